This design comes from an exercise in tuning for small area, a short achievable clock period and few clock cycles on the open sky130 flow, not from production work. RTL that was checked went through simulation tests only; none was proved equivalent to the original. The runs stand in the order in which they began. Some may have run side by side, so a run need not build on the results above it, and the first need not be the original design. Not every run is shown, and edits may drop behaviour that the tests do not exercise. Function not checked in runs 4 to 6, 8, 12, 13 and 26: the RTL went through the layout flow alone.

==> flow/design.v <==
`default_nettype none
module xtea_core(
                 input wire           clk,
                 input wire           reset_n,
                 input wire           encdec,
                 input wire           next,
                 output wire          ready,
                 input wire [5 : 0]   rounds,
                 input wire [127 : 0] key,
                 input wire [63 : 0]  block,
                 output wire [63 : 0] result
                );
  enum {CTRL_IDLE = 2'h0, CTRL_INIT = 2'h1, CTRL_ROUNDS0 = 2'h2, CTRL_ROUNDS1 = 2'h3} core_ctrl_reg, core_ctrl_new;
  localparam DELTA        = 32'h9e3779b9;
  localparam NUM_ROUNDS   = 32;
  logic [31 : 0] v0_reg;
  logic [31 : 0] v0_new;
  logic          v0_we;
  logic [31 : 0] v1_reg;
  logic [31 : 0] v1_new;
  logic          v1_we;
  logic [31 : 0] sum_reg;
  logic [31 : 0] sum_new;
  logic          sum_we;
  logic          ready_reg;
  logic          ready_new;
  logic          ready_we;
  logic [5 : 0]  round_ctr_reg;
  logic [5 : 0]  round_ctr_new;
  logic          round_ctr_rst;
  logic          round_ctr_inc;
  logic          round_ctr_we;
  logic          core_ctrl_we;
  logic init_state;
  logic update_v0;
  logic update_v1;
  logic update_sum;
  assign ready  = ready_reg;
  assign result = {v0_reg, v1_reg};
  always_ff @ (posedge clk or negedge reset_n)
    begin: reg_update
      if (!reset_n)
        begin
          ready_reg     <= 1'h1;
          v0_reg        <= 32'h0;
          v1_reg        <= 32'h0;
          sum_reg       <= 32'h0;
          round_ctr_reg <= NUM_ROUNDS;
          core_ctrl_reg <= CTRL_IDLE;
        end
      else
        begin
          if (ready_we)
            ready_reg <= ready_new;
          if (v0_we)
              v0_reg <= v0_new;
          if (v1_we)
              v1_reg <= v1_new;
          if (sum_we)
            sum_reg <= sum_new;
          if (round_ctr_we)
            round_ctr_reg <= round_ctr_new;
          if (core_ctrl_we)
            core_ctrl_reg <= core_ctrl_new;
        end
    end  
  always_comb 
    begin : xtea_core_dp
      logic [31 : 0] keyw [0 : 3];
      logic [31 : 0] v0_0;
      logic [31 : 0] v0_0_0;
      logic [31 : 0] v0_0_1;
      logic [31 : 0] v0_1;
      logic [31 : 0] v0_delta;
      logic [31 : 0] v1_0;
      logic [31 : 0] v1_0_0;
      logic [31 : 0] v1_0_1;
      logic [31 : 0] v1_1;
      logic [31 : 0] v1_delta;
      v0_new  = 32'h0;
      v0_we   = 1'h0;
      v1_new  = 32'h0;
      v1_we   = 1'h0;
      sum_new = 32'h0;
      sum_we  = 1'h0;
      keyw[0] = key[127 : 096];
      keyw[1] = key[095 : 064];
      keyw[2] = key[063 : 032];
      keyw[3] = key[031 : 000];
      if (init_state)
        begin
          v0_new = block[63 : 32];
          v1_new = block[31 : 0];
          v0_we   = 1'h1;
          v1_we   = 1'h1;
          sum_we  = 1'h1;
          if (encdec)
            sum_new = 32'h0;
          else
            sum_new = DELTA * NUM_ROUNDS;
        end
      v0_0_0 = {v1_reg[27 : 0], 4'h0};
      v0_0_1 = {5'h0, v1_reg[31 : 5]};
      v0_0 = ((v0_0_0 ^ v0_0_1) + v1_reg);
      v0_1 = (sum_reg + keyw[sum_reg[1 : 0]]);
      v0_delta =  v0_0 ^ v0_1;
      if (update_v0)
        begin
          v0_we = 1'h1;
          if (encdec)
            v0_new = v0_reg + v0_delta;
          else
            v0_new = v0_reg - v0_delta;;
        end
      v1_0_0 = {v0_reg[27 : 0], 4'h0};
      v1_0_1 = {5'h0, v0_reg[31 : 5]};
      v1_0 = ((v1_0_0 ^ v1_0_1) + v0_reg);
      v1_1 = (sum_reg + keyw[sum_reg[12 : 11]]);
      v1_delta =  v1_0 ^ v1_1;
      if (update_v1)
        begin
          v1_we = 1'h1;
          if (encdec)
            v1_new = v1_reg + v1_delta;
          else
            v1_new = v1_reg - v1_delta;
        end
      if (update_sum)
        begin
          sum_we  = 1'h1;
          if (encdec)
            sum_new = sum_reg + DELTA;
          else
            sum_new = sum_reg - DELTA;
        end
    end  
  always_comb
    begin : round_ctr
      round_ctr_new = 6'h0;
      round_ctr_we  = 1'h0;
      if (round_ctr_rst)
        round_ctr_we  = 1'h1;
      if (round_ctr_inc)
        begin
          round_ctr_new = round_ctr_reg + 1'h1;
          round_ctr_we  = 1'h1;
        end
    end  
  always_comb
    begin : xtea_core_ctrl
      init_state    = 1'h0;
      update_v0     = 1'h0;
      update_v1     = 1'h0;
      update_sum    = 1'h0;
      ready_new     = 1'h0;
      ready_we      = 1'h0;
      round_ctr_rst = 1'h0;
      round_ctr_inc = 1'h0;
      core_ctrl_new = CTRL_IDLE;
      core_ctrl_we  = 1'h0;
      case (core_ctrl_reg)
        CTRL_IDLE:
          begin
            if (next)
              begin
                ready_new     = 1'h0;
                ready_we      = 1'h1;
                core_ctrl_new = CTRL_INIT;
                core_ctrl_we  = 1'h1;
              end
          end
        CTRL_INIT:
          begin
            round_ctr_rst = 1'h1;
            init_state    = 1'h1;
            core_ctrl_new = CTRL_ROUNDS0;
            core_ctrl_we  = 1'h1;
          end
        CTRL_ROUNDS0:
          begin
            update_sum         = 1'h1;
            if (encdec)
              update_v0        = 1'h1;
            else
              update_v1        = 1'h1;
            core_ctrl_new = CTRL_ROUNDS1;
            core_ctrl_we  = 1'b1;
          end
        CTRL_ROUNDS1:
          begin
            if (encdec)
              update_v1 = 1'h1;
            else
              update_v0 = 1'h1;
            if (round_ctr_reg == (rounds - 1))
              begin
                ready_new     = 1'h1;
                ready_we      = 1'h1;
                core_ctrl_new = CTRL_IDLE;
                core_ctrl_we  = 1'b1;
              end
            else
              begin
                round_ctr_inc = 1'h1;
                core_ctrl_new = CTRL_ROUNDS0;
                core_ctrl_we  = 1'b1;
              end
          end
        default:
          begin
          end
      endcase  
    end  
endmodule  
`default_nettype none
module xtea(
            input wire               clk,
            input wire               reset_n,
            input wire               cs,
            input wire               we,
            input wire      [7 : 0]  address,
            input wire      [31 : 0] write_data,
            output wire     [31 : 0] read_data
           );
  localparam ADDR_CTRL         = 8'h08;
  localparam CTRL_NEXT_BIT     = 1;
  localparam STATUS_READY_BIT  = 0;
  localparam ADDR_CONFIG       = 8'h0a;
  localparam CONFIG_ENCDEC_BIT = 0;
  localparam ADDR_ROUNDS       = 8'h0c;
  localparam ADDR_KEY0         = 8'h10;
  localparam ADDR_KEY3         = 8'h13;
  localparam ADDR_BLOCK0       = 8'h20;
  localparam ADDR_BLOCK1       = 8'h21;
  localparam ADDR_RESULT0      = 8'h30;
  localparam ADDR_RESULT1      = 8'h31;
  localparam CORE_NAME0        = 32'h78746561;  
  localparam CORE_NAME1        = 32'h2d313238;  
  localparam CORE_VERSION      = 32'h302e3630;  
  localparam NUM_ROUNDS        = 32;
  logic next;
  logic next_new;
  logic encdec;
  logic config_we;
  logic [31 : 0] block_reg [0 : 1];
  logic          block_we;
  logic [31 : 0] key_reg [0 : 3];
  logic          key_we;
  logic [5 : 0]  rounds;
  logic          rounds_we;
  logic [31 : 0]   tmp_read_data;
  wire           ready;
  wire [127 : 0] key;
  wire [63 : 0]  block;
  wire [63 : 0]  result;
  assign read_data = tmp_read_data;
  assign key = {key_reg[0], key_reg[1], key_reg[2], key_reg[3]};
  assign block  = {block_reg[0], block_reg[1]};
  xtea_core core(.*);
  enum {ADDR_NAME0 = 4'h0, ADDR_NAME1 = 4'h1, ADDR_VERSION = 4'h2, ADDR_STATUS = 4'h9} address_reg;
  always_ff @ (posedge clk or negedge reset_n)
    begin : reg_update
      integer i;
      if (reset_n == 0) 
        begin
          for (i = 0 ; i < 2 ; i++)
            block_reg[i] <= 32'h0;
          for (i = 0 ; i < 4 ; i++)
            key_reg[i] <= 32'h0;
          rounds <= NUM_ROUNDS;
          next   <= 1'h0;
          encdec <= 1'h0;
        end
      else
        begin
          next <= next_new;
          if (config_we)
            begin
              encdec <= write_data[CONFIG_ENCDEC_BIT];
            end
          if (rounds_we)
            rounds <= write_data[5 : 0];
          if (key_we)
            key_reg[address[1 : 0]] <= write_data;
          if (block_we)
            block_reg[address[0]] <= write_data;
        end
    end  
  always_comb
    begin : api
      rounds_we     = 1'h0;
      next_new      = 1'h0;
      config_we     = 1'h0;
      key_we        = 1'h0;
      block_we      = 1'h0;
      tmp_read_data = 32'h0;
      if (cs)
        begin
          if (we)
            begin
              if (ready)
                begin
                  if (address == ADDR_CTRL)
                    next_new = write_data[CTRL_NEXT_BIT];
                  if (address == ADDR_CONFIG)
                    config_we = 1'h1;
                  if (address == ADDR_ROUNDS)
                    config_we = 1'h1;
                  if ((address >= ADDR_KEY0) && (address <= ADDR_KEY3))
                    key_we = 1'h1;
                  if ((address >= ADDR_BLOCK0) && (address <= ADDR_BLOCK1))
                    block_we = 1'h1;
                end
            end
          else
            begin
              case (address)
                ADDR_NAME0:   tmp_read_data = CORE_NAME0;
                ADDR_NAME1:   tmp_read_data = CORE_NAME1;
                ADDR_VERSION: tmp_read_data = CORE_VERSION;
                ADDR_STATUS:  tmp_read_data = {31'h0, ready};
                default:
                  begin
                  end
              endcase  
              if ((address >= ADDR_RESULT0) && (address <= ADDR_RESULT1))
                tmp_read_data = result[(1 - (address - ADDR_RESULT0)) * 32 +: 32];
            end
        end
    end  
endmodule  
==> flow/run.sh <==
#!/bin/bash
# synth_recipe.tcl (not shown) runs the flow's synth.tcl, then flattens the netlist and writes it again
# the make line also repeats each setting of config.mk as NAME=value (left out here)
make -C /OpenROAD-flow-scripts/flow DESIGN_CONFIG=/design/flow/config.mk WORK_HOME=/design/flow/orfs CLKGATE_MAP_FILE= SYNTH_SCRIPT=/design/flow/synth_recipe.tcl finish
==> flow/config.mk <==
export PLATFORM = sky130hd
export DESIGN_NAME = xtea
export DESIGN_NICKNAME = xtea
export VERILOG_FILES = /design/flow/design.v
export SDC_FILE = /design/flow/constraint.sdc
export NUM_CORES = 4
export LEC_CHECK = 0
export CAP_MARGIN = 20
export CORE_MARGIN = 2
export CORE_UTILIZATION = 40
export SLEW_MARGIN = 20
==> flow/constraint.sdc <==
create_clock -name core_clock -period 7.5 [get_ports {clk}]
set_input_delay 1.5000 -clock core_clock [delete_from_list [all_inputs] [get_ports {clk}]]
set_output_delay 1.5000 -clock core_clock [all_outputs]
set_load 0.01 [all_outputs]
==> results of run 1 <==
-- cell usage in the layout, fill, tap and decap left out, types with 9 or more instances in the layout --
master / instances
o22ai_1: 19
nor4_1: 9
or2_2: 10
mux2i_1: 69
o31ai_1: 10
a211o_1: 9
or3_1: 16
ha_1: 242
and4_1: 10
and3_1: 41
o21ai_0: 149
nand2_1: 179
nor2_1: 175
a21oi_1: 276
and2_1: 24
inv_1: 72
clkbuf_8: 10
clkbuf_16: 37
a31o_2: 13
xor2_1: 137
a311oi_1: 9
nand4_1: 18
dfrtp_1: 292
a21o_1: 90
o211ai_1: 17
clkdlybuf4s50_1: 73
nand2b_1: 24
nor2b_1: 29
a31oi_1: 36
o21a_1: 20
mux4_2: 64
nor3_1: 40
xnor2_1: 190
buf_4: 44
a211oi_1: 35
mux2_2: 220
nand3_1: 62
o21bai_1: 36
-- metal layers --
metal / routed length (um) / up-vias / track usage / share of wire
met2: 40700 / 763 / 0.404 / 0.45
met4: 2540 / 0 / 0.0753 / 0.028
met5: 0 / - / 0 / 0
li1: - / 10900 / - / -
met3: 5990 / 143 / 0.0284 / 0.066
met1: 41400 / 11700 / 0.356 / 0.46
-- how the worst max path moves through the flow --
stage,startpoint,depth (start not counted),slack (ns),end
3_3_place_gp,core.sum_reg[11],26,0.28,core.v1_reg[31]
4_1_cts,core.sum_reg[11],26,0.15,core.v1_reg[31]
6_report,core.sum_reg[1],24,0.41,core.v0_reg[31]
3_5_place_dp,core.sum_reg[11],26,0.17,core.v1_reg[31]
2_1_floorplan,core.sum_reg[1],27,0.67,core.v0_reg[31]
5_1_grt,core.sum_reg[1],24,-0.05,core.v0_reg[31]
-- what timing repair did --
action                                  4_1_cts  5_1_grt
resized for setup                             0       20
hold buffers                                  0        0
setup buffers                                 0        1
endpoints found under the setup margin        0        3
-- synth_stat cells (all sizes together), types with 13 or more instances --
master / count
dfrtp: 297
a21oi: 280
ha: 243
mux2: 220
xnor2: 192
nand2: 179
nor2: 176
o21ai: 154
xor2: 137
a21o: 91
clkbuf: 72
inv: 72
mux2i: 69
mux4: 64
nand3: 64
and3: 41
nor3: 41
a211oi: 38
a31oi: 37
o21bai: 36
buf: 33
nor2b: 29
nand2b: 25
and2: 24
o21a: 20
o22ai: 19
nand4: 18
o211ai: 17
or3: 16
a31o: 13
-- cell type report --
type	instances	area share
Sequential cell	299	0.244
Antenna cell	1	0.0000814
Tap cell	882	0.0359
Clock inverter	10	0.00273
Timing Repair Buffer	126	0.0391
Inverter	72	0.00879
Multi-Input combinational cell	2428	0.635
Clock buffer	51	0.0351
-- metrics by stage --
stage	std cells	hold slack [ns]	setup TNS [ns]
2_1_floorplan	2904	0.453	0
3_3_place_gp	3804	0.463	0
3_5_place_dp	3804	0.486	0
4_1_cts	3865	0.494	0
5_1_grt	3868	0.515	-0.0756
6_report	3869	0.486	0
-- critical path, cell delays in order, from the launching register on --
cell	delay [ns]
dfrtp_4	0.55
mux4_2	0.56
ha_1	0.39
o21a_1	0.22
o21ai_0	0.26
o21ai_1	0.19
a31o_2	0.26
a21oi_1	0.26
xnor3_1	0.57
nor3_1	0.39
nor3b_4	0.36
a21oi_1	0.14
xnor2_1	0.35
ha_1	0.35
a21o_1	0.18
a21oi_1	0.20
o21ai_0	0.14
a21o_1	0.20
a21oi_1	0.22
o41ai_2	0.16
a31oi_1	0.25
a21oi_1	0.10
xnor3_1	0.40
xnor2_1	0.17
a21oi_1	0.08
-- logic make-up after synthesis --
logic type	Yosys count	synth area share
xor gates and xnor gates	337	0.111
muxes	353	0.167
AOI/OAI and AO/OA	807	0.187
DFF	299	0.272
adders and majority gates	250	0.116
buffers and inverters	177	0.0241
and+or+nand+nor	681	0.122
==> results.py, run 1 <==
metrics = {
    "synthesis": {
        "synth_top_cell_area_share": 0.270,
        "netlist_top_cells_area": "dfrtp_1 (27%), ha_1 (11%), mux2_2 (9.0%), xnor2_1 (6.1%), mux4_2 (5.2%)",
        "synth.distinct_cells": 86,
        "yosys_warnings": 5,
        "netlist_instances": 2904,
        "synth_nets": 3198,
        "async_reset_ff_frac": 1.00,
        "synth_area_sq_um": 27500,
        "ys_seq_area_frac": 0.272,
        "ys_ff_latch": 299,
        "yosysTopAreaCell": "dfrtp_1",
        "synth_edf_count": 0,
        "synth_ff_type": "dfrtp_1",
        "synth_area_per_cell_sq_um": 9.48,
    },
    "floorplanning": {
        "core_area_sq_um": 68300,
        "start_util": 0.403,
        "dieWidth_um": 266,
        "num_io_pins": 76,
        "dieArea_sq_um": 70900,
        "die_h_um": 266,
        "fp-row-count": 96,
    },
    "timing": {
        "fmax_ghz": 0.141,
        "report.final.slew_viol_count": 0,
        "max_slew.worst_pin.slew_ns": 1.03,
        "fin_worst_skew_ns": 0.0249,
        "slew-limit-headroom": 0.311,
        "finalHoldViolations": 0,
        "worst_slack_ns": 0.413,
        "post-route-period-util": 0.945,
        "post-route-min-period_ns": 7.09,
        "setup_viol": 0,
    },
    "clock_tree": {
        "cts_sinks": 299,
        "cts_buffers": 34,
        "htree_levels": 2,
        "cts-root-buf": "clkbuf_16",
        "clk_pin_slew_ns": 0.06,
        "cts_tree": "done",
        "cts_buffer_depth": 3,
        "insertion_delay_ns": 0.56,
    },
    "detailed_routing": {
        "num_vias": 23600,
        "wl_per_cell_um": 23.4,
        "detail_route.drc_violations": 0,
        "wl_mm": 90.6,
        "first_pass_iters": 8,
        "via_per_inst": 6.09,
        "drt_iter0_markers": 1955,
        "drtAntennaViolNets": 0,
    },
    "hold_path": {
        "holdCritPathClass": "flop to flop",
        "min_path_cells": 2,
        "hold_end": "core.round_ctr_reg[5]",
        "hold_start": "core.round_ctr_reg[5]",
    },
    "layout": {
        "nNetsFinal": 3255,
        "multiInputGateArea_sq_um": 19500,
        "drive_gt1_frac": 0.156,
        "fill_cells": 6436,
        "regArea_sq_um": 7500,
        "syn_to_final_growth_pct": 11.8,
        "finalCoreUtilization": 0.450,
        "largest_register_ffs": 128,
        "final_cell_area_sq_um": 30800,
    },
    "place": {
        "port_buffers": 75,
        "place_congestion": 0.946,
        "dp_worst_setup_slack_ns": 0.171,
        "dp_hpwl_mm": 70.2,
        "dpl_cell_area_sq_um": 29400,
    },
    "global_routing": {
        "grt_max_degree": 155,
        "grt_pass1_wl_mm": 138,
        "grt_use_total": 0.252,
        "grt_pass1_vias": 23300,
        "grt.overflow.total": 0,
        "antenna_found_initial": 4,
    },
    "worst_setup_path": {
        "path_class": "flop to flop",
        "r2r_start": "core.sum_reg[1]",
        "cp.required_ns": 7.91,
        "crit_path_start_kind": "flop",
        "r2r_end": "core.v0_reg[31]",
        "crit_path_end_kind": "flop",
        "reg2reg_depth": 24,
        "critical_path_peak_fanout": 11,
        "r2r_slack_ns": 0.41,
        "worstPathArrival_ns": 7.50,
    },
    "flow_run": {
        "drv_cap": 0,
    },
    "run_status": {
        "outcome": "no timing/DRC/antenna violations",
    },
}
Testbench counts, summed over its fixed seeds: cycles 37,184.
Power of run 1 is not shown: the default activity estimate is doubtful for this run.
==> inputs of run 2 (changes only) <==
==> flow/design.v (replaced) <==
`default_nettype none
module xtea_core(
                 input wire           clk,
                 input wire           reset_n,
                 input wire           encdec,    
                 input wire           start,     
                 input wire           mode_we,   
                 input wire           mode_new,  
                 output wire          busy,
                 output wire          ready,
                 input wire [127 : 0] key,       
                 input wire [63 : 0]  block,     
                 output wire [63 : 0] result     
                );
  localparam [31 : 0] DELTA    = 32'h9e3779b9;
  localparam [31 : 0] DEC_INIT = 32'hc6ef3720;  
  logic          busy_reg;
  logic [5 : 0]  hr_reg;         
  logic [31 : 0] sum_reg;        
  logic [31 : 0] a_reg;          
  logic [31 : 0] b_reg;          
  logic          last;
  logic          step;
  logic          sum_step;
  logic          fin_dec;
  logic [31 : 0] self_w;
  logic [31 : 0] other_w;
  logic [31 : 0] keyw;
  logic [31 : 0] rk;
  logic [31 : 0] f;
  logic [32 : 0] sum33;
  logic [31 : 0] new_w;
  assign busy   = busy_reg;
  assign last   = (hr_reg == 6'h3f);
  assign ready  = !busy_reg || last;
  assign result = {a_reg, b_reg};
  assign step     = busy_reg || start;
  assign sum_step = step && !hr_reg[0];
  assign fin_dec  = last && !encdec;
  assign self_w  = busy_reg ? a_reg : (encdec ? block[63 : 32] : block[31 : 0]);
  assign other_w = busy_reg ? b_reg : (encdec ? block[31 : 0]  : block[63 : 32]);
  always_comb
    begin
      logic [1 : 0] sel;
      sel = (hr_reg[0] ^ encdec) ? sum_reg[1 : 0] : sum_reg[12 : 11];
      case (sel)
        2'd0: keyw = key[127 : 96];
        2'd1: keyw = key[95 : 64];
        2'd2: keyw = key[63 : 32];
        default: keyw = key[31 : 0];
      endcase
    end
  assign rk    = (sum_reg + keyw) ^ {32{!encdec}};
  assign f     = ({other_w[27 : 0], 4'h0} ^ {5'h0, other_w[31 : 5]}) + other_w;
  assign sum33 = {self_w, 1'b1} + {f ^ rk, !encdec};
  assign new_w = sum33[32 : 1];
  always_ff @ (posedge clk or negedge reset_n)
    begin : ctrl_update
      if (!reset_n)
        begin
          busy_reg <= 1'b0;
          hr_reg   <= 6'h0;
        end
      else
        begin
          if (step)
            hr_reg <= hr_reg + 6'h1;
          if (start)
            busy_reg <= 1'b1;
          else if (last)
            busy_reg <= 1'b0;
        end
    end
  always_ff @ (posedge clk)
    begin : dp_update
      if (step)
        begin
          a_reg <= fin_dec ? new_w : other_w;
          if (!fin_dec)
            b_reg <= new_w;
        end
      if (mode_we)
        sum_reg <= mode_new ? 32'h0 : DEC_INIT;
      else if (last)
        sum_reg <= encdec ? 32'h0 : DEC_INIT;
      else if (sum_step)
        sum_reg <= encdec ? sum_reg + DELTA : sum_reg - DELTA;
    end
endmodule  
`default_nettype none
module xtea(
            input wire               clk,
            input wire               reset_n,
            input wire               cs,
            input wire               we,
            input wire      [7 : 0]  address,
            input wire      [31 : 0] write_data,
            output wire     [31 : 0] read_data
           );
  localparam ADDR_CTRL    = 8'h08;
  localparam ADDR_CONFIG  = 8'h0a;
  localparam ADDR_ROUNDS  = 8'h0c;
  localparam ADDR_KEY0    = 8'h10;
  localparam ADDR_BLOCK0  = 8'h20;
  localparam CORE_NAME0   = 32'h78746561;  
  localparam CORE_NAME1   = 32'h2d313238;  
  localparam CORE_VERSION = 32'h302e3630;  
  logic [31 : 0] key_reg [0 : 3];
  logic [31 : 0] block_reg [0 : 1];
  logic          encdec_reg;
  logic          wr;
  logic          start;
  logic          mode_we;
  logic          busy;
  logic          ready;
  logic [63 : 0] result;
  logic [31 : 0] const_data;
  assign wr      = cs && we && !busy;
  assign start   = wr && (address == ADDR_CTRL) && write_data[1];
  assign mode_we = wr && ((address == ADDR_CONFIG) || (address == ADDR_ROUNDS));
  xtea_core core(
                 .clk(clk),
                 .reset_n(reset_n),
                 .encdec(encdec_reg),
                 .start(start),
                 .mode_we(mode_we),
                 .mode_new(write_data[0]),
                 .busy(busy),
                 .ready(ready),
                 .key({key_reg[0], key_reg[1], key_reg[2], key_reg[3]}),
                 .block({block_reg[0], block_reg[1]}),
                 .result(result)
                );
  always_ff @ (posedge clk)
    begin : reg_update
      if (mode_we)
        encdec_reg <= write_data[0];
      if (wr && (address[7 : 2] == ADDR_KEY0[7 : 2]))
        key_reg[address[1 : 0]] <= write_data;
      if (wr && (address[7 : 1] == ADDR_BLOCK0[7 : 1]))
        block_reg[address[0]] <= write_data;
    end
  always_comb
    begin : const_mux
      if (address[3])
        const_data = {31'h0, ready};
      else if (address[1])
        const_data = CORE_VERSION;
      else if (address[0])
        const_data = CORE_NAME1;
      else
        const_data = CORE_NAME0;
    end
  assign read_data = address[5] ? (address[0] ? result[31 : 0] : result[63 : 32]) :
                     const_data;
endmodule  
==> results.py, run 2 <==
metrics = {
    "worst_setup_path": {
        "crit_path_start_kind": "flop",
        "cp.required_ns": 7.78,
        "r2r_slack_ns": 0.39,
        "critical-path-top-delay-family": "compound AO/OA/AOI/OAI gates",
        "path_depth": 27,
        "r2r_end": "core.a_reg[31]",
        "cp-endpoint": "core.a_reg[31]",
        "reg2reg_depth": 27,
        "crit_path_frequent_cell": "a21o_1",
        "worstPathArrival_ns": 7.39,
        "crit_slowest_cell": "mux4_2",
        "path_class": "flop to flop",
        "cp_num_buf_inv": 0,
        "crit_path_end_kind": "flop",
        "critical_path_peak_fanout": 3,
        "critPathMaxStageDelay_ns": 0.53,
        "crit_path_start": "encdec_reg",
        "r2r_start": "encdec_reg",
    },
    "detailed_routing": {
        "wl_per_cell_um": 21.4,
        "num_vias": 13800,
        "drt_iter0_markers": 1152,
        "wl_mm": 52.2,
        "drtAntennaViolNets": 0,
        "detail_route.drc_violations": 0,
        "first_pass_iters": 5,
        "via_per_inst": 5.66,
    },
    "timing": {
        "report.final.slew_viol_count": 0,
        "post-route-min-period_ns": 7.11,
        "finalHoldViolations": 0,
        "fmax_ghz": 0.141,
        "setup_viol": 0,
        "worst_slack_ns": 0.388,
        "rsz0062_at_grt": "no",
        "post-route-period-util": 0.948,
        "max_slew.worst_pin.slew_ns": 1.06,
        "fin_worst_skew_ns": 0.0252,
        "slew-limit-headroom": 0.291,
        "setup_tns_ns": 0,
    },
    "clock_tree": {
        "insertion_delay_ns": 0.53,
        "cts_tree": "done",
        "htree_levels": 2,
        "ctsHoldBuffers": 0,
        "cts_buffer_depth": 3,
        "cts_buffers": 34,
        "cts-root-buf": "clkbuf_16",
        "cts_sinks": 296,
        "clk_pin_slew_ns": 0.06,
    },
    "hold_path": {
        "holdCritPathClass": "flop to flop",
    },
    "synthesis": {
        "synth_top_cell_area_share": 0.456,
        "synth_area_per_cell_sq_um": 11.2,
        "netlist_top_cells_area": "edfxtp_1 (46%), ha_1 (8.4%), xnor2_1 (7.2%), mux2i_1 (4.4%), a21oi_1 (4.2%)",
        "synth_area_sq_um": 19000,
        "synth_nets": 1875,
        "yosys_warnings": 2,
        "synth_edf_count": 289,
        "netlist_instances": 1699,
        "synth_ff_type": "edfxtp_1",
        "async_reset_ff_frac": 0.0236,
        "ys_ff_latch": 296,
        "ys_seq_area_frac": 0.465,
        "yosysMostFrequentCell": "edfxtp_1",
        "yosysTopAreaCell": "edfxtp_1",
        "synth.distinct_cells": 70,
        "ys_top_cells_by_count": "edfxtp_1 (289), a21oi_1 (159), xnor2_1 (156)",
    },
    "floorplanning": {
        "start_util": 0.407,
        "die_h_um": 222,
        "num_io_pins": 76,
        "core_area_sq_um": 46800,
        "fp-row-count": 79,
        "dieWidth_um": 222,
        "dieArea_sq_um": 49400,
    },
    "run_status": {
        "outcome": "no timing/DRC/antenna violations",
    },
    "global_routing": {
        "antenna_found_initial": 8,
        "grt_max_degree": 92,
        "grt_pass1_vias": 13200,
        "grt_use_total": 0.207,
        "grt_pass1_wl_mm": 78.0,
        "grt.overflow.total": 0,
    },
    "place": {
        "dp_worst_setup_slack_ns": 0.209,
        "dp_hpwl_mm": 38.0,
        "port_buffers": 75,
        "dpl_cell_area_sq_um": 20700,
        "place_congestion": 0.932,
    },
    "layout": {
        "layout_commonest_cell": "edfxtp_1",
        "fill_cells": 4297,
        "syn_to_final_growth_pct": 15.1,
        "final_cell_area_sq_um": 21900,
        "nNetsFinal": 1976,
        "drive_gt1_frac": 0.0937,
        "largest_register_ffs": 128,
        "layout_common_cells": "edfxtp_1 (289), a21oi_1 (157), xnor2_1 (156)",
    },
    "flow_run": {
        "drv_cap": 0,
    },
}
## run 2: changes by cell type after synthesis, sizes merged, moves of 33 or more
cell	delta
a21oi	-121
dfrtp	-290
edfxtp	+289
ha	-115
mux2	-211
nand3	-46
nor2	-89
o21ai	-38
xnor2	-33
xor2	-80
## run 2: cell families (layout without fill, tap and decap cells)
| kind of cell | Yosys count | after routing | share of synthesized area |
|---|---|---|---|
| other | 0 | 2 | 0 |
| AOI/OAI and AO/OA | 462 | 462 | 0.152 |
| DFF | 296 | 296 | 0.465 |
| and+or+nand+nor | 352 | 352 | 0.0840 |
| adders and majority gates | 132 | 132 | 0.0883 |
| muxes | 124 | 124 | 0.0868 |
| xor gates and xnor gates | 216 | 216 | 0.101 |
| buffers and inverters | 117 | 243 | 0.0233 |
## run 2: layer usage
metal,wire [um],share of wire,track usage
met1,24600,0.47,0.301
met2,23000,0.44,0.321
met3,3330,0.064,0.0336
met4,1120,0.022,0.0508
met5,51,0.00098,0
## run 2: area by class of cell
cell class | count | area [sq um] | area share
Multi-Input combinational cell | 1286 | 9830 | 0.448
Sequential cell | 296 | 8860 | 0.404
Timing Repair Buffer | 122 | 1120 | 0.0512
Clock buffer | 44 | 952 | 0.0434
Tap cell | 607 | 759 | 0.0346
Inverter | 60 | 225 | 0.0103
Clock inverter | 17 | 174 | 0.00793
Antenna cell | 2 | 5.00 | 0.000228
## run 2: how the worst min path moves through the flow
stage	to	cells after the start	start
3_5_place_dp	core.hr_reg[5]	1	core.hr_reg[5]
3_3_place_gp	core.hr_reg[5]	1	core.hr_reg[5]
6_report	core.hr_reg[5]	1	core.hr_reg[5]
5_1_grt	core.hr_reg[5]	1	core.hr_reg[5]
2_1_floorplan	core.hr_reg[5]	1	core.hr_reg[5]
4_1_cts	core.hr_reg[5]	1	core.hr_reg[5]
## run 2: repair_timing
item                                    4_1_cts  5_1_grt
buffers inserted                              0        1
gates resized for setup                       0        8
endpoints found under the setup margin        0        2
## run 2: metrics by stage
stage          hold slack (ns)   util  std cells
2_1_floorplan            0.434      -       1699
3_3_place_gp             0.449  0.444       2369
3_5_place_dp             0.453  0.444       2369
4_1_cts                  0.466  0.468       2430
5_1_grt                  0.472  0.469       2432
6_report                 0.466  0.469       2434
Testbench counts for the RTL of run 2, summed over its fixed seeds: cycles 35,136.
Power of run 2 is not shown: default switching activity piles up to over one toggle a cycle in this logic, so the estimate is an artifact.
==> inputs of run 3 (changes only) <==
--- a/flow/design.v
+++ b/flow/design.v
@@ -13,36 +13,34 @@
                  output wire [63 : 0] result     
                 );
-  localparam [31 : 0] DELTA    = 32'h9e3779b9;
-  localparam [31 : 0] DEC_INIT = 32'hc6ef3720;  
+  localparam [31 : 0] DELTA        = 32'h9e3779b9;
+  localparam [31 : 0] DEC_INIT     = ~32'hc6ef3720;  
+  localparam [1 : 0]  DEC_INIT_SEL = 2'd2;           
   logic          busy_reg;
   logic [5 : 0]  hr_reg;         
   logic [31 : 0] sum_reg;        
+  logic [1 : 0]  sel_reg;        
+  logic          swap_reg;       
   logic [31 : 0] a_reg;          
   logic [31 : 0] b_reg;          
   logic          last;
   logic          step;
-  logic          sum_step;
-  logic          fin_dec;
+  logic [31 : 0] sum_inc;
+  logic [1 : 0]  sel_next;
   logic [31 : 0] self_w;
   logic [31 : 0] other_w;
   logic [31 : 0] keyw;
-  logic [31 : 0] rk;
+  logic [32 : 0] rk33;
   logic [31 : 0] f;
-  logic [32 : 0] sum33;
-  logic [31 : 0] new_w;
+  logic [32 : 0] new33;
   assign busy   = busy_reg;
   assign last   = (hr_reg == 6'h3f);
   assign ready  = !busy_reg || last;
-  assign result = {a_reg, b_reg};
-  assign step     = busy_reg || start;
-  assign sum_step = step && !hr_reg[0];
-  assign fin_dec  = last && !encdec;
+  assign result = swap_reg ? {b_reg, a_reg} : {a_reg, b_reg};
+  assign step = busy_reg || start;
   assign self_w  = busy_reg ? a_reg : (encdec ? block[63 : 32] : block[31 : 0]);
   assign other_w = busy_reg ? b_reg : (encdec ? block[31 : 0]  : block[63 : 32]);
   always_comb
     begin
-      logic [1 : 0] sel;
-      sel = (hr_reg[0] ^ encdec) ? sum_reg[1 : 0] : sum_reg[12 : 11];
-      case (sel)
+      case (sel_reg)
         2'd0: keyw = key[127 : 96];
         2'd1: keyw = key[95 : 64];
@@ -51,8 +49,15 @@
       endcase
     end
-  assign rk    = (sum_reg + keyw) ^ {32{!encdec}};
+  assign rk33  = {sum_reg, 1'b1} + {keyw ^ {32{!encdec}}, !encdec};
   assign f     = ({other_w[27 : 0], 4'h0} ^ {5'h0, other_w[31 : 5]}) + other_w;
-  assign sum33 = {self_w, 1'b1} + {f ^ rk, !encdec};
-  assign new_w = sum33[32 : 1];
+  assign new33 = {self_w, 1'b1} + {f ^ rk33[32 : 1], !encdec};
+  assign sum_inc = sum_reg + DELTA;
+  always_comb
+    begin
+      if (!hr_reg[0])
+        sel_next = encdec ? sum_inc[12 : 11] : ~sum_inc[1 : 0];
+      else
+        sel_next = encdec ? sum_reg[1 : 0] : ~sum_reg[12 : 11];
+    end
   always_ff @ (posedge clk or negedge reset_n)
     begin : ctrl_update
@@ -76,14 +81,25 @@
       if (step)
         begin
-          a_reg <= fin_dec ? new_w : other_w;
-          if (!fin_dec)
-            b_reg <= new_w;
+          a_reg <= other_w;
+          b_reg <= new33[32 : 1];
         end
+      if (start)
+        swap_reg <= !encdec;
       if (mode_we)
-        sum_reg <= mode_new ? 32'h0 : DEC_INIT;
+        begin
+          sum_reg <= mode_new ? 32'h0 : DEC_INIT;
+          sel_reg <= mode_new ? 2'd0 : DEC_INIT_SEL;
+        end
       else if (last)
-        sum_reg <= encdec ? 32'h0 : DEC_INIT;
-      else if (sum_step)
-        sum_reg <= encdec ? sum_reg + DELTA : sum_reg - DELTA;
+        begin
+          sum_reg <= encdec ? 32'h0 : DEC_INIT;
+          sel_reg <= encdec ? 2'd0 : DEC_INIT_SEL;
+        end
+      else if (step)
+        begin
+          if (!hr_reg[0])
+            sum_reg <= sum_inc;
+          sel_reg <= sel_next;
+        end
     end
 endmodule  
==> results.py, run 3 <==
metrics = {
    "run_status": {
        "outcome": "no timing/DRC/antenna violations",
    },
    "timing": {
        "rsz0062_at_grt": "no",
        "fmax_ghz": 0.152,
        "slew-limit-headroom": 0.336,
        "max_slew.worst_pin.slew_ns": 0.997,
        "setup_tns_ns": 0,
        "setup_viol": 0,
        "fin_worst_skew_ns": 0.0155,
        "post-route-period-util": 0.874,
        "report.final.slew_viol_count": 0,
        "post-route-min-period_ns": 6.56,
        "worst_slack_ns": 0.942,
        "finalHoldViolations": 0,
    },
    "clock_tree": {
        "cts-root-buf": "clkbuf_16",
        "htree_levels": 2,
        "cts_buffer_depth": 3,
        "insertion_delay_ns": 0.54,
        "post_cts_buffers": 0,
        "ctsHoldBuffers": 0,
        "clk_pin_slew_ns": 0.06,
        "cts_tree": "done",
        "cts_buffers": 35,
        "cts_resized": 0,
        "cts_sinks": 299,
    },
    "synthesis": {
        "synth_nets": 1677,
        "ys_top_cells_by_count": "edfxtp_1 (292), xnor2_1 (160), nand2_1 (147)",
        "synth.distinct_cells": 70,
        "yosysTopAreaCell": "edfxtp_1",
        "netlist_instances": 1534,
        "synth_top_cell_area_share": 0.492,
        "synth_area_sq_um": 17800,
        "ys_seq_area_frac": 0.502,
        "yosys_warnings": 2,
        "yosysMostFrequentCell": "edfxtp_1",
        "ys_ff_latch": 299,
        "synth_area_per_cell_sq_um": 11.6,
        "synth_edf_count": 292,
        "synth_ff_type": "edfxtp_1",
        "async_reset_ff_frac": 0.0234,
        "netlist_top_cells_area": "edfxtp_1 (49%), xnor2_1 (7.9%), ha_1 (6.8%), mux2i_1 (4.3%), mux4_2 (4.2%)",
    },
    "worst_setup_path": {
        "crit_path_end_kind": "flop",
        "path_cells": "o21ai_0, xnor2_1, ha_1, a21o_1, a221o_1, a41oi_1, nand3b_1, nand2_1, a21o_1, a21o_1, a21o_1, a21oi_1, xnor2_1, ha_1, a21oi_1, nor3_1, nor4_1, nor4_1, a2111oi_0, o21ai_1, a21oi_1, o2bb2ai_1, o21ai_0, xnor3_1",
        "r2r_start": "core.busy_reg",
        "crit_slowest_cell": "dfrtp_4",
        "crit_path_start_kind": "flop",
        "r2r_slack_ns": 0.94,
        "crit_path_frequent_cell": "a21o_1",
        "path_class": "flop to flop",
        "r2r_end": "core.b_reg[31]",
        "worstPathArrival_ns": 6.83,
        "critical-path-top-delay-family": "compound AO/OA/AOI/OAI gates",
        "cp_num_buf_inv": 0,
        "reg2reg_depth": 24,
        "critical_path_peak_fanout": 84,
        "cp.required_ns": 7.78,
        "critPathMaxStageDelay_ns": 0.93,
    },
    "global_routing": {
        "grt_max_degree": 85,
        "antenna_found_initial": 1,
        "grt_pass1_vias": 12000,
        "grt.overflow.total": 0,
        "grt_use_total": 0.200,
        "grt_pass1_wl_mm": 71.1,
    },
    "detailed_routing": {
        "via_per_inst": 5.52,
        "first_pass_iters": 5,
        "num_vias": 12400,
        "drt_iter0_markers": 1078,
        "wl_mm": 46.5,
        "detail_route.drc_violations": 0,
        "drtAntennaViolNets": 0,
        "wl_per_cell_um": 20.8,
    },
    "layout": {
        "nNetsFinal": 1762,
        "finalCoreUtilization": 0.465,
        "syn_to_final_growth_pct": 15.1,
        "largest_register_ffs": 128,
        "layout_commonest_cell": "edfxtp_1",
        "finalNonFillerCells": 2238,
        "layout_common_cells": "edfxtp_1 (292), xnor2_1 (159), nand2_1 (147)",
        "drive_gt1_frac": 0.0833,
    },
    "floorplanning": {
        "die_h_um": 215,
        "num_io_pins": 76,
        "core_area_sq_um": 44100,
        "fp-row-count": 77,
        "dieArea_sq_um": 46300,
        "dieWidth_um": 215,
        "start_util": 0.404,
    },
    "place": {
        "dp_cells": 2174,
        "dp_hpwl_mm": 34.0,
        "dp_worst_setup_slack_ns": 0.970,
        "place_congestion": 0.891,
        "port_buffers": 75,
    },
    "hold_path": {
        "holdCritPathClass": "flop to flop",
        "hold_end": "core.hr_reg[4]",
        "hold_start": "core.hr_reg[4]",
        "min_path_cells": 1,
    },
    "flow_run": {
        "drv_cap": 0,
    },
}
## run 3: cell types whose count changed in the layout (fill, tap and decap cells not counted), moves of 4 or more
cell | before | now
a211o_1 | 5 | 1
a21boi_1 | 0 | 4
a21o_1 | 82 | 53
a21oi_1 | 157 | 114
a22o_1 | 4 | 0
a31oi_1 | 8 | 17
buf_4 | 43 | 25
ha_1 | 128 | 97
inv_1 | 60 | 39
mux2_2 | 9 | 0
mux2i_1 | 81 | 77
nor2b_1 | 23 | 8
o21a_1 | 18 | 14
xor2_1 | 57 | 51
## run 3: worst max-delay path by stage
stage | slack, ns | startpoint | endpoint | cells past startpoint
floorplan | 1.32 | encdec_reg | core.b_reg[31] | 28
global placement | 1.08 | core.sel_reg[0] | core.b_reg[31] | 23
detailed placement | 0.97 | encdec_reg | core.b_reg[31] | 27
CTS | 0.98 | core.sel_reg[0] | core.b_reg[28] | 23
global route | 0.38 | core.sel_reg[0] | core.b_reg[31] | 23
finish | 0.94 | core.busy_reg | core.b_reg[31] | 24
## run 3: final cells by class
| class | count | area, sq um |
|---|---|---|
| inverter | 40 | 150 |
| antenna | 2 | 5.00 |
| multi-input combinational | 1141 | 8570 |
| sequential | 299 | 8950 |
| timing repair buffer | 102 | 978 |
| clock inverter | 23 | 238 |
| fill | 4037 | 23600 |
| clock buffer | 39 | 891 |
| tap | 592 | 741 |
## run 3: logic make-up after synthesis
logic type,after synthesis,share of synthesized area
adder cells (fa/ha/maj),99,0.0703
AO/OA/AOI/OAI,381,0.133
AND/OR/NAND/NOR,338,0.0838
flip-flops,299,0.502
multiplexers,111,0.0862
XOR/XNOR,212,0.105
buffers and inverters,94,0.0202
## run 3: metrics by stage
step / area, sq um / hold WS (ns)
finish: 20500 / 0.474
detailed placement: 19400 / 0.465
global placement: 19400 / 0.464
floorplan: 17800 / 0.442
CTS: 20500 / 0.475
global route: 20500 / 0.502
## run 3: layer usage
layer / routed length (um) / up-vias / global-route usage
met5: 0 / - / 0
met4: 971 / 0 / 0.0497
met3: 2880 / 64 / 0.0347
met2: 20000 / 380 / 0.298
met1: 22700 / 6013 / 0.300
li1: - / 5895 / -
Testbench counts for the RTL of run 3, summed over its fixed seeds: cycles 35,136.
Power of run 3 is not shown: the default activity estimate is doubtful for this run.
==> inputs of run 4 (changes only) <==
--- a/flow/design.v
+++ b/flow/design.v
@@ -10,10 +10,12 @@
                  output wire          ready,
                  input wire [127 : 0] key,       
-                 input wire [63 : 0]  block,     
+                 input wire [31 : 0]  blk_self,  
+                 input wire [31 : 0]  blk_other,
+                 output wire          swap,      
                  output wire [63 : 0] result     
                 );
   localparam [31 : 0] DELTA        = 32'h9e3779b9;
-  localparam [31 : 0] DEC_INIT     = ~32'hc6ef3720;  
-  localparam [1 : 0]  DEC_INIT_SEL = 2'd2;           
+  localparam [31 : 0] DEC_INIT     = 32'hc6ef3720;  
+  localparam [1 : 0]  DEC_INIT_SEL = 2'd2;          
   logic          busy_reg;
   logic [5 : 0]  hr_reg;         
@@ -25,10 +27,10 @@
   logic          last;
   logic          step;
-  logic [31 : 0] sum_inc;
+  logic [31 : 0] sum_next;
   logic [1 : 0]  sel_next;
   logic [31 : 0] self_w;
   logic [31 : 0] other_w;
   logic [31 : 0] keyw;
-  logic [32 : 0] rk33;
+  logic [31 : 0] rk;
   logic [31 : 0] f;
   logic [32 : 0] new33;
@@ -36,8 +38,9 @@
   assign last   = (hr_reg == 6'h3f);
   assign ready  = !busy_reg || last;
-  assign result = swap_reg ? {b_reg, a_reg} : {a_reg, b_reg};
+  assign swap   = swap_reg;
+  assign result = {a_reg, b_reg};
   assign step = busy_reg || start;
-  assign self_w  = busy_reg ? a_reg : (encdec ? block[63 : 32] : block[31 : 0]);
-  assign other_w = busy_reg ? b_reg : (encdec ? block[31 : 0]  : block[63 : 32]);
+  assign self_w  = busy_reg ? a_reg : blk_self;
+  assign other_w = busy_reg ? b_reg : blk_other;
   always_comb
     begin
@@ -49,14 +52,14 @@
       endcase
     end
-  assign rk33  = {sum_reg, 1'b1} + {keyw ^ {32{!encdec}}, !encdec};
+  assign rk    = (sum_reg + keyw) ^ {32{!encdec}};
   assign f     = ({other_w[27 : 0], 4'h0} ^ {5'h0, other_w[31 : 5]}) + other_w;
-  assign new33 = {self_w, 1'b1} + {f ^ rk33[32 : 1], !encdec};
-  assign sum_inc = sum_reg + DELTA;
+  assign new33 = {self_w, 1'b1} + {f ^ rk, !encdec};
+  assign sum_next = encdec ? sum_reg + DELTA : sum_reg - DELTA;
   always_comb
     begin
       if (!hr_reg[0])
-        sel_next = encdec ? sum_inc[12 : 11] : ~sum_inc[1 : 0];
+        sel_next = encdec ? sum_next[12 : 11] : sum_next[1 : 0];
       else
-        sel_next = encdec ? sum_reg[1 : 0] : ~sum_reg[12 : 11];
+        sel_next = encdec ? sum_reg[1 : 0] : sum_reg[12 : 11];
     end
   always_ff @ (posedge clk or negedge reset_n)
@@ -99,5 +102,5 @@
         begin
           if (!hr_reg[0])
-            sum_reg <= sum_inc;
+            sum_reg <= sum_next;
           sel_reg <= sel_next;
         end
@@ -119,20 +122,30 @@
   localparam ADDR_KEY0    = 8'h10;
   localparam ADDR_BLOCK0  = 8'h20;
+  localparam ADDR_BLOCK1  = 8'h21;
   localparam CORE_NAME0   = 32'h78746561;  
   localparam CORE_NAME1   = 32'h2d313238;  
   localparam CORE_VERSION = 32'h302e3630;  
   logic [31 : 0] key_reg [0 : 3];
-  logic [31 : 0] block_reg [0 : 1];
+  logic [31 : 0] blk_self_reg;   
+  logic [31 : 0] blk_other_reg;  
   logic          encdec_reg;
   logic          wr;
   logic          start;
   logic          mode_we;
+  logic          mode_swap;
+  logic          self_we;
+  logic          other_we;
   logic          busy;
   logic          ready;
+  logic          swap;
+  logic          rd_b;
   logic [63 : 0] result;
   logic [31 : 0] const_data;
-  assign wr      = cs && we && !busy;
-  assign start   = wr && (address == ADDR_CTRL) && write_data[1];
-  assign mode_we = wr && ((address == ADDR_CONFIG) || (address == ADDR_ROUNDS));
+  assign wr        = cs && we && !busy;
+  assign start     = wr && (address == ADDR_CTRL) && write_data[1];
+  assign mode_we   = wr && ((address == ADDR_CONFIG) || (address == ADDR_ROUNDS));
+  assign mode_swap = mode_we && (write_data[0] != encdec_reg);
+  assign self_we   = wr && (address == (encdec_reg ? ADDR_BLOCK0 : ADDR_BLOCK1));
+  assign other_we  = wr && (address == (encdec_reg ? ADDR_BLOCK1 : ADDR_BLOCK0));
   xtea_core core(
                  .clk(clk),
@@ -145,15 +158,28 @@
                  .ready(ready),
                  .key({key_reg[0], key_reg[1], key_reg[2], key_reg[3]}),
-                 .block({block_reg[0], block_reg[1]}),
+                 .blk_self(blk_self_reg),
+                 .blk_other(blk_other_reg),
+                 .swap(swap),
                  .result(result)
                 );
+  always_ff @ (posedge clk or negedge reset_n)
+    begin : mode_update
+      if (!reset_n)
+        encdec_reg <= 1'b0;
+      else if (mode_we)
+        encdec_reg <= write_data[0];
+    end
   always_ff @ (posedge clk)
     begin : reg_update
-      if (mode_we)
-        encdec_reg <= write_data[0];
       if (wr && (address[7 : 2] == ADDR_KEY0[7 : 2]))
         key_reg[address[1 : 0]] <= write_data;
-      if (wr && (address[7 : 1] == ADDR_BLOCK0[7 : 1]))
-        block_reg[address[0]] <= write_data;
+      if (self_we)
+        blk_self_reg <= write_data;
+      else if (mode_swap)
+        blk_self_reg <= blk_other_reg;
+      if (other_we)
+        blk_other_reg <= write_data;
+      else if (mode_swap)
+        blk_other_reg <= blk_self_reg;
     end
   always_comb
@@ -168,5 +194,6 @@
         const_data = CORE_NAME0;
     end
-  assign read_data = address[5] ? (address[0] ? result[31 : 0] : result[63 : 32]) :
+  assign rd_b      = address[0] ^ swap;
+  assign read_data = address[5] ? (rd_b ? result[31 : 0] : result[63 : 32]) :
                      const_data;
 endmodule  
--- a/flow/config.mk
+++ b/flow/config.mk
@@ -9,3 +9,4 @@
 export CORE_MARGIN = 2
 export CORE_UTILIZATION = 40
+export SETUP_SLACK_MARGIN = 1.5
 export SLEW_MARGIN = 20
==> results.py, run 4 <==
metrics = {
    "flow_run": {
        "drv_cap": 0,
    },
    "clock_tree": {
        "cts_sinks": 299,
        "cts_buffer_depth": 3,
        "ctsHoldBuffers": 0,
        "cts_tree": "done",
        "cts_buffers": 37,
        "insertion_delay_ns": 0.54,
        "htree_levels": 2,
        "clk_pin_slew_ns": 0.06,
        "cts-root-buf": "clkbuf_16",
    },
    "layout": {
        "largest_register_ffs": 128,
        "layout_common_cells": "edfxtp_1 (291), xnor2_1 (148), ha_1 (133)",
        "antennaDiodeCount": 0,
        "layout_commonest_cell": "edfxtp_1",
        "nNetsFinal": 1904,
        "syn_to_final_growth_pct": 15.5,
        "drive_gt1_frac": 0.155,
        "finalNonFillerCells": 2364,
        "finalCoreUtilization": 0.467,
    },
    "detailed_routing": {
        "drt_iter0_markers": 1072,
        "wl_mm": 52.1,
        "wl_per_cell_um": 22.1,
        "detail_route.drc_violations": 0,
        "via_per_inst": 5.67,
        "first_pass_iters": 5,
        "drtAntennaViolNets": 0,
        "num_vias": 13400,
    },
    "global_routing": {
        "grt_pass1_wl_mm": 78.8,
        "grt_use_met2": 0.331,
        "grt_max_degree": 65,
        "grt_use_met3": 0.0232,
        "grt_use_total": 0.207,
        "antenna_found_initial": 1,
        "met1_usage": 0.297,
        "grt_pass1_vias": 13400,
        "grt.overflow.total": 0,
        "top_usage_layer": "met2",
    },
    "floorplanning": {
        "dieWidth_um": 223,
        "start_util": 0.404,
        "fp-row-count": 80,
        "num_io_pins": 76,
        "die_h_um": 223,
        "dieArea_sq_um": 49800,
        "core_area_sq_um": 47500,
    },
    "hold_path": {
        "min_path_cells": 1,
        "hold_end": "core.hr_reg[5]",
        "hold_start": "core.hr_reg[5]",
        "holdCritPathClass": "flop to flop",
    },
    "worst_setup_path": {
        "cp.required_ns": 6.00,
        "r2r_start": "core.busy_reg",
        "crit_path_end_kind": "output port",
        "worstPathArrival_ns": 4.43,
        "path_class": "primary input to output port",
        "r2r_slack_ns": 1.79,
        "crit_path_start_kind": "primary input",
        "critical_path_peak_fanout": 24,
        "r2r_end": "core.b_reg[30]",
        "reg2reg_depth": 20,
    },
    "synthesis": {
        "synth_area_per_cell_sq_um": 11.8,
        "async_reset_ff_frac": 0.0268,
        "synth_ff_type": "edfxtp_1",
        "synth.distinct_cells": 68,
        "netlist_instances": 1630,
        "synth_nets": 1811,
        "yosysTopAreaCell": "edfxtp_1",
        "ys_seq_area_frac": 0.465,
        "ys_ff_latch": 299,
        "yosys_warnings": 2,
        "ys_top_cells_by_count": "edfxtp_1 (291), xnor2_1 (151), ha_1 (133)",
        "synth_edf_count": 291,
        "synth_top_cell_area_share": 0.455,
        "synth_area_sq_um": 19200,
        "netlist_top_cells_area": "edfxtp_1 (45%), ha_1 (8.7%), xnor2_1 (6.9%), mux2_2 (6.3%), mux4_2 (3.7%)",
        "yosysMostFrequentCell": "edfxtp_1",
    },
    "place": {
        "dp_cells": 2290,
        "port_buffers": 75,
        "dp_hpwl_mm": 38.5,
        "place_congestion": 0.883,
    },
    "timing": {
        "max_slew.worst_pin.slew_ns": 1.06,
        "setup_tns_ns": 0,
        "slew-limit-headroom": 0.292,
        "setup_viol": 0,
        "finalHoldViolations": 0,
        "rsz0062_at_grt": "no",
        "post-route-min-period_ns": 5.93,
        "post-route-period-util": 0.791,
        "fmax_ghz": 0.169,
        "fin_worst_skew_ns": 0.0241,
        "report.final.slew_viol_count": 0,
    },
    "run_status": {
        "outcome": "no timing/DRC/antenna violations",
    },
}
run 4: cell count changes after synthesis, sizes merged, moves of 8 or more:
cell / delta
mux2: +108
mux2i: -40
nand2: -38
ha: +36
o21ai: -32
inv: +19
a21oi: +13
nor2: -13
o21bai: +11
xnor2: -9
and2: +8
run 4: area by class of cell:
type,count,area [sq um]
clock buffer,43,991
clock inverter,22,249
fill,4270,25300
inverter,60,225
multi-input combinational,1222,10100
sequential,299,8940
tap,615,769
timing repair buffer,103,978
run 4: kinds of logic after synthesis:
| group | after synthesis | synth area share |
|---|---|---|
| AO/OA/AOI/OAI | 390 | 0.129 |
| XOR/XNOR | 211 | 0.0983 |
| adder cells (fa/ha/maj) | 137 | 0.0907 |
| buffers and inverters | 109 | 0.0214 |
| flip-flops | 299 | 0.465 |
| multiplexers | 178 | 0.121 |
| AND/OR/NAND/NOR | 306 | 0.0746 |
run 4: what timing repair did:
action | 4_1_cts | 5_1_grt
resized for setup | 4 | 21
pin swaps | 0 | 8
buffers inserted | 3 | 6
setup endpoints to repair | 9 | 11
run 4: metrics by stage:
| step | area [sq um] | hold WS (ns) | setup slack (ns) |
|---|---|---|---|
| global route | 22200 | 0.494 | 1.50 |
| detailed placement | 20800 | 0.472 | 1.20 |
| floorplan | 19200 | 0.438 | 1.61 |
| CTS | 22100 | 0.483 | 1.49 |
| global placement | 20800 | 0.456 | 1.30 |
| finish | 22200 | 0.476 | 1.57 |
run 4: worst max path at each step:
stage                          startpoint              to  slack, ns  cells past startpoint
after floorplan           core.sel_reg[0]  core.b_reg[30]       1.61                     23
after global placement    core.sel_reg[0]  core.b_reg[29]       1.30                     21
after detailed placement  core.sel_reg[0]  core.b_reg[29]       1.20                     21
after CTS                 core.sel_reg[1]  core.b_reg[29]       1.49                     21
after global routing        core.busy_reg  core.b_reg[30]       1.50                     23
final                          address[5]   read_data[14]       1.57                      4
run 4: metal layers:
metal / share of wire / vias up
met5: 0 / -
met4: 0.026 / 0
met3: 0.055 / 92
met2: 0.46 / 429
met1: 0.46 / 6555
li1: - / 6338
run 4: worst max-delay path, cell delays in order:
cell and delay [ns]:
clkdlybuf4s50_1 1.06, inv_1 0.70, o21ai_0 0.53, clkdlybuf4s50_1 0.62
Power of run 4 is not shown: default switching activity piles up to over one toggle a cycle in this logic, so the estimate is an artifact.
==> inputs of run 5 (changes only) <==
--- a/flow/config.mk
+++ b/flow/config.mk
@@ -9,4 +9,3 @@
 export CORE_MARGIN = 2
 export CORE_UTILIZATION = 40
-export SETUP_SLACK_MARGIN = 1.5
 export SLEW_MARGIN = 20
==> results.py, run 5 <==
metrics = {
    "timing": {
        "setup_viol": 0,
        "setup_tns_ns": 0,
        "rsz0062_at_grt": "no",
        "fin_worst_skew_ns": 0.0221,
        "max_slew.worst_pin.slew_ns": 1.07,
        "report.final.slew_viol_count": 0,
        "slew-limit-headroom": 0.285,
        "fmax_ghz": 0.157,
        "post-route-min-period_ns": 6.36,
        "finalHoldViolations": 0,
        "post-route-period-util": 0.848,
    },
    "worst_setup_path": {
        "critical-path-top-delay-family": "compound AO/OA/AOI/OAI gates",
        "cp_num_buf_inv": 0,
        "crit_path_start_kind": "flop",
        "cp.required_ns": 7.77,
        "path_class": "flop to flop",
        "r2r_slack_ns": 1.14,
        "cp-endpoint": "core.b_reg[29]",
        "r2r_end": "core.b_reg[29]",
        "path_cells": "mux4_2, ha_1, fa_1, a21o_1, a221oi_1, a21oi_1, a31oi_1, o21ai_0, a21o_1, a21oi_1, o21bai_1, a21o_1, xnor2_1, ha_1, nand3_1, o211ai_1, nor4_1, nor3b_2, a41oi_1, o311ai_1, xor2_1",
        "reg2reg_depth": 21,
        "critPathMaxStageDelay_ns": 0.75,
        "path_depth": 21,
        "crit_slowest_cell": "edfxtp_1",
        "crit_path_frequent_cell": "a21o_1",
        "crit_path_end_kind": "flop",
        "critical_path_peak_fanout": 10,
        "crit_path_start": "core.sel_reg[0]",
        "r2r_start": "core.sel_reg[0]",
        "worstPathArrival_ns": 6.63,
    },
    "clock_tree": {
        "insertion_delay_ns": 0.54,
        "cts-root-buf": "clkbuf_16",
        "cts_buffers": 37,
        "cts_sinks": 299,
        "ctsHoldBuffers": 0,
        "post_cts_buffers": 0,
        "cts_resized": 0,
        "clk_pin_slew_ns": 0.06,
        "htree_levels": 2,
        "cts_buffer_depth": 3,
        "cts_tree": "done",
    },
    "layout": {
        "layout_common_cells": "edfxtp_1 (291), xnor2_1 (150), ha_1 (133)",
        "drive_gt1_frac": 0.141,
        "antennaDiodeCount": 0,
        "fill_cells": 4284,
        "layout_commonest_cell": "edfxtp_1",
        "multiInputGateArea_sq_um": 9950,
        "nNetsFinal": 1895,
        "largest_register_ffs": 128,
        "regArea_sq_um": 8940,
        "syn_to_final_growth_pct": 14.5,
    },
    "synthesis": {
        "synth_area_per_cell_sq_um": 11.8,
        "yosysMostFrequentCell": "edfxtp_1",
        "synth_edf_count": 291,
        "synth_area_sq_um": 19200,
        "yosys_warnings": 2,
        "netlist_instances": 1630,
        "ys_seq_area_frac": 0.465,
        "synth_nets": 1811,
        "async_reset_ff_frac": 0.0268,
        "ys_top_cells_by_count": "edfxtp_1 (291), xnor2_1 (151), ha_1 (133)",
        "synth_ff_type": "edfxtp_1",
        "synth.distinct_cells": 68,
        "ys_ff_latch": 299,
        "yosysTopAreaCell": "edfxtp_1",
        "synth_top_cell_area_share": 0.455,
        "netlist_top_cells_area": "edfxtp_1 (45%), ha_1 (8.7%), xnor2_1 (6.9%), mux2_2 (6.3%), mux4_2 (3.7%)",
    },
    "flow_run": {
        "drv_cap": 0,
    },
    "detailed_routing": {
        "wl_per_cell_um": 22.0,
        "drt_iter0_markers": 1008,
        "drtAntennaViolNets": 0,
        "via_per_inst": 5.65,
        "num_vias": 13300,
        "detail_route.drc_violations": 0,
        "first_pass_iters": 5,
        "wl_mm": 51.9,
    },
    "global_routing": {
        "grt_use_total": 0.207,
        "grt_pass1_wl_mm": 78.8,
        "antenna_found_initial": 1,
        "grt_max_degree": 65,
        "grt_pass1_vias": 13400,
        "grt.overflow.total": 0,
    },
    "floorplanning": {
        "dieArea_sq_um": 49800,
        "dieWidth_um": 223,
        "start_util": 0.404,
        "die_h_um": 223,
        "num_io_pins": 76,
        "fp-row-count": 80,
        "core_area_sq_um": 47500,
    },
    "place": {
        "dp_hpwl_mm": 38.5,
        "port_buffers": 75,
        "place_congestion": 0.883,
    },
    "run_status": {
        "outcome": "no timing/DRC/antenna violations",
    },
    "hold_path": {
        "min_path_cells": 1,
        "holdCritPathClass": "flop to flop",
    },
}
run 5: stage by stage:
stage          hold slack [ns]  std cells  instance area (sq um)  worst slack [ns]   util
2_1_floorplan            0.438       1630                  19200              1.61      -
3_3_place_gp             0.456       2290                  20800              1.30  0.437
3_5_place_dp             0.472       2290                  20800              1.20  0.437
4_1_cts                  0.483       2355                  22000              1.16  0.463
5_1_grt                  0.494       2355                  22000             0.544  0.463
6_report                 0.476       2355                  22000              1.14  0.463
run 5: logic make-up (layout without fill, tap and decap cells):
kind of cell,Yosys count,count (layout),synth area share
muxes,178,178,0.121
and+or+nand+nor,306,306,0.0746
adders and majority gates,137,137,0.0907
buffers and inverters,109,219,0.0214
xor gates and xnor gates,211,211,0.0983
DFF,299,299,0.465
AOI/OAI and AO/OA,390,390,0.129
run 5: per-layer routing:
layer | global-route usage | routed length (um) | vias up
li1 | - | - | 6312
met1 | 0.297 | 24100 | 6519
met2 | 0.331 | 23600 | 401
met3 | 0.0236 | 2750 | 81
met4 | 0.0626 | 1340 | 0
met5 | 0 | 0 | -
run 5: area by class of cell:
class | instances | share of cell area
timing repair buffer | 94 | 0.0406
inverter | 60 | 0.0102
sequential | 299 | 0.406
clock inverter | 22 | 0.0113
clock buffer | 43 | 0.0450
tap | 615 | 0.0350
multi-input combinational | 1222 | 0.452
run 5: worst min-delay path by stage:
| stage | slack, ns | end | start |
|---|---|---|---|
| floorplan | 0.44 | core.hr_reg[5] | core.hr_reg[5] |
| global placement | 0.46 | core.hr_reg[5] | core.hr_reg[5] |
| detailed placement | 0.47 | core.hr_reg[5] | core.hr_reg[5] |
| CTS | 0.48 | core.hr_reg[5] | core.hr_reg[5] |
| global route | 0.49 | core.hr_reg[5] | core.hr_reg[5] |
| finish | 0.48 | core.hr_reg[5] | core.hr_reg[5] |
run 5: worst reg2reg max path, stage by stage, from the launching register on:
cell and delay, ns:
edfxtp_1 0.75, mux4_2 0.59, ha_1 0.25, fa_1 0.44
a21o_1 0.19, a221oi_1 0.35, a21oi_1 0.22, a31oi_1 0.19
o21ai_0 0.16, a21o_1 0.22, a21oi_1 0.23, o21bai_1 0.09
a21o_1 0.20, xnor2_1 0.40, ha_1 0.34, nand3_1 0.11
o211ai_1 0.13, nor4_1 0.44, nor3b_2 0.17, a41oi_1 0.33
o311ai_1 0.14, xor2_1 0.16
Power of run 5 is left out for the same reason.
==> inputs of run 6 (changes only) <==
--- a/flow/config.mk
+++ b/flow/config.mk
@@ -9,3 +9,4 @@
 export CORE_MARGIN = 2
 export CORE_UTILIZATION = 40
+export SETUP_SLACK_MARGIN = 3.0
 export SLEW_MARGIN = 20
==> results.py, run 6 <==
metrics = {
    "worst_setup_path": {
        "r2r_end": "core.b_reg[24]",
        "crit_path_start_kind": "flop",
        "critical-path-top-delay-family": "compound AO/OA/AOI/OAI gates",
        "cp-endpoint": "core.b_reg[24]",
        "path_depth": 23,
        "path_class": "flop to flop",
        "cp_num_buf_inv": 3,
        "reg2reg_depth": 23,
        "path_cells": "buf_6, mux4_2, ha_4, fa_2, a21o_1, a221oi_4, a21oi_2, a31oi_1, o21ai_1, buf_4, xnor2_2, xnor2_2, ha_1, and2_4, nand4_1, nor4bb_2, a211oi_2, a21o_1, a21oi_2, buf_4, o21a_1, o31ai_2, xnor2_1",
        "crit_path_start": "core.sel_reg[0]",
        "crit_path_end_kind": "flop",
        "critPathMaxStageDelay_ns": 0.53,
        "critical_path_peak_fanout": 6,
        "worstPathArrival_ns": 5.61,
        "cp.required_ns": 7.78,
        "crit_slowest_cell": "mux4_2",
        "r2r_slack_ns": 2.16,
        "r2r_start": "core.sel_reg[0]",
    },
    "place": {
        "port_buffers": 75,
        "dp_hpwl_mm": 39.4,
        "place_congestion": 0.918,
    },
    "layout": {
        "largest_register_ffs": 128,
        "layout_commonest_cell": "edfxtp_1",
        "syn_to_final_growth_pct": 24.5,
        "nNetsFinal": 1975,
        "fill_cells": 4087,
        "drive_gt1_frac": 0.270,
        "layout_common_cells": "edfxtp_1 (291), xnor2_1 (122), nand2_1 (106), mux2_2 (106), a21oi_1 (101)",
    },
    "timing": {
        "slew-limit-headroom": 0.469,
        "fmax_ghz": 0.187,
        "max_slew.worst_pin.slew_ns": 0.797,
        "setup_viol": 0,
        "post-route-min-period_ns": 5.34,
        "setup_tns_ns": 0,
        "fin_worst_skew_ns": 0.0180,
        "report.final.slew_viol_count": 0,
        "rsz0062_at_grt": "yes",
        "finalHoldViolations": 0,
        "post-route-period-util": 0.711,
    },
    "clock_tree": {
        "ctsHoldBuffers": 0,
        "clk_pin_slew_ns": 0.06,
        "cts-root-buf": "clkbuf_16",
        "cts_tree": "done",
        "insertion_delay_ns": 0.54,
        "cts_buffer_depth": 3,
        "htree_levels": 2,
        "cts_sinks": 299,
        "cts_buffers": 36,
    },
    "detailed_routing": {
        "detail_route.drc_violations": 0,
        "wl_per_cell_um": 23.2,
        "num_vias": 14000,
        "first_pass_iters": 5,
        "drtAntennaViolNets": 0,
        "drt_iter0_markers": 1018,
        "wl_mm": 56.5,
        "via_per_inst": 5.74,
    },
    "synthesis": {
        "ys_top_cells_by_count": "edfxtp_1 (291), xnor2_1 (151), ha_1 (133)",
        "synth_area_per_cell_sq_um": 11.8,
        "netlist_top_cells_area": "edfxtp_1 (45%), ha_1 (8.7%), xnor2_1 (6.9%), mux2_2 (6.3%), mux4_2 (3.7%)",
        "yosys_warnings": 2,
        "ys_seq_area_frac": 0.465,
        "synth_area_sq_um": 19200,
        "synth_edf_count": 291,
        "netlist_instances": 1630,
        "synth_top_cell_area_share": 0.455,
        "ys_ff_latch": 299,
        "synth_nets": 1811,
        "async_reset_ff_frac": 0.0268,
        "yosysTopAreaCell": "edfxtp_1",
        "synth_ff_type": "edfxtp_1",
        "synth.distinct_cells": 68,
        "yosysMostFrequentCell": "edfxtp_1",
    },
    "hold_path": {
        "holdCritPathClass": "flop to flop",
    },
    "floorplanning": {
        "dieArea_sq_um": 49800,
        "core_area_sq_um": 47500,
        "num_io_pins": 76,
        "start_util": 0.404,
        "die_h_um": 223,
        "dieWidth_um": 223,
        "fp-row-count": 80,
    },
    "run_status": {
        "outcome": "no timing/DRC/antenna violations",
    },
    "global_routing": {
        "grt.overflow.total": 0,
        "grt_pass1_wl_mm": 83.6,
        "grt_pass1_vias": 13900,
        "grt_max_degree": 52,
        "grt_use_total": 0.221,
        "antenna_found_initial": 1,
    },
    "flow_run": {
        "drv_cap": 0,
    },
}
run 6: stage by stage:
stage                     hold WS (ns)  utilization  cells  worst slack (ns)  cell area, sq um
after detailed placement         0.470        0.439   2293              1.36             20900
after global routing             0.508        0.503   2434              1.99             23900
after CTS                        0.481        0.482   2407              2.17             22900
final                            0.475        0.503   2435              2.16             23900
after floorplan                  0.438            -   1630              2.32             19400
after global placement           0.459        0.439   2293              1.37             20900
run 6: final cells by class:
cell class	instances	area, sq um	area share
sequential	299	8940	0.374
multi-input combinational	1222	11200	0.467
inverter	60	231	0.00967
clock buffer	41	941	0.0393
tap	615	769	0.0322
clock inverter	22	223	0.00931
timing repair buffer	175	1630	0.0682
antenna	1	2.50	0.000105
run 6: worst min path at each step:
stage,end,from,cells after the start,slack (ns)
2_1_floorplan,core.hr_reg[5],core.hr_reg[5],1,0.44
3_3_place_gp,core.hr_reg[5],core.hr_reg[5],1,0.46
3_5_place_dp,core.hr_reg[5],core.hr_reg[5],1,0.47
4_1_cts,core.hr_reg[5],core.hr_reg[5],1,0.48
5_1_grt,core.hr_reg[5],core.hr_reg[5],1,0.51
6_report,core.hr_reg[5],core.hr_reg[5],1,0.47
run 6: cells by family after synthesis:
| family | after synthesis | synth area share |
|---|---|---|
| AOI/OAI and AO/OA | 390 | 0.129 |
| xor gates and xnor gates | 211 | 0.0983 |
| adders and majority gates | 137 | 0.0907 |
| buffers and inverters | 109 | 0.0214 |
| DFF | 299 | 0.465 |
| muxes | 178 | 0.121 |
| and+or+nand+nor | 306 | 0.0746 |
run 6: repair_timing:
item / in CTS / in global routing
buffers inserted: 50 / 26
gates cloned: 1 / 0
pin swaps: 64 / 83
gates resized for setup: 144 / 139
setup endpoints to repair: 56 / 54
run 6: per-layer routing:
metal / track usage / share of wire / vias up
li1: - / - / 6489
met1: 0.315 / 0.46 / 6942
met2: 0.342 / 0.45 / 440
met3: 0.0394 / 0.062 / 105
met4: 0.0727 / 0.033 / 2
met5: 0 / 0.00023 / -
Power of run 6 is left out for the same reason.
==> inputs of run 7 (changes only) <==
==> flow/design.v: back to that of run 3 <==
--- a/flow/config.mk
+++ b/flow/config.mk
@@ -9,4 +9,4 @@
 export CORE_MARGIN = 2
 export CORE_UTILIZATION = 40
-export SETUP_SLACK_MARGIN = 3.0
+export SETUP_SLACK_MARGIN = 1.5
 export SLEW_MARGIN = 20
==> results.py, run 7 <==
metrics = {
    "hold_path": {
        "holdCritPathClass": "flop to flop",
        "min_path_cells": 1,
    },
    "clock_tree": {
        "insertion_delay_ns": 0.53,
        "cts_tree": "done",
        "htree_levels": 2,
        "cts_buffers": 35,
        "cts_sinks": 299,
        "cts_buffer_depth": 3,
        "cts-root-buf": "clkbuf_16",
        "clk_pin_slew_ns": 0.06,
    },
    "floorplanning": {
        "num_io_pins": 76,
        "die_h_um": 215,
        "fp-row-count": 77,
        "dieWidth_um": 215,
        "core_area_sq_um": 44100,
        "start_util": 0.404,
        "dieArea_sq_um": 46300,
    },
    "worst_setup_path": {
        "critical-path-top-delay-family": "compound AO/OA/AOI/OAI gates",
        "crit_path_frequent_cell": "a21o_1",
        "worstPathArrival_ns": 6.06,
        "crit_slowest_cell": "edfxtp_1",
        "cp.required_ns": 7.76,
        "reg2reg_depth": 28,
        "cp_num_buf_inv": 4,
        "path_depth": 28,
        "crit_path_start_kind": "flop",
        "path_class": "flop to flop",
        "critical_path_peak_fanout": 9,
        "critPathMaxStageDelay_ns": 0.40,
        "crit_path_end_kind": "flop",
    },
    "layout": {
        "fill_cells": 3998,
        "multiInputGateArea_sq_um": 8780,
        "largest_register_ffs": 128,
        "layout_commonest_cell": "edfxtp_1",
        "regArea_sq_um": 8950,
        "drive_gt1_frac": 0.130,
        "nNetsFinal": 1805,
        "syn_to_final_growth_pct": 18.5,
        "layout_common_cells": "edfxtp_1 (292), xnor2_1 (156), nand2_1 (147)",
    },
    "timing": {
        "rsz0062_at_grt": "no",
        "max_slew.worst_pin.slew_ns": 0.806,
        "fmax_ghz": 0.172,
        "setup_tns_ns": 0,
        "finalHoldViolations": 0,
        "post-route-period-util": 0.774,
        "slew-limit-headroom": 0.462,
        "post-route-min-period_ns": 5.80,
        "setup_viol": 0,
        "fin_worst_skew_ns": 0.0169,
        "report.final.slew_viol_count": 0,
    },
    "detailed_routing": {
        "first_pass_iters": 6,
        "wl_per_cell_um": 21.1,
        "via_per_inst": 5.51,
        "drtAntennaViolNets": 0,
        "num_vias": 12600,
        "drt_iter0_markers": 1214,
        "detail_route.drc_violations": 0,
        "wl_mm": 48.1,
    },
    "synthesis": {
        "synth_area_per_cell_sq_um": 11.6,
        "yosysTopAreaCell": "edfxtp_1",
        "ys_ff_latch": 299,
        "synth_area_sq_um": 17800,
        "yosys_warnings": 2,
        "yosysMostFrequentCell": "edfxtp_1",
        "ys_seq_area_frac": 0.502,
        "synth_nets": 1677,
        "async_reset_ff_frac": 0.0234,
        "synth_top_cell_area_share": 0.492,
        "synth_ff_type": "edfxtp_1",
        "synth_edf_count": 292,
        "synth.distinct_cells": 70,
        "netlist_top_cells_area": "edfxtp_1 (49%), xnor2_1 (7.9%), ha_1 (6.8%), mux2i_1 (4.3%), mux4_2 (4.2%)",
        "ys_top_cells_by_count": "edfxtp_1 (292), xnor2_1 (160), nand2_1 (147)",
        "netlist_instances": 1534,
    },
    "flow_run": {
        "drv_cap": 0,
    },
    "global_routing": {
        "grt_pass1_vias": 12200,
        "grt_pass1_wl_mm": 72.7,
        "grt.overflow.total": 0,
        "grt_max_degree": 51,
        "grt_use_total": 0.204,
        "antenna_found_initial": 1,
    },
    "place": {
        "place_congestion": 0.901,
        "dp_hpwl_mm": 34.2,
        "port_buffers": 75,
    },
    "run_status": {
        "outcome": "no timing/DRC/antenna violations",
    },
}
[run 7: logic make-up (layout without fill, tap and decap cells)]
family,count (synthesis),in the layout,synth area share
AOI/OAI and AO/OA,381,381,0.133
and+or+nand+nor,338,338,0.0838
DFF,299,299,0.502
xor gates and xnor gates,212,212,0.105
muxes,111,111,0.0862
adders and majority gates,99,99,0.0703
buffers and inverters,94,247,0.0202
other,0,2,0
[run 7: final cells by class]
| cell class | count | area share |
|---|---|---|
| sequential | 299 | 0.423 |
| multi-input combinational | 1141 | 0.415 |
| timing repair buffer | 145 | 0.0689 |
| clock buffer | 42 | 0.0436 |
| tap | 592 | 0.0350 |
| inverter | 40 | 0.00710 |
| clock inverter | 20 | 0.00622 |
| antenna | 2 | 0.000237 |
[run 7: worst paths after layout]
check	start	to	slack, ns
min in group asynchronous	reset_n	core.busy_reg	1.24
max in group asynchronous	reset_n	core.busy_reg	5.98
min	core.hr_reg[4]	core.hr_reg[4]	0.47
max reg2reg	encdec_reg	core.b_reg[31]	1.70
max	encdec_reg	core.b_reg[31]	1.70
min reg2reg	core.hr_reg[4]	core.hr_reg[4]	0.47
[run 7: layer usage]
layer  vias to the layer above  GRT usage  routed length, um
li1                       5974          -                  -
met1                      6111      0.308              23000
met2                       426      0.307              20900
met3                        62     0.0314               3160
met4                         0     0.0510               1150
met5                         -          0                  0
[run 7: per-stage QoR]
stage | utilization | setup slack (ns) | hold slack [ns] | instances | cell area [sq um]
floorplan | - | 1.67 | 0.442 | 1534 | 17800
global route | 0.479 | 1.44 | 0.498 | 2279 | 21100
detailed placement | 0.439 | 0.975 | 0.467 | 2175 | 19400
finish | 0.479 | 1.70 | 0.471 | 2281 | 21100
CTS | 0.469 | 1.50 | 0.480 | 2252 | 20700
global placement | 0.439 | 1.07 | 0.461 | 2175 | 19400
[run 7: repair_timing]
| item | CTS | global route |
|---|---|---|
| pin swaps | 0 | 14 |
| gates cloned | 1 | 1 |
| buffers inserted | 14 | 25 |
| hold buffers | 0 | 0 |
| endpoints found under the setup margin | 11 | 11 |
| resized for setup | 27 | 43 |
Testbench counts for the RTL of run 7, summed over its fixed seeds: cycles 35,136.
Power of run 7 is not shown: the default activity estimate is doubtful for this run.
==> inputs of run 8 (changes only) <==
--- a/flow/design.v
+++ b/flow/design.v
@@ -11,4 +11,5 @@
                  input wire [127 : 0] key,       
                  input wire [63 : 0]  block,     
+                 output wire          swap,      
                  output wire [63 : 0] result     
                 );
@@ -36,5 +37,6 @@
   assign last   = (hr_reg == 6'h3f);
   assign ready  = !busy_reg || last;
-  assign result = swap_reg ? {b_reg, a_reg} : {a_reg, b_reg};
+  assign swap   = swap_reg;
+  assign result = {a_reg, b_reg};
   assign step = busy_reg || start;
   assign self_w  = busy_reg ? a_reg : (encdec ? block[63 : 32] : block[31 : 0]);
@@ -130,4 +132,6 @@
   logic          busy;
   logic          ready;
+  logic          swap;
+  logic          rd_b;
   logic [63 : 0] result;
   logic [31 : 0] const_data;
@@ -146,4 +150,5 @@
                  .key({key_reg[0], key_reg[1], key_reg[2], key_reg[3]}),
                  .block({block_reg[0], block_reg[1]}),
+                 .swap(swap),
                  .result(result)
                 );
@@ -168,5 +173,6 @@
         const_data = CORE_NAME0;
     end
-  assign read_data = address[5] ? (address[0] ? result[31 : 0] : result[63 : 32]) :
+  assign rd_b      = address[0] ^ swap;
+  assign read_data = address[5] ? (rd_b ? result[31 : 0] : result[63 : 32]) :
                      const_data;
 endmodule  
==> results.py, run 8 <==
metrics = {
    "timing": {
        "post-route-min-period_ns": 5.77,
        "post-route-period-util": 0.769,
        "rsz0062_at_grt": "no",
        "setup_tns_ns": 0,
        "max_slew.worst_pin.slew_ns": 0.832,
        "setup_viol": 0,
        "finalHoldViolations": 0,
        "fmax_ghz": 0.173,
        "report.final.slew_viol_count": 0,
        "fin_worst_skew_ns": 0.0151,
        "slew-limit-headroom": 0.444,
    },
    "worst_setup_path": {
        "r2r_end": "core.b_reg[29]",
        "crit_slowest_cell": "nor3_1",
        "r2r_start": "encdec_reg",
        "reg2reg_depth": 24,
        "path_class": "flop to flop",
        "r2r_slack_ns": 1.73,
        "critical-path-top-delay-family": "compound AO/OA/AOI/OAI gates",
        "worstPathArrival_ns": 6.08,
        "path_depth": 24,
        "critPathMaxStageDelay_ns": 0.45,
        "cp_num_buf_inv": 4,
        "crit_path_start_kind": "flop",
        "crit_path_frequent_cell": "a21o_1",
        "cp-endpoint": "core.b_reg[29]",
        "critical_path_peak_fanout": 16,
        "cp.required_ns": 7.81,
        "path_cells": "buf_12, bufbuf_16, mux2i_1, o21ai_1, buf_4, ha_1, a21oi_2, nand2_1, o31ai_4, o221ai_2, o31a_1, a21o_1, a21oi_1, xnor2_1, ha_1, nand4_1, nor3_1, a2111oi_4, buf_4, o31ai_1, a21o_1, a21o_1, a21oi_1, xnor2_1",
        "crit_path_start": "encdec_reg",
        "crit_path_end_kind": "flop",
    },
    "global_routing": {
        "grt_use_total": 0.199,
        "grt_use_met2": 0.304,
        "grt_pass1_wl_mm": 71.6,
        "top_usage_layer": "met2",
        "grt.overflow.total": 0,
        "grt_pass1_vias": 12100,
        "grt_max_degree": 49,
        "antenna_found_initial": 1,
        "met1_usage": 0.299,
        "grt_use_met3": 0.0278,
    },
    "layout": {
        "nNetsFinal": 1825,
        "fill_cells": 3904,
        "regArea_sq_um": 8950,
        "layout_common_cells": "edfxtp_1 (292), xnor2_1 (148), nand2_1 (145)",
        "drive_gt1_frac": 0.149,
        "largest_register_ffs": 128,
        "multiInputGateArea_sq_um": 9050,
        "layout_commonest_cell": "edfxtp_1",
        "antennaDiodeCount": 0,
        "syn_to_final_growth_pct": 19.8,
    },
    "synthesis": {
        "async_reset_ff_frac": 0.0234,
        "synth_edf_count": 292,
        "netlist_top_cells_area": "edfxtp_1 (49%), xnor2_1 (7.8%), ha_1 (6.8%), mux2i_1 (4.4%), mux4_2 (4.2%)",
        "yosysTopAreaCell": "edfxtp_1",
        "synth.distinct_cells": 69,
        "synth_nets": 1694,
        "yosys_warnings": 2,
        "ys_ff_latch": 299,
        "synth_ff_type": "edfxtp_1",
        "ys_seq_area_frac": 0.500,
        "ys_top_cells_by_count": "edfxtp_1 (292), xnor2_1 (159), nand2_1 (146)",
        "synth_area_per_cell_sq_um": 11.5,
        "netlist_instances": 1551,
        "yosysMostFrequentCell": "edfxtp_1",
        "synth_area_sq_um": 17900,
        "synth_top_cell_area_share": 0.490,
    },
    "place": {
        "port_buffers": 75,
        "dp_hpwl_mm": 33.9,
        "place_congestion": 0.898,
    },
    "detailed_routing": {
        "wl_per_cell_um": 20.8,
        "num_vias": 12700,
        "detail_route.drc_violations": 0,
        "drtAntennaViolNets": 0,
        "drt_iter0_markers": 1172,
        "first_pass_iters": 5,
        "wl_mm": 47.8,
        "via_per_inst": 5.51,
    },
    "clock_tree": {
        "clk_pin_slew_ns": 0.06,
        "cts_buffer_depth": 3,
        "htree_levels": 1,
        "cts_sinks": 299,
        "cts-root-buf": "clkbuf_16",
        "cts_tree": "done",
        "ctsHoldBuffers": 0,
        "insertion_delay_ns": 0.57,
        "cts_buffers": 31,
    },
    "floorplanning": {
        "start_util": 0.405,
        "die_h_um": 216,
        "dieWidth_um": 216,
        "core_area_sq_um": 44200,
        "dieArea_sq_um": 46500,
        "num_io_pins": 76,
        "fp-row-count": 77,
    },
    "hold_path": {
        "holdCritPathClass": "flop to flop",
    },
    "run_status": {
        "outcome": "no timing/DRC/antenna violations",
    },
    "flow_run": {
        "drv_cap": 0,
    },
}
==> run 8: worst min path at each step <==
stage	start	to	slack, ns	cells after the start
after detailed placement	core.hr_reg[5]	core.hr_reg[5]	0.46	1
after CTS	core.hr_reg[5]	core.hr_reg[5]	0.47	1
final	core.hr_reg[5]	core.hr_reg[5]	0.48	1
after floorplan	core.hr_reg[5]	core.hr_reg[5]	0.43	1
after global routing	core.hr_reg[5]	core.hr_reg[5]	0.49	1
after global placement	core.hr_reg[5]	core.hr_reg[5]	0.46	1
==> run 8: cell families (layout without fill, tap and decap cells) <==
kind of cell,after synthesis,in the layout,share of synthesized area
AO/OA/AOI/OAI,380,380,0.133
AND/OR/NAND/NOR,350,350,0.0869
flip-flops,299,299,0.500
XOR/XNOR,210,210,0.104
multiplexers,111,111,0.0851
buffers and inverters,102,257,0.0215
adder cells (fa/ha/maj),99,99,0.0700
==> run 8: per-layer routing <==
metal,up-vias,routed length (um)
li1,6032,-
met1,6153,22500
met2,412,20800
met3,67,3480
met4,0,1060
met5,-,0
==> run 8: repair_timing <==
item,4_1_cts,5_1_grt
gates cloned,2,1
setup buffers,10,31
endpoints found under the setup margin,8,7
gates resized for setup,27,83
pin swaps,3,35
==> run 8: final cells by class <==
class,count,share of cell area
Sequential cell,299,0.417
Multi-Input combinational cell,1150,0.422
Clock inverter,17,0.00940
Clock buffer,40,0.0392
Inverter,54,0.00945
Tap cell,592,0.0345
Timing Repair Buffer,146,0.0678
==> run 8: stage by stage <==
stage,hold slack [ns],setup WS (ns),cells,util,area (sq um)
2_1_floorplan,0.435,1.51,1551,-,17900
3_3_place_gp,0.458,1.05,2196,0.440,19500
3_5_place_dp,0.460,0.971,2196,0.440,19500
4_1_cts,0.474,1.50,2265,0.470,20800
5_1_grt,0.493,1.51,2298,0.485,21400
6_report,0.482,1.73,2298,0.485,21400
Power of run 8 is not shown: default switching activity piles up to over one toggle a cycle in this logic, so the estimate is an artifact.
==> inputs of run 9 (changes only) <==
--- a/flow/design.v
+++ b/flow/design.v
@@ -11,5 +11,4 @@
                  input wire [127 : 0] key,       
                  input wire [63 : 0]  block,     
-                 output wire          swap,      
                  output wire [63 : 0] result     
                 );
@@ -37,6 +36,5 @@
   assign last   = (hr_reg == 6'h3f);
   assign ready  = !busy_reg || last;
-  assign swap   = swap_reg;
-  assign result = {a_reg, b_reg};
+  assign result = swap_reg ? {b_reg, a_reg} : {a_reg, b_reg};
   assign step = busy_reg || start;
   assign self_w  = busy_reg ? a_reg : (encdec ? block[63 : 32] : block[31 : 0]);
@@ -132,6 +130,4 @@
   logic          busy;
   logic          ready;
-  logic          swap;
-  logic          rd_b;
   logic [63 : 0] result;
   logic [31 : 0] const_data;
@@ -150,5 +146,4 @@
                  .key({key_reg[0], key_reg[1], key_reg[2], key_reg[3]}),
                  .block({block_reg[0], block_reg[1]}),
-                 .swap(swap),
                  .result(result)
                 );
@@ -173,6 +168,5 @@
         const_data = CORE_NAME0;
     end
-  assign rd_b      = address[0] ^ swap;
-  assign read_data = address[5] ? (rd_b ? result[31 : 0] : result[63 : 32]) :
+  assign read_data = address[5] ? (address[0] ? result[31 : 0] : result[63 : 32]) :
                      const_data;
 endmodule  
--- a/flow/config.mk
+++ b/flow/config.mk
@@ -9,4 +9,4 @@
 export CORE_MARGIN = 2
 export CORE_UTILIZATION = 40
-export SETUP_SLACK_MARGIN = 1.5
+export SETUP_SLACK_MARGIN = 2.5
 export SLEW_MARGIN = 20
==> results.py, run 9 <==
metrics = {
    "synthesis": {
        "netlist_instances": 1534,
        "synth_top_cell_area_share": 0.492,
        "async_reset_ff_frac": 0.0234,
        "synth_edf_count": 292,
        "synth_area_sq_um": 17800,
        "synth_area_per_cell_sq_um": 11.6,
        "yosysTopAreaCell": "edfxtp_1",
        "synth.distinct_cells": 70,
        "ys_top_cells_by_count": "edfxtp_1 (292), xnor2_1 (160), nand2_1 (147)",
        "ys_seq_area_frac": 0.502,
        "synth_nets": 1677,
        "yosys_warnings": 2,
        "ys_ff_latch": 299,
        "netlist_top_cells_area": "edfxtp_1 (49%), xnor2_1 (7.9%), ha_1 (6.8%), mux2i_1 (4.3%), mux4_2 (4.2%)",
        "yosysMostFrequentCell": "edfxtp_1",
        "synth_ff_type": "edfxtp_1",
    },
    "floorplanning": {
        "dieArea_sq_um": 46300,
        "core_area_sq_um": 44100,
        "fp-row-count": 77,
        "die_h_um": 215,
        "dieWidth_um": 215,
        "num_io_pins": 76,
        "start_util": 0.404,
    },
    "timing": {
        "setup_viol": 0,
        "slew-limit-headroom": 0.558,
        "finalHoldViolations": 0,
        "fmax_ghz": 0.177,
        "report.final.slew_viol_count": 0,
        "post-route-period-util": 0.755,
        "fin_worst_skew_ns": 0.0181,
        "setup_tns_ns": 0,
        "rsz0062_at_grt": "yes",
        "post-route-min-period_ns": 5.66,
        "max_slew.worst_pin.slew_ns": 0.658,
    },
    "place": {
        "port_buffers": 75,
        "place_congestion": 0.898,
        "dp_hpwl_mm": 34.7,
    },
    "worst_setup_path": {
        "path_class": "flop to flop",
        "crit_path_end_kind": "flop",
        "critical_path_peak_fanout": 4,
        "worstPathArrival_ns": 5.93,
        "crit_path_start_kind": "flop",
        "cp.required_ns": 7.76,
    },
    "clock_tree": {
        "cts-root-buf": "clkbuf_16",
        "cts_buffer_depth": 3,
        "cts_sinks": 299,
        "htree_levels": 2,
        "cts_tree": "done",
        "insertion_delay_ns": 0.53,
        "cts_buffers": 34,
        "clk_pin_slew_ns": 0.06,
    },
    "detailed_routing": {
        "drt_iter0_markers": 959,
        "wl_per_cell_um": 21.3,
        "first_pass_iters": 5,
        "via_per_inst": 5.54,
        "drtAntennaViolNets": 0,
        "num_vias": 13000,
        "wl_mm": 50.1,
        "detail_route.drc_violations": 0,
    },
    "run_status": {
        "outcome": "no timing/DRC/antenna violations",
    },
    "global_routing": {
        "grt.overflow.total": 0,
        "grt_use_total": 0.209,
        "grt_pass1_vias": 12600,
        "antenna_found_initial": 1,
        "grt_pass1_wl_mm": 74.6,
        "grt_max_degree": 48,
    },
    "layout": {
        "nNetsFinal": 1881,
        "antennaDiodeCount": 0,
        "layout_common_cells": "edfxtp_1 (292), nand2_1 (145), xnor2_1 (138)",
        "syn_to_final_growth_pct": 25.7,
        "fill_cells": 3906,
        "finalCoreUtilization": 0.508,
        "largest_register_ffs": 128,
        "drive_gt1_frac": 0.222,
        "layout_commonest_cell": "edfxtp_1",
    },
    "flow_run": {
        "drv_cap": 0,
    },
    "hold_path": {
        "holdCritPathClass": "flop to flop",
    },
}
## run 9: cell types whose count changed in the layout (fill, tap and decap cells not counted), moves of 7 or more
| cell | change |
|---|---|
| buf_4 | +48 |
| buf_6 | +23 |
| o21ai_1 | -18 |
| inv_1 | -14 |
| xnor2_2 | +12 |
| a21oi_1 | +10 |
| o21ai_2 | +10 |
| xnor2_1 | -10 |
| a21oi_2 | +8 |
| ha_1 | -8 |
| nor2_1 | -7 |
## run 9: what timing repair did
action                     in CTS  in global routing
pin swaps                      62                 74
setup buffers                  82                 30
hold buffers                    0                  0
setup endpoints to repair      54                 31
cloned                          2                  0
resized for setup             101                 93
## run 9: final timing paths
check | slack, ns | from | cells past startpoint | to
worst max-delay path | 1.84 | core.sel_reg[0] | 27 | core.b_reg[28]
worst min-delay path | 0.48 | core.hr_reg[4] | 1 | core.hr_reg[4]
worst max register to register | 1.84 | core.sel_reg[0] | 27 | core.b_reg[28]
worst min register to register | 0.48 | core.hr_reg[4] | 1 | core.hr_reg[4]
max in group asynchronous | 5.87 | reset_n | 1 | core.busy_reg
min in group asynchronous | 1.29 | reset_n | 1 | core.busy_reg
## run 9: cell type report
class	count	area (sq um)	share of cell area
timing repair buffer	221	2090	0.0934
sequential	299	8950	0.399
clock buffer	41	877	0.0391
clock inverter	20	211	0.00943
multi-input combinational	1141	9390	0.419
inverter	40	154	0.00686
tap	592	741	0.0330
timing repair inverter	1	7.51	0.000335
## run 9: stage by stage
step	instances	setup WS (ns)	cell area [sq um]	hold WS [ns]
global placement	2179	1.29	19500	0.463
global route	2355	1.58	22400	0.498
detailed placement	2179	1.16	19500	0.464
finish	2355	1.84	22400	0.476
floorplan	1534	2.31	18000	0.442
CTS	2324	1.90	21700	0.478
## run 9: kinds of logic after synthesis
group | synth area share
mux | 0.0862
flops | 0.502
simple gates | 0.0838
compound gates | 0.133
buf+inv | 0.0202
fa+ha+maj | 0.0703
xor+xnor | 0.105
## run 9: worst max-delay path, stage by stage (launching register included)
cell and delay (ns):
edfxtp_1 0.43, buf_6 0.13, mux4_2 0.54, xnor2_2 0.16, ha_1 0.29, nor2b_4 0.14
o21ai_2 0.20, o211ai_1 0.10, buf_4 0.17, a31oi_4 0.18, buf_6 0.14, o21ai_4 0.05
a21o_1 0.18, a21oi_2 0.19, xnor2_2 0.11, xnor2_2 0.21, ha_1 0.30, buf_6 0.13
buf_6 0.10, a21o_1 0.18, a221oi_2 0.35, nand2_1 0.14, o21ai_2 0.22, a41oi_2 0.18
nand3_2 0.14, a21oi_2 0.07, a311oi_2 0.27, xnor2_1 0.11
## run 9: metal layers
metal / part of all wire / wire [um] / GRT usage
met5: 0 / 0 / 0
met4: 0.021 / 1050 / 0.0531
met3: 0.053 / 2670 / 0.0224
met2: 0.45 / 22600 / 0.328
met1: 0.48 / 23800 / 0.310
Testbench counts for the RTL of run 9, summed over its fixed seeds: cycles 35,136.
Power of run 9 is not shown: the default activity estimate is doubtful for this run.
==> inputs of run 10 (changes only) <==
--- a/flow/config.mk
+++ b/flow/config.mk
@@ -9,4 +9,6 @@
 export CORE_MARGIN = 2
 export CORE_UTILIZATION = 40
-export SETUP_SLACK_MARGIN = 2.5
+export CTS_BUF_LIST = sky130_fd_sc_hd__clkbuf_8
+export CTS_CLUSTER_SIZE = 30
+export SETUP_SLACK_MARGIN = 1.5
 export SLEW_MARGIN = 20
==> results.py, run 10 <==
metrics = {
    "floorplanning": {
        "num_io_pins": 76,
        "dieWidth_um": 215,
        "dieArea_sq_um": 46300,
        "die_h_um": 215,
        "core_area_sq_um": 44100,
        "fp-row-count": 77,
        "start_util": 0.404,
    },
    "detailed_routing": {
        "detail_route.drc_violations": 0,
        "drtAntennaViolNets": 0,
        "num_vias": 12700,
        "wl_mm": 48.5,
        "drt_iter0_markers": 1261,
        "wl_per_cell_um": 20.9,
        "via_per_inst": 5.48,
        "first_pass_iters": 5,
    },
    "worst_setup_path": {
        "path_class": "flop to flop",
        "critPathMaxStageDelay_ns": 0.50,
        "crit_path_frequent_cell": "a21o_1",
        "critical_path_peak_fanout": 8,
        "critical-path-top-delay-family": "compound AO/OA/AOI/OAI gates",
        "crit_path_end_kind": "flop",
        "cp.required_ns": 7.85,
        "worstPathArrival_ns": 6.18,
        "cp_num_buf_inv": 3,
        "crit_path_start_kind": "flop",
        "crit_slowest_cell": "edfxtp_1",
    },
    "global_routing": {
        "antenna_found_initial": 1,
        "grt_pass1_wl_mm": 73.2,
        "grt.overflow.total": 0,
        "grt_pass1_vias": 12400,
        "grt_use_total": 0.205,
        "grt_max_degree": 51,
    },
    "synthesis": {
        "synth.distinct_cells": 70,
        "synth_ff_type": "edfxtp_1",
        "ys_ff_latch": 299,
        "ys_seq_area_frac": 0.502,
        "yosysMostFrequentCell": "edfxtp_1",
        "async_reset_ff_frac": 0.0234,
        "synth_area_per_cell_sq_um": 11.6,
        "yosys_warnings": 2,
        "netlist_top_cells_area": "edfxtp_1 (49%), xnor2_1 (7.9%), ha_1 (6.8%), mux2i_1 (4.3%), mux4_2 (4.2%)",
        "synth_nets": 1677,
        "synth_top_cell_area_share": 0.492,
        "netlist_instances": 1534,
        "ys_top_cells_by_count": "edfxtp_1 (292), xnor2_1 (160), nand2_1 (147)",
        "synth_edf_count": 292,
        "yosysTopAreaCell": "edfxtp_1",
        "synth_area_sq_um": 17800,
    },
    "timing": {
        "finalHoldViolations": 0,
        "fin_worst_skew_ns": 0.0329,
        "report.final.slew_viol_count": 0,
        "post-route-min-period_ns": 5.83,
        "setup_viol": 0,
        "post-route-period-util": 0.778,
        "max_slew.worst_pin.slew_ns": 0.831,
        "rsz0062_at_grt": "no",
        "slew-limit-headroom": 0.445,
        "fmax_ghz": 0.171,
        "setup_tns_ns": 0,
    },
    "layout": {
        "syn_to_final_growth_pct": 18.8,
        "fill_cells": 4016,
        "layout_commonest_cell": "edfxtp_1",
        "drive_gt1_frac": 0.142,
        "largest_register_ffs": 128,
        "layout_common_cells": "edfxtp_1 (292), xnor2_1 (156), nand2_1 (147)",
        "nNetsFinal": 1826,
    },
    "place": {
        "dp_hpwl_mm": 34.2,
        "port_buffers": 75,
        "place_congestion": 0.901,
    },
    "hold_path": {
        "holdCritPathClass": "flop to flop",
    },
    "flow_run": {
        "drv_cap": 0,
    },
    "clock_tree": {
        "cts_buffer_depth": 3,
        "cts_sinks": 299,
        "insertion_delay_ns": 0.62,
        "cts_buffers": 51,
        "cts-root-buf": "clkbuf_8",
        "htree_levels": 2,
        "cts_tree": "done",
        "clk_pin_slew_ns": 0.07,
    },
    "run_status": {
        "outcome": "no timing/DRC/antenna violations",
    },
}
run 10: cell counts after synthesis:
No cell type changed its count.
run 10: routing by layer:
metal | wire, um | vias to the layer above | track usage
met2 | 20900 | 428 | 0.303
met3 | 3340 | 84 | 0.0347
li1 | - | 6024 | -
met1 | 23000 | 6172 | 0.307
met5 | 0 | - | 0
met4 | 1260 | 0 | 0.0625
run 10: layout make-up:
cell class | count | area [sq um] | area share
flip-flops and latches | 299 | 8950 | 0.423
repair buffers | 150 | 1490 | 0.0704
inverters | 40 | 150 | 0.00709
diodes | 2 | 5.00 | 0.000236
multi-input cells | 1141 | 8790 | 0.415
clock buffers | 54 | 743 | 0.0351
well taps | 592 | 741 | 0.0350
clock inverters | 39 | 308 | 0.0145
run 10: logic make-up after synthesis:
| logic type | after synthesis | share of synthesized area |
|---|---|---|
| xor+xnor | 212 | 0.105 |
| compound gates | 381 | 0.133 |
| simple gates | 338 | 0.0838 |
| mux | 111 | 0.0862 |
| buf+inv | 94 | 0.0202 |
| fa+ha+maj | 99 | 0.0703 |
| flops | 299 | 0.502 |
run 10: final timing paths:
kind | startpoint | endpoint | slack, ns | depth (start not counted)
max reg2reg | encdec_reg | core.b_reg[31] | 1.67 | 27
min in group asynchronous | reset_n | core.hr_reg[5] | 1.15 | 1
max | encdec_reg | core.b_reg[31] | 1.67 | 27
max in group asynchronous | reset_n | core.busy_reg | 6.07 | 1
min reg2reg | core.hr_reg[4] | core.hr_reg[4] | 0.47 | 1
min | core.hr_reg[4] | core.hr_reg[4] | 0.47 | 1
run 10: what timing repair did:
action                     in CTS  in global routing
hold buffers                    0                  0
cloned                          1                  1
setup endpoints to repair      11                 11
pin swaps                       0                 17
gates resized for setup        27                 44
hold endpoints to repair        0                  0
buffers inserted               14                 30
run 10: through the flow:
stage	instance area [sq um]	utilization	hold slack, ns	setup WS [ns]	std cells
2_1_floorplan	17800	-	0.442	1.67	1534
3_3_place_gp	19400	0.439	0.461	1.07	2175
3_5_place_dp	19400	0.439	0.467	0.975	2175
4_1_cts	20700	0.469	0.480	1.50	2283
5_1_grt	21200	0.480	0.499	1.47	2315
6_report	21200	0.480	0.472	1.67	2317
run 10: worst reg2reg max path, delay by kind of cell (launching register included):
kind / cells / cell delay (ns)
AOI/OAI and AO/OA: 14 / 2.90
xor gates and xnor gates: 2 / 0.32
adders and majority gates: 2 / 0.50
buffers and inverters: 3 / 0.55
DFF: 1 / 0.50
muxes: 1 / 0.12
and+or+nand+nor: 5 / 0.67
Power of run 10 is not shown: the default activity estimate is doubtful for this run.
==> inputs of run 11 (changes only) <==
--- a/flow/config.mk
+++ b/flow/config.mk
@@ -9,6 +9,6 @@
 export CORE_MARGIN = 2
 export CORE_UTILIZATION = 40
-export CTS_BUF_LIST = sky130_fd_sc_hd__clkbuf_8
-export CTS_CLUSTER_SIZE = 30
+export CTS_BUF_LIST = sky130_fd_sc_hd__clkbuf_4
+export CTS_CLUSTER_SIZE = 20
 export SETUP_SLACK_MARGIN = 1.5
 export SLEW_MARGIN = 20
==> results.py, run 11 <==
metrics = {
    "synthesis": {
        "synth_ff_type": "edfxtp_1",
        "synth.area.mux_share": 0.0862,
        "ys_seq_area_frac": 0.502,
        "yosysTopAreaCell": "edfxtp_1",
        "synth_top_family_by_area": "compound AO/OA/AOI/OAI gates",
        "synth_area_per_cell_sq_um": 11.6,
        "ys_top_cells_by_count": "edfxtp_1 (292), xnor2_1 (160), nand2_1 (147)",
        "ys_ff_latch": 299,
        "yosysMostFrequentCell": "edfxtp_1",
        "synth_top_cell_area_share": 0.492,
        "netlist_instances": 1534,
        "synth-compound-area-share": 0.133,
        "synth.distinct_cells": 70,
        "async_reset_ff_frac": 0.0234,
        "synth_area_sq_um": 17800,
        "netlist_top_cells_area": "edfxtp_1 (49%), xnor2_1 (7.9%), ha_1 (6.8%), mux2i_1 (4.3%), mux4_2 (4.2%)",
        "synth-adder-area-share": 0.0703,
        "synth_edf_count": 292,
        "yosys_warnings": 2,
        "synth_nets": 1677,
        "synth-simple-area-share": 0.0838,
        "synthXorXnorAreaFrac": 0.105,
    },
    "worst_setup_path": {
        "reg2reg_depth": 29,
        "critPathMaxStageDelay_ns": 0.44,
        "critical_path_peak_fanout": 4,
        "crit_path_frequent_cell": "a21oi_2",
        "crit_path_end_kind": "flop",
        "cp.required_ns": 8.01,
        "crit_path_start_kind": "flop",
        "path_class": "flop to flop",
        "worstPathArrival_ns": 6.36,
        "crit_slowest_cell": "nor4_1",
    },
    "timing": {
        "slew-limit-headroom": 0.456,
        "report.final.slew_viol_count": 0,
        "fmax_ghz": 0.171,
        "post-route-min-period_ns": 5.85,
        "fin_worst_skew_ns": 0.0495,
        "setup_tns_ns": 0,
        "rsz0062_at_grt": "no",
        "max_slew.worst_pin.slew_ns": 0.810,
        "finalHoldViolations": 0,
        "post-route-period-util": 0.780,
        "setup_viol": 0,
    },
    "detailed_routing": {
        "wl_mm": 49.3,
        "detail_route.drc_violations": 0,
        "num_vias": 13000,
        "drt_iter0_markers": 1248,
        "via_per_inst": 5.51,
        "first_pass_iters": 8,
        "drtAntennaViolNets": 0,
        "wl_per_cell_um": 20.9,
    },
    "floorplanning": {
        "start_util": 0.404,
        "dieWidth_um": 215,
        "dieArea_sq_um": 46300,
        "die_h_um": 215,
        "core_area_sq_um": 44100,
        "fp-row-count": 77,
        "num_io_pins": 76,
    },
    "layout": {
        "final_cell_area_sq_um": 21300,
        "nNetsFinal": 1857,
        "finalNonFillerCells": 2361,
        "layout_common_cells": "edfxtp_1 (292), xnor2_1 (154), nand2_1 (147)",
        "layout_commonest_cell": "edfxtp_1",
        "syn_to_final_growth_pct": 19.3,
        "drive_gt1_frac": 0.172,
        "largest_register_ffs": 128,
        "finalCoreUtilization": 0.482,
    },
    "hold_path": {
        "holdCritPathClass": "flop to flop",
        "min_path_cells": 1,
    },
    "clock_tree": {
        "clk_pin_slew_ns": 0.08,
        "cts-root-buf": "clkbuf_4",
        "cts_buffer_depth": 3,
        "cts_tree": "done",
        "htree_levels": 3,
        "insertion_delay_ns": 0.80,
        "cts_buffers": 80,
        "cts_sinks": 299,
    },
    "run_status": {
        "outcome": "no timing/DRC/antenna violations",
    },
    "global_routing": {
        "grt.overflow.total": 0,
        "grt_pass1_wl_mm": 73.5,
        "grt_use_total": 0.209,
        "grt_max_degree": 51,
        "grt_pass1_vias": 12700,
        "antenna_found_initial": 2,
    },
    "place": {
        "place_congestion": 0.901,
        "dp_hpwl_mm": 34.2,
        "dpl_cell_area_sq_um": 19400,
        "dp_cells": 2175,
        "port_buffers": 75,
    },
    "flow_run": {
        "drv_cap": 0,
    },
}
-- run 11: critical path: cells and delay by family, from the launching register on --
kind	cells	cell delay, ns
and+or+nand+nor	7	1.24
DFF	1	0.43
adders and majority gates	2	0.64
buffers and inverters	3	0.47
AOI/OAI and AO/OA	13	2.15
muxes	1	0.13
xor gates and xnor gates	3	0.53
-- run 11: cells by family after synthesis --
family | after synthesis
buf+inv | 94
compound gates | 381
fa+ha+maj | 99
mux | 111
simple gates | 338
xor+xnor | 212
flops | 299
-- run 11: metal layers --
metal	GRT usage	vias up	share of wire
met5	0	-	0
met4	0.0779	0	0.025
met3	0.0392	84	0.065
met2	0.311	445	0.44
met1	0.302	6342	0.47
li1	-	6135	-
-- run 11: layout make-up --
cell class,count,area [sq um]
timing repair buffer,152,1560
tap,592,741
clock inverter,24,208
antenna,2,5.00
clock buffer,111,833
inverter,40,150
sequential,299,8950
multi-input combinational,1141,8820
fill,4032,22900
-- run 11: what timing repair did --
action | in CTS | in global routing
pin swaps | 0 | 20
cloned | 1 | 3
buffers inserted | 15 | 29
hold buffers | 0 | 0
setup endpoints to repair | 12 | 11
resized for setup | 29 | 50
-- run 11: worst paths after layout --
| path | start | endpoint | slack (ns) |
|---|---|---|---|
| max | encdec_reg | core.b_reg[31] | 1.65 |
| min | core.hr_reg[4] | core.hr_reg[4] | 0.47 |
| max reg2reg | encdec_reg | core.b_reg[31] | 1.65 |
| min reg2reg | core.hr_reg[4] | core.hr_reg[4] | 0.47 |
| max in group asynchronous | reset_n | core.busy_reg | 6.23 |
| min in group asynchronous | reset_n | core.hr_reg[3] | 1.00 |
-- run 11: through the flow --
step / worst slack [ns] / hold WS [ns]
after global routing: 1.41 / 0.499
after detailed placement: 0.975 / 0.467
after global placement: 1.07 / 0.461
final: 1.65 / 0.473
after CTS: 1.51 / 0.479
after floorplan: 1.67 / 0.442
Power of run 11 is not shown: the default activity estimate is doubtful for this run.
==> inputs of run 12 (changes only) <==
--- a/flow/design.v
+++ b/flow/design.v
@@ -11,13 +11,15 @@
                  input wire [127 : 0] key,       
                  input wire [63 : 0]  block,     
+                 output wire          swap,      
                  output wire [63 : 0] result     
                 );
   localparam [31 : 0] DELTA        = 32'h9e3779b9;
-  localparam [31 : 0] DEC_INIT     = ~32'hc6ef3720;  
-  localparam [1 : 0]  DEC_INIT_SEL = 2'd2;           
+  localparam [31 : 0] DEC_INIT     = 32'hc6ef3720;  
+  localparam [1 : 0]  DEC_INIT_SEL = 2'd2;          
   logic          busy_reg;
   logic [5 : 0]  hr_reg;         
   logic [31 : 0] sum_reg;        
   logic [1 : 0]  sel_reg;        
+  logic [31 : 0] rk_reg;         
   logic          swap_reg;       
   logic [31 : 0] a_reg;          
@@ -25,19 +27,15 @@
   logic          last;
   logic          step;
-  logic [31 : 0] sum_inc;
+  logic [31 : 0] sum_next;
   logic [1 : 0]  sel_next;
-  logic [31 : 0] self_w;
-  logic [31 : 0] other_w;
   logic [31 : 0] keyw;
-  logic [32 : 0] rk33;
   logic [31 : 0] f;
   logic [32 : 0] new33;
   assign busy   = busy_reg;
-  assign last   = (hr_reg == 6'h3f);
+  assign last   = busy_reg && (hr_reg == 6'h0);
   assign ready  = !busy_reg || last;
-  assign result = swap_reg ? {b_reg, a_reg} : {a_reg, b_reg};
+  assign swap   = swap_reg;
+  assign result = {a_reg, b_reg};
   assign step = busy_reg || start;
-  assign self_w  = busy_reg ? a_reg : (encdec ? block[63 : 32] : block[31 : 0]);
-  assign other_w = busy_reg ? b_reg : (encdec ? block[31 : 0]  : block[63 : 32]);
   always_comb
     begin
@@ -49,14 +47,13 @@
       endcase
     end
-  assign rk33  = {sum_reg, 1'b1} + {keyw ^ {32{!encdec}}, !encdec};
-  assign f     = ({other_w[27 : 0], 4'h0} ^ {5'h0, other_w[31 : 5]}) + other_w;
-  assign new33 = {self_w, 1'b1} + {f ^ rk33[32 : 1], !encdec};
-  assign sum_inc = sum_reg + DELTA;
+  assign f     = ({b_reg[27 : 0], 4'h0} ^ {5'h0, b_reg[31 : 5]}) + b_reg;
+  assign new33 = {a_reg, 1'b1} + {f ^ rk_reg, !encdec};
+  assign sum_next = encdec ? sum_reg + DELTA : sum_reg - DELTA;
   always_comb
     begin
       if (!hr_reg[0])
-        sel_next = encdec ? sum_inc[12 : 11] : ~sum_inc[1 : 0];
+        sel_next = encdec ? sum_next[12 : 11] : sum_next[1 : 0];
       else
-        sel_next = encdec ? sum_reg[1 : 0] : ~sum_reg[12 : 11];
+        sel_next = encdec ? sum_reg[1 : 0] : sum_reg[12 : 11];
     end
   always_ff @ (posedge clk or negedge reset_n)
@@ -69,5 +66,5 @@
       else
         begin
-          if (step)
+          if (step && !last)
             hr_reg <= hr_reg + 6'h1;
           if (start)
@@ -79,11 +76,16 @@
   always_ff @ (posedge clk)
     begin : dp_update
-      if (step)
+      rk_reg <= (sum_reg + keyw) ^ {32{!encdec}};
+      if (start)
         begin
-          a_reg <= other_w;
+          swap_reg <= !encdec;
+          a_reg    <= encdec ? block[63 : 32] : block[31 : 0];
+          b_reg    <= encdec ? block[31 : 0]  : block[63 : 32];
+        end
+      else if (busy_reg)
+        begin
+          a_reg <= b_reg;
           b_reg <= new33[32 : 1];
         end
-      if (start)
-        swap_reg <= !encdec;
       if (mode_we)
         begin
@@ -99,5 +101,5 @@
         begin
           if (!hr_reg[0])
-            sum_reg <= sum_inc;
+            sum_reg <= sum_next;
           sel_reg <= sel_next;
         end
@@ -130,4 +132,6 @@
   logic          busy;
   logic          ready;
+  logic          swap;
+  logic          rd_b;
   logic [63 : 0] result;
   logic [31 : 0] const_data;
@@ -146,4 +150,5 @@
                  .key({key_reg[0], key_reg[1], key_reg[2], key_reg[3]}),
                  .block({block_reg[0], block_reg[1]}),
+                 .swap(swap),
                  .result(result)
                 );
@@ -168,5 +173,6 @@
         const_data = CORE_NAME0;
     end
-  assign read_data = address[5] ? (address[0] ? result[31 : 0] : result[63 : 32]) :
+  assign rd_b      = address[0] ^ swap;
+  assign read_data = address[5] ? (rd_b ? result[31 : 0] : result[63 : 32]) :
                      const_data;
 endmodule  
--- a/flow/config.mk
+++ b/flow/config.mk
@@ -9,6 +9,4 @@
 export CORE_MARGIN = 2
 export CORE_UTILIZATION = 40
-export CTS_BUF_LIST = sky130_fd_sc_hd__clkbuf_4
-export CTS_CLUSTER_SIZE = 20
-export SETUP_SLACK_MARGIN = 1.5
+export SETUP_SLACK_MARGIN = 2.5
 export SLEW_MARGIN = 20
==> results.py, run 12 <==
metrics = {
    "run_status": {
        "outcome": "no timing/DRC/antenna violations",
    },
    "timing": {
        "fmax_ghz": 0.201,
        "slew-limit-headroom": 0.320,
        "rsz0062_at_grt": "yes",
        "post-route-period-util": 0.663,
        "finalHoldViolations": 0,
        "fin_worst_skew_ns": 0.0124,
        "setup_viol": 0,
        "report.final.slew_viol_count": 0,
        "worst_slack_ns": 2.53,
        "max_slew.worst_pin.slew_ns": 1.02,
        "setup_tns_ns": 0,
        "post-route-min-period_ns": 4.97,
        "whs_ns": 0.480,
    },
    "place": {
        "place_congestion": 0.923,
        "dp_cells": 2346,
        "port_buffers": 75,
        "dp_worst_setup_slack_ns": 1.99,
        "dp_hpwl_mm": 36.7,
    },
    "detailed_routing": {
        "wl_mm": 50.4,
        "wl_per_cell_um": 20.5,
        "first_pass_iters": 5,
        "num_vias": 13500,
        "detail_route.drc_violations": 0,
        "drtAntennaViolNets": 0,
        "drt_iter0_markers": 1193,
        "via_per_inst": 5.49,
    },
    "flow_run": {
        "drv_cap": 0,
    },
    "clock_tree": {
        "cts-root-buf": "clkbuf_16",
        "htree_levels": 2,
        "clk_pin_slew_ns": 0.06,
        "insertion_delay_ns": 0.53,
        "cts_tree": "done",
        "cts_buffers": 36,
        "cts_buffer_depth": 3,
        "cts_sinks": 331,
    },
    "floorplanning": {
        "die_h_um": 225,
        "dieArea_sq_um": 50500,
        "core_area_sq_um": 47900,
        "dieWidth_um": 225,
        "fp-row-count": 80,
        "num_io_pins": 76,
        "start_util": 0.407,
    },
    "global_routing": {
        "antenna_found_initial": 0,
        "grt_use_total": 0.199,
        "grt_pass1_vias": 13100,
        "grt_max_degree": 127,
        "grt.overflow.total": 0,
        "grt_pass1_wl_mm": 76.7,
    },
    "layout": {
        "layout_common_cells": "edfxtp_1 (292), nand2_1 (151), xnor2_1 (130)",
        "antennaDiodeCount": 0,
        "largest_register_ffs": 128,
        "layout_commonest_cell": "edfxtp_1",
        "nNetsFinal": 1988,
        "drive_gt1_frac": 0.114,
        "syn_to_final_growth_pct": 16.3,
        "finalNonFillerCells": 2451,
        "fill_cells": 4252,
    },
    "worst_setup_path": {
        "worstPathArrival_ns": 5.23,
        "crit_path_end_kind": "flop",
        "crit_path_start_kind": "flop",
        "critical_path_peak_fanout": 3,
        "cp.required_ns": 7.76,
        "path_class": "flop to flop",
    },
    "synthesis": {
        "yosys_warnings": 2,
        "ys_top_cells_by_count": "edfxtp_1 (292), nand2_1 (153), xnor2_1 (133)",
        "synth.distinct_cells": 69,
        "netlist_top_cells_area": "edfxtp_1 (45%), ha_1 (8.5%), xnor2_1 (6.0%), mux2i_1 (4.0%), mux4_2 (3.8%)",
        "synth_area_per_cell_sq_um": 11.6,
        "yosysTopAreaCell": "edfxtp_1",
        "synth_nets": 1868,
        "ys_seq_area_frac": 0.492,
        "synth_top_cell_area_share": 0.450,
        "synth_area_sq_um": 19500,
        "synth_ff_type": "edfxtp_1",
        "synth_edf_count": 292,
        "netlist_instances": 1688,
        "yosysMostFrequentCell": "edfxtp_1",
        "ys_ff_latch": 331,
        "async_reset_ff_frac": 0.0211,
    },
    "hold_path": {
        "holdCritPathClass": "flop to flop",
    },
}
[run 12: worst paths after layout]
kind	startpoint	slack (ns)	cells past startpoint	to
max reg2reg	core.b_reg[1]	2.53	21	core.b_reg[31]
min	core.hr_reg[5]	0.48	1	core.hr_reg[5]
min in group asynchronous	reset_n	1.22	1	core.hr_reg[3]
min reg2reg	core.hr_reg[5]	0.48	1	core.hr_reg[5]
max in group asynchronous	reset_n	6.04	1	core.hr_reg[4]
max	core.b_reg[1]	2.53	21	core.b_reg[31]
[run 12: per-layer routing]
| metal | global-route usage | vias to the layer above | wire [um] | share of wire |
|---|---|---|---|---|
| met3 | 0.0239 | 69 | 2630 | 0.052 |
| met2 | 0.311 | 356 | 22400 | 0.45 |
| li1 | - | 6575 | - | - |
| met4 | 0.0540 | 0 | 1160 | 0.023 |
| met5 | 0 | - | 0 | 0 |
| met1 | 0.292 | 6464 | 24100 | 0.48 |
[run 12: cell type report]
class	instances	area, sq um	area share
timing repair inverter	1	7.51	0.000331
clock buffer	48	998	0.0440
tap	615	769	0.0339
clock inverter	18	114	0.00502
sequential	331	9580	0.423
inverter	45	184	0.00811
multi-input combinational	1263	9820	0.433
timing repair buffer	130	1200	0.0531
[run 12: what timing repair did]
item | CTS | global route
hold buffers | 0 | 0
setup endpoints to repair | 39 | 43
pin swaps | 9 | 32
cloned | 1 | 0
resized for setup | 28 | 29
setup buffers | 18 | 20
[run 12: cell families after synthesis]
group,synth area share
AND/OR/NAND/NOR,0.0826
buffers and inverters,0.0182
flip-flops,0.492
AO/OA/AOI/OAI,0.148
XOR/XNOR,0.0934
adder cells (fa/ha/maj),0.0888
multiplexers,0.0776
[run 12: stage by stage]
| stage | cell area, sq um | utilization |
|---|---|---|
| final | 22700 | 0.473 |
| after global routing | 22700 | 0.473 |
| after CTS | 22400 | 0.467 |
| after detailed placement | 21000 | 0.439 |
| after global placement | 21000 | 0.439 |
| after floorplan | 19500 | - |
[run 12: critical path: stages, from the launching register on]
cell	delay, ns
edfxtp_1	0.44
buf_4	0.19
fa_2	0.40
a21o_1	0.17
a21o_1	0.18
a31o_1	0.25
a221oi_4	0.26
buf_4	0.17
a22oi_2	0.07
xnor2_1	0.22
ha_1	0.28
a21o_1	0.18
a211o_1	0.28
a21oi_2	0.19
o21bai_1	0.10
a31o_1	0.20
a211oi_2	0.20
nor3_2	0.08
a41o_1	0.24
o41a_1	0.39
xor2_1	0.15
a21oi_1	0.08
Power of run 12 is not shown: the default activity estimate is doubtful for this run.
==> inputs of run 13 (changes only) <==
--- a/flow/config.mk
+++ b/flow/config.mk
@@ -9,4 +9,4 @@
 export CORE_MARGIN = 2
 export CORE_UTILIZATION = 40
-export SETUP_SLACK_MARGIN = 2.5
+export SETUP_SLACK_MARGIN = 1.5
 export SLEW_MARGIN = 20
==> results.py, run 13 <==
metrics = {
    "clock_tree": {
        "htree_levels": 2,
        "cts_buffers": 36,
        "cts_tree": "done",
        "insertion_delay_ns": 0.53,
        "cts_buffer_depth": 3,
        "ctsHoldBuffers": 0,
        "cts_resized": 0,
        "cts_sinks": 331,
        "clk_pin_slew_ns": 0.06,
        "cts-root-buf": "clkbuf_16",
        "post_cts_buffers": 0,
    },
    "layout": {
        "layout_common_cells": "edfxtp_1 (292), nand2_1 (153), xnor2_1 (132), ha_1 (132), a21oi_1 (125)",
        "drive_gt1_frac": 0.0746,
        "syn_to_final_growth_pct": 13.6,
        "final_cell_area_sq_um": 22100,
        "largest_register_ffs": 128,
        "layout_commonest_cell": "edfxtp_1",
        "nNetsFinal": 1949,
        "finalCoreUtilization": 0.462,
        "antennaDiodeCount": 0,
    },
    "detailed_routing": {
        "detail_route.drc_violations": 0,
        "num_vias": 13200,
        "met1_length_mm": 24.1,
        "met2WireLength_mm": 22.0,
        "drtAntennaViolNets": 0,
        "via_per_inst": 5.48,
        "top_layer": "met4",
        "first_pass_iters": 5,
        "wl_per_cell_um": 20.5,
        "drt_iter0_markers": 1343,
        "wl_mm": 49.5,
        "dr_wl_met3_mm": 2.30,
    },
    "synthesis": {
        "yosysMostFrequentCell": "edfxtp_1",
        "yosys_warnings": 2,
        "netlist_instances": 1688,
        "synth-simple-area-share": 0.0826,
        "synthXorXnorAreaFrac": 0.0934,
        "synth.distinct_cells": 69,
        "ys_top_cells_by_count": "edfxtp_1 (292), nand2_1 (153), xnor2_1 (133)",
        "synth_nets": 1868,
        "synth-adder-area-share": 0.0888,
        "netlist_top_cells_area": "edfxtp_1 (45%), ha_1 (8.5%), xnor2_1 (6.0%), mux2i_1 (4.0%), mux4_2 (3.8%)",
        "synth_edf_count": 292,
        "ys_seq_area_frac": 0.492,
        "synth_top_cell_area_share": 0.450,
        "async_reset_ff_frac": 0.0211,
        "ys_ff_latch": 331,
        "yosysTopAreaCell": "edfxtp_1",
        "synth.area.mux_share": 0.0776,
        "synth-compound-area-share": 0.148,
        "synth_ff_type": "edfxtp_1",
        "synth_area_sq_um": 19500,
        "synth_top_family_by_area": "compound AO/OA/AOI/OAI gates",
        "synth_area_per_cell_sq_um": 11.6,
    },
    "worst_setup_path": {
        "r2r_start": "core.b_reg[5]",
        "cp-endpoint": "read_data[20]",
        "critPathMaxStageDelay_ns": 0.85,
        "crit_path_frequent_cell": "clkdlybuf4s50_1",
        "crit_path_end_kind": "output port",
        "r2r_end": "core.b_reg[31]",
        "crit_path_start": "address[0]",
        "path_cells": "clkdlybuf4s50_1, xnor2_2, buf_4, mux2i_1, o21ai_0, clkdlybuf4s50_1",
        "critical_path_peak_fanout": 31,
        "r2r_slack_ns": 2.11,
        "worstPathArrival_ns": 4.08,
        "crit_slowest_cell": "clkdlybuf4s50_1",
        "cp.required_ns": 6.00,
        "crit_path_start_kind": "primary input",
        "path_class": "primary input to output port",
        "reg2reg_depth": 20,
    },
    "global_routing": {
        "grt_pass1_vias": 13000,
        "grt_use_total": 0.197,
        "antenna_found_initial": 0,
        "grt_pass1_wl_mm": 76.0,
        "grt.overflow.total": 0,
        "grt_max_degree": 127,
    },
    "timing": {
        "report.final.slew_viol_count": 0,
        "finalHoldViolations": 0,
        "fmax_ghz": 0.179,
        "slew-limit-headroom": 0.322,
        "rsz0062_at_grt": "no",
        "setup_viol": 0,
        "post-route-min-period_ns": 5.58,
        "max_slew.worst_pin.slew_ns": 1.02,
        "setup_tns_ns": 0,
        "whs_ns": 0.480,
        "fin_worst_skew_ns": 0.0118,
        "post-route-period-util": 0.744,
    },
    "flow_run": {
        "drv_cap": 0,
    },
    "floorplanning": {
        "num_io_pins": 76,
        "dieArea_sq_um": 50500,
        "start_util": 0.407,
        "dieWidth_um": 225,
        "fp-row-count": 80,
        "die_h_um": 225,
        "core_area_sq_um": 47900,
    },
    "place": {
        "dp_hpwl_mm": 36.7,
        "dpl_cell_area_sq_um": 21000,
        "port_buffers": 75,
        "place_congestion": 0.923,
    },
    "hold_path": {
        "hold_start": "core.hr_reg[5]",
        "min_path_cells": 1,
        "holdCritPathClass": "flop to flop",
    },
    "run_status": {
        "outcome": "no timing/DRC/antenna violations",
    },
}
[run 13: cell types whose count changed in the layout (fill, tap and decap cells not counted), sizes merged]
cell	delta
dlymetal6s2s	-1
dlygate4sd2	-1
clkinvlp	-5
clkdlybuf4s50	+3
inv	+4
clkdlybuf4s18	-1
buf	-38
[run 13: final cells by class]
class                           count  area [sq um]
Multi-Input combinational cell   1263          9620
Clock inverter                     18           114
Sequential cell                   331          9580
Clock buffer                       48           998
Inverter                           45           169
Tap cell                          615           769
Fill cell                        4303         25800
Timing Repair Buffer               92           891
[run 13: metal layers]
layer / GRT usage / up-vias
li1: - / 6492
met1: 0.291 / 6379
met2: 0.307 / 281
met3: 0.0243 / 62
met4: 0.0517 / 0
met5: 0 / -
[run 13: worst max-delay path: cells and delay by family]
kind	cells	cell delay, ns
buffers and inverters	3	1.90
muxes	1	0.13
xor gates and xnor gates	1	0.18
AOI/OAI and AO/OA	1	0.33
[run 13: kinds of logic after synthesis]
group	after synthesis
AO/OA/AOI/OAI	455
flip-flops	331
XOR/XNOR	208
multiplexers	110
AND/OR/NAND/NOR	354
adder cells (fa/ha/maj)	136
buffers and inverters	94
[run 13: how the worst min path moves through the flow]
| stage | end | slack, ns |
|---|---|---|
| after floorplan | core.hr_reg[5] | 0.44 |
| after global placement | core.hr_reg[5] | 0.45 |
| after detailed placement | core.hr_reg[5] | 0.47 |
| after CTS | core.hr_reg[5] | 0.48 |
| after global routing | core.hr_reg[5] | 0.49 |
| final | core.hr_reg[5] | 0.48 |
[run 13: stage by stage]
stage	instances	setup slack, ns
floorplan	1688	2.47
global route	2412	1.80
detailed placement	2346	1.99
CTS	2412	1.99
global placement	2346	2.02
finish	2412	1.92
Power of run 13 is not shown: the default activity estimate is doubtful for this run.
==> inputs of run 14 (changes only) <==
--- a/flow/design.v
+++ b/flow/design.v
@@ -15,5 +15,5 @@
                 );
   localparam [31 : 0] DELTA        = 32'h9e3779b9;
-  localparam [31 : 0] DEC_INIT     = 32'hc6ef3720;  
+  localparam [31 : 0] DEC_INIT     = ~32'hc6ef3720;  
   localparam [1 : 0]  DEC_INIT_SEL = 2'd2;          
   logic          busy_reg;
@@ -28,4 +28,5 @@
   logic          step;
   logic [31 : 0] sum_next;
+  logic [32 : 0] rk33;
   logic [1 : 0]  sel_next;
   logic [31 : 0] keyw;
@@ -47,13 +48,14 @@
       endcase
     end
+  assign rk33  = {sum_reg, 1'b1} + {keyw ^ {32{!encdec}}, !encdec};
   assign f     = ({b_reg[27 : 0], 4'h0} ^ {5'h0, b_reg[31 : 5]}) + b_reg;
   assign new33 = {a_reg, 1'b1} + {f ^ rk_reg, !encdec};
-  assign sum_next = encdec ? sum_reg + DELTA : sum_reg - DELTA;
+  assign sum_next = sum_reg + DELTA;
   always_comb
     begin
       if (!hr_reg[0])
-        sel_next = encdec ? sum_next[12 : 11] : sum_next[1 : 0];
+        sel_next = encdec ? sum_next[12 : 11] : ~sum_next[1 : 0];
       else
-        sel_next = encdec ? sum_reg[1 : 0] : sum_reg[12 : 11];
+        sel_next = encdec ? sum_reg[1 : 0] : ~sum_reg[12 : 11];
     end
   always_ff @ (posedge clk or negedge reset_n)
@@ -76,5 +78,5 @@
   always_ff @ (posedge clk)
     begin : dp_update
-      rk_reg <= (sum_reg + keyw) ^ {32{!encdec}};
+      rk_reg <= rk33[32 : 1];
       if (start)
         begin
--- a/flow/config.mk
+++ b/flow/config.mk
@@ -9,4 +9,4 @@
 export CORE_MARGIN = 2
 export CORE_UTILIZATION = 40
-export SETUP_SLACK_MARGIN = 1.5
+export SETUP_SLACK_MARGIN = 3.2
 export SLEW_MARGIN = 20
==> results.py, run 14 <==
metrics = {
    "run_status": {
        "outcome": "no timing/DRC/antenna violations",
    },
    "timing": {
        "post-route-period-util": 0.657,
        "finalHoldViolations": 0,
        "slew-limit-headroom": 0.330,
        "fmax_ghz": 0.203,
        "setup_tns_ns": 0,
        "report.final.slew_viol_count": 0,
        "rsz0062_at_grt": "yes",
        "post-route-min-period_ns": 4.93,
        "setup_viol": 0,
        "fin_worst_skew_ns": 0.0210,
        "max_slew.worst_pin.slew_ns": 1.00,
    },
    "layout": {
        "syn_to_final_growth_pct": 22.0,
        "layout_common_cells": "edfxtp_1 (292), nand2_1 (141), xnor2_1 (130)",
        "drive_gt1_frac": 0.177,
        "antennaDiodeCount": 0,
        "fill_cells": 4082,
        "layout_commonest_cell": "edfxtp_1",
        "finalNonFillerCells": 2437,
        "nNetsFinal": 1951,
        "largest_register_ffs": 128,
    },
    "place": {
        "port_buffers": 75,
        "dp_hpwl_mm": 37.0,
        "place_congestion": 0.919,
        "dp_cells": 2276,
    },
    "global_routing": {
        "grt_use_total": 0.209,
        "grt_pass1_wl_mm": 78.8,
        "grt_max_degree": 96,
        "grt.overflow.total": 0,
        "grt_pass1_vias": 13100,
        "antenna_found_initial": 0,
    },
    "clock_tree": {
        "insertion_delay_ns": 0.54,
        "cts_buffers": 37,
        "cts_buffer_depth": 3,
        "htree_levels": 2,
        "cts-root-buf": "clkbuf_16",
        "cts_sinks": 331,
        "cts_tree": "done",
        "clk_pin_slew_ns": 0.06,
    },
    "detailed_routing": {
        "drt_iter0_markers": 1258,
        "num_vias": 13600,
        "first_pass_iters": 5,
        "detail_route.drc_violations": 0,
        "wl_per_cell_um": 21.5,
        "drtAntennaViolNets": 0,
        "wl_mm": 52.5,
        "via_per_inst": 5.59,
    },
    "floorplanning": {
        "core_area_sq_um": 46600,
        "fp-row-count": 79,
        "dieArea_sq_um": 48900,
        "num_io_pins": 76,
        "dieWidth_um": 221,
        "start_util": 0.405,
        "die_h_um": 221,
    },
    "synthesis": {
        "synth_area_per_cell_sq_um": 11.5,
        "synth_ff_type": "edfxtp_1",
        "async_reset_ff_frac": 0.0211,
        "ys_top_cells_by_count": "edfxtp_1 (292), nand2_1 (144), xnor2_1 (136)",
        "ys_seq_area_frac": 0.508,
        "ys_ff_latch": 331,
        "yosys_warnings": 2,
        "netlist_instances": 1634,
        "synth_nets": 1783,
        "synth.distinct_cells": 64,
        "netlist_top_cells_area": "edfxtp_1 (46%), ha_1 (6.8%), xnor2_1 (6.3%), mux2i_1 (4.0%), mux4_2 (3.9%)",
        "yosysTopAreaCell": "edfxtp_1",
        "synth_area_sq_um": 18900,
        "synth_top_cell_area_share": 0.465,
        "synth_edf_count": 292,
        "yosysMostFrequentCell": "edfxtp_1",
    },
    "worst_setup_path": {
        "r2r_end": "core.b_reg[29]",
        "r2r_start": "core.b_reg[5]",
        "r2r_slack_ns": 2.57,
        "worstPathArrival_ns": 5.18,
        "crit_path_start": "core.b_reg[5]",
        "crit_path_start_kind": "flop",
        "cp-endpoint": "core.b_reg[29]",
        "path_class": "flop to flop",
        "critical_path_peak_fanout": 5,
        "reg2reg_depth": 22,
        "crit_path_end_kind": "flop",
        "cp.required_ns": 7.75,
    },
    "flow_run": {
        "drv_cap": 0,
    },
    "hold_path": {
        "holdCritPathClass": "flop to flop",
    },
}
-- run 14: final cells by class --
cell class	instances	area, sq um	area share
Timing Repair Buffer	187	1710	0.0744
Clock inverter	19	138	0.00598
Timing Repair inverter	1	7.51	0.000326
Sequential cell	331	9580	0.417
Tap cell	607	759	0.0330
Inverter	33	128	0.00555
Clock buffer	48	1050	0.0457
Multi-Input combinational cell	1211	9630	0.419
-- run 14: worst min-delay path by stage --
stage | start | to | slack [ns] | cells after the start
3_3_place_gp | core.hr_reg[5] | core.hr_reg[5] | 0.46 | 1
4_1_cts | core.hr_reg[5] | core.hr_reg[5] | 0.48 | 1
2_1_floorplan | core.hr_reg[5] | core.hr_reg[5] | 0.45 | 1
6_report | core.hr_reg[5] | core.hr_reg[5] | 0.47 | 1
3_5_place_dp | core.hr_reg[5] | core.hr_reg[5] | 0.48 | 1
5_1_grt | core.hr_reg[5] | core.hr_reg[5] | 0.51 | 1
-- run 14: cells by family after synthesis --
logic type | share of synthesized area
buffers and inverters | 0.0184
AO/OA/AOI/OAI | 0.139
XOR/XNOR | 0.0947
adder cells (fa/ha/maj) | 0.0705
AND/OR/NAND/NOR | 0.0890
multiplexers | 0.0805
flip-flops | 0.508
-- run 14: routing by layer --
layer | vias up | wire length, um | track usage
met1 | 6660 | 24500 | 0.306
met4 | 0 | 1530 | 0.0593
met2 | 423 | 23400 | 0.323
met5 | - | 0 | 0
li1 | 6455 | - | -
met3 | 82 | 3080 | 0.0291
-- run 14: critical path, stage by stage, from the launching register on --
cell       delay [ns]
edfxtp_1         0.42
buf_6            0.15
ha_4             0.16
fa_2             0.40
a21o_1           0.22
a21oi_4          0.18
o211ai_1         0.19
nand3b_1         0.27
a21oi_4          0.13
o21ai_1          0.13
nand2b_1         0.08
a21oi_2          0.15
xnor2_1          0.09
ha_1             0.35
buf_6            0.14
and3_4           0.15
a311o_1          0.38
o311ai_4         0.33
o21ai_4          0.11
o2111ai_2        0.24
nand2_1          0.13
xnor2_2          0.16
mux2i_1          0.09
-- run 14: stage by stage --
| step | hold WS, ns | setup slack [ns] | area (sq um) | util |
|---|---|---|---|---|
| final | 0.473 | 2.57 | 23000 | 0.494 |
| after global routing | 0.505 | 2.40 | 23000 | 0.494 |
| after CTS | 0.483 | 2.73 | 22500 | 0.483 |
| after detailed placement | 0.476 | 1.96 | 20400 | 0.438 |
| after global placement | 0.464 | 1.70 | 20400 | 0.438 |
| after floorplan | 0.446 | 2.50 | 18900 | - |
-- run 14: what timing repair did --
action	in CTS	in global routing
buffers inserted	66	25
gates cloned	2	1
gates resized for setup	138	69
endpoints found under the setup margin	109	34
pin swaps	65	54
hold buffers	0	0
Testbench counts for the RTL of run 14, summed over its fixed seeds: cycles 35,648.
Power of run 14 is not shown: the default activity estimate is doubtful for this run.
==> inputs of run 15 (changes only) <==
--- a/flow/config.mk
+++ b/flow/config.mk
@@ -9,4 +9,4 @@
 export CORE_MARGIN = 2
 export CORE_UTILIZATION = 40
-export SETUP_SLACK_MARGIN = 3.2
+export SETUP_SLACK_MARGIN = 2.5
 export SLEW_MARGIN = 20
==> results.py, run 15 <==
metrics = {
    "synthesis": {
        "yosysMostFrequentCell": "edfxtp_1",
        "synth_nets": 1783,
        "netlist_top_cells_area": "edfxtp_1 (46%), ha_1 (6.8%), xnor2_1 (6.3%), mux2i_1 (4.0%), mux4_2 (3.9%)",
        "synth_ff_type": "edfxtp_1",
        "yosys_warnings": 2,
        "synth_edf_count": 292,
        "ys_seq_area_frac": 0.508,
        "synth.distinct_cells": 64,
        "synth_top_cell_area_share": 0.465,
        "synth_area_sq_um": 18900,
        "synth_area_per_cell_sq_um": 11.5,
        "async_reset_ff_frac": 0.0211,
        "ys_top_cells_by_count": "edfxtp_1 (292), nand2_1 (144), xnor2_1 (136)",
        "yosysTopAreaCell": "edfxtp_1",
        "netlist_instances": 1634,
        "ys_ff_latch": 331,
    },
    "detailed_routing": {
        "num_vias": 13300,
        "first_pass_iters": 6,
        "wl_mm": 50.3,
        "via_per_inst": 5.63,
        "wl_per_cell_um": 21.2,
        "drt_iter0_markers": 1266,
        "drtAntennaViolNets": 0,
        "detail_route.drc_violations": 0,
    },
    "layout": {
        "fill_cells": 4170,
        "nNetsFinal": 1880,
        "layout_commonest_cell": "edfxtp_1",
        "largest_register_ffs": 128,
        "syn_to_final_growth_pct": 15.7,
        "drive_gt1_frac": 0.0973,
        "layout_common_cells": "edfxtp_1 (292), nand2_1 (142), xnor2_1 (135)",
    },
    "floorplanning": {
        "core_area_sq_um": 46600,
        "dieWidth_um": 221,
        "dieArea_sq_um": 48900,
        "num_io_pins": 76,
        "fp-row-count": 79,
        "start_util": 0.405,
        "die_h_um": 221,
    },
    "place": {
        "port_buffers": 75,
        "place_congestion": 0.929,
        "dp_hpwl_mm": 37.2,
    },
    "run_status": {
        "outcome": "no timing/DRC/antenna violations",
    },
    "global_routing": {
        "grt_use_total": 0.203,
        "grt_max_degree": 97,
        "grt_pass1_vias": 13000,
        "antenna_found_initial": 1,
        "grt.overflow.total": 0,
        "grt_pass1_wl_mm": 76.8,
    },
    "clock_tree": {
        "cts_buffer_depth": 3,
        "cts_sinks": 331,
        "cts_buffers": 38,
        "cts_tree": "done",
        "clk_pin_slew_ns": 0.06,
        "insertion_delay_ns": 0.53,
        "ctsHoldBuffers": 0,
        "htree_levels": 2,
        "cts-root-buf": "clkbuf_16",
    },
    "worst_setup_path": {
        "cp_num_buf_inv": 2,
        "worstPathArrival_ns": 3.50,
        "critical_path_peak_fanout": 8,
        "crit_slowest_cell": "clkdlybuf4s50_1",
        "crit_path_start_kind": "primary input",
        "critPathMaxStageDelay_ns": 0.70,
        "path_cells": "clkdlybuf4s50_1, nor2_1, a311o_1, o21ai_0, clkdlybuf4s50_1",
        "crit_path_frequent_cell": "clkdlybuf4s50_1",
        "cp.required_ns": 6.00,
        "path_class": "primary input to output port",
        "critical-path-top-delay-family": "buffers and inverters",
        "crit_path_end_kind": "output port",
    },
    "timing": {
        "fmax_ghz": 0.200,
        "max_slew.worst_pin.slew_ns": 1.02,
        "report.final.slew_viol_count": 0,
        "setup_viol": 0,
        "rsz0062_at_grt": "yes",
        "slew-limit-headroom": 0.318,
        "fin_worst_skew_ns": 0.0172,
        "post-route-min-period_ns": 5.00,
        "finalHoldViolations": 0,
        "post-route-period-util": 0.666,
        "setup_tns_ns": 0,
    },
    "hold_path": {
        "holdCritPathClass": "flop to flop",
    },
    "flow_run": {
        "drv_cap": 0,
    },
}
[run 15: cell counts after synthesis]
Identical to the previous run, type by type.
[run 15: per-stage QoR]
step	util	cell area (sq um)	cells	hold WS [ns]	setup slack [ns]
global placement	0.437	20400	2278	0.466	2.12
CTS	0.465	21700	2355	0.496	2.47
global route	0.469	21800	2365	0.536	2.35
finish	0.469	21800	2366	0.497	2.50
floorplan	-	18900	1634	0.446	2.50
detailed placement	0.437	20400	2278	0.487	2.08
[run 15: metal layers]
metal / share of wire / global-route usage / wire length (um)
met5: 0 / 0 / 0
met4: 0.026 / 0.0580 / 1320
met3: 0.064 / 0.0304 / 3210
met2: 0.45 / 0.318 / 22400
met1: 0.46 / 0.291 / 23300
[run 15: cells by family (layout without fill, tap and decap cells)]
family | count (synthesis) | after routing | synth area share
xor+xnor | 204 | 204 | 0.0947
mux | 110 | 110 | 0.0805
compound gates | 425 | 425 | 0.139
other cells | 0 | 1 | 0
fa+ha+maj | 105 | 105 | 0.0705
buf+inv | 92 | 216 | 0.0184
simple gates | 367 | 367 | 0.0890
flops | 331 | 331 | 0.508
[run 15: final timing paths]
| check | start | to | slack, ns | cells past startpoint |
|---|---|---|---|---|
| worst max register to register | core.b_reg[0] | core.b_reg[31] | 2.63 | 20 |
| worst min-delay path | core.hr_reg[5] | core.hr_reg[5] | 0.50 | 1 |
| worst max-delay path | address[3] | read_data[0] | 2.50 | 5 |
| min in group asynchronous | reset_n | core.hr_reg[1] | 1.23 | 1 |
| max in group asynchronous | reset_n | core.hr_reg[0] | 6.03 | 1 |
| worst min register to register | core.hr_reg[5] | core.hr_reg[5] | 0.50 | 1 |
[run 15: final cells by class]
| class | instances | area [sq um] | area share |
|---|---|---|---|
| clock buffers | 52 | 1070 | 0.0489 |
| flip-flops and latches | 331 | 9580 | 0.439 |
| inverters | 33 | 128 | 0.00585 |
| well taps | 607 | 759 | 0.0348 |
| diodes | 1 | 2.50 | 0.000115 |
| clock inverters | 15 | 135 | 0.00619 |
| repair inverters | 1 | 7.51 | 0.000344 |
| repair buffers | 115 | 1070 | 0.0490 |
| multi-input cells | 1211 | 9070 | 0.416 |
[run 15: repair_timing]
item	in CTS	in global routing
setup endpoints to repair	42	26
gates resized for setup	14	28
cloned	1	0
pin swaps	1	8
setup buffers	9	10
Power of run 15 is not shown: the default activity estimate is doubtful for this run.
==> inputs of run 16 (changes only) <==
==> flow/flow/run.sh (new file) <==
#!/bin/bash
# Standard layout, but the port buffers inserted during placement use
# buf_2 cells (the default choice is a slow delay buffer).
set -euo pipefail
cat >> config.mk <<'EOC'
export BUFFER_PORTS_ARGS = -buffer_cell sky130_fd_sc_hd__buf_2
EOC
bash standard.sh > standard.log 2>&1
==> flow/standard.sh (new file) <==
#!/bin/bash
# synth_recipe.tcl (not shown) runs the flow's synth.tcl, then flattens the netlist and writes it again
# the make line also repeats each setting of config.mk as NAME=value (left out here)
make -C /OpenROAD-flow-scripts/flow DESIGN_CONFIG=/design/flow/config.mk WORK_HOME=/design/flow/orfs CLKGATE_MAP_FILE= SYNTH_SCRIPT=/design/flow/synth_recipe.tcl "${@:-finish}"
--- a/flow/config.mk
+++ b/flow/config.mk
@@ -11,2 +11,3 @@
 export SETUP_SLACK_MARGIN = 2.5
 export SLEW_MARGIN = 20
+export BUFFER_PORTS_ARGS = -buffer_cell sky130_fd_sc_hd__buf_2
removed: flow/run.sh
==> results.py, run 16 <==
metrics = {
    "run_status": {
        "outcome": "no timing/DRC/antenna violations",
    },
    "synthesis": {
        "yosys_warnings": 2,
        "synth_area_per_cell_sq_um": 11.5,
        "async_reset_ff_frac": 0.0211,
        "yosysMostFrequentCell": "edfxtp_1",
        "synthXorXnorAreaFrac": 0.0947,
        "synth.distinct_cells": 64,
        "synth.area.mux_share": 0.0805,
        "synth_top_cell_area_share": 0.465,
        "synth_ff_type": "edfxtp_1",
        "synth_edf_count": 292,
        "synth_nets": 1783,
        "synth_top_family_by_area": "compound AO/OA/AOI/OAI gates",
        "synth-adder-area-share": 0.0705,
        "ys_seq_area_frac": 0.508,
        "netlist_top_cells_area": "edfxtp_1 (46%), ha_1 (6.8%), xnor2_1 (6.3%), mux2i_1 (4.0%), mux4_2 (3.9%)",
        "synth-simple-area-share": 0.0890,
        "netlist_instances": 1634,
        "ys_top_cells_by_count": "edfxtp_1 (292), nand2_1 (144), xnor2_1 (136)",
        "yosysTopAreaCell": "edfxtp_1",
        "ys_ff_latch": 331,
        "synth_area_sq_um": 18900,
        "synth-compound-area-share": 0.139,
    },
    "worst_setup_path": {
        "crit_slowest_cell": "edfxtp_1",
        "r2r_end": "core.b_reg[31]",
        "crit_path_start_kind": "flop",
        "reg2reg_depth": 18,
        "critical_path_peak_fanout": 7,
        "path_class": "flop to flop",
        "crit_path_frequent_cell": "a21oi_1",
        "r2r_slack_ns": 2.62,
        "cp.required_ns": 7.74,
        "r2r_start": "core.b_reg[2]",
        "worstPathArrival_ns": 5.11,
        "crit_path_start": "core.b_reg[2]",
        "critPathMaxStageDelay_ns": 0.46,
        "path_cells": "xor2_1, ha_1, a211o_1, a211o_1, nand4_1, o21ai_0, a21oi_1, xnor2_1, ha_1, nand4_1, a2111oi_4, o31ai_2, or2_2, o21ai_2, o2111ai_1, a21oi_1, xnor2_1, a21oi_1",
        "crit_path_end_kind": "flop",
    },
    "floorplanning": {
        "num_io_pins": 76,
        "die_h_um": 221,
        "dieWidth_um": 221,
        "fp-row-count": 79,
        "start_util": 0.405,
        "core_area_sq_um": 46600,
        "dieArea_sq_um": 48900,
    },
    "hold_path": {
        "hold_start": "core.hr_reg[5]",
        "hold_end": "core.hr_reg[5]",
        "min_path_cells": 1,
        "holdCritPathClass": "flop to flop",
    },
    "clock_tree": {
        "cts_buffers": 36,
        "cts-root-buf": "clkbuf_16",
        "cts_tree": "done",
        "clk_pin_slew_ns": 0.06,
        "ctsHoldBuffers": 0,
        "cts_sinks": 331,
        "insertion_delay_ns": 0.53,
        "htree_levels": 2,
        "cts_buffer_depth": 3,
    },
    "flow_run": {
        "drv_cap": 0,
    },
    "global_routing": {
        "grt_pass1_vias": 13000,
        "grt_max_degree": 96,
        "grt_pass1_wl_mm": 77.9,
        "antenna_found_initial": 3,
        "grt.overflow.total": 0,
        "grt_use_total": 0.207,
    },
    "timing": {
        "setup_tns_ns": 0,
        "whs_ns": 0.477,
        "finalHoldViolations": 0,
        "slew-limit-headroom": 0.320,
        "post-route-min-period_ns": 4.88,
        "report.final.slew_viol_count": 0,
        "fmax_ghz": 0.205,
        "max_slew.worst_pin.slew_ns": 1.02,
        "post-route-period-util": 0.650,
        "rsz0062_at_grt": "yes",
        "fin_worst_skew_ns": 0.0152,
        "setup_viol": 0,
    },
    "detailed_routing": {
        "via_per_inst": 5.62,
        "drtAntennaViolNets": 0,
        "wl_mm": 51.0,
        "detail_route.drc_violations": 0,
        "first_pass_iters": 6,
        "wl_per_cell_um": 21.7,
        "num_vias": 13200,
        "drt_iter0_markers": 1231,
    },
    "layout": {
        "multiInputGateArea_sq_um": 9120,
        "largest_register_ffs": 128,
        "fill_cells": 4232,
        "layout_commonest_cell": "edfxtp_1",
        "syn_to_final_growth_pct": 13.9,
        "nNetsFinal": 1870,
        "antennaDiodeCount": 0,
        "drive_gt1_frac": 0.140,
        "layout_common_cells": "edfxtp_1 (292), nand2_1 (144), xnor2_1 (133)",
        "regArea_sq_um": 9580,
    },
    "place": {
        "dp_hpwl_mm": 38.0,
        "place_congestion": 0.907,
        "port_buffers": 75,
    },
}
[run 16: cell counts after synthesis]
Identical to the previous run, type by type.
[run 16: cells by family (layout without fill, tap and decap cells)]
family | after synthesis | after routing
adders and majority gates | 105 | 105
and+or+nand+nor | 367 | 367
xor gates and xnor gates | 204 | 204
buffers and inverters | 92 | 206
DFF | 331 | 331
AOI/OAI and AO/OA | 425 | 425
muxes | 110 | 110
[run 16: final cells by class]
cell class / count / share of cell area
Clock buffer: 47 / 0.0453
Inverter: 33 / 0.00577
Timing Repair Buffer: 108 / 0.0302
Sequential cell: 331 / 0.446
Tap cell: 607 / 0.0354
Clock inverter: 18 / 0.0126
Multi-Input combinational cell: 1211 / 0.425
[run 16: how the worst max path moves through the flow]
stage | to | slack, ns | cells past startpoint
finish | core.b_reg[31] | 2.62 | 18
global placement | core.b_reg[31] | 2.25 | 21
global route | core.b_reg[31] | 2.35 | 21
CTS | core.b_reg[31] | 2.46 | 20
detailed placement | core.b_reg[31] | 2.21 | 21
floorplan | key_reg[2][0] | 2.50 | 4
[run 16: stage by stage]
stage               instances  worst slack, ns  cell area, sq um   util
CTS                      2349             2.46             21300  0.458
global route             2355             2.35             21500  0.461
floorplan                1634             2.50             18900      -
global placement         2274             2.25             20000  0.429
finish                   2355             2.62             21500  0.461
detailed placement       2274             2.21             20000  0.429
[run 16: per-layer routing]
metal,up-vias,wire (um),track usage
li1,6298,-,-
met1,6522,24200,0.304
met2,348,23000,0.322
met3,57,2870,0.0311
met4,2,939,0.0474
met5,-,11,0
[run 16: critical path: cells and delay by family, from the launching register on]
| family | cells | cell delay [ns] |
|---|---|---|
| AOI/OAI and AO/OA | 10 | 2.07 |
| adders and majority gates | 2 | 0.79 |
| and+or+nand+nor | 3 | 0.76 |
| xor gates and xnor gates | 3 | 0.50 |
| DFF | 1 | 0.46 |
[run 16: what timing repair did]
item | in CTS | in global routing
resized for setup | 6 | 27
pin swaps | 3 | 10
setup endpoints to repair | 11 | 13
buffers inserted | 10 | 6
Power of run 16 is not shown: the default activity estimate is doubtful for this run.
==> inputs of run 17 (changes only) <==
==> flow/flow/run.sh (replaced) <==
#!/bin/bash
# Standard layout, but the port buffers inserted during placement use
# buf_4 cells (the default choice is a slow delay buffer).
set -euo pipefail
cat >> config.mk <<'EOC'
export BUFFER_PORTS_ARGS = -buffer_cell sky130_fd_sc_hd__buf_4
EOC
bash standard.sh > standard.log 2>&1
--- a/flow/config.mk
+++ b/flow/config.mk
@@ -6,4 +6,5 @@
 export NUM_CORES = 4
 export LEC_CHECK = 0
+export ABC_AREA = 1
 export CAP_MARGIN = 20
 export CORE_MARGIN = 2
@@ -11,3 +12,3 @@
 export SETUP_SLACK_MARGIN = 2.5
 export SLEW_MARGIN = 20
-export BUFFER_PORTS_ARGS = -buffer_cell sky130_fd_sc_hd__buf_2
+export BUFFER_PORTS_ARGS = -buffer_cell sky130_fd_sc_hd__buf_4
==> results.py, run 17 <==
metrics = {
    "hold_path": {
        "holdCritPathClass": "flop to flop",
        "min_path_cells": 1,
    },
    "worst_setup_path": {
        "reg2reg_depth": 23,
        "path_class": "primary input to output port",
        "crit_path_end_kind": "output port",
        "worstPathArrival_ns": 3.25,
        "cp-endpoint": "read_data[0]",
        "cp.required_ns": 6.00,
        "crit_path_start_kind": "primary input",
        "r2r_end": "core.b_reg[31]",
        "critical_path_peak_fanout": 32,
        "r2r_start": "core.b_reg[5]",
        "crit_path_start": "address[0]",
        "r2r_slack_ns": 3.05,
    },
    "floorplanning": {
        "core_area_sq_um": 50000,
        "fp-row-count": 82,
        "start_util": 0.403,
        "num_io_pins": 76,
        "die_h_um": 228,
        "dieWidth_um": 228,
        "dieArea_sq_um": 52100,
    },
    "detailed_routing": {
        "num_vias": 16500,
        "drtAntennaViolNets": 0,
        "detail_route.drc_violations": 0,
        "wl_mm": 62.6,
        "drt_iter0_markers": 1507,
        "via_per_inst": 5.30,
        "first_pass_iters": 5,
        "wl_per_cell_um": 20.2,
    },
    "timing": {
        "report.final.slew_viol_count": 0,
        "finalHoldViolations": 0,
        "setup_viol": 0,
        "post-route-period-util": 0.633,
        "post-route-min-period_ns": 4.75,
        "max_slew.worst_pin.slew_ns": 0.933,
        "fmax_ghz": 0.211,
        "setup_tns_ns": 0,
        "slew-limit-headroom": 0.378,
        "rsz0062_at_grt": "no",
        "fin_worst_skew_ns": 0.0261,
    },
    "synthesis": {
        "synth_area_sq_um": 20100,
        "yosysTopAreaCell": "edfxtp_1",
        "async_reset_ff_frac": 0.0211,
        "synth_top_cell_area_share": 0.436,
        "ys_seq_area_frac": 0.476,
        "netlist_instances": 2327,
        "synth.distinct_cells": 51,
        "ys_top_cells_by_count": "nand2_1 (579), edfxtp_1 (292), nor2_1 (236)",
        "ys_ff_latch": 331,
        "synth_edf_count": 292,
        "yosys_warnings": 2,
        "yosysMostFrequentCell": "nand2_1",
        "synth_area_per_cell_sq_um": 8.65,
        "synth_ff_type": "edfxtp_1",
        "netlist_top_cells_area": "edfxtp_1 (44%), nand2_1 (11%), ha_1 (6.4%), xor2_1 (5.8%), nor2_1 (4.4%)",
        "synth_nets": 2476,
    },
    "clock_tree": {
        "insertion_delay_ns": 0.56,
        "post_cts_buffers": 0,
        "htree_levels": 2,
        "cts_resized": 0,
        "cts_tree": "done",
        "cts_sinks": 331,
        "cts_buffers": 37,
        "cts_buffer_depth": 3,
        "ctsHoldBuffers": 0,
        "cts-root-buf": "clkbuf_16",
        "clk_pin_slew_ns": 0.06,
    },
    "place": {
        "place_congestion": 0.974,
        "port_buffers": 75,
        "dp_hpwl_mm": 48.5,
        "dpl_cell_area_sq_um": 21500,
    },
    "layout": {
        "layout_commonest_cell": "nand2_1",
        "layout_common_cells": "nand2_1 (577), edfxtp_1 (292), nor2_1 (230)",
        "fill_cells": 4872,
        "antennaDiodeCount": 0,
        "syn_to_final_growth_pct": 13.0,
        "final_cell_area_sq_um": 22800,
        "largest_register_ffs": 128,
        "drive_gt1_frac": 0.0852,
        "nNetsFinal": 2554,
    },
    "global_routing": {
        "antenna_found_initial": 6,
        "grt_use_total": 0.239,
        "grt.overflow.total": 0,
        "grt_pass1_vias": 16100,
        "grt_pass1_wl_mm": 95.3,
        "grt_max_degree": 66,
    },
    "run_status": {
        "outcome": "no timing/DRC/antenna violations",
    },
    "flow_run": {
        "drv_cap": 0,
    },
}
run 17: cell count changes in the layout (fill, tap and decap cells not counted), sizes merged, moves of 61 or more:
cell / change
nand3: +93
xor2: +65
nor2: +150
inv: +167
mux2i: -61
nand2: +444
xnor2: -102
run 17: layout make-up:
cell class	instances	area (sq um)	share of cell area
Sequential cell	331	9580	0.421
Multi-Input combinational cell	1737	9600	0.422
Clock inverter	14	138	0.00605
Timing Repair Buffer	95	778	0.0342
Inverter	203	762	0.0335
Tap cell	672	841	0.0369
Clock buffer	51	1050	0.0462
run 17: kinds of logic after synthesis:
kind of cell | share of synthesized area
adder cells (fa/ha/maj) | 0.0660
AND/OR/NAND/NOR | 0.204
AO/OA/AOI/OAI | 0.123
buffers and inverters | 0.0494
XOR/XNOR | 0.0727
flip-flops | 0.476
multiplexers | 0.00796
run 17: stage by stage:
| stage | util | std cells | setup WS, ns | hold slack (ns) |
|---|---|---|---|---|
| after CTS | 0.454 | 3100 | 2.74 | 0.477 |
| after global routing | 0.455 | 3103 | 2.63 | 0.502 |
| final | 0.455 | 3103 | 2.75 | 0.479 |
| after floorplan | - | 2327 | 2.58 | 0.442 |
| after detailed placement | 0.430 | 3035 | 2.75 | 0.467 |
| after global placement | 0.430 | 3034 | 2.81 | 0.462 |
run 17: worst min path at each step:
stage | start | endpoint
2_1_floorplan | core.hr_reg[5] | core.hr_reg[5]
3_3_place_gp | core.hr_reg[5] | core.hr_reg[5]
3_5_place_dp | core.hr_reg[5] | core.hr_reg[5]
4_1_cts | core.hr_reg[5] | core.hr_reg[5]
5_1_grt | core.hr_reg[5] | core.hr_reg[5]
6_report | core.hr_reg[5] | core.hr_reg[5]
run 17: routing by layer:
layer,GRT usage,part of all wire
met5,0,0
met4,0.0792,0.032
met3,0.0311,0.055
met2,0.391,0.46
met1,0.328,0.45
run 17: worst max-delay path: stages:
cell	delay, ns
buf_4	0.15
or2_2	0.29
nand2_1	0.06
buf_4	0.29
inv_1	0.19
o21ai_0	0.21
a21oi_1	0.08
o21ai_0	0.27
buf_4	0.18
Power of run 17 is not shown: the default activity estimate is doubtful for this run.
==> inputs of run 18 (changes only) <==
--- a/flow/config.mk
+++ b/flow/config.mk
@@ -6,5 +6,4 @@
 export NUM_CORES = 4
 export LEC_CHECK = 0
-export ABC_AREA = 1
 export CAP_MARGIN = 20
 export CORE_MARGIN = 2
==> results.py, run 18 <==
metrics = {
    "worst_setup_path": {
        "critical_path_peak_fanout": 6,
        "crit_path_start_kind": "flop",
        "worstPathArrival_ns": 5.09,
        "path_class": "flop to flop",
        "cp.required_ns": 7.74,
        "crit_path_end_kind": "flop",
    },
    "timing": {
        "max_slew.worst_pin.slew_ns": 1.02,
        "setup_tns_ns": 0,
        "post-route-min-period_ns": 4.86,
        "slew-limit-headroom": 0.315,
        "finalHoldViolations": 0,
        "fin_worst_skew_ns": 0.0201,
        "post-route-period-util": 0.647,
        "fmax_ghz": 0.206,
        "report.final.slew_viol_count": 0,
        "rsz0062_at_grt": "yes",
        "setup_viol": 0,
    },
    "synthesis": {
        "ys_seq_area_frac": 0.508,
        "synth-compound-area-share": 0.139,
        "synth_nets": 1783,
        "synth_area_per_cell_sq_um": 11.5,
        "synth_top_cell_area_share": 0.465,
        "async_reset_ff_frac": 0.0211,
        "synth_edf_count": 292,
        "netlist_instances": 1634,
        "netlist_top_cells_area": "edfxtp_1 (46%), ha_1 (6.8%), xnor2_1 (6.3%), mux2i_1 (4.0%), mux4_2 (3.9%)",
        "yosys_warnings": 2,
        "synth.area.mux_share": 0.0805,
        "synth-simple-area-share": 0.0890,
        "synth_top_family_by_area": "compound AO/OA/AOI/OAI gates",
        "yosysTopAreaCell": "edfxtp_1",
        "synth_ff_type": "edfxtp_1",
        "ys_top_cells_by_count": "edfxtp_1 (292), nand2_1 (144), xnor2_1 (136)",
        "synth.distinct_cells": 64,
        "ys_ff_latch": 331,
        "yosysMostFrequentCell": "edfxtp_1",
        "synth_area_sq_um": 18900,
        "synthXorXnorAreaFrac": 0.0947,
        "synth-adder-area-share": 0.0705,
    },
    "run_status": {
        "outcome": "no timing/DRC/antenna violations",
    },
    "detailed_routing": {
        "wl_per_cell_um": 21.5,
        "detail_route.drc_violations": 0,
        "num_vias": 13200,
        "wl_mm": 50.6,
        "drt_iter0_markers": 1157,
        "first_pass_iters": 5,
        "via_per_inst": 5.60,
        "drtAntennaViolNets": 0,
    },
    "place": {
        "dp_hpwl_mm": 37.8,
        "place_congestion": 0.935,
        "port_buffers": 75,
        "dpl_cell_area_sq_um": 20200,
    },
    "clock_tree": {
        "clk_pin_slew_ns": 0.06,
        "insertion_delay_ns": 0.53,
        "cts-root-buf": "clkbuf_16",
        "cts_buffer_depth": 3,
        "ctsHoldBuffers": 0,
        "cts_tree": "done",
        "cts_buffers": 37,
        "cts_sinks": 331,
        "htree_levels": 2,
    },
    "floorplanning": {
        "dieWidth_um": 221,
        "dieArea_sq_um": 48900,
        "die_h_um": 221,
        "core_area_sq_um": 46600,
        "fp-row-count": 79,
        "start_util": 0.405,
        "num_io_pins": 76,
    },
    "hold_path": {
        "holdCritPathClass": "flop to flop",
    },
    "layout": {
        "multiInputGateArea_sq_um": 9130,
        "fill_cells": 4239,
        "drive_gt1_frac": 0.143,
        "regArea_sq_um": 9580,
        "antennaDiodeCount": 0,
        "nNetsFinal": 1875,
        "layout_commonest_cell": "edfxtp_1",
        "layout_common_cells": "edfxtp_1 (292), nand2_1 (144), xnor2_1 (133)",
        "syn_to_final_growth_pct": 14.5,
        "final_cell_area_sq_um": 21600,
        "largest_register_ffs": 128,
    },
    "global_routing": {
        "grt_pass1_wl_mm": 77.2,
        "grt_pass1_vias": 13000,
        "grt.overflow.total": 0,
        "grt_max_degree": 96,
        "grt_use_total": 0.204,
        "antenna_found_initial": 0,
    },
    "flow_run": {
        "drv_cap": 0,
    },
}
[run 18: cell types whose count changed in the layout (fill, tap and decap cells not counted), sizes merged, moves of 22 or more]
cell and change:
o21ai -36, nor2b +22, a21o +35, nand3 -93
a31oi -29, xnor2 +102, inv -168, a21oi -46
nor2 -150, mux4 +33, xor2 -65, nand2 -444
mux2i +61
[run 18: worst max-delay path, stage by stage, from the launching register on]
cell       delay [ns]
edfxtp_1         0.48
xor2_1           0.20
ha_2             0.34
a211o_1          0.32
a211o_1          0.24
nand4_1          0.17
o21ai_1          0.12
a31oi_1          0.28
nor3_2           0.11
a21oi_2          0.17
xnor2_2          0.10
ha_2             0.40
nand2_1          0.11
a2111oi_4        0.29
o31ai_2          0.14
or2_2            0.33
o21ai_2          0.18
o2111ai_2        0.17
a21oi_2          0.17
xnor2_1          0.14
a21oi_1          0.08
[run 18: routing by layer]
layer  vias up  part of all wire  GRT usage
met4         0             0.023     0.0543
met5         -                 0          0
met3        64             0.051     0.0226
met2       382              0.44      0.317
met1      6453              0.48      0.302
li1       6311                 -          -
[run 18: cells by family after synthesis]
group	after synthesis
mux	110
fa+ha+maj	105
buf+inv	92
flops	331
simple gates	367
xor+xnor	204
compound gates	425
[run 18: final timing paths]
path                                start              to  slack, ns  cells after the start
min                        core.hr_reg[5]  core.hr_reg[5]       0.49                      1
max in group asynchronous         reset_n   core.busy_reg       6.60                      1
min reg2reg                core.hr_reg[5]  core.hr_reg[5]       0.49                      1
min in group asynchronous         reset_n  core.hr_reg[4]       0.78                      1
max reg2reg                 core.b_reg[2]  core.b_reg[31]       2.64                     20
max                         core.b_reg[2]  core.b_reg[31]       2.64                     20
[run 18: per-stage QoR]
stage	utilization	setup WS (ns)	std cells	hold slack [ns]
finish	0.464	2.64	2358	0.488
global route	0.464	2.37	2358	0.499
CTS	0.458	2.38	2342	0.497
detailed placement	0.433	2.25	2275	0.487
global placement	0.432	2.31	2274	0.467
floorplan	-	2.50	1634	0.446
[run 18: area by class of cell]
cell class	instances	area share
tap	607	0.0352
clock buffer	50	0.0465
inverter	33	0.00574
timing repair buffer	112	0.0395
multi-input combinational	1211	0.423
sequential	331	0.444
clock inverter	14	0.00626
[run 18: timing repair]
item                                    4_1_cts  5_1_grt
endpoints found under the setup margin        9       13
pin swaps                                     0       10
gates resized for setup                       4       37
buffers inserted                              3       16
Power of run 18 is not shown: the default activity estimate is doubtful for this run.
==> inputs of run 19 (changes only) <==
==> flow/flow/run.sh (replaced) <==
#!/bin/bash
# Standard layout, but the port buffers inserted during placement use
# buf_1 cells (the default choice is a slow delay buffer).
set -euo pipefail
cat >> config.mk <<'EOC'
export BUFFER_PORTS_ARGS = -buffer_cell sky130_fd_sc_hd__buf_1
EOC
bash standard.sh > standard.log 2>&1
--- a/flow/config.mk
+++ b/flow/config.mk
@@ -8,6 +8,6 @@
 export CAP_MARGIN = 20
 export CORE_MARGIN = 2
-export CORE_UTILIZATION = 40
+export CORE_UTILIZATION = 65
 export SETUP_SLACK_MARGIN = 2.5
 export SLEW_MARGIN = 20
-export BUFFER_PORTS_ARGS = -buffer_cell sky130_fd_sc_hd__buf_4
+export BUFFER_PORTS_ARGS = -buffer_cell sky130_fd_sc_hd__buf_1
==> results.py, run 19 <==
metrics = {
    "timing": {
        "max_slew.worst_pin.slew_ns": 1.06,
        "setup_tns_ns": 0,
        "setup_viol": 0,
        "slew-limit-headroom": 0.291,
        "post-route-min-period_ns": 4.80,
        "finalHoldViolations": 0,
        "fin_worst_skew_ns": 0.0319,
        "report.final.slew_viol_count": 0,
        "rsz0062_at_grt": "yes",
        "post-route-period-util": 0.640,
        "fmax_ghz": 0.208,
    },
    "detailed_routing": {
        "drt_iter0_markers": 1453,
        "detail_route.drc_violations": 0,
        "wl_mm": 49.3,
        "wl_per_cell_um": 23.0,
        "num_vias": 13600,
        "via_per_inst": 6.35,
        "first_pass_iters": 6,
        "drtAntennaViolNets": 0,
    },
    "synthesis": {
        "synth_nets": 1783,
        "yosys_warnings": 2,
        "synth_area_sq_um": 18900,
        "async_reset_ff_frac": 0.0211,
        "synth.distinct_cells": 64,
        "synth_area_per_cell_sq_um": 11.5,
        "synth_ff_type": "edfxtp_1",
        "ys_top_cells_by_count": "edfxtp_1 (292), nand2_1 (144), xnor2_1 (136)",
        "ys_ff_latch": 331,
        "netlist_top_cells_area": "edfxtp_1 (46%), ha_1 (6.8%), xnor2_1 (6.3%), mux2i_1 (4.0%), mux4_2 (3.9%)",
        "synth_top_cell_area_share": 0.465,
        "netlist_instances": 1634,
        "yosysTopAreaCell": "edfxtp_1",
        "ys_seq_area_frac": 0.508,
        "yosysMostFrequentCell": "edfxtp_1",
        "synth_edf_count": 292,
    },
    "layout": {
        "antennaDiodeCount": 0,
        "finalCoreUtilization": 0.732,
        "layout_commonest_cell": "edfxtp_1",
        "layout_common_cells": "edfxtp_1 (292), nand2_1 (144), xnor2_1 (135)",
        "regArea_sq_um": 9580,
        "multiInputGateArea_sq_um": 9120,
        "largest_register_ffs": 128,
        "drive_gt1_frac": 0.100,
        "nNetsFinal": 1879,
        "syn_to_final_growth_pct": 11.2,
        "fill_cells": 1939,
    },
    "clock_tree": {
        "htree_levels": 2,
        "clk_pin_slew_ns": 0.06,
        "cts_buffer_depth": 3,
        "cts_sinks": 331,
        "cts_tree": "done",
        "cts-root-buf": "clkbuf_16",
        "cts_buffers": 35,
        "insertion_delay_ns": 0.53,
    },
    "worst_setup_path": {
        "critical-path-top-delay-family": "compound AO/OA/AOI/OAI gates",
        "crit_slowest_cell": "edfxtp_1",
        "critical_path_peak_fanout": 7,
        "path_class": "flop to flop",
        "worstPathArrival_ns": 5.01,
        "cp.required_ns": 7.71,
        "crit_path_start_kind": "flop",
        "critPathMaxStageDelay_ns": 0.52,
        "crit_path_end_kind": "flop",
        "cp_num_buf_inv": 1,
        "path_cells": "buf_4, ha_4, a211o_1, a211o_1, nand4_1, o21ai_0, a21oi_1, xnor2_1, ha_1, nand4_1, a2111oi_4, o31ai_2, or2_2, o21ai_2, o2111ai_2, a21oi_2, xnor2_1, a21oi_1",
    },
    "global_routing": {
        "grt_use_met3": 0.0595,
        "top_usage_layer": "met1",
        "grt_use_total": 0.327,
        "grt_use_met2": 0.490,
        "met1_usage": 0.498,
        "grt_pass1_vias": 13200,
        "grt.overflow.total": 0,
        "grt_max_degree": 97,
        "antenna_found_initial": 0,
        "grt_pass1_wl_mm": 76.0,
    },
    "place": {
        "place_congestion": 0.957,
        "dp_hpwl_mm": 35.2,
        "port_buffers": 75,
    },
    "floorplanning": {
        "core_area_sq_um": 28600,
        "dieWidth_um": 174,
        "die_h_um": 174,
        "dieArea_sq_um": 30400,
        "num_io_pins": 76,
        "fp-row-count": 62,
        "start_util": 0.659,
    },
    "hold_path": {
        "holdCritPathClass": "flop to flop",
    },
    "flow_run": {
        "drv_cap": 0,
    },
    "run_status": {
        "outcome": "no timing/DRC/antenna violations",
    },
}
-- run 19: routing by layer --
metal  share of wire  vias up
met5               0        -
met4           0.021        0
met3           0.093       72
met2            0.44      616
met1            0.45     6579
li1                -     6313
-- run 19: worst paths after layout --
path,end,slack (ns),startpoint,cells after the start
setup / recovery,core.b_reg[31],2.70,core.b_reg[6],18
hold / removal,core.hr_reg[5],0.51,core.hr_reg[5],1
setup reg to reg,core.b_reg[31],2.70,core.b_reg[6],18
hold reg to reg,core.hr_reg[5],0.51,core.hr_reg[5],1
max in group asynchronous,core.hr_reg[5],6.26,reset_n,1
min in group asynchronous,core.hr_reg[1],0.90,reset_n,1
-- run 19: kinds of logic after synthesis --
family / Yosys count / share of synthesized area
AO/OA/AOI/OAI: 425 / 0.139
XOR/XNOR: 204 / 0.0947
adder cells (fa/ha/maj): 105 / 0.0705
buffers and inverters: 92 / 0.0184
flip-flops: 331 / 0.508
multiplexers: 110 / 0.0805
AND/OR/NAND/NOR: 367 / 0.0890
-- run 19: metrics by stage --
stage | instances | worst slack [ns] | hold slack [ns] | area [sq um]
final | 2140 | 2.70 | 0.511 | 21000
after global routing | 2140 | 2.45 | 0.538 | 21000
after CTS | 2124 | 2.52 | 0.514 | 20700
after detailed placement | 2052 | 2.25 | 0.469 | 19600
after global placement | 2052 | 2.37 | 0.465 | 19600
after floorplan | 1634 | 2.50 | 0.446 | 18900
-- run 19: cell type report --
| cell class | count | area share |
|---|---|---|
| timing repair buffer | 118 | 0.0290 |
| inverter | 33 | 0.00591 |
| clock buffer | 46 | 0.0452 |
| clock inverter | 17 | 0.00483 |
| tap | 384 | 0.0229 |
| sequential | 331 | 0.457 |
| multi-input combinational | 1211 | 0.435 |
-- run 19: timing repair --
action | in CTS | in global routing
pin swaps | 1 | 13
setup buffers | 9 | 16
resized for setup | 4 | 35
gates cloned | 0 | 0
hold buffers | 0 | 0
endpoints found under the setup margin | 5 | 14
-- run 19: worst reg2reg max path, cell delays in order (launching register included) --
cell and delay (ns):
edfxtp_1 0.52, buf_4 0.21, ha_4 0.26, a211o_1 0.32
a211o_1 0.23, nand4_1 0.18, o21ai_0 0.18, a21oi_1 0.31
xnor2_1 0.16, ha_1 0.40, nand4_1 0.28, a2111oi_4 0.28
o31ai_2 0.14, or2_2 0.33, o21ai_2 0.18, o2111ai_2 0.15
a21oi_2 0.16, xnor2_1 0.13, a21oi_1 0.09
Power of run 19 is not shown: the default activity estimate is doubtful for this run.
==> inputs of run 20 (changes only) <==
--- a/flow/config.mk
+++ b/flow/config.mk
@@ -9,4 +9,6 @@
 export CORE_MARGIN = 2
 export CORE_UTILIZATION = 65
+export CTS_CLUSTER_DIAMETER = 60
+export CTS_CLUSTER_SIZE = 35
 export SETUP_SLACK_MARGIN = 2.5
 export SLEW_MARGIN = 20
==> results.py, run 20 <==
metrics = {
    "run_status": {
        "outcome": "no timing/DRC/antenna violations",
    },
    "synthesis": {
        "synth_area_sq_um": 18900,
        "netlist_instances": 1634,
        "yosysMostFrequentCell": "edfxtp_1",
        "synth_nets": 1783,
        "synth_area_per_cell_sq_um": 11.5,
        "netlist_top_cells_area": "edfxtp_1 (46%), ha_1 (6.8%), xnor2_1 (6.3%), mux2i_1 (4.0%), mux4_2 (3.9%)",
        "synth.distinct_cells": 64,
        "yosys_warnings": 2,
        "ys_seq_area_frac": 0.508,
        "ys_top_cells_by_count": "edfxtp_1 (292), nand2_1 (144), xnor2_1 (136)",
        "ys_ff_latch": 331,
        "synth_ff_type": "edfxtp_1",
        "async_reset_ff_frac": 0.0211,
        "synth_top_cell_area_share": 0.465,
        "yosysTopAreaCell": "edfxtp_1",
        "synth_edf_count": 292,
    },
    "clock_tree": {
        "ctsHoldBuffers": 0,
        "insertion_delay_ns": 0.57,
        "htree_levels": 1,
        "cts_buffers": 27,
        "cts_tree": "done",
        "cts_buffer_depth": 3,
        "cts_sinks": 331,
        "cts-root-buf": "clkbuf_16",
        "clk_pin_slew_ns": 0.09,
    },
    "timing": {
        "worst_slack_ns": 2.69,
        "report.final.slew_viol_count": 0,
        "rsz0062_at_grt": "yes",
        "finalHoldViolations": 0,
        "fin_worst_skew_ns": 0.0275,
        "post-route-period-util": 0.641,
        "setup_tns_ns": 0,
        "slew-limit-headroom": 0.291,
        "max_slew.worst_pin.slew_ns": 1.06,
        "post-route-min-period_ns": 4.81,
        "fmax_ghz": 0.208,
        "setup_viol": 0,
    },
    "detailed_routing": {
        "num_vias": 13500,
        "drtAntennaViolNets": 0,
        "detail_route.drc_violations": 0,
        "via_per_inst": 6.37,
        "drt_iter0_markers": 1490,
        "wl_per_cell_um": 22.9,
        "first_pass_iters": 5,
        "wl_mm": 48.7,
    },
    "worst_setup_path": {
        "crit_path_start_kind": "flop",
        "worstPathArrival_ns": 5.08,
        "reg2reg_depth": 18,
        "crit_slowest_cell": "edfxtp_1",
        "path_class": "flop to flop",
        "crit_path_end_kind": "flop",
        "critical_path_peak_fanout": 7,
        "path_cells": "buf_4, ha_1, o21a_1, a211o_1, nand4_1, o21ai_0, a21oi_1, xnor2_1, ha_1, nand4_1, a2111oi_4, o31ai_2, or2_2, o21ai_2, o2111ai_2, a21oi_2, xnor2_1, a21oi_1",
        "cp.required_ns": 7.77,
        "critPathMaxStageDelay_ns": 0.46,
    },
    "layout": {
        "antennaDiodeCount": 0,
        "regArea_sq_um": 9580,
        "nNetsFinal": 1872,
        "fill_cells": 1947,
        "drive_gt1_frac": 0.101,
        "finalNonFillerCells": 2127,
        "largest_register_ffs": 128,
        "multiInputGateArea_sq_um": 9120,
        "layout_common_cells": "edfxtp_1 (292), nand2_1 (144), xnor2_1 (135)",
        "syn_to_final_growth_pct": 11.2,
        "layout_commonest_cell": "edfxtp_1",
    },
    "place": {
        "place_congestion": 0.957,
        "dp_worst_setup_slack_ns": 2.25,
        "dp_hpwl_mm": 35.2,
        "dp_cells": 2052,
        "port_buffers": 75,
    },
    "global_routing": {
        "grt_max_degree": 97,
        "grt_use_total": 0.320,
        "grt_pass1_wl_mm": 74.6,
        "grt.overflow.total": 0,
        "antenna_found_initial": 0,
        "grt_pass1_vias": 13100,
    },
    "floorplanning": {
        "core_area_sq_um": 28600,
        "dieArea_sq_um": 30400,
        "dieWidth_um": 174,
        "fp-row-count": 62,
        "start_util": 0.659,
        "num_io_pins": 76,
        "die_h_um": 174,
    },
    "hold_path": {
        "min_path_cells": 1,
        "holdCritPathClass": "flop to flop",
    },
    "flow_run": {
        "drv_cap": 0,
    },
}
## run 20: cell count changes in the layout (fill, tap and decap cells not counted), sizes merged
| cell | change |
|---|---|
| clkinv | -6 |
| buf | +1 |
| clkbuf | -19 |
| inv | +9 |
| bufinv | +1 |
| clkinvlp | +1 |
## run 20: area by class of cell
| class | instances | share of cell area |
|---|---|---|
| clock inverter | 22 | 0.0174 |
| timing repair buffer | 119 | 0.0294 |
| multi-input combinational | 1211 | 0.435 |
| clock buffer | 27 | 0.0322 |
| sequential | 331 | 0.457 |
| inverter | 33 | 0.00591 |
| tap | 384 | 0.0229 |
## run 20: kinds of logic after synthesis
group	synth area share
compound gates	0.139
xor+xnor	0.0947
fa+ha+maj	0.0705
buf+inv	0.0184
flops	0.508
mux	0.0805
simple gates	0.0890
## run 20: critical path: cells and delay by family, from the launching register on
family / cells / cell delay [ns]
AO/OA/AOI/OAI: 10 / 2.03
AND/OR/NAND/NOR: 3 / 0.77
adder cells (fa/ha/maj): 2 / 0.75
flip-flops: 1 / 0.46
XOR/XNOR: 2 / 0.29
buffers and inverters: 1 / 0.19
## run 20: per-stage QoR
stage / area (sq um) / hold WS (ns) / util
global placement: 19600 / 0.465 / 0.684
global route: 21000 / 0.519 / 0.732
CTS: 20700 / 0.508 / 0.723
floorplan: 18900 / 0.446 / -
detailed placement: 19600 / 0.469 / 0.684
finish: 21000 / 0.506 / 0.732
## run 20: final timing paths
path | startpoint | endpoint | slack [ns]
worst max-delay path | core.b_reg[2] | core.b_reg[31] | 2.69
worst min-delay path | core.hr_reg[5] | core.hr_reg[5] | 0.51
worst max register to register | core.b_reg[2] | core.b_reg[31] | 2.69
worst min register to register | core.hr_reg[5] | core.hr_reg[5] | 0.51
max in group asynchronous | reset_n | core.hr_reg[0] | 6.39
min in group asynchronous | reset_n | core.hr_reg[5] | 0.82
## run 20: repair_timing
item | in CTS | in global routing
resized for setup | 4 | 34
pin swaps | 1 | 15
endpoints found under the setup margin | 5 | 14
buffers inserted | 9 | 17
## run 20: layer usage
layer / routed length, um / GRT usage / vias to the layer above
met5: 0 / 0 / -
met4: 999 / 0.0704 / 0
met3: 4790 / 0.0630 / 69
met2: 21200 / 0.483 / 597
met1: 21700 / 0.485 / 6571
li1: - / - / 6306
Power of run 20 is not shown: the default activity estimate is doubtful for this run.
==> inputs of run 21 (changes only) <==
--- a/flow/config.mk
+++ b/flow/config.mk
@@ -9,6 +9,7 @@
 export CORE_MARGIN = 2
 export CORE_UTILIZATION = 65
-export CTS_CLUSTER_DIAMETER = 60
-export CTS_CLUSTER_SIZE = 35
+export CTS_BUF_LIST = sky130_fd_sc_hd__clkbuf_8
+export CTS_CLUSTER_DIAMETER = 50
+export CTS_CLUSTER_SIZE = 25
 export SETUP_SLACK_MARGIN = 2.5
 export SLEW_MARGIN = 20
==> results.py, run 21 <==
metrics = {
    "run_status": {
        "outcome": "no timing/DRC/antenna violations",
    },
    "synthesis": {
        "synth_area_per_cell_sq_um": 11.5,
        "synth-adder-area-share": 0.0705,
        "yosysTopAreaCell": "edfxtp_1",
        "netlist_top_cells_area": "edfxtp_1 (46%), ha_1 (6.8%), xnor2_1 (6.3%), mux2i_1 (4.0%), mux4_2 (3.9%)",
        "synthXorXnorAreaFrac": 0.0947,
        "async_reset_ff_frac": 0.0211,
        "synth_nets": 1783,
        "synth_area_sq_um": 18900,
        "synth_top_family_by_area": "compound AO/OA/AOI/OAI gates",
        "yosys_warnings": 2,
        "synth-compound-area-share": 0.139,
        "ys_ff_latch": 331,
        "synth.distinct_cells": 64,
        "synth_edf_count": 292,
        "synth_ff_type": "edfxtp_1",
        "synth_top_cell_area_share": 0.465,
        "ys_seq_area_frac": 0.508,
        "ys_top_cells_by_count": "edfxtp_1 (292), nand2_1 (144), xnor2_1 (136)",
        "yosysMostFrequentCell": "edfxtp_1",
        "synth.area.mux_share": 0.0805,
        "netlist_instances": 1634,
        "synth-simple-area-share": 0.0890,
    },
    "layout": {
        "largest_register_ffs": 128,
        "nNetsFinal": 1880,
        "drive_gt1_frac": 0.110,
        "final_cell_area_sq_um": 20700,
        "fill_cells": 2026,
        "layout_common_cells": "edfxtp_1 (292), nand2_1 (144), xnor2_1 (135)",
        "syn_to_final_growth_pct": 9.69,
        "layout_commonest_cell": "edfxtp_1",
        "antennaDiodeCount": 0,
    },
    "detailed_routing": {
        "wl_per_cell_um": 22.4,
        "via_per_inst": 6.29,
        "first_pass_iters": 8,
        "num_vias": 13500,
        "drt_iter0_markers": 1486,
        "drtAntennaViolNets": 0,
        "detail_route.drc_violations": 0,
        "wl_mm": 48.0,
    },
    "global_routing": {
        "grt.overflow.total": 0,
        "grt_max_degree": 97,
        "grt_pass1_vias": 13000,
        "grt_use_total": 0.316,
        "grt_pass1_wl_mm": 73.7,
        "antenna_found_initial": 0,
    },
    "hold_path": {
        "holdCritPathClass": "flop to flop",
        "hold_start": "core.hr_reg[5]",
        "min_path_cells": 1,
        "hold_end": "core.hr_reg[5]",
    },
    "clock_tree": {
        "cts-root-buf": "clkbuf_8",
        "cts_tree": "done",
        "cts_sinks": 331,
        "ctsHoldBuffers": 0,
        "insertion_delay_ns": 0.56,
        "cts_buffers": 34,
        "htree_levels": 2,
        "clk_pin_slew_ns": 0.11,
        "cts_buffer_depth": 3,
    },
    "worst_setup_path": {
        "reg2reg_depth": 18,
        "r2r_slack_ns": 2.68,
        "crit_path_end_kind": "flop",
        "critical_path_peak_fanout": 7,
        "r2r_start": "core.b_reg[2]",
        "r2r_end": "core.b_reg[31]",
        "worstPathArrival_ns": 5.06,
        "cp.required_ns": 7.74,
        "crit_path_start_kind": "flop",
        "path_class": "flop to flop",
    },
    "floorplanning": {
        "dieWidth_um": 174,
        "fp-row-count": 62,
        "num_io_pins": 76,
        "start_util": 0.659,
        "dieArea_sq_um": 30400,
        "die_h_um": 174,
        "core_area_sq_um": 28600,
    },
    "timing": {
        "finalHoldViolations": 0,
        "max_slew.worst_pin.slew_ns": 1.05,
        "slew-limit-headroom": 0.301,
        "setup_viol": 0,
        "setup_tns_ns": 0,
        "rsz0062_at_grt": "yes",
        "report.final.slew_viol_count": 0,
        "post-route-min-period_ns": 4.82,
        "post-route-period-util": 0.643,
        "fin_worst_skew_ns": 0.0477,
        "fmax_ghz": 0.208,
    },
    "place": {
        "dp_hpwl_mm": 35.2,
        "port_buffers": 75,
        "dpl_cell_area_sq_um": 19600,
        "place_congestion": 0.957,
    },
    "flow_run": {
        "drv_cap": 0,
    },
}
## run 21: cell count changes in the layout (fill, tap and decap cells not counted), sizes merged
cell      previous run  this run
clkbuf              27        35
bufinv               1         0
buf                119       120
clkinv               9         5
inv                 44        48
clkinvlp             1         6
## run 21: layer usage
metal | GRT usage | up-vias | share of wire
li1 | - | 6312 | -
met3 | 0.0647 | 70 | 0.088
met1 | 0.474 | 6491 | 0.45
met4 | 0.0777 | 0 | 0.023
met2 | 0.475 | 580 | 0.44
met5 | 0 | - | 0
## run 21: metrics by stage
step,cells,hold slack (ns),setup slack (ns),util
finish,2140,0.516,2.68,0.723
global route,2140,0.523,2.47,0.723
CTS,2122,0.519,2.51,0.711
detailed placement,2052,0.469,2.25,0.684
global placement,2052,0.465,2.37,0.684
floorplan,1634,0.446,2.50,-
## run 21: area by class of cell
type	count	area [sq um]	share of cell area
Clock buffer	35	482	0.0233
Clock inverter	26	233	0.0112
Inverter	33	124	0.00599
Multi-Input combinational cell	1211	9160	0.443
Sequential cell	331	9580	0.463
Tap cell	384	480	0.0232
Timing Repair Buffer	120	623	0.0301
## run 21: worst max-delay path: stages, from the launching register on
cell and delay, ns:
edfxtp_1 0.46, buf_4 0.19, ha_1 0.35, o21a_1 0.23, a211o_1 0.30, nand4_1 0.17
o21ai_0 0.18, a21oi_1 0.32, xnor2_1 0.16, ha_1 0.40, nand4_1 0.28, a2111oi_4 0.28
o31ai_2 0.15, or2_2 0.33, o21ai_2 0.18, o2111ai_2 0.15, a21oi_2 0.16, xnor2_1 0.13
a21oi_1 0.09
## run 21: logic make-up after synthesis
group / count (synthesis)
and+or+nand+nor: 367
buffers and inverters: 92
muxes: 110
adders and majority gates: 105
xor gates and xnor gates: 204
DFF: 331
AOI/OAI and AO/OA: 425
## run 21: worst max-delay path by stage
stage,to,startpoint
2_1_floorplan,key_reg[2][0],address[6]
3_3_place_gp,core.b_reg[31],core.b_reg[5]
3_5_place_dp,core.b_reg[31],core.b_reg[5]
4_1_cts,core.b_reg[31],core.b_reg[6]
5_1_grt,core.b_reg[31],core.b_reg[2]
6_report,core.b_reg[31],core.b_reg[2]
## run 21: what timing repair did
action / in CTS / in global routing
setup buffers: 9 / 18
gates resized for setup: 4 / 43
setup endpoints to repair: 6 / 14
pin swaps: 1 / 17
endpoints found under the hold margin: 0 / 0
Power of run 21 is not shown: the default activity estimate is doubtful for this run.
==> inputs of run 22 (changes only) <==
--- a/flow/config.mk
+++ b/flow/config.mk
@@ -10,7 +10,7 @@
 export CORE_UTILIZATION = 65
 export CTS_BUF_LIST = sky130_fd_sc_hd__clkbuf_8
-export CTS_CLUSTER_DIAMETER = 50
-export CTS_CLUSTER_SIZE = 25
-export SETUP_SLACK_MARGIN = 2.5
+export CTS_CLUSTER_DIAMETER = 40
+export CTS_CLUSTER_SIZE = 20
+export SETUP_SLACK_MARGIN = 2.2
 export SLEW_MARGIN = 20
 export BUFFER_PORTS_ARGS = -buffer_cell sky130_fd_sc_hd__buf_1
==> results.py, run 22 <==
metrics = {
    "timing": {
        "rsz0062_at_grt": "yes",
        "post-route-period-util": 0.667,
        "setup_tns_ns": 0,
        "setup_viol": 0,
        "report.final.slew_viol_count": 0,
        "fmax_ghz": 0.200,
        "finalHoldViolations": 0,
        "max_slew.worst_pin.slew_ns": 1.02,
        "worst_slack_ns": 2.50,
        "fin_worst_skew_ns": 0.0202,
        "slew-limit-headroom": 0.320,
        "post-route-min-period_ns": 5.00,
    },
    "global_routing": {
        "antenna_found_initial": 0,
        "grt_pass1_wl_mm": 73.6,
        "grt_use_total": 0.315,
        "grt_pass1_vias": 13100,
        "grt_max_degree": 97,
        "grt.overflow.total": 0,
    },
    "worst_setup_path": {
        "crit_path_end_kind": "flop",
        "crit_slowest_cell": "edfxtp_1",
        "crit_path_frequent_cell": "a21oi_1",
        "cp-endpoint": "core.b_reg[31]",
        "r2r_slack_ns": 2.50,
        "path_class": "flop to flop",
        "crit_path_start": "core.b_reg[0]",
        "critical_path_peak_fanout": 7,
        "path_cells": "ha_1, fa_1, a21o_1, a21oi_2, o211ai_1, nand3b_1, a21oi_1, o21ai_0, nand2b_1, a21oi_1, xnor2_1, ha_2, nand2_1, a2111oi_2, o31ai_1, or2_2, o21ai_2, o2111ai_2, a21oi_1, xnor2_1, a21oi_1",
        "r2r_start": "core.b_reg[0]",
        "cp.required_ns": 7.77,
        "worstPathArrival_ns": 5.27,
        "r2r_end": "core.b_reg[31]",
        "crit_path_start_kind": "flop",
        "critPathMaxStageDelay_ns": 0.47,
        "reg2reg_depth": 21,
    },
    "detailed_routing": {
        "via_per_inst": 6.25,
        "wl_mm": 47.6,
        "drt_iter0_markers": 1266,
        "detail_route.drc_violations": 0,
        "drtAntennaViolNets": 0,
        "first_pass_iters": 5,
        "num_vias": 13300,
        "wl_per_cell_um": 22.3,
    },
    "run_status": {
        "outcome": "no timing/DRC/antenna violations",
    },
    "synthesis": {
        "async_reset_ff_frac": 0.0211,
        "netlist_instances": 1634,
        "yosys_warnings": 2,
        "synth_ff_type": "edfxtp_1",
        "synth_top_cell_area_share": 0.465,
        "synth_area_sq_um": 18900,
        "synth_area_per_cell_sq_um": 11.5,
        "yosysTopAreaCell": "edfxtp_1",
        "ys_top_cells_by_count": "edfxtp_1 (292), nand2_1 (144), xnor2_1 (136)",
        "ys_ff_latch": 331,
        "netlist_top_cells_area": "edfxtp_1 (46%), ha_1 (6.8%), xnor2_1 (6.3%), mux2i_1 (4.0%), mux4_2 (3.9%)",
        "yosysMostFrequentCell": "edfxtp_1",
        "ys_seq_area_frac": 0.508,
        "synth_nets": 1783,
        "synth.distinct_cells": 64,
        "synth_edf_count": 292,
    },
    "layout": {
        "largest_register_ffs": 128,
        "nNetsFinal": 1866,
        "layout_common_cells": "edfxtp_1 (292), nand2_1 (144), xnor2_1 (135)",
        "layout_commonest_cell": "edfxtp_1",
        "final_cell_area_sq_um": 20600,
        "syn_to_final_growth_pct": 9.06,
        "drive_gt1_frac": 0.0887,
        "finalCoreUtilization": 0.719,
        "antennaDiodeCount": 0,
    },
    "place": {
        "dp_hpwl_mm": 35.2,
        "port_buffers": 75,
        "dp_worst_setup_slack_ns": 2.25,
        "dpl_cell_area_sq_um": 19600,
        "place_congestion": 0.957,
    },
    "floorplanning": {
        "core_area_sq_um": 28600,
        "num_io_pins": 76,
        "fp-row-count": 62,
        "dieArea_sq_um": 30400,
        "dieWidth_um": 174,
        "start_util": 0.659,
        "die_h_um": 174,
    },
    "clock_tree": {
        "cts_buffer_depth": 3,
        "cts_sinks": 331,
        "insertion_delay_ns": 0.56,
        "clk_pin_slew_ns": 0.08,
        "htree_levels": 2,
        "cts_tree": "done",
        "ctsHoldBuffers": 0,
        "cts_buffers": 41,
        "cts-root-buf": "clkbuf_8",
    },
    "hold_path": {
        "holdCritPathClass": "flop to flop",
    },
    "flow_run": {
        "drv_cap": 0,
    },
}
==> run 22: cell types whose count changed in the layout (fill, tap and decap cells not counted), sizes merged <==
cell and delta:
clkbuf +7, clkinv +4, clkinvlp -2, buf -21
bufinv +3, inv +1
==> run 22: layer usage <==
metal / routed length [um] / up-vias / global-route usage
met5: 0 / - / 0
met4: 1220 / 0 / 0.0875
met3: 4120 / 74 / 0.0580
met2: 20500 / 555 / 0.468
met1: 21700 / 6404 / 0.479
li1: - / 6292 / -
==> run 22: critical path: cells and delay by family (launching register included) <==
| kind | cells | cell delay, ns |
|---|---|---|
| xor gates and xnor gates | 2 | 0.24 |
| and+or+nand+nor | 4 | 0.65 |
| AOI/OAI and AO/OA | 12 | 2.22 |
| adders and majority gates | 3 | 1.11 |
| DFF | 1 | 0.47 |
==> run 22: kinds of logic (layout without fill, tap and decap cells) <==
| group | after synthesis | after routing | synth area share |
|---|---|---|---|
| buffers and inverters | 92 | 206 | 0.0184 |
| xor gates and xnor gates | 204 | 204 | 0.0947 |
| muxes | 110 | 110 | 0.0805 |
| and+or+nand+nor | 367 | 367 | 0.0890 |
| adders and majority gates | 105 | 105 | 0.0705 |
| DFF | 331 | 331 | 0.508 |
| AOI/OAI and AO/OA | 425 | 425 | 0.139 |
==> run 22: repair_timing <==
action	in CTS	in global routing
gates resized for setup	0	12
buffers inserted	0	6
endpoints found under the setup margin	0	11
==> run 22: how the worst min path moves through the flow <==
stage                               from              to  slack, ns  cells past startpoint
after floorplan           core.hr_reg[5]  core.hr_reg[5]       0.45                      1
after global placement    core.hr_reg[5]  core.hr_reg[5]       0.47                      1
after detailed placement  core.hr_reg[5]  core.hr_reg[5]       0.47                      1
after CTS                 core.hr_reg[5]  core.hr_reg[5]       0.48                      1
after global routing      core.hr_reg[5]  core.hr_reg[5]       0.51                      1
final                     core.hr_reg[5]  core.hr_reg[5]       0.49                      1
==> run 22: cell type report <==
| class | count | area, sq um |
|---|---|---|
| Clock buffer | 42 | 578 |
| Sequential cell | 331 | 9580 |
| Timing Repair Buffer | 99 | 462 |
| Multi-Input combinational cell | 1211 | 9010 |
| Inverter | 33 | 124 |
| Clock inverter | 32 | 327 |
| Fill cell | 1993 | 8060 |
| Tap cell | 384 | 480 |
==> run 22: through the flow <==
step           cells  hold slack, ns
2_1_floorplan   1634           0.446
3_3_place_gp    2052           0.465
3_5_place_dp    2052           0.469
4_1_cts         2126           0.483
5_1_grt         2132           0.507
6_report        2132           0.488
Power of run 22 is not shown: the default activity estimate is doubtful for this run.
==> inputs of run 23 (changes only) <==
--- a/flow/config.mk
+++ b/flow/config.mk
@@ -12,5 +12,5 @@
 export CTS_CLUSTER_DIAMETER = 40
 export CTS_CLUSTER_SIZE = 20
-export SETUP_SLACK_MARGIN = 2.2
+export SETUP_SLACK_MARGIN = 2.8
 export SLEW_MARGIN = 20
 export BUFFER_PORTS_ARGS = -buffer_cell sky130_fd_sc_hd__buf_1
==> results.py, run 23 <==
metrics = {
    "layout": {
        "layout_commonest_cell": "edfxtp_1",
        "largest_register_ffs": 128,
        "nNetsFinal": 1909,
        "layout_common_cells": "edfxtp_1 (292), nand2_1 (144), xnor2_1 (134)",
        "finalNonFillerCells": 2178,
        "syn_to_final_growth_pct": 12.8,
        "antennaDiodeCount": 0,
        "drive_gt1_frac": 0.136,
    },
    "worst_setup_path": {
        "reg2reg_depth": 20,
        "crit_path_start_kind": "flop",
        "cp.required_ns": 7.79,
        "r2r_slack_ns": 2.79,
        "r2r_end": "core.b_reg[31]",
        "r2r_start": "core.b_reg[6]",
        "critical_path_peak_fanout": 6,
        "crit_path_end_kind": "flop",
        "worstPathArrival_ns": 4.99,
        "path_class": "flop to flop",
    },
    "synthesis": {
        "ys_ff_latch": 331,
        "synth-adder-area-share": 0.0705,
        "netlist_top_cells_area": "edfxtp_1 (46%), ha_1 (6.8%), xnor2_1 (6.3%), mux2i_1 (4.0%), mux4_2 (3.9%)",
        "synth_area_per_cell_sq_um": 11.5,
        "synth_top_family_by_area": "compound AO/OA/AOI/OAI gates",
        "netlist_instances": 1634,
        "synth-compound-area-share": 0.139,
        "synth-simple-area-share": 0.0890,
        "synth_top_cell_area_share": 0.465,
        "yosysTopAreaCell": "edfxtp_1",
        "async_reset_ff_frac": 0.0211,
        "synth_area_sq_um": 18900,
        "ys_seq_area_frac": 0.508,
        "synth_nets": 1783,
        "ys_top_cells_by_count": "edfxtp_1 (292), nand2_1 (144), xnor2_1 (136)",
        "synth_ff_type": "edfxtp_1",
        "yosys_warnings": 2,
        "yosysMostFrequentCell": "edfxtp_1",
        "synthXorXnorAreaFrac": 0.0947,
        "synth.area.mux_share": 0.0805,
        "synth.distinct_cells": 64,
        "synth_edf_count": 292,
    },
    "timing": {
        "slew-limit-headroom": 0.291,
        "fmax_ghz": 0.212,
        "whs_ns": 0.485,
        "worst_slack_ns": 2.79,
        "fin_worst_skew_ns": 0.0440,
        "finalHoldViolations": 0,
        "post-route-min-period_ns": 4.71,
        "setup_tns_ns": 0,
        "post-route-period-util": 0.628,
        "rsz0062_at_grt": "yes",
        "max_slew.worst_pin.slew_ns": 1.06,
        "setup_viol": 0,
        "report.final.slew_viol_count": 0,
    },
    "global_routing": {
        "antenna_found_initial": 0,
        "grt_use_met3": 0.0402,
        "grt.overflow.total": 0,
        "grt_max_degree": 96,
        "grt_use_met2": 0.489,
        "grt_pass1_vias": 13100,
        "grt_pass1_wl_mm": 74.0,
        "top_usage_layer": "met2",
        "met1_usage": 0.486,
        "grt_use_total": 0.317,
    },
    "detailed_routing": {
        "first_pass_iters": 5,
        "num_vias": 13700,
        "drt_iter0_markers": 1519,
        "detail_route.drc_violations": 0,
        "wl_per_cell_um": 22.4,
        "via_per_inst": 6.29,
        "drtAntennaViolNets": 0,
        "wl_mm": 48.7,
    },
    "floorplanning": {
        "dieWidth_um": 174,
        "fp-row-count": 62,
        "core_area_sq_um": 28600,
        "start_util": 0.659,
        "dieArea_sq_um": 30400,
        "die_h_um": 174,
        "num_io_pins": 76,
    },
    "place": {
        "dp_worst_setup_slack_ns": 2.25,
        "place_congestion": 0.974,
        "dp_cells": 2050,
        "port_buffers": 75,
        "dp_hpwl_mm": 34.6,
    },
    "hold_path": {
        "hold_end": "core.hr_reg[5]",
        "holdCritPathClass": "flop to flop",
        "min_path_cells": 1,
        "hold_start": "core.hr_reg[5]",
    },
    "clock_tree": {
        "cts-root-buf": "clkbuf_8",
        "cts_sinks": 331,
        "cts_buffer_depth": 3,
        "cts_buffers": 42,
        "cts_tree": "done",
        "htree_levels": 2,
        "clk_pin_slew_ns": 0.09,
        "insertion_delay_ns": 0.60,
    },
    "run_status": {
        "outcome": "no timing/DRC/antenna violations",
    },
    "flow_run": {
        "drv_cap": 0,
    },
}
[run 23: worst max path at each step]
stage,depth (start not counted),end,slack (ns),startpoint
5_1_grt,21,core.b_reg[31],2.57,core.b_reg[0]
3_3_place_gp,21,core.b_reg[31],2.32,core.b_reg[5]
2_1_floorplan,4,key_reg[2][0],2.50,address[6]
4_1_cts,19,core.b_reg[31],2.71,core.b_reg[6]
3_5_place_dp,21,core.b_reg[31],2.25,core.b_reg[5]
6_report,20,core.b_reg[31],2.79,core.b_reg[6]
[run 23: cell type report]
cell class / count / area [sq um]
sequential: 331 / 9580
multi-input combinational: 1211 / 9300
fill: 1949 / 7360
timing repair buffer: 140 / 787
clock buffer: 43 / 592
tap: 384 / 480
clock inverter: 35 / 392
inverter: 33 / 128
timing repair inverter: 1 / 5.00
[run 23: kinds of logic (layout without fill, tap and decap cells)]
group                    Yosys count  count (layout)
multiplexers                     110             110
AND/OR/NAND/NOR                  367             367
XOR/XNOR                         204             204
buffers and inverters             92             252
flip-flops                       331             331
AO/OA/AOI/OAI                    425             425
adder cells (fa/ha/maj)          105             105
[run 23: what timing repair did]
action	4_1_cts	5_1_grt
buffers inserted	23	25
gates cloned	0	1
pin swaps	5	37
endpoints found under the setup margin	20	21
gates resized for setup	18	62
hold buffers	0	0
[run 23: layer usage]
layer  vias to the layer above  routed length, um
li1                       6378                  -
met1                      6668              21900
met2                       581              21700
met3                        73               4270
met4                         0                918
met5                         -                  0
[run 23: critical path: stages (launching register included)]
cell       delay, ns
edfxtp_1        0.50
buf_4           0.19
ha_4            0.26
a211o_1         0.32
a211o_1         0.23
nand4_1         0.17
o21ai_2         0.11
a31oi_4         0.25
nor3_4          0.07
a21oi_2         0.16
xnor2_1         0.18
ha_1            0.35
a21oi_1         0.14
a21boi_0        0.09
a311o_1         0.39
o311ai_4        0.35
o21ai_4         0.12
o2111ai_4       0.22
a21oi_2         0.09
xnor2_1         0.14
a21oi_1         0.10
[run 23: stage by stage]
step,utilization,area (sq um)
CTS,0.726,20800
finish,0.743,21300
floorplan,-,18900
global route,0.743,21300
detailed placement,0.684,19600
global placement,0.684,19600
Power of run 23 is not shown: the default activity estimate is doubtful for this run.
==> inputs of run 24 (changes only) <==
--- a/flow/config.mk
+++ b/flow/config.mk
@@ -12,5 +12,5 @@
 export CTS_CLUSTER_DIAMETER = 40
 export CTS_CLUSTER_SIZE = 20
-export SETUP_SLACK_MARGIN = 2.8
+export SETUP_SLACK_MARGIN = 2.5
 export SLEW_MARGIN = 20
 export BUFFER_PORTS_ARGS = -buffer_cell sky130_fd_sc_hd__buf_1
==> results.py, run 24 <==
metrics = {
    "synthesis": {
        "synthXorXnorAreaFrac": 0.0947,
        "yosysMostFrequentCell": "edfxtp_1",
        "synth-simple-area-share": 0.0890,
        "netlist_instances": 1634,
        "synth-adder-area-share": 0.0705,
        "yosys_warnings": 2,
        "ys_top_cells_by_count": "edfxtp_1 (292), nand2_1 (144), xnor2_1 (136)",
        "synth_nets": 1783,
        "synth_area_per_cell_sq_um": 11.5,
        "synth_top_family_by_area": "compound AO/OA/AOI/OAI gates",
        "synth.distinct_cells": 64,
        "synth_ff_type": "edfxtp_1",
        "ys_ff_latch": 331,
        "synth_area_sq_um": 18900,
        "synth_edf_count": 292,
        "async_reset_ff_frac": 0.0211,
        "yosysTopAreaCell": "edfxtp_1",
        "synth_top_cell_area_share": 0.465,
        "netlist_top_cells_area": "edfxtp_1 (46%), ha_1 (6.8%), xnor2_1 (6.3%), mux2i_1 (4.0%), mux4_2 (3.9%)",
        "synth.area.mux_share": 0.0805,
        "ys_seq_area_frac": 0.508,
        "synth-compound-area-share": 0.139,
    },
    "worst_setup_path": {
        "path_cells": "buf_4, ha_4, a211o_1, a211o_1, nand4_1, o21ai_0, a21oi_1, xnor2_1, ha_1, nand4_1, nor2_1, o311ai_2, a211oi_2, o21bai_1, a31oi_1, xnor2_1, a21oi_1",
        "critical-path-top-delay-family": "compound AO/OA/AOI/OAI gates",
        "critPathMaxStageDelay_ns": 0.53,
        "crit_path_start_kind": "flop",
        "r2r_end": "core.b_reg[30]",
        "cp_num_buf_inv": 1,
        "cp-endpoint": "core.b_reg[30]",
        "critical_path_peak_fanout": 7,
        "crit_slowest_cell": "edfxtp_1",
        "worstPathArrival_ns": 5.05,
        "path_depth": 17,
        "reg2reg_depth": 17,
        "cp.required_ns": 7.77,
        "r2r_start": "core.b_reg[6]",
        "r2r_slack_ns": 2.72,
        "crit_path_start": "core.b_reg[6]",
        "path_class": "flop to flop",
        "crit_path_end_kind": "flop",
    },
    "place": {
        "place_congestion": 0.957,
        "port_buffers": 75,
        "dp_hpwl_mm": 35.2,
        "dp_cells": 2052,
    },
    "detailed_routing": {
        "first_pass_iters": 5,
        "met1_length_mm": 21.5,
        "num_vias": 13400,
        "drtAntennaViolNets": 0,
        "wl_mm": 47.8,
        "met2WireLength_mm": 20.8,
        "dr_wl_met3_mm": 4.29,
        "via_per_inst": 6.25,
        "detail_route.drc_violations": 0,
        "top_layer": "met4",
        "drt_iter0_markers": 1379,
        "wl_per_cell_um": 22.3,
    },
    "clock_tree": {
        "cts-root-buf": "clkbuf_8",
        "clk_pin_slew_ns": 0.08,
        "cts_sinks": 331,
        "cts_buffer_depth": 3,
        "insertion_delay_ns": 0.57,
        "cts_tree": "done",
        "htree_levels": 2,
        "cts_buffers": 41,
    },
    "flow_run": {
        "drv_cap": 0,
    },
    "global_routing": {
        "grt_max_degree": 97,
        "grt.overflow.total": 0,
        "grt_use_total": 0.317,
        "antenna_found_initial": 0,
        "grt_pass1_vias": 13200,
        "grt_pass1_wl_mm": 73.9,
    },
    "floorplanning": {
        "dieWidth_um": 174,
        "fp-row-count": 62,
        "start_util": 0.659,
        "num_io_pins": 76,
        "core_area_sq_um": 28600,
        "die_h_um": 174,
        "dieArea_sq_um": 30400,
    },
    "layout": {
        "nNetsFinal": 1882,
        "layout_commonest_cell": "edfxtp_1",
        "drive_gt1_frac": 0.108,
        "antennaDiodeCount": 0,
        "largest_register_ffs": 128,
        "finalNonFillerCells": 2148,
        "syn_to_final_growth_pct": 10.3,
        "finalCoreUtilization": 0.727,
        "layout_common_cells": "edfxtp_1 (292), nand2_1 (144), xnor2_1 (135)",
    },
    "hold_path": {
        "holdCritPathClass": "flop to flop",
    },
    "timing": {
        "post-route-min-period_ns": 4.78,
        "max_slew.worst_pin.slew_ns": 1.03,
        "slew-limit-headroom": 0.314,
        "fin_worst_skew_ns": 0.0223,
        "setup_tns_ns": 0,
        "report.final.slew_viol_count": 0,
        "rsz0062_at_grt": "yes",
        "finalHoldViolations": 0,
        "setup_viol": 0,
        "post-route-period-util": 0.637,
        "fmax_ghz": 0.209,
    },
    "run_status": {
        "outcome": "no timing/DRC/antenna violations",
    },
}
[run 24: worst min-delay path by stage]
stage / startpoint / to / slack, ns / cells past startpoint
CTS: core.hr_reg[5] / core.hr_reg[5] / 0.48 / 1
detailed placement: core.hr_reg[5] / core.hr_reg[5] / 0.47 / 1
floorplan: core.hr_reg[5] / core.hr_reg[5] / 0.45 / 1
global placement: core.hr_reg[5] / core.hr_reg[5] / 0.47 / 1
global route: core.hr_reg[5] / core.hr_reg[5] / 0.51 / 1
finish: core.hr_reg[5] / core.hr_reg[5] / 0.49 / 1
[run 24: layout make-up]
| class | count | area [sq um] |
|---|---|---|
| sequential | 331 | 9580 |
| multi-input combinational | 1211 | 9120 |
| fill | 1962 | 7830 |
| timing repair buffer | 115 | 586 |
| clock buffer | 42 | 578 |
| tap | 384 | 480 |
| clock inverter | 32 | 327 |
| inverter | 33 | 124 |
[run 24: worst register-to-register path: stages, from the launching register on]
cell and delay (ns):
edfxtp_1 0.53, buf_4 0.21, ha_4 0.26, a211o_1 0.32
a211o_1 0.23, nand4_1 0.15, o21ai_0 0.16, a21oi_1 0.31
xnor2_1 0.16, ha_1 0.40, nand4_1 0.26, nor2_1 0.35
o311ai_2 0.28, a211oi_2 0.29, o21bai_1 0.11, a31oi_1 0.20
xnor2_1 0.17, a21oi_1 0.10
[run 24: cell families (layout without fill, tap and decap cells)]
family / after synthesis / in the layout
compound gates: 425 / 425
simple gates: 367 / 367
flops: 331 / 331
fa+ha+maj: 105 / 105
buf+inv: 92 / 222
xor+xnor: 204 / 204
mux: 110 / 110
[run 24: per-layer routing]
| metal | vias to the layer above | global-route usage |
|---|---|---|
| li1 | 6327 | - |
| met1 | 6439 | 0.476 |
| met2 | 593 | 0.471 |
| met3 | 68 | 0.0636 |
| met4 | 0 | 0.0893 |
| met5 | - | 0 |
[run 24: what timing repair did]
| item | in CTS | in global routing |
|---|---|---|
| pin swaps | 1 | 15 |
| setup buffers | 9 | 13 |
| setup endpoints to repair | 5 | 14 |
| cloned | 0 | 0 |
| hold buffers | 0 | 0 |
| gates resized for setup | 4 | 35 |
[run 24: through the flow]
| step | hold slack (ns) | setup slack, ns | instance area, sq um |
|---|---|---|---|
| finish | 0.488 | 2.72 | 20800 |
| global route | 0.507 | 2.45 | 20800 |
| CTS | 0.483 | 2.51 | 20600 |
| detailed placement | 0.469 | 2.25 | 19600 |
| global placement | 0.465 | 2.37 | 19600 |
| floorplan | 0.446 | 2.50 | 18900 |
Power of run 24 is not shown: the default activity estimate is doubtful for this run.
==> inputs of run 25 (changes only) <==
--- a/flow/config.mk
+++ b/flow/config.mk
@@ -12,4 +12,5 @@
 export CTS_CLUSTER_DIAMETER = 40
 export CTS_CLUSTER_SIZE = 20
+export PLACE_DENSITY = 0.8
 export SETUP_SLACK_MARGIN = 2.5
 export SLEW_MARGIN = 20
==> results.py, run 25 <==
metrics = {
    "detailed_routing": {
        "wl_mm": 48.5,
        "num_vias": 13700,
        "detail_route.drc_violations": 0,
        "wl_per_cell_um": 22.5,
        "via_per_inst": 6.34,
        "drtAntennaViolNets": 0,
        "drt_iter0_markers": 1649,
        "first_pass_iters": 7,
    },
    "synthesis": {
        "synth-adder-area-share": 0.0705,
        "synth_ff_type": "edfxtp_1",
        "synth-compound-area-share": 0.139,
        "synth_area_sq_um": 18900,
        "ys_ff_latch": 331,
        "async_reset_ff_frac": 0.0211,
        "synth.distinct_cells": 64,
        "synth_top_cell_area_share": 0.465,
        "ys_top_cells_by_count": "edfxtp_1 (292), nand2_1 (144), xnor2_1 (136)",
        "synth_nets": 1783,
        "synth-simple-area-share": 0.0890,
        "yosysTopAreaCell": "edfxtp_1",
        "netlist_top_cells_area": "edfxtp_1 (46%), ha_1 (6.8%), xnor2_1 (6.3%), mux2i_1 (4.0%), mux4_2 (3.9%)",
        "ys_seq_area_frac": 0.508,
        "netlist_instances": 1634,
        "synth.area.mux_share": 0.0805,
        "synthXorXnorAreaFrac": 0.0947,
        "synth_area_per_cell_sq_um": 11.5,
        "yosysMostFrequentCell": "edfxtp_1",
        "yosys_warnings": 2,
        "synth_top_family_by_area": "compound AO/OA/AOI/OAI gates",
        "synth_edf_count": 292,
    },
    "flow_run": {
        "drv_cap": 0,
    },
    "clock_tree": {
        "htree_levels": 2,
        "cts_sinks": 331,
        "ctsHoldBuffers": 0,
        "cts_buffers": 41,
        "cts_tree": "done",
        "cts_buffer_depth": 3,
        "clk_pin_slew_ns": 0.09,
        "insertion_delay_ns": 0.59,
        "cts-root-buf": "clkbuf_8",
    },
    "global_routing": {
        "grt_pass1_wl_mm": 74.6,
        "grt.overflow.total": 0,
        "grt_max_degree": 65,
        "grt_pass1_vias": 13200,
        "antenna_found_initial": 0,
        "grt_use_total": 0.320,
    },
    "timing": {
        "fin_worst_skew_ns": 0.0487,
        "max_slew.worst_pin.slew_ns": 1.05,
        "whs_ns": 0.497,
        "setup_tns_ns": 0,
        "fmax_ghz": 0.203,
        "setup_viol": 0,
        "post-route-min-period_ns": 4.92,
        "rsz0062_at_grt": "yes",
        "report.final.slew_viol_count": 0,
        "post-route-period-util": 0.656,
        "slew-limit-headroom": 0.301,
        "finalHoldViolations": 0,
    },
    "worst_setup_path": {
        "worstPathArrival_ns": 3.42,
        "path_class": "primary input to output port",
        "critical_path_peak_fanout": 20,
        "cp.required_ns": 6.00,
        "r2r_slack_ns": 2.73,
        "crit_path_start_kind": "primary input",
        "crit_path_end_kind": "output port",
    },
    "layout": {
        "layout_commonest_cell": "edfxtp_1",
        "nNetsFinal": 1885,
        "largest_register_ffs": 128,
        "antennaDiodeCount": 0,
        "syn_to_final_growth_pct": 10.8,
        "layout_common_cells": "edfxtp_1 (292), nand2_1 (144), xnor2_1 (135)",
        "drive_gt1_frac": 0.113,
    },
    "floorplanning": {
        "num_io_pins": 76,
        "dieWidth_um": 174,
        "die_h_um": 174,
        "start_util": 0.659,
        "fp-row-count": 62,
        "core_area_sq_um": 28600,
        "dieArea_sq_um": 30400,
    },
    "place": {
        "port_buffers": 75,
        "dp_hpwl_mm": 34.9,
        "place_congestion": 0.966,
    },
    "run_status": {
        "outcome": "no timing/DRC/antenna violations",
    },
    "hold_path": {
        "holdCritPathClass": "flop to flop",
    },
}
==> run 25: changes by cell type in the layout (fill, tap and decap cells not counted), sizes merged <==
cell and delta:
clkbuf +2, buf +1, inv +6, clkinvlp +1, clkdlybuf4s15 +1, bufinv -2, clkinv -4
==> run 25: metrics by stage <==
stage / cells / instance area (sq um) / util / setup slack [ns]
after global routing: 2153 / 20900 / 0.730 / 2.43
after detailed placement: 2050 / 19600 / 0.683 / 2.21
after CTS: 2131 / 20600 / 0.718 / 2.43
final: 2153 / 20900 / 0.730 / 2.58
after floorplan: 1634 / 18900 / - / 2.50
after global placement: 2050 / 19600 / 0.683 / 2.17
==> run 25: cell type report <==
type / count / area, sq um
fillers: 1982 / 7730
clock buffers: 44 / 606
inverters: 33 / 128
repair inverters: 1 / 5.00
flip-flops and latches: 331 / 9580
multi-input cells: 1211 / 9120
clock inverters: 32 / 348
repair buffers: 117 / 621
well taps: 384 / 480
==> run 25: path summary, 6_finish.rpt <==
check / from / end / cells past startpoint
worst max-delay path: address[5] / read_data[14] / 4
worst min-delay path: core.hr_reg[5] / core.hr_reg[5] / 1
worst max register to register: core.b_reg[11] / core.b_reg[31] / 19
worst min register to register: core.hr_reg[5] / core.hr_reg[5] / 1
max in group asynchronous: reset_n / core.busy_reg / 1
min in group asynchronous: reset_n / core.hr_reg[4] / 1
==> run 25: kinds of logic (layout without fill, tap and decap cells) <==
kind of cell / Yosys count / count (layout)
XOR/XNOR: 204 / 204
multiplexers: 110 / 110
buffers and inverters: 92 / 227
AO/OA/AOI/OAI: 425 / 425
adder cells (fa/ha/maj): 105 / 105
flip-flops: 331 / 331
AND/OR/NAND/NOR: 367 / 367
==> run 25: what timing repair did <==
item / 4_1_cts / 5_1_grt
endpoints found under the setup margin: 6 / 15
gates resized for setup: 5 / 35
pin swaps: 0 / 14
setup buffers: 4 / 21
gates cloned: 1 / 0
==> run 25: per-layer routing <==
metal	vias up	global-route usage	routed length [um]
met1	6565	0.492	22000
met2	666	0.472	20900
li1	6334	-	-
met5	-	0	0
met3	91	0.0523	4460
met4	0	0.0900	1250
==> run 25: critical path: stages <==
cell,delay [ns]
clkdlybuf4s15_2,0.54
clkinvlp_2,0.80
o21ai_0,0.38
buf_1,0.19
Power of run 25 is not shown: the default activity estimate is doubtful for this run.
==> inputs of run 26 (changes only) <==
--- a/flow/design.v
+++ b/flow/design.v
@@ -18,4 +18,5 @@
   localparam [1 : 0]  DEC_INIT_SEL = 2'd2;          
   logic          busy_reg;
+  logic          load2_reg;      
   logic [5 : 0]  hr_reg;         
   logic [31 : 0] sum_reg;        
@@ -34,9 +35,9 @@
   logic [32 : 0] new33;
   assign busy   = busy_reg;
-  assign last   = busy_reg && (hr_reg == 6'h0);
+  assign last   = busy_reg && !load2_reg && (hr_reg == 6'h0);
   assign ready  = !busy_reg || last;
   assign swap   = swap_reg;
   assign result = {a_reg, b_reg};
-  assign step = busy_reg || start;
+  assign step = busy_reg;
   always_comb
     begin
@@ -63,6 +64,7 @@
       if (!reset_n)
         begin
-          busy_reg <= 1'b0;
-          hr_reg   <= 6'h0;
+          busy_reg  <= 1'b0;
+          load2_reg <= 1'b0;
+          hr_reg    <= 6'h0;
         end
       else
@@ -70,4 +72,5 @@
           if (step && !last)
             hr_reg <= hr_reg + 6'h1;
+          load2_reg <= start;
           if (start)
             busy_reg <= 1'b1;
@@ -80,13 +83,14 @@
       rk_reg <= rk33[32 : 1];
       if (start)
-        begin
-          swap_reg <= !encdec;
-          a_reg    <= encdec ? block[63 : 32] : block[31 : 0];
-          b_reg    <= encdec ? block[31 : 0]  : block[63 : 32];
-        end
-      else if (busy_reg)
+        swap_reg <= !encdec;
+      if (start || busy_reg)
         begin
           a_reg <= b_reg;
-          b_reg <= new33[32 : 1];
+          if (start)
+            b_reg <= encdec ? block[63 : 32] : block[31 : 0];
+          else if (load2_reg)
+            b_reg <= encdec ? block[31 : 0] : block[63 : 32];
+          else
+            b_reg <= new33[32 : 1];
         end
       if (mode_we)
--- a/flow/config.mk
+++ b/flow/config.mk
@@ -12,5 +12,4 @@
 export CTS_CLUSTER_DIAMETER = 40
 export CTS_CLUSTER_SIZE = 20
-export PLACE_DENSITY = 0.8
 export SETUP_SLACK_MARGIN = 2.5
 export SLEW_MARGIN = 20
==> results.py, run 26 <==
metrics = {
    "synthesis": {
        "synthXorXnorAreaFrac": 0.0977,
        "synth_area_per_cell_sq_um": 11.9,
        "yosys_warnings": 2,
        "synth-adder-area-share": 0.0716,
        "synth_nets": 1712,
        "synth.distinct_cells": 72,
        "yosysMostFrequentCell": "edfxtp_1",
        "synth_top_family_by_area": "compound AO/OA/AOI/OAI gates",
        "synth_ff_type": "edfxtp_1",
        "synth_area_sq_um": 18600,
        "netlist_instances": 1563,
        "synth_top_cell_area_share": 0.472,
        "yosysTopAreaCell": "edfxtp_1",
        "synth.area.mux_share": 0.0495,
        "netlist_top_cells_area": "edfxtp_1 (47%), ha_1 (6.9%), xnor2_1 (6.4%), mux4_2 (4.0%), dfxtp_1 (3.5%)",
        "synth-simple-area-share": 0.0860,
        "synth-compound-area-share": 0.157,
        "ys_ff_latch": 332,
        "ys_seq_area_frac": 0.518,
        "synth_edf_count": 292,
        "async_reset_ff_frac": 0.0241,
        "ys_top_cells_by_count": "edfxtp_1 (292), xnor2_1 (135), nand2_1 (117)",
    },
    "floorplanning": {
        "core_area_sq_um": 27900,
        "dieWidth_um": 173,
        "num_io_pins": 76,
        "fp-row-count": 61,
        "start_util": 0.664,
        "die_h_um": 173,
        "dieArea_sq_um": 29900,
    },
    "global_routing": {
        "grt_pass1_wl_mm": 72.2,
        "grt_use_total": 0.310,
        "grt.overflow.total": 0,
        "grt_pass1_vias": 12900,
        "grt_max_degree": 54,
        "antenna_found_initial": 2,
    },
    "worst_setup_path": {
        "cp-endpoint": "core.b_reg[31]",
        "r2r_start": "core.b_reg[0]",
        "critical_path_peak_fanout": 6,
        "crit_path_start_kind": "flop",
        "r2r_end": "core.b_reg[31]",
        "reg2reg_depth": 20,
        "crit_path_start": "core.b_reg[0]",
        "r2r_slack_ns": 2.43,
        "worstPathArrival_ns": 5.38,
        "cp.required_ns": 7.81,
        "crit_path_end_kind": "flop",
        "path_class": "flop to flop",
    },
    "clock_tree": {
        "cts_tree": "done",
        "cts-root-buf": "clkbuf_8",
        "htree_levels": 2,
        "clk_pin_slew_ns": 0.08,
        "cts_buffers": 42,
        "ctsHoldBuffers": 0,
        "cts_buffer_depth": 3,
        "insertion_delay_ns": 0.60,
        "cts_sinks": 332,
    },
    "timing": {
        "post-route-period-util": 0.676,
        "fmax_ghz": 0.197,
        "finalHoldViolations": 0,
        "report.final.slew_viol_count": 0,
        "max_slew.worst_pin.slew_ns": 0.911,
        "setup_viol": 0,
        "rsz0062_at_grt": "yes",
        "fin_worst_skew_ns": 0.0452,
        "post-route-min-period_ns": 5.07,
        "slew-limit-headroom": 0.392,
        "setup_tns_ns": 0,
    },
    "place": {
        "dp_hpwl_mm": 33.7,
        "port_buffers": 75,
        "dpl_cell_area_sq_um": 19200,
        "dp_cells": 1964,
        "place_congestion": 1.04,
    },
    "layout": {
        "layout_common_cells": "edfxtp_1 (292), xnor2_1 (134), nand2_1 (116)",
        "drive_gt1_frac": 0.123,
        "fill_cells": 1926,
        "finalCoreUtilization": 0.739,
        "finalNonFillerCells": 2065,
        "syn_to_final_growth_pct": 11.2,
        "nNetsFinal": 1802,
        "layout_commonest_cell": "edfxtp_1",
        "final_cell_area_sq_um": 20600,
        "largest_register_ffs": 128,
    },
    "hold_path": {
        "holdCritPathClass": "flop to flop",
    },
    "detailed_routing": {
        "num_vias": 13400,
        "drt_iter0_markers": 1432,
        "drtAntennaViolNets": 0,
        "detail_route.drc_violations": 0,
        "wl_mm": 46.4,
        "first_pass_iters": 6,
        "via_per_inst": 6.50,
        "wl_per_cell_um": 22.5,
    },
    "flow_run": {
        "drv_cap": 0,
    },
    "run_status": {
        "outcome": "no timing/DRC/antenna violations",
    },
}
-- run 26: changes by cell type in the layout (fill, tap and decap cells not counted), sizes merged, moves of 15 or more --
| cell | delta |
|---|---|
| inv | -17 |
| mux2i | -61 |
| o22ai | +23 |
| a21oi | -27 |
| nand2 | -27 |
| nor2 | -15 |
| a221oi | +50 |
| o21ai | -40 |
-- run 26: per-layer routing --
| metal | up-vias | global-route usage | share of wire |
|---|---|---|---|
| met4 | 2 | 0.0773 | 0.021 |
| met5 | - | 0 | 0.00028 |
| met1 | 6556 | 0.479 | 0.45 |
| met2 | 587 | 0.467 | 0.45 |
| met3 | 90 | 0.0418 | 0.085 |
| li1 | 6195 | - | - |
-- run 26: worst min-delay path by stage --
stage / depth (start not counted) / slack, ns / endpoint / from
after global routing: 1 / 0.52 / core.hr_reg[4] / core.hr_reg[4]
final: 1 / 0.48 / core.hr_reg[5] / core.hr_reg[5]
after floorplan: 1 / 0.44 / core.hr_reg[5] / core.hr_reg[5]
after detailed placement: 1 / 0.46 / core.hr_reg[5] / core.hr_reg[5]
after global placement: 1 / 0.46 / core.hr_reg[5] / core.hr_reg[5]
after CTS: 1 / 0.48 / core.hr_reg[5] / core.hr_reg[5]
-- run 26: stage by stage --
stage	worst slack [ns]	hold slack, ns
2_1_floorplan	2.49	0.443
3_3_place_gp	2.14	0.461
3_5_place_dp	2.27	0.463
4_1_cts	2.50	0.478
5_1_grt	2.31	0.520
6_report	2.43	0.477
-- run 26: repair_timing --
action | 4_1_cts | 5_1_grt
setup buffers | 7 | 15
endpoints found under the setup margin | 7 | 10
gates resized for setup | 13 | 28
pin swaps | 1 | 13
-- run 26: cell families after synthesis --
family / after synthesis
adder cells (fa/ha/maj): 105
XOR/XNOR: 207
multiplexers: 50
buffers and inverters: 97
flip-flops: 332
AO/OA/AOI/OAI: 434
AND/OR/NAND/NOR: 338
-- run 26: layout make-up --
class,instances,area (sq um),share of cell area
Sequential cell,332,9610,0.466
Timing Repair Buffer,118,617,0.0299
Antenna cell,1,2.50,0.000121
Tap cell,378,473,0.0229
Clock buffer,43,592,0.0287
Clock inverter,34,435,0.0211
Multi-Input combinational cell,1134,8810,0.427
Inverter,25,93.8,0.00455
-- run 26: worst max-delay path, stage by stage (launching register included) --
cell      delay, ns
edfxtp_1       0.47
xor2_1         0.18
ha_1           0.39
o211ai_1       0.13
o211ai_1       0.31
nand3_1        0.18
a22oi_2        0.23
a21o_1         0.19
a21o_1         0.21
a31oi_4        0.12
o41ai_2        0.39
xnor2_1        0.12
ha_1           0.38
and3_1         0.23
a221o_1        0.34
a21oi_1        0.20
o21a_1         0.15
a31oi_1        0.05
xnor2_1        0.16
nor4_1         0.29
nor4_1         0.09
Power of run 26 is not shown: the default activity estimate is doubtful for this run.
==> inputs of run 27 (changes only) <==
--- a/flow/design.v
+++ b/flow/design.v
@@ -18,5 +18,4 @@
   localparam [1 : 0]  DEC_INIT_SEL = 2'd2;          
   logic          busy_reg;
-  logic          load2_reg;      
   logic [5 : 0]  hr_reg;         
   logic [31 : 0] sum_reg;        
@@ -35,9 +34,9 @@
   logic [32 : 0] new33;
   assign busy   = busy_reg;
-  assign last   = busy_reg && !load2_reg && (hr_reg == 6'h0);
+  assign last   = busy_reg && (hr_reg == 6'h0);
   assign ready  = !busy_reg || last;
   assign swap   = swap_reg;
   assign result = {a_reg, b_reg};
-  assign step = busy_reg;
+  assign step = busy_reg || start;
   always_comb
     begin
@@ -64,7 +63,6 @@
       if (!reset_n)
         begin
-          busy_reg  <= 1'b0;
-          load2_reg <= 1'b0;
-          hr_reg    <= 6'h0;
+          busy_reg <= 1'b0;
+          hr_reg   <= 6'h0;
         end
       else
@@ -72,5 +70,4 @@
           if (step && !last)
             hr_reg <= hr_reg + 6'h1;
-          load2_reg <= start;
           if (start)
             busy_reg <= 1'b1;
@@ -83,14 +80,13 @@
       rk_reg <= rk33[32 : 1];
       if (start)
-        swap_reg <= !encdec;
-      if (start || busy_reg)
+        begin
+          swap_reg <= !encdec;
+          a_reg    <= encdec ? block[63 : 32] : block[31 : 0];
+          b_reg    <= encdec ? block[31 : 0]  : block[63 : 32];
+        end
+      else if (busy_reg)
         begin
           a_reg <= b_reg;
-          if (start)
-            b_reg <= encdec ? block[63 : 32] : block[31 : 0];
-          else if (load2_reg)
-            b_reg <= encdec ? block[31 : 0] : block[63 : 32];
-          else
-            b_reg <= new33[32 : 1];
+          b_reg <= new33[32 : 1];
         end
       if (mode_we)
==> flow/run.sh (new file) <==
#!/bin/bash
# synth_recipe.tcl (not shown) runs the flow's synth.tcl, then flattens the netlist and writes it again
# the make line also repeats each setting of config.mk as NAME=value (left out here)
make -C /OpenROAD-flow-scripts/flow DESIGN_CONFIG=/design/flow/config.mk WORK_HOME=/design/flow/orfs CLKGATE_MAP_FILE= SYNTH_SCRIPT=/design/flow/synth_recipe.tcl finish
--- a/flow/config.mk
+++ b/flow/config.mk
@@ -14,3 +14,2 @@
 export SETUP_SLACK_MARGIN = 2.5
 export SLEW_MARGIN = 20
-export BUFFER_PORTS_ARGS = -buffer_cell sky130_fd_sc_hd__buf_1
removed: flow/flow/run.sh
removed: flow/standard.sh
==> results.py, run 27 <==
metrics = {
    "global_routing": {
        "antenna_found_initial": 1,
        "grt_pass1_wl_mm": 74.7,
        "grt_pass1_vias": 13200,
        "grt_max_degree": 97,
        "grt.overflow.total": 0,
        "grt_use_total": 0.320,
    },
    "clock_tree": {
        "insertion_delay_ns": 0.59,
        "cts_buffers": 42,
        "clk_pin_slew_ns": 0.08,
        "cts_sinks": 331,
        "cts-root-buf": "clkbuf_8",
        "cts_tree": "done",
        "cts_buffer_depth": 3,
        "ctsHoldBuffers": 0,
        "htree_levels": 2,
    },
    "synthesis": {
        "synth-simple-area-share": 0.0890,
        "ys_seq_area_frac": 0.508,
        "synth-compound-area-share": 0.139,
        "ys_ff_latch": 331,
        "netlist_top_cells_area": "edfxtp_1 (46%), ha_1 (6.8%), xnor2_1 (6.3%), mux2i_1 (4.0%), mux4_2 (3.9%)",
        "synth.area.mux_share": 0.0805,
        "ys_top_cells_by_count": "edfxtp_1 (292), nand2_1 (144), xnor2_1 (136)",
        "async_reset_ff_frac": 0.0211,
        "synth_area_sq_um": 18900,
        "synth-adder-area-share": 0.0705,
        "synth_area_per_cell_sq_um": 11.5,
        "yosysMostFrequentCell": "edfxtp_1",
        "synth_nets": 1783,
        "synth_top_cell_area_share": 0.465,
        "synth.distinct_cells": 64,
        "synth_top_family_by_area": "compound AO/OA/AOI/OAI gates",
        "yosysTopAreaCell": "edfxtp_1",
        "synth_ff_type": "edfxtp_1",
        "yosys_warnings": 2,
        "synthXorXnorAreaFrac": 0.0947,
        "synth_edf_count": 292,
        "netlist_instances": 1634,
    },
    "floorplanning": {
        "dieWidth_um": 174,
        "die_h_um": 174,
        "dieArea_sq_um": 30400,
        "fp-row-count": 62,
        "num_io_pins": 76,
        "core_area_sq_um": 28600,
        "start_util": 0.659,
    },
    "layout": {
        "syn_to_final_growth_pct": 13.2,
        "largest_register_ffs": 128,
        "nNetsFinal": 1882,
        "finalNonFillerCells": 2149,
        "drive_gt1_frac": 0.112,
        "layout_commonest_cell": "edfxtp_1",
        "antennaDiodeCount": 0,
        "layout_common_cells": "edfxtp_1 (292), nand2_1 (144), xnor2_1 (134)",
    },
    "worst_setup_path": {
        "crit_slowest_cell": "clkdlybuf4s50_1",
        "critPathMaxStageDelay_ns": 0.58,
        "cp.required_ns": 6.00,
        "critical-path-top-delay-family": "buffers and inverters",
        "crit_path_end_kind": "output port",
        "cp_num_buf_inv": 3,
        "worstPathArrival_ns": 3.45,
        "critical_path_peak_fanout": 20,
        "path_cells": "clkdlybuf4s15_2, clkinvlp_4, o21ai_0, clkdlybuf4s50_1",
        "crit_path_start_kind": "primary input",
        "path_class": "primary input to output port",
    },
    "detailed_routing": {
        "wl_per_cell_um": 22.6,
        "wl_mm": 48.7,
        "via_per_inst": 6.40,
        "first_pass_iters": 5,
        "detail_route.drc_violations": 0,
        "num_vias": 13800,
        "drt_iter0_markers": 1720,
        "drtAntennaViolNets": 0,
    },
    "place": {
        "dp_hpwl_mm": 34.9,
        "dp_cells": 2052,
        "port_buffers": 75,
        "place_congestion": 1.08,
    },
    "flow_run": {
        "drv_cap": 0,
    },
    "timing": {
        "fin_worst_skew_ns": 0.0371,
        "rsz0062_at_grt": "yes",
        "post-route-period-util": 0.660,
        "max_slew.worst_pin.slew_ns": 0.939,
        "report.final.slew_viol_count": 0,
        "setup_tns_ns": 0,
        "slew-limit-headroom": 0.358,
        "setup_viol": 0,
        "finalHoldViolations": 0,
        "post-route-min-period_ns": 4.95,
        "fmax_ghz": 0.202,
    },
    "hold_path": {
        "holdCritPathClass": "flop to flop",
    },
    "run_status": {
        "outcome": "no timing/DRC/antenna violations",
    },
}
==> run 27: changes by cell type after synthesis, sizes merged, moves of 10 or more <==
cell / change
nor2b: +10
o22ai: -23
nand2: +27
a221oi: -50
mux2i: +61
nor2: +15
clkbuf: -19
a21oi: +27
o21ai: +40
==> run 27: repair_timing <==
item,CTS,global route
cloned,1,0
pin swaps,0,7
buffers inserted,7,12
endpoints found under the hold margin,0,0
endpoints found under the setup margin,36,16
resized for setup,11,28
==> run 27: final timing paths <==
kind | startpoint | to | slack (ns) | depth (start not counted)
setup / recovery | address[5] | read_data[24] | 2.55 | 4
hold / removal | core.hr_reg[5] | core.hr_reg[5] | 0.49 | 1
setup reg to reg | core.b_reg[14] | core.b_reg[31] | 2.62 | 21
hold reg to reg | core.hr_reg[5] | core.hr_reg[5] | 0.49 | 1
max in group asynchronous | reset_n | core.hr_reg[0] | 6.03 | 1
min in group asynchronous | reset_n | core.hr_reg[1] | 1.21 | 1
==> run 27: kinds of logic (layout without fill, tap and decap cells) <==
logic type,Yosys count,in the layout
compound gates,425,425
xor+xnor,204,204
fa+ha+maj,105,105
buf+inv,92,223
flops,331,331
mux,110,110
simple gates,367,367
==> run 27: metal layers <==
metal,GRT usage,wire length [um]
met3,0.0464,4450
met1,0.498,21800
met5,0,13
met4,0.0931,1300
met2,0.469,21100
==> run 27: layout make-up <==
type	instances	area, sq um
multi-input combinational	1211	9080
tap	384	480
clock buffer	42	578
inverter	33	128
clock inverter	34	428
sequential	331	9580
timing repair buffer	113	1060
fill	1946	7280
timing repair inverter	1	7.51
==> run 27: metrics by stage <==
step | utilization | cell area [sq um] | hold slack [ns] | worst slack, ns
2_1_floorplan | - | 18900 | 0.446 | 2.50
3_5_place_dp | 0.700 | 20000 | 0.469 | 2.07
6_report | 0.746 | 21300 | 0.491 | 2.55
5_1_grt | 0.746 | 21300 | 0.504 | 2.38
3_3_place_gp | 0.700 | 20000 | 0.466 | 2.19
4_1_cts | 0.738 | 21100 | 0.488 | 2.52
Testbench counts for the RTL of run 27, summed over its fixed seeds: cycles 35,648.
Power of run 27 is not shown: the default activity estimate is doubtful for this run.
==> inputs of run 28 (changes only) <==
==> flow/flow/run.sh (new file) <==
#!/bin/bash
# Standard layout, but the port buffers inserted during placement use
# buf_1 cells (the default choice is a slow delay buffer).
set -euo pipefail
cat >> config.mk <<'EOC'
export BUFFER_PORTS_ARGS = -buffer_cell sky130_fd_sc_hd__buf_1
EOC
bash standard.sh > standard.log 2>&1
==> flow/standard.sh (new file) <==
#!/bin/bash
# synth_recipe.tcl (not shown) runs the flow's synth.tcl, then flattens the netlist and writes it again
# the make line also repeats each setting of config.mk as NAME=value (left out here)
make -C /OpenROAD-flow-scripts/flow DESIGN_CONFIG=/design/flow/config.mk WORK_HOME=/design/flow/orfs CLKGATE_MAP_FILE= SYNTH_SCRIPT=/design/flow/synth_recipe.tcl "${@:-finish}"
--- a/flow/config.mk
+++ b/flow/config.mk
@@ -9,7 +9,8 @@
 export CORE_MARGIN = 2
 export CORE_UTILIZATION = 65
-export CTS_BUF_LIST = sky130_fd_sc_hd__clkbuf_8
-export CTS_CLUSTER_DIAMETER = 40
-export CTS_CLUSTER_SIZE = 20
+export CTS_BUF_LIST = sky130_fd_sc_hd__clkbuf_4
+export CTS_CLUSTER_DIAMETER = 30
+export CTS_CLUSTER_SIZE = 12
 export SETUP_SLACK_MARGIN = 2.5
 export SLEW_MARGIN = 20
+export BUFFER_PORTS_ARGS = -buffer_cell sky130_fd_sc_hd__buf_1
removed: flow/run.sh
==> results.py, run 28 <==
metrics = {
    "run_status": {
        "outcome": "no timing/DRC/antenna violations",
    },
    "timing": {
        "slew-limit-headroom": 0.302,
        "fmax_ghz": 0.211,
        "max_slew.worst_pin.slew_ns": 1.04,
        "post-route-period-util": 0.632,
        "finalHoldViolations": 0,
        "whs_ns": 0.512,
        "setup_viol": 0,
        "fin_worst_skew_ns": 0.0527,
        "setup_tns_ns": 0,
        "rsz0062_at_grt": "yes",
        "post-route-min-period_ns": 4.74,
        "report.final.slew_viol_count": 0,
    },
    "flow_run": {
        "drv_cap": 0,
    },
    "synthesis": {
        "ys_seq_area_frac": 0.508,
        "synth_ff_type": "edfxtp_1",
        "netlist_top_cells_area": "edfxtp_1 (46%), ha_1 (6.8%), xnor2_1 (6.3%), mux2i_1 (4.0%), mux4_2 (3.9%)",
        "synth_edf_count": 292,
        "yosysMostFrequentCell": "edfxtp_1",
        "synth_area_per_cell_sq_um": 11.5,
        "synth.distinct_cells": 64,
        "netlist_instances": 1634,
        "yosys_warnings": 2,
        "ys_top_cells_by_count": "edfxtp_1 (292), nand2_1 (144), xnor2_1 (136)",
        "yosysTopAreaCell": "edfxtp_1",
        "synth_area_sq_um": 18900,
        "synth_nets": 1783,
        "async_reset_ff_frac": 0.0211,
        "synth_top_cell_area_share": 0.465,
        "ys_ff_latch": 331,
    },
    "layout": {
        "finalCoreUtilization": 0.735,
        "largest_register_ffs": 128,
        "nNetsFinal": 1913,
        "layout_commonest_cell": "edfxtp_1",
        "finalNonFillerCells": 2202,
        "syn_to_final_growth_pct": 11.6,
        "drive_gt1_frac": 0.137,
        "layout_common_cells": "edfxtp_1 (292), nand2_1 (144), xnor2_1 (135)",
    },
    "worst_setup_path": {
        "path_class": "flop to flop",
        "cp.required_ns": 7.90,
        "critical_path_peak_fanout": 7,
        "path_cells": "ha_1, fa_2, a21o_1, a21oi_2, o21ai_0, nand3_1, a21oi_1, a311oi_2, xnor2_1, ha_2, nand4_1, o221ai_1, nor2b_1, a211oi_2, a211oi_2, or2_2, a21oi_1, xor2_1, mux2i_1",
        "crit_path_end_kind": "flop",
        "worstPathArrival_ns": 5.14,
        "crit_path_start_kind": "flop",
        "crit_slowest_cell": "edfxtp_1",
        "critPathMaxStageDelay_ns": 0.46,
    },
    "detailed_routing": {
        "first_pass_iters": 6,
        "wl_mm": 48.6,
        "via_per_inst": 6.26,
        "num_vias": 13800,
        "wl_per_cell_um": 22.1,
        "drt_iter0_markers": 1379,
        "detail_route.drc_violations": 0,
        "drtAntennaViolNets": 0,
    },
    "place": {
        "dp_cells": 2052,
        "dp_hpwl_mm": 35.2,
        "port_buffers": 75,
        "place_congestion": 0.957,
    },
    "clock_tree": {
        "cts_tree": "done",
        "insertion_delay_ns": 0.69,
        "cts-root-buf": "clkbuf_4",
        "cts_sinks": 331,
        "ctsHoldBuffers": 0,
        "htree_levels": 3,
        "clk_pin_slew_ns": 0.11,
        "cts_buffers": 66,
        "cts_buffer_depth": 3,
    },
    "floorplanning": {
        "fp-row-count": 62,
        "num_io_pins": 76,
        "die_h_um": 174,
        "core_area_sq_um": 28600,
        "dieWidth_um": 174,
        "dieArea_sq_um": 30400,
        "start_util": 0.659,
    },
    "global_routing": {
        "antenna_found_initial": 1,
        "grt_pass1_wl_mm": 74.8,
        "grt_pass1_vias": 13500,
        "grt_use_total": 0.321,
        "grt_max_degree": 97,
        "grt.overflow.total": 0,
    },
    "hold_path": {
        "holdCritPathClass": "flop to flop",
    },
}
run 28: cell types whose count changed in the layout (fill, tap and decap cells not counted), moves of 3 or more:
cell / previous run / this run
o21ai_1: 1 / 4
buf_4: 35 / 44
clkdlybuf4s50_1: 73 / 0
clkbuf_4: 0 / 68
ha_1: 99 / 95
buf_1: 0 / 75
clkbuf_8: 42 / 0
clkinv_1: 0 / 5
clkinv_8: 5 / 0
clkinv_2: 3 / 8
bufinv_16: 4 / 8
inv_2: 0 / 4
run 28: through the flow:
step / area (sq um) / setup WS, ns
floorplan: 18900 / 2.50
global placement: 19600 / 2.37
detailed placement: 19600 / 2.25
CTS: 20700 / 2.50
global route: 21000 / 2.48
finish: 21000 / 2.76
run 28: repair_timing:
item | CTS | global route
pin swaps | 1 | 15
resized for setup | 4 | 40
setup buffers | 8 | 20
endpoints found under the setup margin | 5 | 14
run 28: kinds of logic (layout without fill, tap and decap cells):
family          after synthesis  after routing  synth area share
other cells                   0              1                 0
xor+xnor                    204            204            0.0947
simple gates                367            367            0.0890
flops                       331            331             0.508
fa+ha+maj                   105            105            0.0705
mux                         110            110            0.0805
buf+inv                      92            275            0.0184
compound gates              425            425             0.139
run 28: path summary, 6_finish.rpt:
kind                       cells past startpoint            from  slack, ns        endpoint
max reg2reg                                   19   core.b_reg[0]       2.76  core.b_reg[26]
min reg2reg                                    1  core.hr_reg[4]       0.51  core.hr_reg[4]
max in group asynchronous                      1         reset_n       6.49  core.hr_reg[5]
min in group asynchronous                      1         reset_n       0.70  core.hr_reg[1]
max                                           19   core.b_reg[0]       2.76  core.b_reg[26]
min                                            1  core.hr_reg[4]       0.51  core.hr_reg[4]
run 28: area by class of cell:
| type | instances | area, sq um |
|---|---|---|
| Fill cell | 1980 | 7580 |
| Tap cell | 384 | 480 |
| Antenna cell | 1 | 2.50 |
| Inverter | 33 | 124 |
| Sequential cell | 331 | 9580 |
| Multi-Input combinational cell | 1211 | 9150 |
| Clock inverter | 53 | 568 |
| Clock buffer | 68 | 510 |
| Timing Repair Buffer | 121 | 634 |
run 28: metal layers:
layer | wire length (um) | global-route usage
met5 | 0 | 0
met4 | 1100 | 0.0928
met3 | 4540 | 0.0752
met2 | 21300 | 0.476
met1 | 21700 | 0.475
run 28: critical path: cells and delay by family (launching register included):
family          cells  cell delay, ns
compound gates      9            1.80
xor+xnor            2            0.33
fa+ha+maj           3            1.01
flops               1            0.46
mux                 1            0.08
simple gates        4            0.81
Power of run 28 is not shown: the default activity estimate is doubtful for this run.
==> inputs of run 29 (changes only) <==
--- a/flow/config.mk
+++ b/flow/config.mk
@@ -8,8 +8,8 @@
 export CAP_MARGIN = 20
 export CORE_MARGIN = 2
-export CORE_UTILIZATION = 65
-export CTS_BUF_LIST = sky130_fd_sc_hd__clkbuf_4
-export CTS_CLUSTER_DIAMETER = 30
-export CTS_CLUSTER_SIZE = 12
+export CORE_UTILIZATION = 72
+export CTS_BUF_LIST = sky130_fd_sc_hd__clkbuf_8
+export CTS_CLUSTER_DIAMETER = 40
+export CTS_CLUSTER_SIZE = 20
 export SETUP_SLACK_MARGIN = 2.5
 export SLEW_MARGIN = 20
==> results.py, run 29 <==
metrics = {
    "timing": {
        "fmax_ghz": 0.203,
        "post-route-period-util": 0.656,
        "fin_worst_skew_ns": 0.0474,
        "slew-limit-headroom": 0.350,
        "max_slew.worst_pin.slew_ns": 0.951,
        "setup_tns_ns": 0,
        "setup_viol": 0,
        "rsz0062_at_grt": "yes",
        "post-route-min-period_ns": 4.92,
        "finalHoldViolations": 0,
        "report.final.slew_viol_count": 0,
    },
    "floorplanning": {
        "start_util": 0.728,
        "dieWidth_um": 166,
        "die_h_um": 166,
        "fp-row-count": 59,
        "dieArea_sq_um": 27500,
        "num_io_pins": 76,
        "core_area_sq_um": 25900,
    },
    "detailed_routing": {
        "via_per_inst": 6.69,
        "drt_iter0_markers": 1754,
        "wl_per_cell_um": 23.6,
        "num_vias": 14000,
        "drtAntennaViolNets": 0,
        "detail_route.drc_violations": 0,
        "wl_mm": 49.5,
        "first_pass_iters": 6,
    },
    "synthesis": {
        "ys_ff_latch": 331,
        "yosysTopAreaCell": "edfxtp_1",
        "synth_ff_type": "edfxtp_1",
        "ys_top_cells_by_count": "edfxtp_1 (292), nand2_1 (144), xnor2_1 (136)",
        "synth_area_sq_um": 18900,
        "netlist_instances": 1634,
        "synth.distinct_cells": 64,
        "ys_seq_area_frac": 0.508,
        "synth_edf_count": 292,
        "yosysMostFrequentCell": "edfxtp_1",
        "synth_top_cell_area_share": 0.465,
        "synth_nets": 1783,
        "async_reset_ff_frac": 0.0211,
        "yosys_warnings": 2,
        "netlist_top_cells_area": "edfxtp_1 (46%), ha_1 (6.8%), xnor2_1 (6.3%), mux2i_1 (4.0%), mux4_2 (3.9%)",
        "synth_area_per_cell_sq_um": 11.5,
    },
    "worst_setup_path": {
        "r2r_slack_ns": 2.73,
        "path_cells": "clkdlybuf4s15_1, inv_1, o21ai_0, buf_1",
        "path_depth": 4,
        "cp_num_buf_inv": 3,
        "critical-path-top-delay-family": "buffers and inverters",
        "critical_path_peak_fanout": 22,
        "path_class": "primary input to output port",
        "crit_slowest_cell": "clkdlybuf4s15_1",
        "crit_path_end_kind": "output port",
        "worstPathArrival_ns": 3.42,
        "critPathMaxStageDelay_ns": 0.69,
        "cp.required_ns": 6.00,
        "crit_path_start_kind": "primary input",
        "reg2reg_depth": 20,
    },
    "clock_tree": {
        "cts_buffer_depth": 3,
        "insertion_delay_ns": 0.62,
        "cts_buffers": 41,
        "clk_pin_slew_ns": 0.09,
        "htree_levels": 2,
        "cts-root-buf": "clkbuf_8",
        "cts_sinks": 331,
        "ctsHoldBuffers": 0,
        "cts_tree": "done",
    },
    "place": {
        "dp_hpwl_mm": 35.2,
        "port_buffers": 75,
        "place_congestion": 0.963,
    },
    "global_routing": {
        "grt_pass1_wl_mm": 75.4,
        "antenna_found_initial": 1,
        "grt_use_total": 0.354,
        "grt_pass1_vias": 13300,
        "grt.overflow.total": 0,
        "grt_max_degree": 114,
    },
    "run_status": {
        "outcome": "no timing/DRC/antenna violations",
    },
    "hold_path": {
        "min_path_cells": 1,
        "holdCritPathClass": "flop to flop",
    },
    "layout": {
        "nNetsFinal": 1878,
        "layout_common_cells": "edfxtp_1 (292), nand2_1 (144), xnor2_1 (135)",
        "syn_to_final_growth_pct": 10.0,
        "largest_register_ffs": 128,
        "drive_gt1_frac": 0.106,
        "antennaDiodeCount": 0,
        "layout_commonest_cell": "edfxtp_1",
    },
    "flow_run": {
        "drv_cap": 0,
    },
}
[run 29: worst paths after layout]
path,end,startpoint
max,read_data[26],address[5]
min,core.hr_reg[5],core.hr_reg[5]
max reg2reg,core.b_reg[31],core.b_reg[4]
min reg2reg,core.hr_reg[5],core.hr_reg[5]
max in group asynchronous,core.hr_reg[0],reset_n
min in group asynchronous,core.hr_reg[5],reset_n
[run 29: layer usage]
| layer | GRT usage | part of all wire | vias to the layer above |
|---|---|---|---|
| li1 | - | - | 6315 |
| met4 | 0.0919 | 0.025 | 0 |
| met3 | 0.0624 | 0.12 | 111 |
| met2 | 0.541 | 0.45 | 872 |
| met1 | 0.535 | 0.41 | 6741 |
| met5 | 0 | 0 | - |
[run 29: cell type report]
type,count,area (sq um)
Clock buffer,43,592
Clock inverter,33,398
Fill cell,1529,5160
Inverter,33,124
Multi-Input combinational cell,1211,9060
Sequential cell,331,9580
Tap cell,335,419
Timing Repair Buffer,111,574
[run 29: what timing repair did]
| action | 4_1_cts | 5_1_grt |
|---|---|---|
| setup buffers | 6 | 13 |
| cloned | 0 | 0 |
| pin swaps | 1 | 6 |
| setup endpoints to repair | 2 | 15 |
| resized for setup | 3 | 28 |
[run 29: cell families after synthesis]
logic type	after synthesis	synth area share
mux	110	0.0805
flops	331	0.508
xor+xnor	204	0.0947
simple gates	367	0.0890
buf+inv	92	0.0184
fa+ha+maj	105	0.0705
compound gates	425	0.139
[run 29: worst register-to-register path, stage by stage (launching register included)]
cell	delay [ns]
edfxtp_1	0.47
xor2_1	0.18
ha_1	0.38
a211o_1	0.32
a211o_1	0.26
nand4_1	0.16
o21ai_2	0.10
nand3_1	0.08
nand2_1	0.05
a21oi_1	0.20
xnor2_1	0.12
ha_1	0.42
nand4_1	0.25
a2111oi_2	0.30
o31ai_2	0.15
or2_2	0.34
o21ai_2	0.18
o2111ai_2	0.18
a21oi_2	0.16
xnor2_1	0.14
a21oi_1	0.09
[run 29: stage by stage]
stage	setup slack (ns)	hold slack (ns)	std cells	cell area (sq um)	util
final	2.58	0.499	2097	20800	0.801
after global routing	2.47	0.522	2097	20800	0.801
after CTS	2.52	0.489	2084	20600	0.793
after detailed placement	2.31	0.471	2002	19500	0.753
after global placement	2.40	0.464	2002	19500	0.753
after floorplan	2.50	0.446	1634	18900	-
Power of run 29 is not shown: the default activity estimate is doubtful for this run.

==> what the ideal ports hide <==
How much do the figures lean on ideal ports? The routed layouts below were timed once more, with nothing changed but the port constraints. Step 1 (the two cells are an assumption about what drives the block):
set clk [get_ports {clk}]
set_driving_cell -lib_cell sky130_fd_sc_hd__clkbuf_16 $clk
set_driving_cell -lib_cell sky130_fd_sc_hd__buf_2 [delete_from_list [all_inputs] $clk]
Step 2 moves the port delays by t, midway between the first and last clock arrival at a register: inputs arrive t later, outputs are due t later. That takes back most of the time a late clock gives input paths. a / b / c = ideal ports / drivers / drivers and shift; a / b = the first two.
run | shift t [ns] | setup WS [ns] | worst setup path after step 2 | pins driven straight from the clock port
run 1 | 0.609 | 0.413 / 0.413 / 0.413 | register to register | 1
run 2 | 0.578 | 0.388 / 0.388 / 0.388 | register to register | 1
run 3 | 0.582 | 0.942 / 0.942 / 0.942 | register to register | 1
run 4 | 0.575 | 1.569 / 1.548 / 1.548 | input to output | 1
run 5 | 0.577 | 1.143 / 1.143 / 1.143 | register to register | 1
run 6 | 0.584 | 2.165 / 2.165 / 2.165 | register to register | 1
run 7 | 0.575 | 1.697 / 1.697 / 1.697 | register to register | 1
run 8 | 0.613 | 1.732 / 1.732 / 1.732 | register to register | 1
run 9 | 0.578 | 1.838 / 1.838 / 1.838 | register to register | 1
run 10 | 0.653 | 1.668 / 1.668 / 1.668 | register to register | 1
run 11 | 0.820 | 1.653 / 1.653 / 1.653 | register to register | 1
run 12 | 0.580 | 2.528 / 2.522 / 2.495 | input to register | 1
run 13 | 0.579 | 1.918 / 1.847 / 1.847 | input to output | 1
run 14 | 0.579 | 2.572 / 2.572 / 2.572 | register to register | 1
run 15 | 0.576 | 2.502 / 2.471 / 2.333 | input to register | 1
run 16 | 0.573 | 2.622 / 2.622 / 2.528 | input to register | 1
run 17 | 0.603 | 2.754 / 2.724 / 2.724 | input to output | 1
run 18 | 0.571 | 2.645 / 2.645 / 2.645 | register to register | 1
run 19 | 0.561 | 2.697 / 2.697 / 2.697 | register to register | 1
run 20 | 0.609 | 2.694 / 2.694 / 2.694 | register to register | 1
run 21 | 0.581 | 2.681 / 2.681 / 2.681 | register to register | 1
run 22 | 0.599 | 2.496 / 2.496 / 2.496 | register to register | 1
run 23 | 0.619 | 2.793 / 2.793 / 2.448 | input to register | 1
run 24 | 0.600 | 2.723 / 2.723 / 2.723 | register to register | 1
run 25 | 0.617 | 2.581 / 2.557 / 2.076 | input to register | 1
run 26 | 0.624 | 2.431 / 2.431 / 2.209 | input to register | 1
run 27 | 0.613 | 2.552 / 2.520 / 2.520 | input to output | 1
run 28 | 0.709 | 2.758 / 2.758 / 2.752 | input to register | 1
run 29 | 0.637 | 2.581 / 2.556 / 2.244 | input to register | 1
After both steps setup and hold are still met in every run listed. For run 25, which loses most, drivers alone change the setup slack by -0.024 ns; drivers and shift together by -0.505 ns.
